Source: an optimization exercise on an open RTL-to-GDS flow (aim: small area and a short achievable clock period). Production flows keep margins and buffers that such runs may drop.
Function was checked by simulation only, so behaviour that the tests miss may differ from the original.
The runs stand in the order in which they began. Some may have run side by side, so a run need not build on the results above it, and the first need not be the original design.
Not every run is shown, and edits may drop behaviour that the tests do not exercise.

$ cat design/flow/design.v
`timescale 1ns / 1ps
module Mux1Bit2To1(out, inA, inB, sel);
    input inA, inB, sel;
    output reg out;
    always@(inA, inB, sel) begin
        case(sel)
            1'b0: out <= inA;
            1'b1: out <= inB;
        endcase
    end
endmodule
`timescale 1ns / 1ps
module Mux5Bit2To1(out, inA, inB, sel);
    output reg [4:0] out;
    input [4:0] inA;
    input [4:0] inB;
    input sel;
    always @(inA, inB, sel) begin
        case(sel)
            1'b0: out = inA;
            1'b1: out = inB;
        endcase
    end
endmodule
`timescale 1ns / 1ps
module Mux32Bit2To1(out, inA, inB, sel);
    output reg [31:0] out;
    input [31:0] inA;
    input [31:0] inB;
    input sel;
    always @(inA, inB, sel) begin
        case(sel)
            1'b0: out = inA;
            1'b1: out = inB;
        endcase
    end
endmodule
`timescale 1ns / 1ps
module And2(A, B, out);
    input A, B;
    output reg out;     
    always @(A, B) begin
        out <= A & B;
    end
endmodule
`timescale 1ns / 1ps
module Or2(A, B, out);
    input A, B;
    output reg out;
    always@(A, B) begin
        out <= A | B;
    end
endmodule
`timescale 1ns / 1ps
module Xnor2(A, B, out);
    input A, B;
    output reg out;
    always@(A, B) begin
        out <= A ^ B;
    end
endmodule
`timescale 1ns / 1ps
module CompareZero(in, out);
    input [31:0] in;
    output reg out;
    always@(in) begin
        if (in == 32'h00000000)
            out <= 1'b1;
        else
            out <= 1'b0;
    end
endmodule
`timescale 1ns / 1ps
module SignExtension(in, out);
    input [15:0] in;
    output reg [31:0] out;     
    always @(in) begin
        out[31:0] <= { {16{in[15]}}, in[15:0] };
    end
endmodule
`timescale 1ns / 1ps
module ShiftLeft2(unshifted, shifted);
    input [31:0] unshifted;
    output reg [31:0] shifted ;
    always@(unshifted) begin
        shifted <= unshifted << 2;
    end
endmodule
`timescale 1ns / 1ps
module PCAdder(PCResult, PCAddResult);
    input [31:0] PCResult;
    output reg [31:0] PCAddResult;
    always @(PCResult) begin
        PCAddResult <= PCResult + 'd4;
    end
endmodule
`timescale 1ns / 1ps
module Adder32Bit(A, B, out);
    input [31:0] A, B;
    output reg [31:0] out;
    always@(A, B) begin
        out <= A + B;
    end
endmodule
`timescale 1ns / 1ps
module Adder64Bit(A, B, add64, out);
    input [63:0] A, B;
    input add64;
    output reg [63:0] out;
    always@(A, B, add64) begin
        if (add64 == 1'b1)
            out <= A + B;
        else 
            out <= A - B;
    end
endmodule
`timescale 1ns / 1ps
module BranchLogic(rs, zero, branch_cntrl, branch_out);
    input [31:0] rs;
    input [1:0] branch_cntrl;
    input zero;
    output reg branch_out;
    always@(rs, branch_cntrl, zero) begin
        case(branch_cntrl)
            2'b00: begin     
                branch_out <= ~rs[31];
            end
            2'b01: begin     
                branch_out <= rs[31];
            end
            2'b10: begin     
                branch_out <= ~rs[31] & ~zero; 
            end
            2'b11: begin     
                branch_out <= rs[31] | zero;
            end
            default: begin
                branch_out <= 0;
            end
        endcase
    end
endmodule
`timescale 1ns / 1ps
module ProgramCounter(Address, PCResult, Reset, Clk);
	input [31:0] Address;
	input Reset, Clk;
	output reg [31:0] PCResult;
    always @(posedge Clk) begin
        if (Reset == 0)
            PCResult <= Address;
        else 
            PCResult <= 0;
    end
endmodule
`timescale 1ns / 1ps
module HiLoRegisterFile(Clk, write_lo, write_hi, ld_lo, ld_hi, Hi, Lo);   
    input Clk;
    input [31:0] write_lo, write_hi;
    input ld_lo, ld_hi;
    output reg [31:0] Hi, Lo;
    always@(posedge Clk) begin
        if (ld_hi == 1)
            Hi <= write_hi;
        if (ld_lo == 1)
            Lo <= write_lo;
    end
endmodule
`timescale 1ns / 1ps
module RegisterFile(ReadRegister1, ReadRegister2, WriteRegister, WriteData, RegWrite, Clk, ReadData1, ReadData2);
	input Clk;
	input [4:0] ReadRegister1;
	input [4:0] ReadRegister2;
	input [4:0] WriteRegister;
	input [31:0] WriteData;
	input RegWrite;
	reg [31:0] RegArray [0:31];
	output reg [31:0] ReadData1;
	output reg [31:0] ReadData2;
    always @(*) begin
        ReadData1 = (ReadRegister1 == 5'd0) ? 32'h00000000 : RegArray[ReadRegister1];
        ReadData2 = (ReadRegister2 == 5'd0) ? 32'h00000000 : RegArray[ReadRegister2];
    end
    always @(posedge Clk) begin
        if (RegWrite == 1'b1)
            RegArray[WriteRegister] <= WriteData;
    end
endmodule
`timescale 1ns / 1ps
module ALU32Bit(ALUControl, A, B, ALUResult, HiResult, Zero);
	input [4:0] ALUControl;  
	input [31:0] A, B;	     
	output reg [31:0] ALUResult;	 
	output reg [31:0] HiResult;
	output reg Zero;	     
    always @(A, B, ALUControl, ALUResult) begin
        HiResult <= 32'h00000000;
        case (ALUControl)
            5'b00000: begin   
                ALUResult <= A & B;
            end
            5'b00001: begin   
                ALUResult <= A | B;
            end
            5'b00010: begin   
                ALUResult <= A + B;
            end
            5'b00011: begin   
                ALUResult <= A ^ B;
            end
            5'b00100: begin   
                ALUResult <= ~(A | B);
            end
            5'b00101: begin  
                if (B[31] == 1'b1) begin
                     ALUResult <= (32'hffffffff << ('d32-A)) | (B >> A);
                end
                else begin 
                     ALUResult <= B >> A;                
                end
            end
            5'b00110: begin   
                ALUResult <= A - B;
            end
            5'b00111: begin   
                if (A < B)
                    ALUResult <= 32'h00000001;
                else
                    ALUResult <= 32'h00000000;
            end
            5'b01000: begin   
                ALUResult <= B << A;
            end
            5'b01001: begin   
                ALUResult <= B >> A;
            end
            5'b01010: begin   
                {{HiResult}, {ALUResult}} <= $signed(A * B);
            end
            5'b01011: begin  
                {{HiResult}, {ALUResult}} <= A * B;
            end
            5'b01100: begin   
                ALUResult <= (B << ('d32-A)) | (B >> A);
            end  
            5'b01101: begin   
                ALUResult <= {{24{B[7]}},{B[7:0]}};
            end
            5'b01110: begin  
                ALUResult <= {{16{B[15]}},{B[15:0]}};
            end
            5'b01111: begin   
                ALUResult <= A;   
            end
            5'b10000: begin
                ALUResult <= B << 16;
            end
            default: begin             
                ALUResult <= 32'h00000000;
            end
        endcase
    end
    always @(ALUResult) begin
        if (ALUResult == 32'h00000000)
            Zero <= 1'b1;
        else
            Zero <= 1'b0;
    end
endmodule
`timescale 1ns / 1ps
module Controller(Instruction, ALUOp, ALUSrc, RegDst, Jump, Branch, MemRead, MemWrite, MemToReg, RegWrite, WriteHi, WriteLo, HiOrLo, HiLoReg, MovEn, Movz, SignExtension, Add64, HiLoSelect, RsRtMux, HiRsSel, SignExtendImmediate, MEMop, BRANCHop, regAddr_jal, regWrite_jal, JumpType, Branch_sel, zero_sel);
    input [31:0] Instruction;
    output reg [4:0] ALUOp;
    output reg [3:0] MEMop;
    output reg [1:0] BRANCHop;
    output reg ALUSrc, RegDst, Jump, Branch, MemRead, MemWrite, MemToReg, RegWrite, WriteHi, WriteLo, HiOrLo, HiLoReg, MovEn, Movz, SignExtension, Add64, HiLoSelect, RsRtMux, HiRsSel, SignExtendImmediate, regAddr_jal, regWrite_jal, JumpType, Branch_sel, zero_sel;
    always@(Instruction) begin
        ALUOp <= 5'b00000; MEMop <= 4'b0000; BRANCHop <= 2'b00;
        ALUSrc <= 0; RegDst <= 0; Jump <= 0; Branch <= 0; MemRead <= 0; MemWrite <= 0;
        MemToReg <= 0; RegWrite <= 0; WriteHi <= 0; WriteLo <= 0; HiOrLo <= 0; HiLoReg <= 0; SignExtendImmediate <= 0;
        MovEn <= 0; Movz <= 0; SignExtension <= 0; Add64 <= 0; HiLoSelect <= 0; RsRtMux <= 0; HiRsSel <= 0; zero_sel <= 0;
        regAddr_jal <= 0; regWrite_jal <= 0; JumpType <= 0; Branch_sel <= 0;
        case(Instruction[31:26])    
            6'b000000: begin     
			    case(Instruction[5:0])
					6'b100000: begin  
						ALUOp <= 5'b00010;
						ALUSrc <= 0; RegDst <= 1; Jump <= 0; Branch <= 0; MemRead <= 0; MemWrite <= 0; MemToReg <= 0; RegWrite <= 1; RsRtMux <= 0; SignExtendImmediate <= 0;
						WriteHi <= 0; WriteLo <= 0; HiOrLo <= 1'b0; HiLoReg <= 0; MovEn <= 0; Movz <= 1'b0; SignExtension <= 0; Add64 <= 0; HiLoSelect <= 1'b0;  HiRsSel <= 0;
						MEMop <= 4'b0000;  BRANCHop <= 2'b00; regAddr_jal <= 1'b0; regWrite_jal <= 1'b0; JumpType <= 1'b0; Branch_sel <= 1'b0; zero_sel <= 1'b0;
					end
					6'b100001: begin  
						ALUOp <= 5'b00010;
						ALUSrc <= 0; RegDst <= 1; Jump <= 0; Branch <= 0; MemRead <= 0; MemWrite <= 0; MemToReg <= 0; RegWrite <= 1; RsRtMux <= 0; SignExtendImmediate <= 0;
					    WriteHi <= 0; WriteLo <= 0; HiOrLo <= 1'b0; HiLoReg <= 0; MovEn <= 0; Movz <= 1'b0; SignExtension <= 0; Add64 <= 0; HiLoSelect <= 1'b0; HiRsSel <= 0;
					    MEMop <= 4'b0000;  BRANCHop <= 2'b00; regAddr_jal <= 1'b0; regWrite_jal <= 1'b0; JumpType <= 1'b0; Branch_sel <= 1'b0; zero_sel <= 1'b0;
					end
					6'b100100: begin  
                        ALUOp <= 5'b00000;
                        ALUSrc <= 0; RegDst <= 1; Jump <= 0; Branch <= 0; MemRead <= 0; MemWrite <= 0; MemToReg <= 0; RegWrite <= 1;  RsRtMux <= 0; SignExtendImmediate <= 0;
                        WriteHi <= 0; WriteLo <= 0; HiOrLo <= 1'b0; HiLoReg <= 0; MovEn <= 0; Movz <= 1'b0; SignExtension <= 0; Add64 <= 0; HiLoSelect <= 1'b0;  HiRsSel <= 0;
                        MEMop <= 4'b0000;  BRANCHop <= 2'b00; regAddr_jal <= 1'b0; regWrite_jal <= 1'b0; JumpType <= 1'b0; Branch_sel <= 1'b0; zero_sel <= 1'b0;
                    end
					6'b001000: begin  
                        ALUOp <= 5'b00000;
                        ALUSrc <= 1'b0; RegDst <= 1'b0; Jump <= 1; Branch <= 0; MemRead <= 0; MemWrite <= 0; MemToReg <= 0; RegWrite <= 0;  RsRtMux <= 0; SignExtendImmediate <= 0;
                        WriteHi <= 0; WriteLo <= 0; HiOrLo <= 1'b0; HiLoReg <= 0; MovEn <= 0; Movz <= 1'b0; SignExtension <= 0; Add64 <= 0; HiLoSelect <= 1'b0; HiRsSel <= 0;
                        MEMop <= 4'b0000;  BRANCHop <= 2'b00; regAddr_jal <= 1'b0; regWrite_jal <= 1'b0; JumpType <= 1'b1; Branch_sel <= 1'b0; zero_sel <= 1'b0;
                    end
					6'b010000: begin  
                        ALUOp <= 5'b00000;
                        ALUSrc <= 1'b0; RegDst <= 1; Jump <= 0; Branch <= 0; MemRead <= 0; MemWrite <= 0; MemToReg <= 1'b0; RegWrite <= 1;  RsRtMux <= 0; SignExtendImmediate <= 0;
                        WriteHi <= 0; WriteLo <= 0; HiOrLo <= 1; HiLoReg <= 1; MovEn <= 0; Movz <= 1'b0; SignExtension <= 0; Add64 <= 0; HiLoSelect <= 1'b0; HiRsSel <= 0;
                        MEMop <= 4'b0000;  BRANCHop <= 2'b00; regAddr_jal <= 1'b0; regWrite_jal <= 1'b0; JumpType <= 1'b0; Branch_sel <= 1'b0; zero_sel <= 1'b0;
                    end
					6'b010010: begin  
                        ALUOp <= 5'b00000;
                        ALUSrc <= 1'b0; RegDst <= 1; Jump <= 0; Branch <= 0; MemRead <= 0; MemWrite <= 0; MemToReg <= 1'b0; RegWrite <= 1; RsRtMux <= 0;SignExtendImmediate <= 0;
                        WriteHi <= 0; WriteLo <= 0; HiOrLo <= 0; HiLoReg <= 1; MovEn <= 0; Movz <= 1'b0; SignExtension <= 0; Add64 <= 0; HiLoSelect <= 1'b0; HiRsSel <= 0;
                        MEMop <= 4'b0000;  BRANCHop <= 2'b00; regAddr_jal <= 1'b0; regWrite_jal <= 1'b0; JumpType <= 1'b0; Branch_sel <= 1'b0; zero_sel <= 1'b0;
                    end
					6'b010001: begin  
                        ALUOp <= 5'b00010;
                        ALUSrc <= 0; RegDst <= 0; Jump <= 0; Branch <= 0; MemRead <= 0; MemWrite <= 0; MemToReg <= 0; RegWrite <= 0;  RsRtMux <= 0;SignExtendImmediate <= 0;
                        WriteHi <= 1; WriteLo <= 0; HiOrLo <= 1'b0; HiLoReg <= 0; MovEn <= 0; Movz <= 1'b0; SignExtension <= 0; Add64 <= 0; HiLoSelect <= 0; HiRsSel <= 1;
                        MEMop <= 4'b0000;  BRANCHop <= 2'b00; regAddr_jal <= 1'b0; regWrite_jal <= 1'b0; JumpType <= 1'b0; Branch_sel <= 1'b0; zero_sel <= 1'b0;
                    end
                    6'b010011: begin  
                        ALUOp <= 5'b00010;
                        ALUSrc <= 0; RegDst <= 0; Jump <= 0; Branch <= 0; MemRead <= 0; MemWrite <= 0; MemToReg <= 0; RegWrite <= 0;  RsRtMux <= 0;SignExtendImmediate <= 0;
                        WriteHi <= 0; WriteLo <= 1; HiOrLo <= 1'b0; HiLoReg <= 0; MovEn <= 0; Movz <= 1'b0; SignExtension <= 0; Add64 <= 0; HiLoSelect <= 0;  HiRsSel <= 0;
                        MEMop <= 4'b0000;  BRANCHop <= 2'b00; regAddr_jal <= 1'b0; regWrite_jal <= 1'b0; JumpType <= 1'b0; Branch_sel <= 1'b0; zero_sel <= 1'b0;
                    end
					6'b011000: begin  
                        ALUOp <= 5'b01010;     
                        ALUSrc <= 0; RegDst <= 1; Jump <= 0; Branch <= 0; MemRead <= 0; MemWrite <= 0; MemToReg <= 0; RegWrite <= 0;  RsRtMux <= 0;SignExtendImmediate <= 0;
                        WriteHi <= 1; WriteLo <= 1; HiOrLo <= 1'b0; HiLoReg <= 0; MovEn <= 0; Movz <= 1'b0; SignExtension <= 0; Add64 <= 0; HiLoSelect <= 1'b0;    HiRsSel <= 0; 
                        MEMop <= 4'b0000;  BRANCHop <= 2'b00; regAddr_jal <= 1'b0; regWrite_jal <= 1'b0; JumpType <= 1'b0; Branch_sel <= 1'b0; zero_sel <= 1'b0;
                    end
                    6'b011001: begin  
                        ALUOp <= 5'b01011;
                        ALUSrc <= 0; RegDst <= 1; Jump <= 0; Branch <= 0; MemRead <= 0; MemWrite <= 0; MemToReg <= 0; RegWrite <= 0;  RsRtMux <= 0;SignExtendImmediate <= 0;
                        WriteHi <= 1; WriteLo <= 1; HiOrLo <= 1'b0; HiLoReg <= 0; MovEn <= 0; Movz <= 1'b0; SignExtension <= 0; Add64 <= 0; HiLoSelect <= 1'b0; HiRsSel <= 0;
                        MEMop <= 4'b0000;  BRANCHop <= 2'b00; regAddr_jal <= 1'b0; regWrite_jal <= 1'b0; JumpType <= 1'b0; Branch_sel <= 1'b0; zero_sel <= 1'b0;
                    end
					6'b100111: begin  
                        ALUOp <= 5'b00100;
                        ALUSrc <= 0; RegDst <= 1; Jump <= 0; Branch <= 0; MemRead <= 0; MemWrite <= 0; MemToReg <= 0; RegWrite <= 1;  RsRtMux <= 0;SignExtendImmediate <= 0;
                        WriteHi <= 0; WriteLo <= 0; HiOrLo <= 1'b0; HiLoReg <= 0; MovEn <= 0; Movz <= 1'b0; SignExtension <= 0; Add64 <= 0; HiLoSelect <= 1'b0; HiRsSel <= 0;
                        MEMop <= 4'b0000;  BRANCHop <= 2'b00; regAddr_jal <= 1'b0; regWrite_jal <= 1'b0; JumpType <= 1'b0; Branch_sel <= 1'b0; zero_sel <= 1'b0;
                    end
                    6'b100101: begin  
                        ALUOp <= 5'b00001;
                        ALUSrc <= 0; RegDst <= 1; Jump <= 0; Branch <= 0; MemRead <= 0; MemWrite <= 0; MemToReg <= 0; RegWrite <= 1;  RsRtMux <= 0;SignExtendImmediate <= 0;
                        WriteHi <= 0; WriteLo <= 0; HiOrLo <= 1'b0; HiLoReg <= 0; MovEn <= 0; Movz <= 1'b0; SignExtension <= 0; Add64 <= 0; HiLoSelect <= 1'b0; HiRsSel <= 0;
                        MEMop <= 4'b0000;  BRANCHop <= 2'b00; regAddr_jal <= 1'b0; regWrite_jal <= 1'b0; JumpType <= 1'b0; Branch_sel <= 1'b0; zero_sel <= 1'b0;
                    end
					6'b100010: begin  
						ALUOp <= 5'b00110;
						ALUSrc <= 0; RegDst <= 1; Jump <= 0; Branch <= 0; MemRead <= 0; MemWrite <= 0; MemToReg <= 0; RegWrite <= 1;  RsRtMux <= 0;SignExtendImmediate <= 0;
					    WriteHi <= 0; WriteLo <= 0; HiOrLo <= 1'b0; HiLoReg <= 0; MovEn <= 0; Movz <= 1'b0; SignExtension <= 0; Add64 <= 0; HiLoSelect <= 1'b0; HiRsSel <= 0;
					    MEMop <= 4'b0000;  BRANCHop <= 2'b00; regAddr_jal <= 1'b0; regWrite_jal <= 1'b0; JumpType <= 1'b0; Branch_sel <= 1'b0; zero_sel <= 1'b0;
					end
					6'b100110: begin  
						ALUOp <= 5'b00011;
						ALUSrc <= 0; RegDst <= 1; Jump <= 0; Branch <= 0; MemRead <= 0; MemWrite <= 0; MemToReg <= 0; RegWrite <= 1;  RsRtMux <= 0;SignExtendImmediate <= 0;
					    WriteHi <= 0; WriteLo <= 0; HiOrLo <= 1'b0; HiLoReg <= 0; MovEn <= 0; Movz <= 1'b0; SignExtension <= 0; Add64 <= 0; HiLoSelect <= 1'b0; HiRsSel <= 0;
					    MEMop <= 4'b0000;  BRANCHop <= 2'b00; regAddr_jal <= 1'b0; regWrite_jal <= 1'b0; JumpType <= 1'b0; Branch_sel <= 1'b0; zero_sel <= 1'b0;
					end                
					6'b000000: begin  
						ALUOp <= 5'b01000;
						ALUSrc <= 0; RegDst <= 1; Jump <= 0; Branch <= 0; MemRead <= 0; MemWrite <= 0; MemToReg <= 0; RegWrite <= 1;  RsRtMux <= 1;SignExtendImmediate <= 0;
					    WriteHi <= 0; WriteLo <= 0; HiOrLo <= 1'b0; HiLoReg <= 0; MovEn <= 0; Movz <= 1'b0; SignExtension <= 0; Add64 <= 0; HiLoSelect <= 1'b0; HiRsSel <= 0;
					    MEMop <= 4'b0000;  BRANCHop <= 2'b00; regAddr_jal <= 1'b0; regWrite_jal <= 1'b0; JumpType <= 1'b0; Branch_sel <= 1'b0; zero_sel <= 1'b0;
					end 
					6'b000100: begin  
                        ALUOp <= 5'b01000;
                        ALUSrc <= 0; RegDst <= 1; Jump <= 0; Branch <= 0; MemRead <= 0; MemWrite <= 0; MemToReg <= 0; RegWrite <= 1;  RsRtMux <= 0;SignExtendImmediate <= 0;
                        WriteHi <= 0; WriteLo <= 0; HiOrLo <= 1'b0; HiLoReg <= 0; MovEn <= 0; Movz <= 1'b0; SignExtension <= 0; Add64 <= 0; HiLoSelect <= 1'b0; HiRsSel <= 0;
                        MEMop <= 4'b0000;  BRANCHop <= 2'b00; regAddr_jal <= 1'b0; regWrite_jal <= 1'b0; JumpType <= 1'b0; Branch_sel <= 1'b0; zero_sel <= 1'b0;
                    end
					6'b101010: begin  
                        ALUOp <= 5'b00111;
                        ALUSrc <= 0; RegDst <= 1; Jump <= 0; Branch <= 0; MemRead <= 0; MemWrite <= 0; MemToReg <= 0; RegWrite <= 1;  RsRtMux <= 0;SignExtendImmediate <= 0;
                        WriteHi <= 0; WriteLo <= 0; HiOrLo <= 1'b0; HiLoReg <= 0; MovEn <= 0; Movz <= 1'b0; SignExtension <= 0; Add64 <= 0; HiLoSelect <= 1'b0; HiRsSel <= 0;
                        MEMop <= 4'b0000;  BRANCHop <= 2'b00; regAddr_jal <= 1'b0; regWrite_jal <= 1'b0; JumpType <= 1'b0; Branch_sel <= 1'b0; zero_sel <= 1'b0;
                    end
					6'b101011: begin  
                        ALUOp <= 5'b00111;
                        ALUSrc <= 0; RegDst <= 1; Jump <= 0; Branch <= 0; MemRead <= 0; MemWrite <= 0; MemToReg <= 0; RegWrite <= 1;  RsRtMux <= 0;SignExtendImmediate <= 0;
                        WriteHi <= 0; WriteLo <= 0; HiOrLo <= 1'b0; HiLoReg <= 0; MovEn <= 0; Movz <= 1'b0; SignExtension <= 0; Add64 <= 0; HiLoSelect <= 1'b0; HiRsSel <= 0;
                        MEMop <= 4'b0000;  BRANCHop <= 2'b00; regAddr_jal <= 1'b0; regWrite_jal <= 1'b0; JumpType <= 1'b0; Branch_sel <= 1'b0; zero_sel <= 1'b0;
                    end 
					6'b000011: begin  
    					ALUOp <= 5'b00101;
                        ALUSrc <= 0; RegDst <= 1; Jump <= 0; Branch <= 0; MemRead <= 0; MemWrite <= 0; MemToReg <= 0; RegWrite <= 1;  RsRtMux <= 1;SignExtendImmediate <= 0;
                        WriteHi <= 0; WriteLo <= 0; HiOrLo <= 1'b0; HiLoReg <= 0; MovEn <= 0; Movz <= 1'b0; SignExtension <= 0; Add64 <= 0; HiLoSelect <= 1'b0; HiRsSel <= 0;
                        MEMop <= 4'b0000;  BRANCHop <= 2'b00; regAddr_jal <= 1'b0; regWrite_jal <= 1'b0; JumpType <= 1'b0; Branch_sel <= 1'b0; zero_sel <= 1'b0;
                    end
                    6'b000111: begin  
                        ALUOp <= 5'b00101;
                        ALUSrc <= 0; RegDst <= 1; Jump <= 0; Branch <= 0; MemRead <= 0; MemWrite <= 0; MemToReg <= 0; RegWrite <= 1; RsRtMux <= 0;SignExtendImmediate <= 0;
                        WriteHi <= 0; WriteLo <= 0; HiOrLo <= 1'b0; HiLoReg <= 0; MovEn <= 0; Movz <= 1'b0; SignExtension <= 0; Add64 <= 0; HiLoSelect <= 1'b0; HiRsSel <= 0;
                        MEMop <= 4'b0000;  BRANCHop <= 2'b00; regAddr_jal <= 1'b0; regWrite_jal <= 1'b0; JumpType <= 1'b0; Branch_sel <= 1'b0; zero_sel <= 1'b0;
                    end
					6'b001011: begin  
                        ALUOp <= 5'b01001;
                        ALUSrc <= 1; RegDst <= 1; Jump <= 0; Branch <= 0; MemRead <= 0; MemWrite <= 0; MemToReg <= 0; RegWrite <= 0;  RsRtMux <= 0;SignExtendImmediate <= 0;
                        WriteHi <= 0; WriteLo <= 0; HiOrLo <= 1'b0; HiLoReg <= 0; MovEn <= 1; Movz <= 0; SignExtension <= 0; Add64 <= 0; HiLoSelect <= 1'b0; HiRsSel <= 0;
                        MEMop <= 4'b0000;  BRANCHop <= 2'b00; regAddr_jal <= 1'b0; regWrite_jal <= 1'b0; JumpType <= 1'b0; Branch_sel <= 1'b0; zero_sel <= 1'b0;
                    end
                    6'b001010: begin  
                        ALUOp <= 5'b00111;
                        ALUSrc <= 0; RegDst <= 1; Jump <= 0; Branch <= 0; MemRead <= 0; MemWrite <= 0; MemToReg <= 0; RegWrite <= 0; RsRtMux <= 0;SignExtendImmediate <= 0;
                        WriteHi <= 0; WriteLo <= 0; HiOrLo <= 1'b0; HiLoReg <= 0; MovEn <= 1; Movz <= 1; SignExtension <= 0; Add64 <= 0; HiLoSelect <= 1'b0; HiRsSel <= 0;
                        MEMop <= 4'b0000;  BRANCHop <= 2'b00; regAddr_jal <= 1'b0; regWrite_jal <= 1'b0; JumpType <= 1'b0; Branch_sel <= 1'b0; zero_sel <= 1'b0;
                    end                    
					6'b000010: begin  
					    if (Instruction[21] == 1'b0) begin  
					        ALUOp <= 5'b01001;
                            ALUSrc <= 0; RegDst <= 1; Jump <= 0; Branch <= 0; MemRead <= 0; MemWrite <= 0; MemToReg <= 0; RegWrite <= 1;  RsRtMux <= 1;SignExtendImmediate <= 0;
                            WriteHi <= 0; WriteLo <= 0; HiOrLo <= 1'b0; HiLoReg <= 0; MovEn <= 0; Movz <= 1'b0; SignExtension <= 0; Add64 <= 0; HiLoSelect <= 1'b0; HiRsSel <= 0;
                            MEMop <= 4'b0000;  BRANCHop <= 2'b00; regAddr_jal <= 1'b0; regWrite_jal <= 1'b0; JumpType <= 1'b0; Branch_sel <= 1'b0; zero_sel <= 1'b0;
                        end
                        else begin
                            ALUOp <= 5'b01100;
                            ALUSrc <= 0; RegDst <= 1; Jump <= 0; Branch <= 0; MemRead <= 0; MemWrite <= 0; MemToReg <= 0; RegWrite <= 1; RsRtMux <= 1;SignExtendImmediate <= 0;
                            WriteHi <= 0; WriteLo <= 0; HiOrLo <= 1'b0; HiLoReg <= 0; MovEn <= 0; Movz <= 1'b0; SignExtension <= 0; Add64 <= 0; HiLoSelect <= 1'b0; HiRsSel <= 0;
                            MEMop <= 4'b0000;  BRANCHop <= 2'b00; regAddr_jal <= 1'b0; regWrite_jal <= 1'b0; JumpType <= 1'b0; Branch_sel <= 1'b0; zero_sel <= 1'b0;
                        end
                    end     
                    6'b000110: begin  
                        if (Instruction[6] == 1'b0) begin    
                            ALUOp <= 5'b01001;
                            ALUSrc <= 0; RegDst <= 1; Jump <= 0; Branch <= 0; MemRead <= 0; MemWrite <= 0; MemToReg <= 0; RegWrite <= 1;  RsRtMux <= 0;SignExtendImmediate <= 0;
                            WriteHi <= 0; WriteLo <= 0; HiOrLo <= 1'b0; HiLoReg <= 0; MovEn <= 0; Movz <= 1'b0; SignExtension <= 0; Add64 <= 0; HiLoSelect <= 1'b0; HiRsSel <= 0;
                            MEMop <= 4'b0000;  BRANCHop <= 2'b00; regAddr_jal <= 1'b0; regWrite_jal <= 1'b0; JumpType <= 1'b0; Branch_sel <= 1'b0; zero_sel <= 1'b0;
                        end
                        else begin
                            ALUOp <= 5'b01100;
                            ALUSrc <= 0; RegDst <= 1; Jump <= 0; Branch <= 0; MemRead <= 0; MemWrite <= 0; MemToReg <= 0; RegWrite <= 1; RsRtMux <= 0;SignExtendImmediate <= 0;
                            WriteHi <= 0; WriteLo <= 0; HiOrLo <= 1'b0; HiLoReg <= 0; MovEn <= 0; Movz <= 1'b0; SignExtension <= 0; Add64 <= 0; HiLoSelect <= 1'b0; HiRsSel <= 0;
                            MEMop <= 4'b0000;  BRANCHop <= 2'b00; regAddr_jal <= 1'b0; regWrite_jal <= 1'b0; JumpType <= 1'b0; Branch_sel <= 1'b0; zero_sel <= 1'b0;
                        end
                    end
				endcase
            end
            6'b011100: begin     
                if (Instruction[5:0] == 6'b000000) begin  
                    ALUOp <= 5'b01010;
                    ALUSrc <= 0; RegDst <= 1'b0; Jump <= 0; Branch <= 0; MemRead <= 0; MemWrite <= 0; MemToReg <= 0; RegWrite <= 0;  RsRtMux <= 0;SignExtendImmediate <= 0;
                    WriteHi <= 1; WriteLo <= 1; HiOrLo <= 1'b0; HiLoReg <= 0; MovEn <= 0; Movz <= 1'b0; SignExtension <= 0; Add64 <= 1; HiLoSelect <= 1; HiRsSel <= 0;
                    MEMop <= 4'b0000;  BRANCHop <= 2'b00; regAddr_jal <= 1'b0; regWrite_jal <= 1'b0; JumpType <= 1'b0; Branch_sel <= 1'b0; zero_sel <= 1'b0;
                end
                else if (Instruction[5:0] == 6'b000010) begin  
                    ALUOp <= 5'b01010;
                    ALUSrc <= 0; RegDst <= 1'b1; Jump <= 0; Branch <= 0; MemRead <= 0; MemWrite <= 0; MemToReg <= 1'b0; RegWrite <= 1;  RsRtMux <= 0;SignExtendImmediate <= 0;
                    WriteHi <= 0; WriteLo <= 0; HiOrLo <= 1'b0; HiLoReg <= 0;  MovEn <= 0; Movz <= 1'b0; SignExtension <= 0; Add64 <= 0; HiLoSelect <= 1'b0; HiRsSel <= 0;
                    MEMop <= 4'b0000;  BRANCHop <= 2'b00; regAddr_jal <= 1'b0; regWrite_jal <= 1'b0; JumpType <= 1'b0; Branch_sel <= 1'b0; zero_sel <= 1'b0;
                end
                else begin   
                    ALUOp <= 5'b01010;
                    ALUSrc <= 0; RegDst <= 1'b0; Jump <= 0; Branch <= 0; MemRead <= 0; MemWrite <= 0; MemToReg <= 0; RegWrite <= 0;  RsRtMux <= 0;SignExtendImmediate <= 0;
                    WriteHi <= 1; WriteLo <= 1; HiOrLo <= 1'b0; HiLoReg <= 0; MovEn <= 0; Movz <= 1'b0; SignExtension <= 0; Add64 <= 0; HiLoSelect <= 1; HiRsSel <= 0;
                    MEMop <= 4'b0000;  BRANCHop <= 2'b00; regAddr_jal <= 1'b0; regWrite_jal <= 1'b0; JumpType <= 1'b0; Branch_sel <= 1'b0; zero_sel <= 1'b0;
                end
            end
            6'b011111: begin     
                if (Instruction[10:6] == 5'b11000) begin    
                    ALUOp <= 5'b01110;
                    ALUSrc <= 0; RegDst <= 1'b1; Jump <= 0; Branch <= 0; MemRead <= 0; MemWrite <= 0; MemToReg <= 0; RegWrite <= 1;  RsRtMux <= 0;SignExtendImmediate <= 0;
                    WriteHi <= 0; WriteLo <= 0; HiOrLo <= 1'b0; HiLoReg <= 0; MovEn <= 0; Movz <= 1'b0; SignExtension <= 1; Add64 <= 0; HiLoSelect <= 1'b0; HiRsSel <= 0;
                    MEMop <= 4'b0000;  BRANCHop <= 2'b00; regAddr_jal <= 1'b0; regWrite_jal <= 1'b0; JumpType <= 1'b0; Branch_sel <= 1'b0; zero_sel <= 1'b0;
                end
                else begin    
                    ALUOp <= 5'b01101;
                    ALUSrc <= 0; RegDst <= 1'b1; Jump <= 0; Branch <= 0; MemRead <= 0; MemWrite <= 0; MemToReg <= 0; RegWrite <= 1;  RsRtMux <= 0;SignExtendImmediate <= 0;
                    WriteHi <= 0; WriteLo <= 0; HiOrLo <= 1'b0; HiLoReg <= 0; MovEn <= 0; Movz <= 1'b0; SignExtension <= 1; Add64 <= 0; HiLoSelect <= 1'b0; HiRsSel <= 0;
                    MEMop <= 4'b0000;  BRANCHop <= 2'b00; regAddr_jal <= 1'b0; regWrite_jal <= 1'b0; JumpType <= 1'b0; Branch_sel <= 1'b0; zero_sel <= 1'b0;
                end
            end
            6'b001000: begin     
                ALUOp <= 5'b00010;
                ALUSrc <= 1; RegDst <= 0; Jump <= 0; Branch <= 0; MemRead <= 0; MemWrite <= 0; MemToReg <= 0; RegWrite <= 1;  RsRtMux <= 0;SignExtendImmediate <= 0;
                WriteHi <= 0; WriteLo <= 0; HiOrLo <= 1'b0; HiLoReg <= 0; MovEn <= 0; Movz <= 1'b0; SignExtension <= 0; Add64 <= 0; HiLoSelect <= 1'b0; HiRsSel <= 0;
                MEMop <= 4'b0000;  BRANCHop <= 2'b00; regAddr_jal <= 1'b0; regWrite_jal <= 1'b0; JumpType <= 1'b0; Branch_sel <= 1'b0; zero_sel <= 1'b0;
            end
            6'b001001: begin     
                ALUOp <= 5'b00010;
                ALUSrc <= 1; RegDst <= 0; Jump <= 0; Branch <= 0; MemRead <= 0; MemWrite <= 0; MemToReg <= 0; RegWrite <= 1;  RsRtMux <= 0;SignExtendImmediate <= 0;
                WriteHi <= 0; WriteLo <= 0; HiOrLo <= 1'b0; HiLoReg <= 0; MovEn <= 0; Movz <= 1'b0; SignExtension <= 0; Add64 <= 0; HiLoSelect <= 1'b0; HiRsSel <= 0;
                MEMop <= 4'b0000;  BRANCHop <= 2'b00; regAddr_jal <= 1'b0; regWrite_jal <= 1'b0; JumpType <= 1'b0; Branch_sel <= 1'b0; zero_sel <= 1'b0;
            end
            6'b001100: begin     
                ALUOp <= 5'b00000;
                ALUSrc <= 1; RegDst <= 0; Jump <= 0; Branch <= 0; MemRead <= 0; MemWrite <= 0; MemToReg <= 0; RegWrite <= 1;  RsRtMux <= 0;SignExtendImmediate <= 1;
                WriteHi <= 0; WriteLo <= 0; HiOrLo <= 1'b0; HiLoReg <= 0; MovEn <= 0; Movz <= 1'b0; SignExtension <= 0; Add64 <= 0; HiLoSelect <= 1'b0;   HiRsSel <= 0; 
                MEMop <= 4'b0000;  BRANCHop <= 2'b00; regAddr_jal <= 1'b0; regWrite_jal <= 1'b0; JumpType <= 1'b0; Branch_sel <= 1'b0; zero_sel <= 1'b0;
            end
            6'b001101: begin     
                ALUOp <= 5'b00001;
                ALUSrc <= 1; RegDst <= 0; Jump <= 0; Branch <= 0; MemRead <= 0; MemWrite <= 0; MemToReg <= 0; RegWrite <= 1;  RsRtMux <= 0;SignExtendImmediate <= 1;
                WriteHi <= 0; WriteLo <= 0; HiOrLo <= 1'b0; HiLoReg <= 0; MovEn <= 0; Movz <= 1'b0; SignExtension <= 0; Add64 <= 0; HiLoSelect <= 1'b0;  HiRsSel <= 0;   
                MEMop <= 4'b0000;  BRANCHop <= 2'b00; regAddr_jal <= 1'b0; regWrite_jal <= 1'b0; JumpType <= 1'b0; Branch_sel <= 1'b0; zero_sel <= 1'b0;
            end
            6'b001110: begin     
                ALUOp <= 5'b00011;
                ALUSrc <= 1; RegDst <= 0; Jump <= 0; Branch <= 0; MemRead <= 0; MemWrite <= 0; MemToReg <= 0; RegWrite <= 1;  RsRtMux <= 0;SignExtendImmediate <= 1;
                WriteHi <= 0; WriteLo <= 0; HiOrLo <= 1'b0; HiLoReg <= 0;  MovEn <= 0; Movz <= 1'b0; SignExtension <= 0; Add64 <= 0; HiLoSelect <= 1'b0; HiRsSel <= 0;
                MEMop <= 4'b0000;  BRANCHop <= 2'b00; regAddr_jal <= 1'b0; regWrite_jal <= 1'b0; JumpType <= 1'b0; Branch_sel <= 1'b0; zero_sel <= 1'b0;
            end            
            6'b001010: begin     
                ALUOp <= 5'b00111;
                ALUSrc <= 1; RegDst <= 0; Jump <= 0; Branch <= 0; MemRead <= 0; MemWrite <= 0; MemToReg <= 0; RegWrite <= 1;  RsRtMux <= 0;SignExtendImmediate <= 0;
                WriteHi <= 0; WriteLo <= 0; HiOrLo <= 1'b0; HiLoReg <= 0;  MovEn <= 0; Movz <= 1'b0; SignExtension <= 0; Add64 <= 0; HiLoSelect <= 1'b0; HiRsSel <= 0;
                MEMop <= 4'b0000;  BRANCHop <= 2'b00; regAddr_jal <= 1'b0; regWrite_jal <= 1'b0; JumpType <= 1'b0; Branch_sel <= 1'b0; zero_sel <= 1'b0;
            end                     
            6'b001011: begin     
                ALUOp <= 5'b00111;
                ALUSrc <= 1; RegDst <= 0; Jump <= 0; Branch <= 0; MemRead <= 0; MemWrite <= 0; MemToReg <= 0; RegWrite <= 1;  RsRtMux <= 0;SignExtendImmediate <= 0;
                WriteHi <= 0; WriteLo <= 0; HiOrLo <= 1'b0; HiLoReg <= 0;MovEn <= 0; Movz <= 1'b0; SignExtension <= 0; Add64 <= 0;  HiLoSelect <= 1'b0;  HiRsSel <= 0; 
                MEMop <= 4'b0000;  BRANCHop <= 2'b00; regAddr_jal <= 1'b0; regWrite_jal <= 1'b0; JumpType <= 1'b0; Branch_sel <= 1'b0; zero_sel <= 1'b0;
            end 
            6'b100011: begin     
                ALUOp <= 5'b00010;
                ALUSrc <= 1; RegDst <= 0; Jump <= 0; Branch <= 0; MemRead <= 1; MemWrite <= 0; MemToReg <= 1; RegWrite <= 1;  RsRtMux <= 0; SignExtendImmediate <= 0;
                WriteHi <= 0; WriteLo <= 0; HiOrLo <= 1'b0; HiLoReg <= 0; MovEn <= 0; Movz <= 1'b0; SignExtension <= 1'b0; Add64 <= 1'b0;  HiLoSelect <= 1'b0;  HiRsSel <= 1'b0;  
                MEMop <= 4'b0011;  BRANCHop <= 2'b00; regAddr_jal <= 1'b0; regWrite_jal <= 1'b0; JumpType <= 1'b0; Branch_sel <= 1'b0; zero_sel <= 1'b0;
            end 
            6'b101011: begin     
                ALUOp <= 5'b00010;
                ALUSrc <= 1; RegDst <= 0; Jump <= 0; Branch <= 0; MemRead <= 0; MemWrite <= 1; MemToReg <= 1'b0; RegWrite <= 0;  RsRtMux <= 0; SignExtendImmediate <= 0;
                WriteHi <= 0; WriteLo <= 0; HiOrLo <= 1'b0; HiLoReg <= 0; MovEn <= 0; Movz <= 1'b0; SignExtension <= 1'b0; Add64 <= 1'b0;  HiLoSelect <= 1'b0;  HiRsSel <= 1'b0;
                MEMop <= 4'b1100;  BRANCHop <= 2'b00; regAddr_jal <= 1'b0; regWrite_jal <= 1'b0; JumpType <= 1'b0; Branch_sel <= 1'b0; zero_sel <= 1'b0;
            end 
            6'b101000: begin     
                ALUOp <= 5'b00010;
                ALUSrc <= 1; RegDst <= 0; Jump <= 0; Branch <= 0; MemRead <= 0; MemWrite <= 1; MemToReg <= 1'b0; RegWrite <= 0;  RsRtMux <= 0; SignExtendImmediate <= 0;
                WriteHi <= 0; WriteLo <= 0; HiOrLo <= 1'b0; HiLoReg <= 0; MovEn <= 0; Movz <= 1'b0; SignExtension <= 1'b0; Add64 <= 1'b0;  HiLoSelect <= 1'b0;  HiRsSel <= 1'b0;
                MEMop <= 4'b0100;  BRANCHop <= 2'b00; regAddr_jal <= 1'b0; regWrite_jal <= 1'b0; JumpType <= 1'b0; Branch_sel <= 1'b0; zero_sel <= 1'b0;
            end 
            6'b100001: begin     
                ALUOp <= 5'b00010;
                ALUSrc <= 1; RegDst <= 0; Jump <= 0; Branch <= 0; MemRead <= 1; MemWrite <= 0; MemToReg <= 1; RegWrite <= 1;  RsRtMux <= 0; SignExtendImmediate <= 0;
                WriteHi <= 0; WriteLo <= 0; HiOrLo <= 1'b0; HiLoReg <= 0; MovEn <= 0; Movz <= 1'b0; SignExtension <= 1'b0; Add64 <= 1'b0;  HiLoSelect <= 1'b0;  HiRsSel <= 1'b0;
                MEMop <= 4'b0010;  BRANCHop <= 2'b00; regAddr_jal <= 1'b0; regWrite_jal <= 1'b0; JumpType <= 1'b0; Branch_sel <= 1'b0; zero_sel <= 1'b0;
            end 
            6'b100000: begin     
                ALUOp <= 5'b00010;
                ALUSrc <= 1; RegDst <= 0; Jump <= 0; Branch <= 0; MemRead <= 1; MemWrite <= 0; MemToReg <= 1; RegWrite <= 1;  RsRtMux <= 0; SignExtendImmediate <= 0;
                WriteHi <= 0; WriteLo <= 0; HiOrLo <= 1'b0; HiLoReg <= 0; MovEn <= 0; Movz <= 1'b0; SignExtension <= 1'b0; Add64 <= 1'b0;  HiLoSelect <= 1'b0;  HiRsSel <= 1'b0;
                MEMop <= 4'b0001;  BRANCHop <= 2'b00; regAddr_jal <= 1'b0; regWrite_jal <= 1'b0; JumpType <= 1'b0; Branch_sel <= 1'b0; zero_sel <= 1'b0;
            end 
            6'b101001: begin     
                ALUOp <= 5'b00010;
                ALUSrc <= 1; RegDst <= 0; Jump <= 0; Branch <= 0; MemRead <= 0; MemWrite <= 1; MemToReg <= 1'b0; RegWrite <= 0;  RsRtMux <= 0; SignExtendImmediate <= 0;
                WriteHi <= 0; WriteLo <= 0; HiOrLo <= 1'b0; HiLoReg <= 0; MovEn <= 0; Movz <= 1'b0; SignExtension <= 1'b0; Add64 <= 1'b0;  HiLoSelect <= 1'b0;  HiRsSel <= 1'b0;  
                MEMop <= 4'b1000;  BRANCHop <= 2'b00; regAddr_jal <= 1'b0; regWrite_jal <= 1'b0; JumpType <= 1'b0; Branch_sel <= 1'b0; zero_sel <= 1'b0;
            end 
            6'b001111: begin     
                ALUOp <= 5'b10000;
                ALUSrc <= 1; RegDst <= 0; Jump <= 0; Branch <= 0; MemRead <= 0; MemWrite <= 0; MemToReg <= 0; RegWrite <= 1;  RsRtMux <= 0; SignExtendImmediate <= 0;
                WriteHi <= 0; WriteLo <= 0; HiOrLo <= 1'b0; HiLoReg <= 0; MovEn <= 0; Movz <= 1'b0; SignExtension <= 1'b0; Add64 <= 1'b0;  HiLoSelect <= 1'b0;  HiRsSel <= 1'b0;
                MEMop <= 4'b0000;  BRANCHop <= 2'b00; regAddr_jal <= 1'b0; regWrite_jal <= 1'b0; JumpType <= 1'b0; Branch_sel <= 1'b0; zero_sel <= 1'b0;
            end 
            6'b000100: begin     
                ALUOp <= 5'b00110;
                ALUSrc <= 0; RegDst <= 0; Jump <= 0; Branch <= 1; MemRead <= 0; MemWrite <= 0; MemToReg <= 1'b0; RegWrite <= 0;  RsRtMux <= 0; SignExtendImmediate <= 0;
                WriteHi <= 0; WriteLo <= 0; HiOrLo <= 1'b0; HiLoReg <= 0; MovEn <= 0; Movz <= 1'b0; SignExtension <= 1'b0; Add64 <= 1'b0;  HiLoSelect <= 1'b0;  HiRsSel <= 1'b0;
                MEMop <= 4'b0000;  BRANCHop <= 2'b00; regAddr_jal <= 1'b0; regWrite_jal <= 1'b0; JumpType <= 1'b0; Branch_sel <= 1'b0; zero_sel <= 0;
            end 
            6'b000101: begin     
                ALUOp <= 5'b00110;
                ALUSrc <= 0; RegDst <= 0; Jump <= 0; Branch <= 1; MemRead <= 0; MemWrite <= 0; MemToReg <= 1'b0; RegWrite <= 0;  RsRtMux <= 0; SignExtendImmediate <= 0;
                WriteHi <= 0; WriteLo <= 0; HiOrLo <= 1'b0; HiLoReg <= 0; MovEn <= 0; Movz <= 1'b0; SignExtension <= 1'b0; Add64 <= 1'b0;  HiLoSelect <= 1'b0;  HiRsSel <= 1'b0;
                MEMop <= 4'b0000;  BRANCHop <= 2'b00; regAddr_jal <= 1'b0; regWrite_jal <= 1'b0; JumpType <= 1'b0; Branch_sel <= 1'b0;  zero_sel <= 1;
            end
            6'b000001: begin
                case(Instruction[20:16])
                    5'b00001: begin     
                        ALUOp <= 5'b01111;
                        ALUSrc <= 0; RegDst <= 0; Jump <= 0; Branch <= 1; MemRead <= 0; MemWrite <= 0; MemToReg <= 1'b0; RegWrite <= 0;  RsRtMux <= 0; SignExtendImmediate <= 0;
                        WriteHi <= 0; WriteLo <= 0; HiOrLo <= 1'b0; HiLoReg <= 0; MovEn <= 0; Movz <= 1'b0; SignExtension <= 1'b0; Add64 <= 1'b0;  HiLoSelect <= 1'b0;  HiRsSel <= 1'b0; 
                        MEMop <= 4'b0000;  BRANCHop <= 2'b00; regAddr_jal <= 1'b0; regWrite_jal <= 1'b0; JumpType <= 1'b0; Branch_sel <= 1'b1; zero_sel <= 1'b0;
                    end 
                    5'b00000: begin     
                        ALUOp <= 5'b01111;
                        ALUSrc <= 0; RegDst <= 0; Jump <= 0; Branch <= 1; MemRead <= 0; MemWrite <= 0; MemToReg <= 1'b0; RegWrite <= 0;  RsRtMux <= 0; SignExtendImmediate <= 0;
                        WriteHi <= 0; WriteLo <= 0; HiOrLo <= 1'b0; HiLoReg <= 0; MovEn <= 0; Movz <= 1'b0; SignExtension <= 1'b0; Add64 <= 1'b0;  HiLoSelect <= 1'b0;  HiRsSel <= 1'b0;
                        MEMop <= 4'b0000;  BRANCHop <= 2'b01; regAddr_jal <= 1'b0; regWrite_jal <= 1'b0; JumpType <= 1'b0; Branch_sel <= 1'b1; zero_sel <= 1'b0;
                    end 
                endcase
            end
            6'b000111: begin     
                ALUOp <= 5'b01111;
                ALUSrc <= 0; RegDst <= 0; Jump <= 0; Branch <= 1; MemRead <= 0; MemWrite <= 0; MemToReg <= 1'b0; RegWrite <= 0;  RsRtMux <= 0; SignExtendImmediate <= 0;
                WriteHi <= 0; WriteLo <= 0; HiOrLo <= 1'b0; HiLoReg <= 0; MovEn <= 0; Movz <= 1'b0; SignExtension <= 1'b0; Add64 <= 1'b0;  HiLoSelect <= 1'b0;  HiRsSel <= 1'b0;
                MEMop <= 4'b0000;  BRANCHop <= 2'b10; regAddr_jal <= 1'b0; regWrite_jal <= 1'b0; JumpType <= 1'b0; Branch_sel <= 1'b1; zero_sel <= 1'b0;
            end 
            6'b000110: begin     
                ALUOp <= 5'b01111;
                ALUSrc <= 0; RegDst <= 0; Jump <= 0; Branch <= 1; MemRead <= 0; MemWrite <= 0; MemToReg <= 1'b0; RegWrite <= 0;  RsRtMux <= 0; SignExtendImmediate <= 0;
                WriteHi <= 0; WriteLo <= 0; HiOrLo <= 1'b0; HiLoReg <= 0; MovEn <= 0; Movz <= 1'b0; SignExtension <= 1'b0; Add64 <= 1'b0;  HiLoSelect <= 1'b0;  HiRsSel <= 1'b0;
                MEMop <= 4'b0000;  BRANCHop <= 2'b11; regAddr_jal <= 1'b0; regWrite_jal <= 1'b0; JumpType <= 1'b0; Branch_sel <= 1'b1; zero_sel <= 1'b0;
            end 
            6'b000010: begin     
                ALUOp <= 5'b00000;
                ALUSrc <= 1'b0; RegDst <= 1'b0; Jump <= 1; Branch <= 0; MemRead <= 0; MemWrite <= 0; MemToReg <= 0; RegWrite <= 0;  RsRtMux <= 0; SignExtendImmediate <= 0;
                WriteHi <= 0; WriteLo <= 0; HiOrLo <= 1'b0; HiLoReg <= 0; MovEn <= 0; Movz <= 1'b0; SignExtension <= 1'b0; Add64 <= 1'b0;  HiLoSelect <= 1'b0;  HiRsSel <= 1'b0;
                MEMop <= 4'b0000;  BRANCHop <= 2'b00; regAddr_jal <= 1'b0; regWrite_jal <= 1'b0; JumpType <= 1'b0; Branch_sel <= 1'b0; zero_sel <= 1'b0;
            end 
            6'b000011: begin     
                ALUOp <= 5'b00000;
                ALUSrc <= 1'b0; RegDst <= 1'b0; Jump <= 1; Branch <= 0; MemRead <= 0; MemWrite <= 0; MemToReg <= 0; RegWrite <= 1;  RsRtMux <= 0; SignExtendImmediate <= 0;
                WriteHi <= 0; WriteLo <= 0; HiOrLo <= 1'b0; HiLoReg <= 0; MovEn <= 0; Movz <= 1'b0; SignExtension <= 1'b0; Add64 <= 1'b0;  HiLoSelect <= 1'b0;  HiRsSel <= 1'b0;
                MEMop <= 4'b0000;  BRANCHop <= 2'b00; regAddr_jal <= 1'b1; regWrite_jal <= 1'b1; JumpType <= 1'b0; Branch_sel <= 1'b0; zero_sel <= 1'b0;
            end 
            default: begin
            ALUOp <= 5'b00000;
            ALUSrc <= 1'b0; RegDst <= 1'b0; Jump <= 1'b0; Branch <= 1'b0; MemRead <= 1'b0; MemWrite <= 1'b0; MemToReg <= 1'b0; RegWrite <= 1'b0;  RsRtMux <= 1'b0;SignExtendImmediate <= 1'b0;
            WriteHi <= 1'b0; WriteLo <= 1'b0; HiOrLo <= 1'b0; HiLoReg <= 1'b0; MovEn <= 1'b0; Movz <= 1'b0; SignExtension <= 1'b0; Add64 <= 1'b0; HiLoSelect <= 1'b0; HiRsSel <= 1'b0;
            MEMop <= 4'b0000;  BRANCHop <= 2'b00; regAddr_jal <= 1'b0; regWrite_jal <= 1'b0; JumpType <= 1'b0; Branch_sel <= 1'b0; zero_sel <= 1'b0;
            end
        endcase
    end
endmodule
`timescale 1ns / 1ps
module DataMemoryPort(Address, WriteData, MemWrite, MemRead, MemOp, WordIn,
                      WordAddress, WordData, WordMask, WordRead, ReadData);
    input [31:0] Address;
    input [31:0] WriteData;
    input MemWrite;
    input MemRead;
    input [3:0] MemOp;
    input [31:0] WordIn;           
    output [9:0] WordAddress;
    output reg [31:0] WordData;
    output reg [3:0] WordMask;
    output WordRead;
    output reg [31:0] ReadData;
    assign WordAddress = Address[11:2];
    assign WordRead = MemRead;
    always @(*) begin
        WordMask = 4'b0000;
        WordData = WriteData;
        if (MemWrite == 1'b1) begin
            if (MemOp[3:0] == 4'b1000) begin           
                WordMask = 4'b0011;
                WordData = {WriteData[15:0], WriteData[15:0]};
            end
            else if (MemOp[3:0] == 4'b0100) begin      
                WordData = {4{WriteData[7:0]}};
                case (Address[1:0])
                    2'b00: WordMask = 4'b0001;
                    2'b01: WordMask = 4'b0010;
                    2'b10: WordMask = 4'b0100;
                    default: WordMask = 4'b1000;
                endcase
            end
            else if (MemOp[3:0] == 4'b1100) begin      
                WordMask = 4'b1111;
            end
        end
    end
    always @(*) begin
        ReadData = 32'h00000000;
        if (MemRead == 1) begin
            if (MemOp[3:0] == 4'b0010) begin  
                if (Address[1:0] == 2'b01)
                    ReadData = {{16{WordIn[23]}}, WordIn[23:8]};
                else if (Address[1:0] == 2'b10)
                    ReadData = {{16{WordIn[31]}}, WordIn[31:16]};
                else
                    ReadData = {{16{WordIn[15]}}, WordIn[15:0]};
            end
            else if (MemOp[3:0] == 4'b0001) begin   
                case (Address[1:0])
                    2'b00: ReadData = {{24{WordIn[7]}}, WordIn[7:0]};
                    2'b01: ReadData = {{24{WordIn[15]}}, WordIn[15:8]};
                    2'b10: ReadData = {{24{WordIn[23]}}, WordIn[23:16]};
                    default: ReadData = {{24{WordIn[31]}}, WordIn[31:24]};
                endcase
            end
            else if (MemOp[3:0] == 4'b0011) begin  
                ReadData = WordIn;
            end
        end
    end
endmodule
`timescale 1ns / 1ps
module Datapath(Clk, Reset, PC_Counter, IM_out, DMem_Addr, DMem_WData, DMem_WMask, DMem_Read, DMem_RData,
                Reg_Write, RegWrite_or, Write_Reg);
    input Clk, Reset;
    output wire [31:0] PC_Counter;
    input wire [31:0] IM_out;           
    output wire [9:0] DMem_Addr;        
    output wire [31:0] DMem_WData;      
    output wire [3:0] DMem_WMask;       
    output wire DMem_Read;              
    input wire [31:0] DMem_RData;       
    output wire [31:0] Reg_Write;
    output wire [4:0] Write_Reg;
    wire [31:0] ReadReg1, ReadReg2; 
    wire [31:0] ALU_out;
    output wire RegWrite_or;
    wire  Branch_type, Branch_ineq;
    wire [31:0] Mux_Mem, Mux_regData_HiLo;
    wire [31:0] Mux_regData_Mov;
    wire [31:0] Mux_Branch_out, Mux_JumpType, Mux_Jump;
    wire [63:0] HiLoAddition;
    wire [31:0] SE_out , Mux_ALU_In;
    wire [31:0] ReadMem;
    wire [31:0] PC_PlusFour, Branch_Shift, regFile_writeData;   
    wire [31:0] ALU_hi, Hi, Lo, Lo_in, Hi_in, HiLo_out, Branch_add, Address_to_PC, RsRtReg, HiRsMux, SignExtendOrNot;
    wire [4:0] Mux_RegF_In, Mux_RegF_RdRt;
    wire zero_inv;
    wire [4:0] ALUOp;
    wire [3:0] MEMop;
    wire [1:0] BRANCHop;
    wire ALUSrc, MovEn, Movz, Add64, zero_sel, RegDst, Jump, Branch, MemRead, MemWrite, MemToReg, RegWrite, WriteHi, WriteLo, HiOrLo, HiLoReg, HiLo_sel;
    wire ALU_zero;
    wire Mux_Mov;
    wire compare_out, xnor_out, Mux_Branch, and_mov_out, RsRtMux, HiRsSel;  
    wire SignExtensionX, SignExtendImmediate;
    wire regAddr_jal, regWrite_jal, JumpType, Branch_sel;
    Controller Controller_1(IM_out, ALUOp, ALUSrc, RegDst, Jump, Branch, MemRead, MemWrite, MemToReg, 
        RegWrite, WriteHi, WriteLo, HiOrLo, HiLoReg, MovEn, Movz, SignExtensionX, Add64, HiLo_sel, RsRtMux, 
        HiRsSel, SignExtendImmediate, MEMop, BRANCHop, regAddr_jal, regWrite_jal, JumpType, Branch_sel, zero_sel);
    ProgramCounter ProgramCounter_1( Address_to_PC, PC_Counter, Reset, Clk);
    PCAdder PCAdder_1(PC_Counter, PC_PlusFour);
    Mux5Bit2To1 Mux5Bit2To1_rdReg(Mux_RegF_RdRt, IM_out[20:16], IM_out[15:11], RegDst);
    Mux5Bit2To1 Mux5Bit2To1_Jal(Mux_RegF_In, Mux_RegF_RdRt, 5'b11111, regAddr_jal);
    assign Write_Reg = Mux_RegF_In;
    RegisterFile RegisterFile_1(IM_out[25:21], IM_out[20:16], Mux_RegF_In, Reg_Write, RegWrite_or, Clk, ReadReg1, ReadReg2);
    SignExtension SignExtension_1(IM_out[15:0], SE_out[31:0]);
    Mux32Bit2To1 Mux32Bit2To1_SignExtendImmediate(SignExtendOrNot, SE_out[31:0] ,{{16{1'b0}},{IM_out[15:0]}} ,SignExtendImmediate );
    Mux32Bit2To1 Mux32Bit2To1_ALUsrc(Mux_ALU_In, ReadReg2, SignExtendOrNot, ALUSrc);
    Mux32Bit2To1 Mux32Bit2To1_RsShift(RsRtReg, ReadReg1, {{27{1'b0}},{IM_out[10:6]}},  RsRtMux);
    Mux32Bit2To1 Mux32Bit2To1_HiLo(Mux_regData_HiLo, Mux_Mem, HiLo_out, HiLoReg);
    Mux32Bit2To1 Mux32Bit2To1_Mov(Mux_regData_Mov, Mux_regData_HiLo, ReadReg1, MovEn);
    Mux32Bit2To1 Mux32Bit2To1_Jal(Reg_Write, Mux_regData_Mov, PC_PlusFour + 32'h00000000, regWrite_jal);
    CompareZero CompareZero_2(ReadReg2,compare_out);
    Xnor2 XNOR2_2(compare_out, Movz, xnor_out); 
    And2 And2_2(xnor_out, MovEn, and_mov_out);   
    Or2 Or2_1(and_mov_out, RegWrite, RegWrite_or);
    ALU32Bit ALU32Bit_1( ALUOp, RsRtReg, Mux_ALU_In, ALU_out, ALU_hi, ALU_zero);
    Mux1Bit2To1 Mux1Bit2To1_ZeroSel(zero_inv, ALU_zero, ~ALU_zero, zero_sel);
    HiLoRegisterFile HiLoRegisterFile_1(Clk, Lo_in, HiRsMux, WriteLo, WriteHi, Hi, Lo);
    Adder64Bit Adder64Bit_1({{Hi},{Lo}}, {{ALU_hi},{ALU_out}}, Add64, HiLoAddition);
    Mux32Bit2To1 Mux32Bit2To1_LoData(Lo_in, ALU_out, HiLoAddition[31:0], HiLo_sel); 
    Mux32Bit2To1 Mux32Bit2To1_HiData(Hi_in, ALU_hi, HiLoAddition[63:32], HiLo_sel);
    Mux32Bit2To1 Mux32Bit2To1_HiRs(HiRsMux, Hi_in, ReadReg1, HiRsSel);
    Mux32Bit2To1 Mux32Bit2To1_HiLoOut(HiLo_out, Lo, Hi, HiOrLo);
    DataMemoryPort DataMemoryPort_1(ALU_out, ReadReg2, MemWrite, MemRead, MEMop, DMem_RData,
        DMem_Addr, DMem_WData, DMem_WMask, DMem_Read, ReadMem);
    Mux32Bit2To1 Mux32Bit2To1_Mem(Mux_Mem, ALU_out, ReadMem, MemToReg);     
    Mux32Bit2To1 Mux32Bit2To1_JumpType(Mux_JumpType, {{PC_PlusFour[31:28]},{IM_out[25:0] << 2}}, ReadReg1, JumpType);
    ShiftLeft2 ShiftLeft2_Branch(SE_out, Branch_Shift);
    Adder32Bit Adder32Bit_Branch(PC_PlusFour, Branch_Shift, Branch_add);
    BranchLogic BranchLogic_1(ALU_out, ALU_zero, BRANCHop, Branch_ineq);
    Mux1Bit2To1 Mux1Bit2To1_Branch_eqIneq(Branch_type, zero_inv, Branch_ineq, Branch_sel);
    And2 And2_Branch(Branch_type, Branch, Mux_Branch);
    Mux32Bit2To1 Mux32Bit2To1_Branch(Mux_Branch_out,PC_PlusFour, Branch_add, Mux_Branch);
    Mux32Bit2To1 Mux32Bit2To1_BranchOrJump(Address_to_PC, Mux_Branch_out, Mux_JumpType, Jump); 
endmodule
$ cat design/flow/run.sh
#!/bin/bash
# synth_recipe.tcl (not shown) runs the flow's synth.tcl, then flattens the netlist and writes it again
# the make line also repeats each setting of config.mk as NAME=value (left out here)
make -C /OpenROAD-flow-scripts/flow DESIGN_CONFIG=/design/flow/config.mk WORK_HOME=/design/flow/orfs CLKGATE_MAP_FILE= SYNTH_SCRIPT=/design/flow/synth_recipe.tcl finish
$ cat design/flow/config.mk
export PLATFORM = sky130hd
export DESIGN_NAME = Datapath
export DESIGN_NICKNAME = Datapath
export VERILOG_FILES = /design/flow/design.v
export SDC_FILE = /design/flow/constraint.sdc
export NUM_CORES = 4
export LEC_CHECK = 0
export CAP_MARGIN = 30
export CORE_MARGIN = 2
export CORE_UTILIZATION = 40
export SLEW_MARGIN = 30
$ cat design/flow/constraint.sdc
create_clock -name core_clock -period 25.0 [get_ports {Clk}]
set_input_delay 5.0000 -clock core_clock [delete_from_list [all_inputs] [get_ports {Clk}]]
set_output_delay 5.0000 -clock core_clock [all_outputs]
set_load 0.01 [all_outputs]
==> results of run 1 <==
## cells in the final DEF, fill, tap and decap left out, types with 111 or more instances in the layout
cell / count
sky130_fd_sc_hd__nand2_1: 1152
sky130_fd_sc_hd__edfxtp_1: 1088
sky130_fd_sc_hd__inv_1: 938
sky130_fd_sc_hd__fa_1: 900
sky130_fd_sc_hd__nor2_1: 821
sky130_fd_sc_hd__mux2i_1: 746
sky130_fd_sc_hd__a21oi_1: 587
sky130_fd_sc_hd__ha_1: 457
sky130_fd_sc_hd__buf_4: 448
sky130_fd_sc_hd__o21ai_0: 334
sky130_fd_sc_hd__a22oi_1: 324
sky130_fd_sc_hd__mux4_2: 222
sky130_fd_sc_hd__clkdlybuf4s50_1: 173
sky130_fd_sc_hd__xnor2_1: 162
sky130_fd_sc_hd__nand3_1: 152
sky130_fd_sc_hd__o22ai_1: 129
sky130_fd_sc_hd__nor3_1: 127
sky130_fd_sc_hd__clkbuf_16: 111
## state kept, by name, indices dropped and copies added, names as in the netlist
register / flops
HiLoRegisterFile_1.Hi: 32
RegisterFile_1.RegArray: 1024
HiLoRegisterFile_1.Lo: 32
ProgramCounter_1.PCResult: 32
## per-stage QoR
step	cells	utilization [%]
3_5_place_dp	14000	43.0
6_report	14300	44.4
5_1_grt	14200	44.3
3_3_place_gp	14000	42.9
2_1_floorplan	10600	-
4_1_cts	14200	44.3
## logic make-up after synthesis
kind of cell / share of synthesized area (%)
and+or+nand+nor: 11.6
AOI/OAI and AO/OA: 14.0
buffers and inverters: 6.58
adders and majority gates: 22.1
DFF: 31.0
muxes: 12.8
xor gates and xnor gates: 1.98
## final timing paths
kind / startpoint / slack (ns) / to
setup / recovery: IM_out[27] / 1.19 / Reg_Write[30]
hold / removal: ProgramCounter_1.PCResult[0] / 0.58 / ProgramCounter_1.PCResult[0]
setup reg to reg: RegisterFile_1.RegArray[5][15] / 7.76 / HiLoRegisterFile_1.Hi[31]
hold reg to reg: ProgramCounter_1.PCResult[0] / 0.58 / ProgramCounter_1.PCResult[0]
## worst max-delay path, delay by kind of cell
family	cells	cell delay (ns)
AOI/OAI and AO/OA	14	4.52
xor gates and xnor gates	1	0.20
adders and majority gates	9	4.04
buffers and inverters	9	3.43
and+or+nand+nor	6	1.55
## layer usage
metal  global-route usage (%)  wire length [um]  part of all wire, %  up-vias
li1                         -                 -                    -    37900
met1                     46.4            190000                   36    47500
met2                     56.1            224000                   43     6651
met3                     10.5             61600                   12     1668
met4                     27.2             45900                  8.8       38
met5                        0               218                0.042        -
## cell type report
| type | instances | area [um2] | area share (%) |
|---|---|---|---|
| Multi-Input combinational cell | 7746 | 68100 | 57.4 |
| Sequential cell | 1120 | 33300 | 28.1 |
| Timing Repair Buffer | 649 | 5540 | 4.67 |
| Tap cell | 3552 | 4440 | 3.74 |
| Inverter | 968 | 3640 | 3.06 |
| Clock buffer | 126 | 2830 | 2.39 |
| Clock inverter | 71 | 682 | 0.575 |
| Antenna cell | 34 | 85.1 | 0.0717 |
==> run notes, run 1 <==
- Across all setup checks in the final design, the least slack found is 1.19 ns.
- The via count of the first global-routing pass came to 92300.
- The tightest hold path in the finished design has a slack of 0.578 ns.
- In this design, the critical path's most frequently occurring cell is sky130_fd_sc_hd__fa_1.
- Summing all placed instances gives a cell area of 115000 um2.
- The summed instance area of the synthesized netlist is 107000 um2.
- The area fraction of the dominant cell type after synthesis is 30.4%.
- The final hold violation count is 0.
- The endpoint type of the worst setup path is a primary output.
- On the critical path, the stage with the largest delay is an instance of sky130_fd_sc_hd__clkdlybuf4s50_1.
- The violation count after the first detailed-routing iteration is 13700.
- The mean area per synthesized cell is 10.2 um2.
- The final critical path time including I/O delays and setup is 23.81 ns.
- The number of clock buffers inserted by TritonCTS is 109.
- The root buffer cell is sky130_fd_sc_hd__clkbuf_16.
- The area added between synthesis and finish is 10.5%.
- The clock skew after layout is 0.0982 ns.
- The arrival time at the worst endpoint is 18.81 ns.
- The routability congestion estimate from global placement is 1.06.
- The full die area is 273000 um2.
- The leading area contributor after synthesis is sky130_fd_sc_hd__edfxtp_1.
- Ranked by total cell area, the synthesized netlist is headed by sky130_fd_sc_hd__edfxtp_1, sky130_fd_sc_hd__fa_1, sky130_fd_sc_hd__mux2i_1.
- The initial antenna violation count is 48.
- The sequential-to-total area share from yosys stat is 31.0%.
- For this run, the slowest stage of the critical path takes 0.84 ns.
- The number of buffers added to fix hold violations after cts is 0.
- The number of DRC violations after detailed routing is 0.
- The final critical-path share of the clock period is 95.2%.
- In this run, post-CTS repair resized a total of 0 instances.
- The flow ran to the end and the layout has no timing, DRC or antenna violations.
- Global routing consumed, over all layers together, 37.5% of the routing resources.
- Setup repair after global routing left no endpoint under its margin.
- The total number of clock tree sinks is 1120.
- The TritonCTS clock tree is built.
- The clock tree buffer depth is 3.
- Counting distinct cell types in the post-synthesis netlist gives 123.
- The pre-CTS setup slack is 1.39 ns.
- After floorplanning, the core was divided into 190 placement rows.
- By startpoint and endpoint, the worst setup path is classified as in -> out.
- The worst hold path class is reg -> reg.
- By count the netlist is led by sky130_fd_sc_hd__nand2_1, sky130_fd_sc_hd__edfxtp_1, sky130_fd_sc_hd__inv_1, sky130_fd_sc_hd__fa_1, sky130_fd_sc_hd__nor2_1.
- After legalization and detailed placement, the total HPWL measured 378000 um.
- After clock tree synthesis, the clock-pin slew on the worst setup and hold paths is 0.06 ns.
- The routed length per placed instance is 36.6 um.
- Once the floorplan was initialized, standard cells occupied 40.2% of the core.
- Setup violations remaining at the end of the flow were counted as 0.
- The count of max-cap constraint violations is 0.
- The height of the chip is 522 um.
- Counting cells, the worst reg-to-reg path comes to 47.
- The slew at the pin closest to its max-slew limit is 1.25 ns.
- The number of enable-type register cells in the synthesized netlist is 1088.
- The count of TritonRoute iterations in the first routing pass is 8.
- The setup fix buffers added after clock tree synthesis is 0.
- The largest net degree at the start of global routing is 107.
- The final layout contains routed wiring with a total length of 522000 um.
- The global route total overflow is 0.
- The number of port buffers is 182.
- The total I/O pin count is 183.
- Yosys instantiated no cell more often than sky130_fd_sc_hd__nand2_1.
- Among all flip-flop cells after synthesis, the most frequent one is sky130_fd_sc_hd__edfxtp_1.
- The largest fanout of any net on the critical path is 20.
- The remaining number of nets flagged by the antenna check after routing is 0.
- Counting every net in the synthesized netlist gives 12000.
- For this run, the post-layout net count is 12000.
- The post-route cell area is 119000 um2.
- The number of max-slew violations in the final report is 0.
- The remaining max-slew budget at the tightest pin is 16.6%.
- The final-layout setup total negative slack is 0 ns.
- The width of the die is 522 um.
- The fraction of registers with async set or reset after synthesis is 0%.
- The required time of the critical path is 20.00 ns.
- The number of vias in the routed layout is 93700.
- The post-route netlist has 11.5% of its cells at a drive strength greater than 1.
- The top achievable clock speed is 42.0 MHz.
- After floorplanning, the core was sized to cover 267000 um2.
- The number of storage elements in the synthesis netlist is 1120.
- The clock latency on the worst-skew pair is 0.81 ns.
- The CTS H-tree depth is 3.
- Counting instances, the worst hold path has a depth of 2.
- The first global-routing pass estimated 722000 um of wire.
- The number of cells produced by synthesis is 10600.
- Fill cells in the final layout number 25100.
- The worst setup path is launched from a primary input.
- Dividing the detail-routed via count by the number of cells gives 6.57.
- The number of warnings reported in the yosys synthesis log is 20.
Power of run 1 is left out: the tool's default activity adds up to more than one toggle a clock period on the data nets, which glitch-free logic cannot reach.
==> inputs of run 2 (changes only) <==
==> design/flow/design.v (replaced) <==
`timescale 1ns / 1ps
module Datapath(Clk, Reset, PC_Counter, IM_out, DMem_Addr, DMem_WData, DMem_WMask, DMem_Read, DMem_RData,
                Reg_Write, RegWrite_or, Write_Reg);
    input Clk, Reset;
    output wire [31:0] PC_Counter;
    input wire [31:0] IM_out;
    output wire [9:0] DMem_Addr;
    output wire [31:0] DMem_WData;
    output wire [3:0] DMem_WMask;
    output wire DMem_Read;
    input wire [31:0] DMem_RData;
    output wire [31:0] Reg_Write;
    output wire RegWrite_or;
    output wire [4:0] Write_Reg;
    reg [31:0] PC;
    reg [31:0] Hi, Lo;
    reg [31:0] RF [1:31];
    assign PC_Counter = PC;
    wire [5:0] op = IM_out[31:26];
    wire [5:0] fn = IM_out[5:0];
    wire [4:0] rs = IM_out[25:21];
    wire [4:0] rt = IM_out[20:16];
    wire [4:0] rd = IM_out[15:11];
    wire [4:0] sa = IM_out[10:6];
    wire [15:0] imm = IM_out[15:0];
    wire rtype = (op == 6'h00);
    wire f_sll  = rtype & (fn == 6'h00);
    wire f_srl  = rtype & (fn == 6'h02);    
    wire f_sra  = rtype & (fn == 6'h03);
    wire f_sllv = rtype & (fn == 6'h04);
    wire f_srlv = rtype & (fn == 6'h06);    
    wire f_srav = rtype & (fn == 6'h07);
    wire f_jr   = rtype & (fn == 6'h08);
    wire f_movz = rtype & (fn == 6'h0A);
    wire f_movn = rtype & (fn == 6'h0B);
    wire f_mfhi = rtype & (fn == 6'h10);
    wire f_mthi = rtype & (fn == 6'h11);
    wire f_mflo = rtype & (fn == 6'h12);
    wire f_mtlo = rtype & (fn == 6'h13);
    wire f_mult = rtype & (fn == 6'h18);
    wire f_multu= rtype & (fn == 6'h19);
    wire f_add  = rtype & ((fn == 6'h20) | (fn == 6'h21));
    wire f_sub  = rtype & (fn == 6'h22);
    wire f_and  = rtype & (fn == 6'h24);
    wire f_or   = rtype & (fn == 6'h25);
    wire f_xor  = rtype & (fn == 6'h26);
    wire f_nor  = rtype & (fn == 6'h27);
    wire f_slt  = rtype & ((fn == 6'h2A) | (fn == 6'h2B));
    wire o_regimm = (op == 6'h01);
    wire o_bltz = o_regimm & (rt == 5'd0);
    wire o_bgez = o_regimm & (rt == 5'd1);
    wire o_j    = (op == 6'h02);
    wire o_jal  = (op == 6'h03);
    wire o_beq  = (op == 6'h04);
    wire o_bne  = (op == 6'h05);
    wire o_blez = (op == 6'h06);
    wire o_bgtz = (op == 6'h07);
    wire o_addi = (op == 6'h08) | (op == 6'h09);
    wire o_slti = (op == 6'h0A) | (op == 6'h0B);
    wire o_andi = (op == 6'h0C);
    wire o_ori  = (op == 6'h0D);
    wire o_xori = (op == 6'h0E);
    wire o_lui  = (op == 6'h0F);
    wire o_sp2  = (op == 6'h1C);
    wire o_madd = o_sp2 & (fn == 6'h00);
    wire o_mul  = o_sp2 & (fn == 6'h02);
    wire o_msub = o_sp2 & ~(fn == 6'h00) & ~(fn == 6'h02);
    wire o_sp3  = (op == 6'h1F);            
    wire o_seh  = o_sp3 & (sa == 5'b11000);
    wire o_lb   = (op == 6'h20);
    wire o_lh   = (op == 6'h21);
    wire o_lw   = (op == 6'h23);
    wire o_sb   = (op == 6'h28);
    wire o_sh   = (op == 6'h29);
    wire o_sw   = (op == 6'h2B);
    wire is_load  = o_lb | o_lh | o_lw;
    wire is_store = o_sb | o_sh | o_sw;
    wire is_shift = f_sll | f_srl | f_sra | f_sllv | f_srlv | f_srav;
    wire is_mov   = f_movz | f_movn;
    wire [31:0] R1 = (rs == 5'd0) ? 32'd0 : RF[rs];
    wire [31:0] R2 = (rt == 5'd0) ? 32'd0 : RF[rt];
    wire use_imm = (op[5:3] == 3'b001) | is_load | is_store;
    wire zext    = o_andi | o_ori | o_xori;
    wire [31:0] IMMX = {{16{imm[15] & ~zext}}, imm};
    wire [31:0] B = use_imm ? IMMX : R2;
    wire do_sub = f_sub | f_slt | o_slti;
    wire [32:0] sum = {1'b0, R1} + {1'b0, do_sub ? ~B : B} + {32'd0, do_sub};
    wire ltu = ~sum[32];                     
    wire [31:0] x_and = R1 & B;
    wire [31:0] x_or  = R1 | B;
    wire [31:0] x_xor = R1 ^ B;
    wire var_sh = f_sllv | f_srlv | f_srav;
    wire [31:0] A = var_sh ? R1 : {27'd0, sa};
    wire [4:0] s = A[4:0];
    wire big  = |A[31:5];
    wire eq32 = (A[31:5] == 27'd1) & (s == 5'd0);
    wire sh_left = f_sll | f_sllv;
    wire sh_sra  = f_sra | f_srav;
    wire sh_rot  = (f_srl & IM_out[21]) | (f_srlv & IM_out[6]);
    wire [4:0] rot = sh_left ? (5'd0 - s) : s;
    wire [63:0] rr = {R2, R2} >> rot;
    wire [31:0] r = rr[31:0];
    reg  [31:0] therm;                       
    integer k;
    always @(*) for (k = 0; k < 32; k = k + 1) therm[k] = (k >= s);
    wire [31:0] keep;
    genvar gi;
    generate for (gi = 0; gi < 32; gi = gi + 1) begin : g_keep
        assign keep[gi] = sh_rot | (sh_left ? therm[gi] : therm[31 - gi]);
    end endgenerate
    wire fill = sh_sra & R2[31];
    wire zero_all = big & ~(eq32 & (sh_rot | sh_sra));
    wire sra32 = big & eq32 & sh_sra;
    wire [31:0] x_sh = zero_all ? 32'd0 : ((keep & ~{32{sra32}} & r) | (~(keep & ~{32{sra32}}) & {32{fill}}));
    wire [63:0] P = R1 * R2;
    wire [31:0] EA = sum[31:0];
    reg [31:0] LD;
    always @(*) begin
        if (o_lw) LD = DMem_RData;
        else if (o_lh) begin
            case (EA[1:0])
                2'b01: LD = {{16{DMem_RData[23]}}, DMem_RData[23:8]};
                2'b10: LD = {{16{DMem_RData[31]}}, DMem_RData[31:16]};
                default: LD = {{16{DMem_RData[15]}}, DMem_RData[15:0]};
            endcase
        end else begin
            case (EA[1:0])
                2'b00: LD = {{24{DMem_RData[7]}}, DMem_RData[7:0]};
                2'b01: LD = {{24{DMem_RData[15]}}, DMem_RData[15:8]};
                2'b10: LD = {{24{DMem_RData[23]}}, DMem_RData[23:16]};
                default: LD = {{24{DMem_RData[31]}}, DMem_RData[31:24]};
            endcase
        end
    end
    wire [31:0] PC4 = PC + 32'd4;
    reg [31:0] WB;
    always @(*) begin
        WB = x_and;
        if (f_add | o_addi | f_sub) WB = sum[31:0];
        if (f_or | o_ori) WB = x_or;
        if (f_xor | o_xori) WB = x_xor;
        if (f_nor) WB = ~x_or;
        if (f_slt | o_slti) WB = {31'd0, ltu};
        if (is_shift) WB = x_sh;
        if (o_lui) WB = {imm, 16'd0};
        if (o_sp3) WB = o_seh ? {{16{R2[15]}}, R2[15:0]} : {{24{R2[7]}}, R2[7:0]};
        if (f_mfhi) WB = Hi;
        if (f_mflo) WB = Lo;
        if (is_mov) WB = R1;
        if (o_jal) WB = PC4;
        if (is_load) WB = LD;
        if (o_mul) WB = P[31:0];
    end
    assign Reg_Write = WB;
    wire reg_write = f_add | f_sub | f_and | f_or | f_xor | f_nor | f_slt | is_shift |
                     f_mfhi | f_mflo | o_addi | o_slti | o_andi | o_ori | o_xori | o_lui |
                     is_load | o_mul | o_sp3 | o_jal;
    wire r2zero = (R2 == 32'd0);
    assign RegWrite_or = reg_write | (f_movn & r2zero) | (f_movz & ~r2zero);
    assign Write_Reg = o_jal ? 5'd31 : ((rtype | o_sp2 | o_sp3) ? rd : rt);
    always @(posedge Clk)
        if (RegWrite_or & (Write_Reg != 5'd0)) RF[Write_Reg] <= Reg_Write;
    wire [63:0] HL = {Hi, Lo};
    wire [63:0] MX = {{32{P[31]}}, P[31:0]};
    wire [63:0] HLsum = HL + (o_msub ? ~MX : MX) + {63'd0, o_msub};
    always @(posedge Clk) begin
        if (f_mthi) Hi <= R1;
        else if (f_mult) Hi <= {32{P[31]}};
        else if (f_multu) Hi <= P[63:32];
        else if (o_madd | o_msub) Hi <= HLsum[63:32];
        if (f_mtlo) Lo <= sum[31:0];
        else if (f_mult | f_multu) Lo <= P[31:0];
        else if (o_madd | o_msub) Lo <= HLsum[31:0];
    end
    wire eq = (x_xor == 32'd0);              
    wire r1zero = (R1 == 32'd0);
    wire taken = (o_beq & eq) | (o_bne & ~eq) | (o_bltz & R1[31]) | (o_bgez & ~R1[31]) |
                 (o_bgtz & ~R1[31] & ~r1zero) | (o_blez & (R1[31] | r1zero));
    wire [31:0] BT = PC4 + {{14{imm[15]}}, imm, 2'b00};
    wire [31:0] JT = {2'b00, PC4[31:28], IM_out[23:0], 2'b00};
    wire [31:0] NPC = f_jr ? R1 : ((o_j | o_jal) ? JT : (taken ? BT : PC4));
    always @(posedge Clk)
        PC <= Reset ? 32'd0 : NPC;
    assign DMem_Addr = EA[11:2];
    assign DMem_Read = is_load;
    assign DMem_WMask = o_sw ? 4'b1111 : o_sh ? 4'b0011 :
                        o_sb ? (4'b0001 << EA[1:0]) : 4'b0000;
    assign DMem_WData = {o_sb ? R2[7:0] : R2[31:24],
                         o_sb ? R2[7:0] : R2[23:16],
                         o_sb ? R2[7:0] : R2[15:8],
                         R2[7:0]};
endmodule
==> run notes, run 2 <==
- The post-synthesis cell type count was 116 (was 123).
- Unrepaired setup endpoints after global routing: no (unchanged).
- The CTS H-tree depth came to 3 (unchanged).
- The source of the critical timing path was IM_out[24] (was IM_out[27]).
- The root buffer cell is sky130_fd_sc_hd__clkbuf_16 (unchanged).
- The remaining number of nets flagged by the antenna check after routing is 0 (unchanged).
- The total I/O pin count came to 183 (unchanged).
- The top achievable clock speed was 44.8 MHz (was 42.0 MHz).
- The multiplexer share of the synthesized area came to 13.3% (was 12.8%).
- The beginning of the worst hold path is PC[1] (was ProgramCounter_1.PCResult[0]).
- The full die area came to 257000 um2 (was 273000 um2).
- The largest register by flop count is RF (was RegisterFile_1.RegArray).
- The fraction of the mapped netlist area in compound gates is 11.7% (was 14.0%).
- The total nets after synthesis was 10800 (was 12000).
- The final critical-path share of the clock period came to 89.3% (was 95.2%).
- Dominant cells by area after synthesis: sky130_fd_sc_hd__edfxtp_1, sky130_fd_sc_hd__fa_1, sky130_fd_sc_hd__mux4_2 (was sky130_fd_sc_hd__edfxtp_1, sky130_fd_sc_hd__fa_1, sky130_fd_sc_hd__mux2i_1).
- The area added between synthesis and finish was 10.7% (was 10.5%).
- The number of flip-flops under the largest register name was 992 (was 1024).
- The slew at the pin closest to its max-slew limit is 1.22 ns (was 1.25 ns).
- List of most frequent post-synthesis cells: sky130_fd_sc_hd__edfxtp_1, sky130_fd_sc_hd__nand2_1, sky130_fd_sc_hd__inv_1, sky130_fd_sc_hd__fa_1, sky130_fd_sc_hd__nor2_1 (was sky130_fd_sc_hd__nand2_1, sky130_fd_sc_hd__edfxtp_1, sky130_fd_sc_hd__inv_1, sky130_fd_sc_hd__fa_1, sky130_fd_sc_hd__nor2_1).
- The prevailing post-synth register cell is sky130_fd_sc_hd__edfxtp_1 (unchanged).
- The count of max-cap constraint violations came to 0 (unchanged).
- The number of clock buffers inserted by TritonCTS came to 115 (was 109).
- The routed length per placed instance is 35.0 um (was 36.6 um).
- The worst hold margin is 0.611 ns (was 0.578 ns).
- The global route total overflow is 0 (unchanged).
- The leading cell type in the layout, fill and taps excluded is sky130_fd_sc_hd__edfxtp_1 (was sky130_fd_sc_hd__nand2_1).
- The number of buffers added to fix hold violations after cts is 0 (unchanged).
- The critical register-to-register path startpoint is RF[31][19] (was RegisterFile_1.RegArray[5][15]).
- The post-synthesis share of cell area spent on and, or, nand and nor gates is 10.3% (was 11.6%).
- The count of endpoints failing setup in the final report is 0 (unchanged).
- The clock tree buffer depth came to 3 (unchanged).
- The final-layout setup total negative slack is 0 ns (unchanged).
- Top library cells by usage in the layout, fill and taps aside: sky130_fd_sc_hd__edfxtp_1, sky130_fd_sc_hd__nand2_1, sky130_fd_sc_hd__inv_1 (was sky130_fd_sc_hd__nand2_1, sky130_fd_sc_hd__edfxtp_1, sky130_fd_sc_hd__inv_1).
- The clock edge transition at the registers on the reported setup and hold paths is 0.06 ns (about the same).
- The violation count after the first detailed-routing iteration is 12100 (was 13700).
- The library cell with the highest instance count after synthesis is sky130_fd_sc_hd__edfxtp_1 (was sky130_fd_sc_hd__nand2_1).
- The global router's overall resource usage is 34.6% (was 37.5%).
- The total number of placement rows is 184 (was 190).
- The endpoint type of the worst setup path was a primary output (unchanged).
- The leading area contributor after synthesis is sky130_fd_sc_hd__edfxtp_1 (unchanged).
- The worst hold path class is reg -> reg (unchanged).
- The total number of clock tree sinks came to 1088 (was 1120).
- The sequential-to-total area share from yosys stat was 32.0% (was 31.0%).
- The kind of start point of the critical path is a primary input (unchanged).
- The required time of the critical path is 20.00 ns (about the same).
- The area fraction of the dominant cell type after synthesis is 31.4% (was 30.4%).
- The number of enable-type register cells in the synthesized netlist is 1056 (was 1088).
- The wire length of the first global-routing pass is 630000 um (was 722000 um).
- The via count normalized by instance count is 6.43 (was 6.57).
- The count of TritonRoute iterations in the first routing pass is 8 (unchanged).
- The number of storage elements in the synthesis netlist is 1088 (was 1120).
- The initial antenna violation count was 29 (was 48).
- The number of warnings reported in the yosys synthesis log was 1 (was 20).
- The total core area is 251000 um2 (was 267000 um2).
- The overall routed net length was 452000 um (was 522000 um).
- The fraction of registers with async set or reset after synthesis is 0% (unchanged).
- The number of gates given a new drive strength after cts came to 0 (unchanged).
- The cell depth of the worst min-delay path is 2 (unchanged).
- The number of max-slew violations in the final report is 0 (unchanged).
- The type of the worst setup path is in -> out (unchanged).
- The mean area per synthesized cell is 10.7 um2 (was 10.2 um2).
- The final critical path time including I/O delays and setup is 22.33 ns (was 23.81 ns).
- The remaining max-slew budget at the tightest pin is 17.8% (was 16.6%).
- The initial cell density of the core came to 40.2% (about the same).
- The delay of the slowest cell on the worst path is 0.84 ns (about the same).
- The setup fix buffers added after clock tree synthesis came to 0 (unchanged).
- The path depth of the worst reg2reg path is 47 (unchanged).
- The number of port buffers is 182 (unchanged).
- The HPWL reported at the end of detailed placement is 326000 um (was 378000 um).
- The arrival time at the worst endpoint is 17.33 ns (was 18.81 ns).
- The via count of the first global-routing pass was 82300 (was 92300).
- The summed instance area of the synthesized netlist is 101000 um2 (was 107000 um2).
- The largest family of logic cells by synthesized area is adder cells (unchanged).
- The net total in the final layout is 10900 (was 12000).
- The number of DRC violations after detailed routing is 0 (unchanged).
- Result of the run: finished clean (unchanged).
- The xor and xnor area share after synthesis was 2.29% (was 1.98%).
- The routability congestion estimate from global placement is 1.13 (was 1.06).
- The height of the chip is 507 um (was 522 um).
- The TritonCTS clock tree is built (unchanged).
- The clock skew after layout is 0.0843 ns (was 0.0982 ns).
- The clock latency on the worst-skew pair is 0.82 ns (was 0.81 ns).
- The largest net degree at the start of global routing came to 99 (was 107).
- The final hold violation count is 0 (unchanged).
- The adder and majority gate portion of the synthesized area came to 23.5% (was 22.1%).
- The largest fanout of any net on the critical path is 32 (was 20).
- The share of post-route cells with drive strength above 1 came to 12.9% (was 11.5%).
- The slowest cell on the critical path is sky130_fd_sc_hd__a22oi_1 (was sky130_fd_sc_hd__clkdlybuf4s50_1).
- The number of cells produced by synthesis is 9405 (was 10600).
- The number of vias in the routed layout is 83000 (was 93700).
- The width of the die is 507 um (was 522 um).
==> run 2: changes by cell type after synthesis, sizes merged, moves of 50 or more <==
| cell | previous run | this run |
|---|---|---|
| a21oi | 612 | 513 |
| a22oi | 324 | 48 |
| buf | 309 | 222 |
| inv | 951 | 1049 |
| mux2i | 747 | 353 |
| mux4 | 223 | 402 |
| nand2 | 1153 | 1055 |
| nand3 | 154 | 104 |
| nor2 | 871 | 771 |
| nor3 | 145 | 94 |
| o22ai | 130 | 68 |
==> run 2: cells by family (layout without fill, tap and decap cells) <==
kind of cell | Yosys count | count (layout)
compound gates | 1783 | 1783
xor+xnor | 262 | 262
fa+ha+maj | 1359 | 1359
buf+inv | 1669 | 1813
flops | 1088 | 1088
mux | 830 | 830
other cells | 0 | 18
simple gates | 2414 | 2414
==> run 2: path summary, 6_finish.rpt <==
check / end / slack, ns
max reg2reg: Hi[24] / 10.26
max: Reg_Write[20] / 2.67
min: PC[1] / 0.61
min reg2reg: PC[1] / 0.61
==> run 2: metrics by stage <==
step	setup WS (ns)	instances	utilization (%)	cell area, um2
after floorplan	5.49	9405	-	101000
after global placement	2.89	12700	42.9	108000
after detailed placement	2.77	12700	43.0	108000
after CTS	2.72	12900	44.5	112000
after global routing	2.49	12900	44.5	112000
final	2.67	12900	44.5	112000
==> run 2: area by class of cell <==
type | count | area, um2
fillers | 23300 | 139000
multi-input cells | 6648 | 62800
flip-flops and latches | 1088 | 32400
repair buffers | 542 | 4690
well taps | 3348 | 4190
inverters | 1061 | 3980
clock buffers | 141 | 3010
clock inverters | 69 | 749
diodes | 18 | 45.0
==> run 2: routing by layer <==
metal | vias up | GRT usage (%) | share of wire (%)
met3 | 1401 | 8.33 | 11
met1 | 42600 | 43.5 | 36
li1 | 33400 | - | -
met2 | 5654 | 53.3 | 45
met4 | 18 | 22.9 | 8.0
met5 | - | 0 | 0.032
==> run 2: critical path: cells and delay by family <==
kind,cells,cell delay (ns)
and+or+nand+nor,5,1.57
xor gates and xnor gates,1,0.36
adders and majority gates,9,3.90
buffers and inverters,13,3.46
AOI/OAI and AO/OA,9,2.83
Power of run 2 is left out for the same reason.
## Run 3: large edit since run 2, in outline
design/flow/design.v: 192 -> 2476 lines; modules unchanged: 0
  AddBK32: new, 124 lines
  AddBK30: new, 112 lines
  AddBK64: new, 250 lines
  IncBK30: new, 85 lines
  BoothMul32: new, 1692 lines, shown in part
  FA: new, 6 lines
  HA: new, 6 lines
  Datapath: edited, 191 -> 200 lines
==> module AddBK32 as of run 3 <==
module AddBK32(a, b, ci, s, co);
    input [31:0] a, b;
    input ci;
    output [31:0] s;
    output co;
    wire [31:0] p = a ^ b;
    wire g1 = (a[0] & b[0]) | (p[0] & ci);
    wire g2 = (a[2] & b[2]) | (p[2] & (a[1] & b[1]));
    wire q2 = p[2] & p[1];
    wire g3 = (a[4] & b[4]) | (p[4] & (a[3] & b[3]));
    wire q3 = p[4] & p[3];
    wire g4 = (a[6] & b[6]) | (p[6] & (a[5] & b[5]));
    wire q4 = p[6] & p[5];
    wire g5 = (a[8] & b[8]) | (p[8] & (a[7] & b[7]));
    wire q5 = p[8] & p[7];
    wire g6 = (a[10] & b[10]) | (p[10] & (a[9] & b[9]));
    wire q6 = p[10] & p[9];
    wire g7 = (a[12] & b[12]) | (p[12] & (a[11] & b[11]));
    wire q7 = p[12] & p[11];
    wire g8 = (a[14] & b[14]) | (p[14] & (a[13] & b[13]));
    wire q8 = p[14] & p[13];
    wire g9 = (a[16] & b[16]) | (p[16] & (a[15] & b[15]));
    wire q9 = p[16] & p[15];
    wire g10 = (a[18] & b[18]) | (p[18] & (a[17] & b[17]));
    wire q10 = p[18] & p[17];
    wire g11 = (a[20] & b[20]) | (p[20] & (a[19] & b[19]));
    wire q11 = p[20] & p[19];
    wire g12 = (a[22] & b[22]) | (p[22] & (a[21] & b[21]));
    wire q12 = p[22] & p[21];
    wire g13 = (a[24] & b[24]) | (p[24] & (a[23] & b[23]));
    wire q13 = p[24] & p[23];
    wire g14 = (a[26] & b[26]) | (p[26] & (a[25] & b[25]));
    wire q14 = p[26] & p[25];
    wire g15 = (a[28] & b[28]) | (p[28] & (a[27] & b[27]));
    wire q15 = p[28] & p[27];
    wire g16 = (a[30] & b[30]) | (p[30] & (a[29] & b[29]));
    wire q16 = p[30] & p[29];
    wire g17 = g2 | (q2 & g1);
    wire g18 = g4 | (q4 & g3);
    wire q18 = q4 & q3;
    wire g19 = g6 | (q6 & g5);
    wire q19 = q6 & q5;
    wire g20 = g8 | (q8 & g7);
    wire q20 = q8 & q7;
    wire g21 = g10 | (q10 & g9);
    wire q21 = q10 & q9;
    wire g22 = g12 | (q12 & g11);
    wire q22 = q12 & q11;
    wire g23 = g14 | (q14 & g13);
    wire q23 = q14 & q13;
    wire g24 = g16 | (q16 & g15);
    wire q24 = q16 & q15;
    wire g25 = g18 | (q18 & g17);
    wire g26 = g20 | (q20 & g19);
    wire q26 = q20 & q19;
    wire g27 = g22 | (q22 & g21);
    wire q27 = q22 & q21;
    wire g28 = g24 | (q24 & g23);
    wire q28 = q24 & q23;
    wire g29 = g26 | (q26 & g25);
    wire g30 = g28 | (q28 & g27);
    wire q30 = q28 & q27;
    wire g31 = g30 | (q30 & g29);
    wire g32 = g27 | (q27 & g29);
    wire g33 = g19 | (q19 & g25);
    wire g34 = g21 | (q21 & g29);
    wire g35 = g23 | (q23 & g32);
    wire g36 = g3 | (q3 & g17);
    wire g37 = g5 | (q5 & g25);
    wire g38 = g7 | (q7 & g33);
    wire g39 = g9 | (q9 & g29);
    wire g40 = g11 | (q11 & g34);
    wire g41 = g13 | (q13 & g32);
    wire g42 = g15 | (q15 & g35);
    wire g43 = (a[1] & b[1]) | (p[1] & g1);
    wire g44 = (a[3] & b[3]) | (p[3] & g17);
    wire g45 = (a[5] & b[5]) | (p[5] & g36);
    wire g46 = (a[7] & b[7]) | (p[7] & g25);
    wire g47 = (a[9] & b[9]) | (p[9] & g37);
    wire g48 = (a[11] & b[11]) | (p[11] & g33);
    wire g49 = (a[13] & b[13]) | (p[13] & g38);
    wire g50 = (a[15] & b[15]) | (p[15] & g29);
    wire g51 = (a[17] & b[17]) | (p[17] & g39);
    wire g52 = (a[19] & b[19]) | (p[19] & g34);
    wire g53 = (a[21] & b[21]) | (p[21] & g40);
    wire g54 = (a[23] & b[23]) | (p[23] & g32);
    wire g55 = (a[25] & b[25]) | (p[25] & g41);
    wire g56 = (a[27] & b[27]) | (p[27] & g35);
    wire g57 = (a[29] & b[29]) | (p[29] & g42);
    wire g58 = (a[31] & b[31]) | (p[31] & g31);
    assign s[0] = p[0] ^ ci;
    assign s[1] = p[1] ^ g1;
    assign s[2] = p[2] ^ g43;
    assign s[3] = p[3] ^ g17;
    assign s[4] = p[4] ^ g44;
    assign s[5] = p[5] ^ g36;
    assign s[6] = p[6] ^ g45;
    assign s[7] = p[7] ^ g25;
    assign s[8] = p[8] ^ g46;
    assign s[9] = p[9] ^ g37;
    assign s[10] = p[10] ^ g47;
    assign s[11] = p[11] ^ g33;
    assign s[12] = p[12] ^ g48;
    assign s[13] = p[13] ^ g38;
    assign s[14] = p[14] ^ g49;
    assign s[15] = p[15] ^ g29;
    assign s[16] = p[16] ^ g50;
    assign s[17] = p[17] ^ g39;
    assign s[18] = p[18] ^ g51;
    assign s[19] = p[19] ^ g34;
    assign s[20] = p[20] ^ g52;
    assign s[21] = p[21] ^ g40;
    assign s[22] = p[22] ^ g53;
    assign s[23] = p[23] ^ g32;
    assign s[24] = p[24] ^ g54;
    assign s[25] = p[25] ^ g41;
    assign s[26] = p[26] ^ g55;
    assign s[27] = p[27] ^ g35;
    assign s[28] = p[28] ^ g56;
    assign s[29] = p[29] ^ g42;
    assign s[30] = p[30] ^ g57;
    assign s[31] = p[31] ^ g31;
    assign co = g58;
endmodule
==> module AddBK30 as of run 3 <==
module AddBK30(a, b, ci, s, co);
    input [29:0] a, b;
    input ci;
    output [29:0] s;
    output co;
    wire [29:0] p = a ^ b;
    wire g1 = (a[0] & b[0]) | (p[0] & ci);
    wire g2 = (a[2] & b[2]) | (p[2] & (a[1] & b[1]));
    wire q2 = p[2] & p[1];
    wire g3 = (a[4] & b[4]) | (p[4] & (a[3] & b[3]));
    wire q3 = p[4] & p[3];
    wire g4 = (a[6] & b[6]) | (p[6] & (a[5] & b[5]));
    wire q4 = p[6] & p[5];
    wire g5 = (a[8] & b[8]) | (p[8] & (a[7] & b[7]));
    wire q5 = p[8] & p[7];
    wire g6 = (a[10] & b[10]) | (p[10] & (a[9] & b[9]));
    wire q6 = p[10] & p[9];
    wire g7 = (a[12] & b[12]) | (p[12] & (a[11] & b[11]));
    wire q7 = p[12] & p[11];
    wire g8 = (a[14] & b[14]) | (p[14] & (a[13] & b[13]));
    wire q8 = p[14] & p[13];
    wire g9 = (a[16] & b[16]) | (p[16] & (a[15] & b[15]));
    wire q9 = p[16] & p[15];
    wire g10 = (a[18] & b[18]) | (p[18] & (a[17] & b[17]));
    wire q10 = p[18] & p[17];
    wire g11 = (a[20] & b[20]) | (p[20] & (a[19] & b[19]));
    wire q11 = p[20] & p[19];
    wire g12 = (a[22] & b[22]) | (p[22] & (a[21] & b[21]));
    wire q12 = p[22] & p[21];
    wire g13 = (a[24] & b[24]) | (p[24] & (a[23] & b[23]));
    wire q13 = p[24] & p[23];
    wire g14 = (a[26] & b[26]) | (p[26] & (a[25] & b[25]));
    wire q14 = p[26] & p[25];
    wire g15 = (a[28] & b[28]) | (p[28] & (a[27] & b[27]));
    wire q15 = p[28] & p[27];
    wire g16 = g2 | (q2 & g1);
    wire g17 = g4 | (q4 & g3);
    wire q17 = q4 & q3;
    wire g18 = g6 | (q6 & g5);
    wire q18 = q6 & q5;
    wire g19 = g8 | (q8 & g7);
    wire q19 = q8 & q7;
    wire g20 = g10 | (q10 & g9);
    wire q20 = q10 & q9;
    wire g21 = g12 | (q12 & g11);
    wire q21 = q12 & q11;
    wire g22 = g14 | (q14 & g13);
    wire q22 = q14 & q13;
    wire g23 = g17 | (q17 & g16);
    wire g24 = g19 | (q19 & g18);
    wire q24 = q19 & q18;
    wire g25 = g21 | (q21 & g20);
    wire q25 = q21 & q20;
    wire g26 = g24 | (q24 & g23);
    wire g27 = g25 | (q25 & g26);
    wire g28 = g18 | (q18 & g23);
    wire g29 = g20 | (q20 & g26);
    wire g30 = g22 | (q22 & g27);
    wire g31 = g3 | (q3 & g16);
    wire g32 = g5 | (q5 & g23);
    wire g33 = g7 | (q7 & g28);
    wire g34 = g9 | (q9 & g26);
    wire g35 = g11 | (q11 & g29);
    wire g36 = g13 | (q13 & g27);
    wire g37 = g15 | (q15 & g30);
    wire g38 = (a[1] & b[1]) | (p[1] & g1);
    wire g39 = (a[3] & b[3]) | (p[3] & g16);
    wire g40 = (a[5] & b[5]) | (p[5] & g31);
    wire g41 = (a[7] & b[7]) | (p[7] & g23);
    wire g42 = (a[9] & b[9]) | (p[9] & g32);
    wire g43 = (a[11] & b[11]) | (p[11] & g28);
    wire g44 = (a[13] & b[13]) | (p[13] & g33);
    wire g45 = (a[15] & b[15]) | (p[15] & g26);
    wire g46 = (a[17] & b[17]) | (p[17] & g34);
    wire g47 = (a[19] & b[19]) | (p[19] & g29);
    wire g48 = (a[21] & b[21]) | (p[21] & g35);
    wire g49 = (a[23] & b[23]) | (p[23] & g27);
    wire g50 = (a[25] & b[25]) | (p[25] & g36);
    wire g51 = (a[27] & b[27]) | (p[27] & g30);
    wire g52 = (a[29] & b[29]) | (p[29] & g37);
    assign s[0] = p[0] ^ ci;
    assign s[1] = p[1] ^ g1;
    assign s[2] = p[2] ^ g38;
    assign s[3] = p[3] ^ g16;
    assign s[4] = p[4] ^ g39;
    assign s[5] = p[5] ^ g31;
    assign s[6] = p[6] ^ g40;
    assign s[7] = p[7] ^ g23;
    assign s[8] = p[8] ^ g41;
    assign s[9] = p[9] ^ g32;
    assign s[10] = p[10] ^ g42;
    assign s[11] = p[11] ^ g28;
    assign s[12] = p[12] ^ g43;
    assign s[13] = p[13] ^ g33;
    assign s[14] = p[14] ^ g44;
    assign s[15] = p[15] ^ g26;
    assign s[16] = p[16] ^ g45;
    assign s[17] = p[17] ^ g34;
    assign s[18] = p[18] ^ g46;
    assign s[19] = p[19] ^ g29;
    assign s[20] = p[20] ^ g47;
    assign s[21] = p[21] ^ g35;
    assign s[22] = p[22] ^ g48;
    assign s[23] = p[23] ^ g27;
    assign s[24] = p[24] ^ g49;
    assign s[25] = p[25] ^ g36;
    assign s[26] = p[26] ^ g50;
    assign s[27] = p[27] ^ g30;
    assign s[28] = p[28] ^ g51;
    assign s[29] = p[29] ^ g37;
    assign co = g52;
endmodule
==> module AddBK64 as of run 3 <==
module AddBK64(a, b, ci, s, co);
    input [63:0] a, b;
    input ci;
    output [63:0] s;
    output co;
    wire [63:0] p = a ^ b;
    wire g1 = (a[0] & b[0]) | (p[0] & ci);
    wire g2 = (a[2] & b[2]) | (p[2] & (a[1] & b[1]));
    wire q2 = p[2] & p[1];
    wire g3 = (a[4] & b[4]) | (p[4] & (a[3] & b[3]));
    wire q3 = p[4] & p[3];
    wire g4 = (a[6] & b[6]) | (p[6] & (a[5] & b[5]));
    wire q4 = p[6] & p[5];
    wire g5 = (a[8] & b[8]) | (p[8] & (a[7] & b[7]));
    wire q5 = p[8] & p[7];
    wire g6 = (a[10] & b[10]) | (p[10] & (a[9] & b[9]));
    wire q6 = p[10] & p[9];
    wire g7 = (a[12] & b[12]) | (p[12] & (a[11] & b[11]));
    wire q7 = p[12] & p[11];
    wire g8 = (a[14] & b[14]) | (p[14] & (a[13] & b[13]));
    wire q8 = p[14] & p[13];
    wire g9 = (a[16] & b[16]) | (p[16] & (a[15] & b[15]));
    wire q9 = p[16] & p[15];
    wire g10 = (a[18] & b[18]) | (p[18] & (a[17] & b[17]));
    wire q10 = p[18] & p[17];
    wire g11 = (a[20] & b[20]) | (p[20] & (a[19] & b[19]));
    wire q11 = p[20] & p[19];
    wire g12 = (a[22] & b[22]) | (p[22] & (a[21] & b[21]));
    wire q12 = p[22] & p[21];
    wire g13 = (a[24] & b[24]) | (p[24] & (a[23] & b[23]));
    wire q13 = p[24] & p[23];
    wire g14 = (a[26] & b[26]) | (p[26] & (a[25] & b[25]));
    wire q14 = p[26] & p[25];
    wire g15 = (a[28] & b[28]) | (p[28] & (a[27] & b[27]));
    wire q15 = p[28] & p[27];
    wire g16 = (a[30] & b[30]) | (p[30] & (a[29] & b[29]));
    wire q16 = p[30] & p[29];
    wire g17 = (a[32] & b[32]) | (p[32] & (a[31] & b[31]));
    wire q17 = p[32] & p[31];
    wire g18 = (a[34] & b[34]) | (p[34] & (a[33] & b[33]));
    wire q18 = p[34] & p[33];
    wire g19 = (a[36] & b[36]) | (p[36] & (a[35] & b[35]));
    wire q19 = p[36] & p[35];
    wire g20 = (a[38] & b[38]) | (p[38] & (a[37] & b[37]));
    wire q20 = p[38] & p[37];
    wire g21 = (a[40] & b[40]) | (p[40] & (a[39] & b[39]));
    wire q21 = p[40] & p[39];
    wire g22 = (a[42] & b[42]) | (p[42] & (a[41] & b[41]));
    wire q22 = p[42] & p[41];
    wire g23 = (a[44] & b[44]) | (p[44] & (a[43] & b[43]));
    wire q23 = p[44] & p[43];
    wire g24 = (a[46] & b[46]) | (p[46] & (a[45] & b[45]));
    wire q24 = p[46] & p[45];
    wire g25 = (a[48] & b[48]) | (p[48] & (a[47] & b[47]));
    wire q25 = p[48] & p[47];
    wire g26 = (a[50] & b[50]) | (p[50] & (a[49] & b[49]));
    wire q26 = p[50] & p[49];
    wire g27 = (a[52] & b[52]) | (p[52] & (a[51] & b[51]));
    wire q27 = p[52] & p[51];
    wire g28 = (a[54] & b[54]) | (p[54] & (a[53] & b[53]));
    wire q28 = p[54] & p[53];
    wire g29 = (a[56] & b[56]) | (p[56] & (a[55] & b[55]));
    wire q29 = p[56] & p[55];
    wire g30 = (a[58] & b[58]) | (p[58] & (a[57] & b[57]));
    wire q30 = p[58] & p[57];
    wire g31 = (a[60] & b[60]) | (p[60] & (a[59] & b[59]));
    wire q31 = p[60] & p[59];
    wire g32 = (a[62] & b[62]) | (p[62] & (a[61] & b[61]));
    wire q32 = p[62] & p[61];
    wire g33 = g2 | (q2 & g1);
    wire g34 = g4 | (q4 & g3);
    wire q34 = q4 & q3;
    wire g35 = g6 | (q6 & g5);
    wire q35 = q6 & q5;
    wire g36 = g8 | (q8 & g7);
    wire q36 = q8 & q7;
    wire g37 = g10 | (q10 & g9);
    wire q37 = q10 & q9;
    wire g38 = g12 | (q12 & g11);
    wire q38 = q12 & q11;
    wire g39 = g14 | (q14 & g13);
    wire q39 = q14 & q13;
    wire g40 = g16 | (q16 & g15);
    wire q40 = q16 & q15;
    wire g41 = g18 | (q18 & g17);
    wire q41 = q18 & q17;
    wire g42 = g20 | (q20 & g19);
    wire q42 = q20 & q19;
    wire g43 = g22 | (q22 & g21);
    wire q43 = q22 & q21;
    wire g44 = g24 | (q24 & g23);
    wire q44 = q24 & q23;
    wire g45 = g26 | (q26 & g25);
    wire q45 = q26 & q25;
    wire g46 = g28 | (q28 & g27);
    wire q46 = q28 & q27;
    wire g47 = g30 | (q30 & g29);
    wire q47 = q30 & q29;
    wire g48 = g32 | (q32 & g31);
    wire q48 = q32 & q31;
    wire g49 = g34 | (q34 & g33);
    wire g50 = g36 | (q36 & g35);
    wire q50 = q36 & q35;
    wire g51 = g38 | (q38 & g37);
    wire q51 = q38 & q37;
    wire g52 = g40 | (q40 & g39);
    wire q52 = q40 & q39;
    wire g53 = g42 | (q42 & g41);
    wire q53 = q42 & q41;
    wire g54 = g44 | (q44 & g43);
    wire q54 = q44 & q43;
    wire g55 = g46 | (q46 & g45);
    wire q55 = q46 & q45;
    wire g56 = g48 | (q48 & g47);
    wire q56 = q48 & q47;
    wire g57 = g50 | (q50 & g49);
    wire g58 = g52 | (q52 & g51);
    wire q58 = q52 & q51;
    wire g59 = g54 | (q54 & g53);
    wire q59 = q54 & q53;
    wire g60 = g56 | (q56 & g55);
    wire q60 = q56 & q55;
    wire g61 = g58 | (q58 & g57);
    wire g62 = g60 | (q60 & g59);
    wire q62 = q60 & q59;
    wire g63 = g62 | (q62 & g61);
    wire g64 = g59 | (q59 & g61);
    wire g65 = g51 | (q51 & g57);
    wire g66 = g53 | (q53 & g61);
    wire g67 = g55 | (q55 & g64);
    wire g68 = g35 | (q35 & g49);
    wire g69 = g37 | (q37 & g57);
    wire g70 = g39 | (q39 & g65);
    wire g71 = g41 | (q41 & g61);
    wire g72 = g43 | (q43 & g66);
    wire g73 = g45 | (q45 & g64);
    wire g74 = g47 | (q47 & g67);
    wire g75 = g3 | (q3 & g33);
    wire g76 = g5 | (q5 & g49);
    wire g77 = g7 | (q7 & g68);
    wire g78 = g9 | (q9 & g57);
    wire g79 = g11 | (q11 & g69);
    wire g80 = g13 | (q13 & g65);
    wire g81 = g15 | (q15 & g70);
    wire g82 = g17 | (q17 & g61);
    wire g83 = g19 | (q19 & g71);
    wire g84 = g21 | (q21 & g66);
    wire g85 = g23 | (q23 & g72);
    wire g86 = g25 | (q25 & g64);
    wire g87 = g27 | (q27 & g73);
    wire g88 = g29 | (q29 & g67);
    wire g89 = g31 | (q31 & g74);
    wire g90 = (a[1] & b[1]) | (p[1] & g1);
    wire g91 = (a[3] & b[3]) | (p[3] & g33);
    wire g92 = (a[5] & b[5]) | (p[5] & g75);
    wire g93 = (a[7] & b[7]) | (p[7] & g49);
    wire g94 = (a[9] & b[9]) | (p[9] & g76);
    wire g95 = (a[11] & b[11]) | (p[11] & g68);
    wire g96 = (a[13] & b[13]) | (p[13] & g77);
    wire g97 = (a[15] & b[15]) | (p[15] & g57);
    wire g98 = (a[17] & b[17]) | (p[17] & g78);
    wire g99 = (a[19] & b[19]) | (p[19] & g69);
    wire g100 = (a[21] & b[21]) | (p[21] & g79);
    wire g101 = (a[23] & b[23]) | (p[23] & g65);
    wire g102 = (a[25] & b[25]) | (p[25] & g80);
    wire g103 = (a[27] & b[27]) | (p[27] & g70);
    wire g104 = (a[29] & b[29]) | (p[29] & g81);
    wire g105 = (a[31] & b[31]) | (p[31] & g61);
    wire g106 = (a[33] & b[33]) | (p[33] & g82);
    wire g107 = (a[35] & b[35]) | (p[35] & g71);
    wire g108 = (a[37] & b[37]) | (p[37] & g83);
    wire g109 = (a[39] & b[39]) | (p[39] & g66);
    wire g110 = (a[41] & b[41]) | (p[41] & g84);
    wire g111 = (a[43] & b[43]) | (p[43] & g72);
    wire g112 = (a[45] & b[45]) | (p[45] & g85);
    wire g113 = (a[47] & b[47]) | (p[47] & g64);
    wire g114 = (a[49] & b[49]) | (p[49] & g86);
    wire g115 = (a[51] & b[51]) | (p[51] & g73);
    wire g116 = (a[53] & b[53]) | (p[53] & g87);
    wire g117 = (a[55] & b[55]) | (p[55] & g67);
    wire g118 = (a[57] & b[57]) | (p[57] & g88);
    wire g119 = (a[59] & b[59]) | (p[59] & g74);
    wire g120 = (a[61] & b[61]) | (p[61] & g89);
    wire g121 = (a[63] & b[63]) | (p[63] & g63);
    assign s[0] = p[0] ^ ci;
    assign s[1] = p[1] ^ g1;
    assign s[2] = p[2] ^ g90;
    assign s[3] = p[3] ^ g33;
    assign s[4] = p[4] ^ g91;
    assign s[5] = p[5] ^ g75;
    assign s[6] = p[6] ^ g92;
    assign s[7] = p[7] ^ g49;
    assign s[8] = p[8] ^ g93;
    assign s[9] = p[9] ^ g76;
    assign s[10] = p[10] ^ g94;
    assign s[11] = p[11] ^ g68;
    assign s[12] = p[12] ^ g95;
    assign s[13] = p[13] ^ g77;
    assign s[14] = p[14] ^ g96;
    assign s[15] = p[15] ^ g57;
    assign s[16] = p[16] ^ g97;
    assign s[17] = p[17] ^ g78;
    assign s[18] = p[18] ^ g98;
    assign s[19] = p[19] ^ g69;
    assign s[20] = p[20] ^ g99;
    assign s[21] = p[21] ^ g79;
    assign s[22] = p[22] ^ g100;
    assign s[23] = p[23] ^ g65;
    assign s[24] = p[24] ^ g101;
    assign s[25] = p[25] ^ g80;
    assign s[26] = p[26] ^ g102;
    assign s[27] = p[27] ^ g70;
    assign s[28] = p[28] ^ g103;
    assign s[29] = p[29] ^ g81;
    assign s[30] = p[30] ^ g104;
    assign s[31] = p[31] ^ g61;
    assign s[32] = p[32] ^ g105;
    assign s[33] = p[33] ^ g82;
    assign s[34] = p[34] ^ g106;
    assign s[35] = p[35] ^ g71;
    assign s[36] = p[36] ^ g107;
    assign s[37] = p[37] ^ g83;
    assign s[38] = p[38] ^ g108;
    assign s[39] = p[39] ^ g66;
    assign s[40] = p[40] ^ g109;
    assign s[41] = p[41] ^ g84;
    assign s[42] = p[42] ^ g110;
    assign s[43] = p[43] ^ g72;
    assign s[44] = p[44] ^ g111;
    assign s[45] = p[45] ^ g85;
    assign s[46] = p[46] ^ g112;
    assign s[47] = p[47] ^ g64;
    assign s[48] = p[48] ^ g113;
    assign s[49] = p[49] ^ g86;
    assign s[50] = p[50] ^ g114;
    assign s[51] = p[51] ^ g73;
    assign s[52] = p[52] ^ g115;
    assign s[53] = p[53] ^ g87;
    assign s[54] = p[54] ^ g116;
    assign s[55] = p[55] ^ g67;
    assign s[56] = p[56] ^ g117;
    assign s[57] = p[57] ^ g88;
    assign s[58] = p[58] ^ g118;
    assign s[59] = p[59] ^ g74;
    assign s[60] = p[60] ^ g119;
    assign s[61] = p[61] ^ g89;
    assign s[62] = p[62] ^ g120;
    assign s[63] = p[63] ^ g63;
    assign co = g121;
endmodule
==> module IncBK30 as of run 3 <==
module IncBK30(a, s);
    input [29:0] a;
    output [29:0] s;
    wire t1 = a[1] & a[0];
    wire t2 = a[3] & a[2];
    wire t3 = a[5] & a[4];
    wire t4 = a[7] & a[6];
    wire t5 = a[9] & a[8];
    wire t6 = a[11] & a[10];
    wire t7 = a[13] & a[12];
    wire t8 = a[15] & a[14];
    wire t9 = a[17] & a[16];
    wire t10 = a[19] & a[18];
    wire t11 = a[21] & a[20];
    wire t12 = a[23] & a[22];
    wire t13 = a[25] & a[24];
    wire t14 = a[27] & a[26];
    wire t15 = a[29] & a[28];
    wire t16 = t2 & t1;
    wire t17 = t4 & t3;
    wire t18 = t6 & t5;
    wire t19 = t8 & t7;
    wire t20 = t10 & t9;
    wire t21 = t12 & t11;
    wire t22 = t14 & t13;
    wire t23 = t17 & t16;
    wire t24 = t19 & t18;
    wire t25 = t21 & t20;
    wire t26 = t24 & t23;
    wire t27 = t25 & t26;
    wire t28 = t18 & t23;
    wire t29 = t20 & t26;
    wire t30 = t22 & t27;
    wire t31 = t3 & t16;
    wire t32 = t5 & t23;
    wire t33 = t7 & t28;
    wire t34 = t9 & t26;
    wire t35 = t11 & t29;
    wire t36 = t13 & t27;
    wire t37 = t15 & t30;
    wire t38 = a[2] & t1;
    wire t39 = a[4] & t16;
    wire t40 = a[6] & t31;
    wire t41 = a[8] & t23;
    wire t42 = a[10] & t32;
    wire t43 = a[12] & t28;
    wire t44 = a[14] & t33;
    wire t45 = a[16] & t26;
    wire t46 = a[18] & t34;
    wire t47 = a[20] & t29;
    wire t48 = a[22] & t35;
    wire t49 = a[24] & t27;
    wire t50 = a[26] & t36;
    wire t51 = a[28] & t30;
    assign s[0] = ~a[0];
    assign s[1] = a[1] ^ a[0];
    assign s[2] = a[2] ^ t1;
    assign s[3] = a[3] ^ t38;
    assign s[4] = a[4] ^ t16;
    assign s[5] = a[5] ^ t39;
    assign s[6] = a[6] ^ t31;
    assign s[7] = a[7] ^ t40;
    assign s[8] = a[8] ^ t23;
    assign s[9] = a[9] ^ t41;
    assign s[10] = a[10] ^ t32;
    assign s[11] = a[11] ^ t42;
    assign s[12] = a[12] ^ t28;
    assign s[13] = a[13] ^ t43;
    assign s[14] = a[14] ^ t33;
    assign s[15] = a[15] ^ t44;
    assign s[16] = a[16] ^ t26;
    assign s[17] = a[17] ^ t45;
    assign s[18] = a[18] ^ t34;
    assign s[19] = a[19] ^ t46;
    assign s[20] = a[20] ^ t29;
    assign s[21] = a[21] ^ t47;
    assign s[22] = a[22] ^ t35;
    assign s[23] = a[23] ^ t48;
    assign s[24] = a[24] ^ t27;
    assign s[25] = a[25] ^ t49;
    assign s[26] = a[26] ^ t36;
    assign s[27] = a[27] ^ t50;
    assign s[28] = a[28] ^ t30;
    assign s[29] = a[29] ^ t51;
endmodule
==> module BoothMul32 as of run 3, first 33 of 1692 lines <==
module BoothMul32(X, Y, P);
    input [31:0] X, Y;
    output [63:0] P;
    wire [33:0] yy = {2'b00, Y};
    wire [32:0] xx = {1'b0, X};
    wire b0_n = yy[1] & ~(yy[0] & 1'b0);
    wire b0_1 = yy[0] ^ 1'b0;
    wire b0_2 = (yy[1] & ~yy[0] & ~1'b0) | (~yy[1] & yy[0] & 1'b0);
    wire pp0_0 = ((xx[0] & b0_1) | (1'b0 & b0_2)) ^ b0_n;
    wire pp0_1 = ((xx[1] & b0_1) | (xx[0] & b0_2)) ^ b0_n;
    wire pp0_2 = ((xx[2] & b0_1) | (xx[1] & b0_2)) ^ b0_n;
    wire pp0_3 = ((xx[3] & b0_1) | (xx[2] & b0_2)) ^ b0_n;
    wire pp0_4 = ((xx[4] & b0_1) | (xx[3] & b0_2)) ^ b0_n;
    wire pp0_5 = ((xx[5] & b0_1) | (xx[4] & b0_2)) ^ b0_n;
    wire pp0_6 = ((xx[6] & b0_1) | (xx[5] & b0_2)) ^ b0_n;
    wire pp0_7 = ((xx[7] & b0_1) | (xx[6] & b0_2)) ^ b0_n;
    wire pp0_8 = ((xx[8] & b0_1) | (xx[7] & b0_2)) ^ b0_n;
    wire pp0_9 = ((xx[9] & b0_1) | (xx[8] & b0_2)) ^ b0_n;
    wire pp0_10 = ((xx[10] & b0_1) | (xx[9] & b0_2)) ^ b0_n;
    wire pp0_11 = ((xx[11] & b0_1) | (xx[10] & b0_2)) ^ b0_n;
    wire pp0_12 = ((xx[12] & b0_1) | (xx[11] & b0_2)) ^ b0_n;
    wire pp0_13 = ((xx[13] & b0_1) | (xx[12] & b0_2)) ^ b0_n;
    wire pp0_14 = ((xx[14] & b0_1) | (xx[13] & b0_2)) ^ b0_n;
    wire pp0_15 = ((xx[15] & b0_1) | (xx[14] & b0_2)) ^ b0_n;
    wire pp0_16 = ((xx[16] & b0_1) | (xx[15] & b0_2)) ^ b0_n;
    wire pp0_17 = ((xx[17] & b0_1) | (xx[16] & b0_2)) ^ b0_n;
    wire pp0_18 = ((xx[18] & b0_1) | (xx[17] & b0_2)) ^ b0_n;
    wire pp0_19 = ((xx[19] & b0_1) | (xx[18] & b0_2)) ^ b0_n;
    wire pp0_20 = ((xx[20] & b0_1) | (xx[19] & b0_2)) ^ b0_n;
    wire pp0_21 = ((xx[21] & b0_1) | (xx[20] & b0_2)) ^ b0_n;
    wire pp0_22 = ((xx[22] & b0_1) | (xx[21] & b0_2)) ^ b0_n;
    wire pp0_23 = ((xx[23] & b0_1) | (xx[22] & b0_2)) ^ b0_n;
    wire pp0_24 = ((xx[24] & b0_1) | (xx[23] & b0_2)) ^ b0_n;
==> module FA as of run 3 <==
module FA(a, b, c, s, co);
    input a, b, c;
    output s, co;
    assign s = a ^ b ^ c;
    assign co = (a & b) | (a & c) | (b & c);
endmodule
==> module HA as of run 3 <==
module HA(a, b, s, co);
    input a, b;
    output s, co;
    assign s = a ^ b;
    assign co = a & b;
endmodule
==> module Datapath, changes in run 3 <==
@@ -84,9 +84,20 @@
     wire [31:0] B = use_imm ? IMMX : R2;
     wire do_sub = f_sub | f_slt | o_slti;
-    wire [32:0] sum = {1'b0, R1} + {1'b0, do_sub ? ~B : B} + {32'd0, do_sub};
-    wire ltu = ~sum[32];                     
-    wire [31:0] x_and = R1 & B;
-    wire [31:0] x_or  = R1 | B;
-    wire [31:0] x_xor = R1 ^ B;
+    wire [31:0] sum;
+    wire sum_co;
+    AddBK32 u_add(R1, do_sub ? ~B : B, do_sub, sum, sum_co);
+    wire ltu = ~sum_co;                      
+    wire lu_and = f_and | o_andi;
+    wire lu_or  = f_or | o_ori;
+    wire lu_xor = f_xor | o_xori;
+    wire lu_eq  = o_beq | o_bne;             
+    wire lu_nor = f_nor;
+    wire lu_a   = is_mov;                    
+    wire [3:0] tt = {lu_and | lu_or | lu_a, lu_or | lu_xor | lu_eq | lu_a, lu_or | lu_xor | lu_eq, lu_nor};
+    wire [31:0] LU;
+    genvar gl;
+    generate for (gl = 0; gl < 32; gl = gl + 1) begin : g_lu
+        assign LU[gl] = tt[{R1[gl], B[gl]}];
+    end endgenerate
     wire var_sh = f_sllv | f_srlv | f_srav;
     wire [31:0] A = var_sh ? R1 : {27'd0, sa};
@@ -111,7 +122,9 @@
     wire zero_all = big & ~(eq32 & (sh_rot | sh_sra));
     wire sra32 = big & eq32 & sh_sra;
-    wire [31:0] x_sh = zero_all ? 32'd0 : ((keep & ~{32{sra32}} & r) | (~(keep & ~{32{sra32}}) & {32{fill}}));
-    wire [63:0] P = R1 * R2;
-    wire [31:0] EA = sum[31:0];
+    wire [31:0] keep2 = keep & ~{32{sra32}};
+    wire [31:0] x_sh = zero_all ? 32'd0 : ((keep2 & r) | (~keep2 & {32{fill}}));
+    wire [63:0] P;
+    BoothMul32 u_mul(R1, R2, P);
+    wire [31:0] EA = sum;
     reg [31:0] LD;
     always @(*) begin
@@ -132,23 +145,19 @@
         end
     end
-    wire [31:0] PC4 = PC + 32'd4;
-    reg [31:0] WB;
-    always @(*) begin
-        WB = x_and;
-        if (f_add | o_addi | f_sub) WB = sum[31:0];
-        if (f_or | o_ori) WB = x_or;
-        if (f_xor | o_xori) WB = x_xor;
-        if (f_nor) WB = ~x_or;
-        if (f_slt | o_slti) WB = {31'd0, ltu};
-        if (is_shift) WB = x_sh;
-        if (o_lui) WB = {imm, 16'd0};
-        if (o_sp3) WB = o_seh ? {{16{R2[15]}}, R2[15:0]} : {{24{R2[7]}}, R2[7:0]};
-        if (f_mfhi) WB = Hi;
-        if (f_mflo) WB = Lo;
-        if (is_mov) WB = R1;
-        if (o_jal) WB = PC4;
-        if (is_load) WB = LD;
-        if (o_mul) WB = P[31:0];
-    end
+    wire [29:0] pc_inc, pc_bt;
+    wire bt_co;
+    IncBK30 u_inc(PC[31:2], pc_inc);
+    AddBK30 u_bt(PC[31:2], {{14{imm[15]}}, imm}, 1'b1, pc_bt, bt_co);
+    wire [31:0] PC4 = {pc_inc, PC[1:0]};
+    wire [31:0] BT = {pc_bt, PC[1:0]};      
+    wire sel_lu  = lu_and | lu_or | lu_xor | lu_nor | lu_a;
+    wire sel_sum = f_add | o_addi | f_sub;
+    wire sel_slt = f_slt | o_slti;
+    wire [31:0] WB0 = ({32{sel_lu}} & LU) | ({32{sel_sum}} & sum) | {31'd0, sel_slt & ltu} |
+                      ({32{is_shift}} & x_sh) | ({32{o_lui}} & {imm, 16'd0}) |
+                      ({32{o_sp3}} & (o_seh ? {{16{R2[15]}}, R2[15:0]} : {{24{R2[7]}}, R2[7:0]})) |
+                      ({32{f_mfhi}} & Hi) | ({32{f_mflo}} & Lo) | ({32{o_jal}} & PC4) |
+                      ({32{is_load}} & LD);
+    wire [31:0] WB = o_mul ? P[31:0] : WB0;
     assign Reg_Write = WB;
     wire reg_write = f_add | f_sub | f_and | f_or | f_xor | f_nor | f_slt | is_shift |
@@ -159,8 +168,9 @@
     assign Write_Reg = o_jal ? 5'd31 : ((rtype | o_sp2 | o_sp3) ? rd : rt);
     always @(posedge Clk)
-        if (RegWrite_or & (Write_Reg != 5'd0)) RF[Write_Reg] <= Reg_Write;
-    wire [63:0] HL = {Hi, Lo};
+        if (RegWrite_or & (Write_Reg != 5'd0)) RF[Write_Reg] <= WB;
     wire [63:0] MX = {{32{P[31]}}, P[31:0]};
-    wire [63:0] HLsum = HL + (o_msub ? ~MX : MX) + {63'd0, o_msub};
+    wire [63:0] HLsum;
+    wire hl_co;
+    AddBK64 u_hl({Hi, Lo}, o_msub ? ~MX : MX, o_msub, HLsum, hl_co);
     always @(posedge Clk) begin
         if (f_mthi) Hi <= R1;
@@ -168,13 +178,12 @@
         else if (f_multu) Hi <= P[63:32];
         else if (o_madd | o_msub) Hi <= HLsum[63:32];
-        if (f_mtlo) Lo <= sum[31:0];
+        if (f_mtlo) Lo <= sum;
         else if (f_mult | f_multu) Lo <= P[31:0];
         else if (o_madd | o_msub) Lo <= HLsum[31:0];
     end
-    wire eq = (x_xor == 32'd0);              
+    wire eq = (LU == 32'd0);                 
     wire r1zero = (R1 == 32'd0);
     wire taken = (o_beq & eq) | (o_bne & ~eq) | (o_bltz & R1[31]) | (o_bgez & ~R1[31]) |
                  (o_bgtz & ~R1[31] & ~r1zero) | (o_blez & (R1[31] | r1zero));
-    wire [31:0] BT = PC4 + {{14{imm[15]}}, imm, 2'b00};
     wire [31:0] JT = {2'b00, PC4[31:28], IM_out[23:0], 2'b00};
     wire [31:0] NPC = f_jr ? R1 : ((o_j | o_jal) ? JT : (taken ? BT : PC4));
--- a/design/flow/config.mk
+++ b/design/flow/config.mk
@@ -8,4 +8,7 @@
 export CAP_MARGIN = 30
 export CORE_MARGIN = 2
-export CORE_UTILIZATION = 40
+export CORE_UTILIZATION = 50
+export SETUP_SLACK_MARGIN = 5
 export SLEW_MARGIN = 30
+export SYNTH_HIERARCHICAL = 1
+export SYNTH_MINIMUM_KEEP_SIZE = 0
==> run notes, run 3 <==
- The total buffers and inverters traversed by the critical path was 9 (was 13).
- The share of post-route cells with drive strength above 1 is 15.5% (was 12.9%).
- The TritonCTS clock tree was built (unchanged).
- The delay of the slowest cell on the worst path is 0.66 ns (was 0.84 ns).
- The routability congestion estimate from global placement is 1.03 (was 1.13).
- The count of TritonRoute iterations in the first routing pass is 7 (was 8).
- The worst-case register-to-register setup slack is 13.13 ns (was 10.26 ns).
- The number of flip-flops under the largest register name is 992 (unchanged).
- The count of max-cap constraint violations is 0 (unchanged).
- The summed instance area of the synthesized netlist is 91200 um2 (was 101000 um2).
- Result of the run: finished clean (unchanged).
- The arrival time at the worst endpoint was 14.94 ns (was 17.33 ns).
- The area added between synthesis and finish is 10.4% (was 10.7%).
- The critical path's most frequent cell is sky130_fd_sc_hd__fa_1.
- The height of the chip is 431 um (was 507 um).
- The initial cell density of the core is 50.4% (was 40.2%).
- The total nets after synthesis is 8750 (was 10800).
- The leading cell type in the layout, fill and taps excluded is sky130_fd_sc_hd__edfxtp_1 (unchanged).
- The critical path depth is 31 (was 37).
- The worst hold margin came to 0.607 ns (was 0.611 ns).
- The number of DRC violations after detailed routing was 0 (unchanged).
- The via count normalized by instance count is 7.26 (was 6.43).
- The remaining number of nets flagged by the antenna check after routing is 0 (unchanged).
- The overall routed net length is 419000 um (was 452000 um).
- The path depth of the worst reg2reg path is 38 (was 47).
- The number of clock buffers inserted by TritonCTS is 116 (was 115).
- The top achievable clock speed is 50.2 MHz (was 44.8 MHz).
- The count of endpoints failing setup in the final report came to 0 (unchanged).
- The capture instance of the worst register-to-register path was Hi[21] (was Hi[24]).
- The CTS H-tree depth is 3 (unchanged).
- The full die area is 186000 um2 (was 257000 um2).
- Unrepaired setup endpoints after global routing: yes (was no).
- The largest register by flop count is RF (unchanged).
- The total number of clock tree sinks is 1088 (unchanged).
- The clock edge transition at the registers on the reported setup and hold paths is 0.05 ns (was 0.06 ns).
- The end point of the critical path was Reg_Write[31] (was Reg_Write[20]).
- The global router's overall resource usage is 44.2% (was 34.6%).
- The slew at the pin closest to its max-slew limit is 1.15 ns (was 1.22 ns).
- The total core area was 181000 um2 (was 251000 um2).
- The number of warnings reported in the yosys synthesis log is 7 (was 1).
- The via count of the first global-routing pass came to 72100 (was 82300).
- The final-layout setup total negative slack is 0 ns (unchanged).
- The largest net degree at the start of global routing came to 82 (was 99).
- The number of vias in the routed layout is 74800 (was 83000).
- The global route total overflow is 0 (unchanged).
- The total I/O pin count is 183 (unchanged).
- The kind of start point of the critical path is a primary input (unchanged).
- The initial antenna violation count is 19 (was 29).
- The endpoint type of the worst setup path is a primary output (unchanged).
- The final critical path time including I/O delays and setup is 19.94 ns (was 22.33 ns).
- The root buffer cell is sky130_fd_sc_hd__clkbuf_16 (unchanged).
- The net total in the final layout is 8706 (was 10900).
- The number of max-slew violations in the final report is 0 (unchanged).
- The worst hold path class is reg -> reg (unchanged).
- The number of cells produced by synthesis is 7860 (was 9405).
- The clock skew after layout is 0.0826 ns (was 0.0843 ns).
- The mean area per synthesized cell is 11.6 um2 (was 10.7 um2).
- The routed length per placed instance is 40.7 um (was 35.0 um).
- The largest fanout of any net on the critical path is 59 (was 32).
- The multi-input combinational cell area was 55600 um2 (was 62800 um2).
- The final critical-path share of the clock period is 79.8% (was 89.3%).
- The remaining max-slew budget at the tightest pin came to 23.0% (was 17.8%).
- The combined flip-flop and latch cell area is 32400 um2 (unchanged).
- The critical path's top delay family is adder cells (unchanged).
- The source of the critical timing path is IM_out[18] (was IM_out[24]).
- The HPWL reported at the end of detailed placement is 285000 um (was 326000 um).
- The critical register-to-register path startpoint is RF[7][9] (was RF[31][19]).
- The number of inserted filler cells in the final layout was 15300 (was 23300).
- The non-filler instance count after layout is 10300 (was 12900).
- The required time of the critical path is 20.00 ns (about the same).
- The number of port buffers came to 182 (unchanged).
- The total instance count after detailed placement is 10000 (was 12700).
- The clock tree buffer depth is 3 (unchanged).
- Top library cells by usage in the layout, fill and taps aside: sky130_fd_sc_hd__edfxtp_1, sky130_fd_sc_hd__a22oi_1, sky130_fd_sc_hd__xnor2_1 (was sky130_fd_sc_hd__edfxtp_1, sky130_fd_sc_hd__nand2_1, sky130_fd_sc_hd__inv_1).
- The type of the worst setup path is in -> out (unchanged).
- The total number of placement rows was 156 (was 184).
- The slowest cell on the critical path is sky130_fd_sc_hd__a221oi_2 (was sky130_fd_sc_hd__a22oi_1).
- The wire length of the first global-routing pass came to 575000 um (was 630000 um).
- The violation count after the first detailed-routing iteration came to 10500 (was 12100).
- The clock latency on the worst-skew pair was 0.81 ns (was 0.82 ns).
- The final hold violation count is 0 (unchanged).
- The width of the die is 431 um (was 507 um).
-- run 3: cell count changes in the layout (fill, tap and decap cells not counted), moves of 194 or more --
cell	change
sky130_fd_sc_hd__ha_1	-194
sky130_fd_sc_hd__nand2_1	-590
sky130_fd_sc_hd__inv_1	-784
sky130_fd_sc_hd__fa_1	-347
sky130_fd_sc_hd__nor2_1	-400
sky130_fd_sc_hd__a21oi_1	-195
sky130_fd_sc_hd__xnor2_1	+406
sky130_fd_sc_hd__a22oi_1	+567
-- run 3: stage by stage --
step / utilization [%] / area [um2] / setup slack, ns
global route: 55.6 / 101000 / 4.97
global placement: 53.1 / 96000 / 3.60
CTS: 55.4 / 100000 / 4.97
finish: 55.6 / 101000 / 5.06
floorplan: - / 91200 / 6.12
detailed placement: 53.2 / 96200 / 3.44
-- run 3: worst min-delay path by stage --
stage                     slack [ns]  depth (start not counted)     to   from
after floorplan                 0.50                          2  PC[0]  PC[0]
after global placement          0.58                          2  PC[0]  PC[0]
after detailed placement        0.58                          2  PC[0]  PC[0]
after CTS                       0.60                          2  PC[0]  PC[0]
after global routing            0.65                          2  PC[0]  PC[0]
final                           0.61                          2  PC[0]  PC[0]
-- run 3: worst register-to-register path: cells and delay by family (launching register included) --
family / cells / cell delay, ns
simple gates: 3 / 0.80
xor+xnor: 3 / 0.73
compound gates: 17 / 3.99
flops: 1 / 0.39
fa+ha+maj: 9 / 3.95
buf+inv: 5 / 1.36
mux: 1 / 0.49
-- run 3: layout make-up --
cell class / instances / share of cell area, %
antenna: 9 / 0.0224
clock buffer: 149 / 3.03
clock inverter: 67 / 0.600
inverter: 274 / 1.06
multi-input combinational: 5790 / 55.3
sequential: 1088 / 32.1
tap: 2370 / 2.95
timing repair buffer: 546 / 4.94
-- run 3: repair_timing --
item / in CTS / in global routing
gates cloned: 3 / 3
pin swaps: 0 / 3
gates resized for setup: 46 / 48
buffers inserted: 6 / 10
endpoints found under the setup margin: 18 / 9
hold buffers: 0 / 0
-- run 3: layer usage --
layer | up-vias | global-route usage [%] | wire, um
met5 | - | 0 | 92
met4 | 14 | 31.4 | 36200
met3 | 1313 | 11.1 | 49400
met2 | 5802 | 65.7 | 182000
met1 | 38000 | 56.6 | 152000
li1 | 29600 | - | -
Power of run 3 is left out for the same reason.
==> inputs of run 4 (changes only) <==
--- a/design/flow/design.v
+++ b/design/flow/design.v
@@ -1,2 +1,10 @@
+`timescale 1ns / 1ps
+module Mux32Bit2To1(out, inA, inB, sel);
+    output [31:0] out;
+    input [31:0] inA;
+    input [31:0] inB;
+    input sel;
+    assign out = sel ? inB : inA;
+endmodule
 module AddBK32(a, b, ci, s, co);
     input [31:0] a, b;
@@ -235,254 +243,4 @@
     assign co = g52;
 endmodule
-module AddBK64(a, b, ci, s, co);
-    input [63:0] a, b;
-    input ci;
-    output [63:0] s;
-    output co;
-    wire [63:0] p = a ^ b;
-    wire g1 = (a[0] & b[0]) | (p[0] & ci);
-    wire g2 = (a[2] & b[2]) | (p[2] & (a[1] & b[1]));
-    wire q2 = p[2] & p[1];
-    wire g3 = (a[4] & b[4]) | (p[4] & (a[3] & b[3]));
-    wire q3 = p[4] & p[3];
-    wire g4 = (a[6] & b[6]) | (p[6] & (a[5] & b[5]));
-    wire q4 = p[6] & p[5];
-    wire g5 = (a[8] & b[8]) | (p[8] & (a[7] & b[7]));
-    wire q5 = p[8] & p[7];
-    wire g6 = (a[10] & b[10]) | (p[10] & (a[9] & b[9]));
-    wire q6 = p[10] & p[9];
-    wire g7 = (a[12] & b[12]) | (p[12] & (a[11] & b[11]));
-    wire q7 = p[12] & p[11];
-    wire g8 = (a[14] & b[14]) | (p[14] & (a[13] & b[13]));
-    wire q8 = p[14] & p[13];
-    wire g9 = (a[16] & b[16]) | (p[16] & (a[15] & b[15]));
-    wire q9 = p[16] & p[15];
-    wire g10 = (a[18] & b[18]) | (p[18] & (a[17] & b[17]));
-    wire q10 = p[18] & p[17];
-    wire g11 = (a[20] & b[20]) | (p[20] & (a[19] & b[19]));
-    wire q11 = p[20] & p[19];
-    wire g12 = (a[22] & b[22]) | (p[22] & (a[21] & b[21]));
-    wire q12 = p[22] & p[21];
-    wire g13 = (a[24] & b[24]) | (p[24] & (a[23] & b[23]));
-    wire q13 = p[24] & p[23];
-    wire g14 = (a[26] & b[26]) | (p[26] & (a[25] & b[25]));
-    wire q14 = p[26] & p[25];
-    wire g15 = (a[28] & b[28]) | (p[28] & (a[27] & b[27]));
-    wire q15 = p[28] & p[27];
-    wire g16 = (a[30] & b[30]) | (p[30] & (a[29] & b[29]));
-    wire q16 = p[30] & p[29];
-    wire g17 = (a[32] & b[32]) | (p[32] & (a[31] & b[31]));
-    wire q17 = p[32] & p[31];
-    wire g18 = (a[34] & b[34]) | (p[34] & (a[33] & b[33]));
-    wire q18 = p[34] & p[33];
-    wire g19 = (a[36] & b[36]) | (p[36] & (a[35] & b[35]));
-    wire q19 = p[36] & p[35];
-    wire g20 = (a[38] & b[38]) | (p[38] & (a[37] & b[37]));
-    wire q20 = p[38] & p[37];
-    wire g21 = (a[40] & b[40]) | (p[40] & (a[39] & b[39]));
-    wire q21 = p[40] & p[39];
-    wire g22 = (a[42] & b[42]) | (p[42] & (a[41] & b[41]));
-    wire q22 = p[42] & p[41];
-    wire g23 = (a[44] & b[44]) | (p[44] & (a[43] & b[43]));
-    wire q23 = p[44] & p[43];
-    wire g24 = (a[46] & b[46]) | (p[46] & (a[45] & b[45]));
-    wire q24 = p[46] & p[45];
-    wire g25 = (a[48] & b[48]) | (p[48] & (a[47] & b[47]));
-    wire q25 = p[48] & p[47];
-    wire g26 = (a[50] & b[50]) | (p[50] & (a[49] & b[49]));
-    wire q26 = p[50] & p[49];
-    wire g27 = (a[52] & b[52]) | (p[52] & (a[51] & b[51]));
-    wire q27 = p[52] & p[51];
-    wire g28 = (a[54] & b[54]) | (p[54] & (a[53] & b[53]));
-    wire q28 = p[54] & p[53];
-    wire g29 = (a[56] & b[56]) | (p[56] & (a[55] & b[55]));
-    wire q29 = p[56] & p[55];
-    wire g30 = (a[58] & b[58]) | (p[58] & (a[57] & b[57]));
-    wire q30 = p[58] & p[57];
-    wire g31 = (a[60] & b[60]) | (p[60] & (a[59] & b[59]));
-    wire q31 = p[60] & p[59];
-    wire g32 = (a[62] & b[62]) | (p[62] & (a[61] & b[61]));
-    wire q32 = p[62] & p[61];
-    wire g33 = g2 | (q2 & g1);
-    wire g34 = g4 | (q4 & g3);
-    wire q34 = q4 & q3;
-    wire g35 = g6 | (q6 & g5);
-    wire q35 = q6 & q5;
-    wire g36 = g8 | (q8 & g7);
-    wire q36 = q8 & q7;
-    wire g37 = g10 | (q10 & g9);
-    wire q37 = q10 & q9;
-    wire g38 = g12 | (q12 & g11);
-    wire q38 = q12 & q11;
-    wire g39 = g14 | (q14 & g13);
-    wire q39 = q14 & q13;
-    wire g40 = g16 | (q16 & g15);
-    wire q40 = q16 & q15;
-    wire g41 = g18 | (q18 & g17);
-    wire q41 = q18 & q17;
-    wire g42 = g20 | (q20 & g19);
-    wire q42 = q20 & q19;
-    wire g43 = g22 | (q22 & g21);
-    wire q43 = q22 & q21;
-    wire g44 = g24 | (q24 & g23);
-    wire q44 = q24 & q23;
-    wire g45 = g26 | (q26 & g25);
-    wire q45 = q26 & q25;
-    wire g46 = g28 | (q28 & g27);
-    wire q46 = q28 & q27;
-    wire g47 = g30 | (q30 & g29);
-    wire q47 = q30 & q29;
-    wire g48 = g32 | (q32 & g31);
-    wire q48 = q32 & q31;
-    wire g49 = g34 | (q34 & g33);
-    wire g50 = g36 | (q36 & g35);
-    wire q50 = q36 & q35;
-    wire g51 = g38 | (q38 & g37);
-    wire q51 = q38 & q37;
-    wire g52 = g40 | (q40 & g39);
-    wire q52 = q40 & q39;
-    wire g53 = g42 | (q42 & g41);
-    wire q53 = q42 & q41;
-    wire g54 = g44 | (q44 & g43);
-    wire q54 = q44 & q43;
-    wire g55 = g46 | (q46 & g45);
-    wire q55 = q46 & q45;
-    wire g56 = g48 | (q48 & g47);
-    wire q56 = q48 & q47;
-    wire g57 = g50 | (q50 & g49);
-    wire g58 = g52 | (q52 & g51);
-    wire q58 = q52 & q51;
-    wire g59 = g54 | (q54 & g53);
-    wire q59 = q54 & q53;
-    wire g60 = g56 | (q56 & g55);
-    wire q60 = q56 & q55;
-    wire g61 = g58 | (q58 & g57);
-    wire g62 = g60 | (q60 & g59);
-    wire q62 = q60 & q59;
-    wire g63 = g62 | (q62 & g61);
-    wire g64 = g59 | (q59 & g61);
-    wire g65 = g51 | (q51 & g57);
-    wire g66 = g53 | (q53 & g61);
-    wire g67 = g55 | (q55 & g64);
-    wire g68 = g35 | (q35 & g49);
-    wire g69 = g37 | (q37 & g57);
-    wire g70 = g39 | (q39 & g65);
-    wire g71 = g41 | (q41 & g61);
-    wire g72 = g43 | (q43 & g66);
-    wire g73 = g45 | (q45 & g64);
-    wire g74 = g47 | (q47 & g67);
-    wire g75 = g3 | (q3 & g33);
-    wire g76 = g5 | (q5 & g49);
-    wire g77 = g7 | (q7 & g68);
-    wire g78 = g9 | (q9 & g57);
-    wire g79 = g11 | (q11 & g69);
-    wire g80 = g13 | (q13 & g65);
-    wire g81 = g15 | (q15 & g70);
-    wire g82 = g17 | (q17 & g61);
-    wire g83 = g19 | (q19 & g71);
-    wire g84 = g21 | (q21 & g66);
-    wire g85 = g23 | (q23 & g72);
-    wire g86 = g25 | (q25 & g64);
-    wire g87 = g27 | (q27 & g73);
-    wire g88 = g29 | (q29 & g67);
-    wire g89 = g31 | (q31 & g74);
-    wire g90 = (a[1] & b[1]) | (p[1] & g1);
-    wire g91 = (a[3] & b[3]) | (p[3] & g33);
-    wire g92 = (a[5] & b[5]) | (p[5] & g75);
-    wire g93 = (a[7] & b[7]) | (p[7] & g49);
-    wire g94 = (a[9] & b[9]) | (p[9] & g76);
-    wire g95 = (a[11] & b[11]) | (p[11] & g68);
-    wire g96 = (a[13] & b[13]) | (p[13] & g77);
-    wire g97 = (a[15] & b[15]) | (p[15] & g57);
-    wire g98 = (a[17] & b[17]) | (p[17] & g78);
-    wire g99 = (a[19] & b[19]) | (p[19] & g69);
-    wire g100 = (a[21] & b[21]) | (p[21] & g79);
-    wire g101 = (a[23] & b[23]) | (p[23] & g65);
-    wire g102 = (a[25] & b[25]) | (p[25] & g80);
-    wire g103 = (a[27] & b[27]) | (p[27] & g70);
-    wire g104 = (a[29] & b[29]) | (p[29] & g81);
-    wire g105 = (a[31] & b[31]) | (p[31] & g61);
-    wire g106 = (a[33] & b[33]) | (p[33] & g82);
-    wire g107 = (a[35] & b[35]) | (p[35] & g71);
-    wire g108 = (a[37] & b[37]) | (p[37] & g83);
-    wire g109 = (a[39] & b[39]) | (p[39] & g66);
-    wire g110 = (a[41] & b[41]) | (p[41] & g84);
-    wire g111 = (a[43] & b[43]) | (p[43] & g72);
-    wire g112 = (a[45] & b[45]) | (p[45] & g85);
-    wire g113 = (a[47] & b[47]) | (p[47] & g64);
-    wire g114 = (a[49] & b[49]) | (p[49] & g86);
-    wire g115 = (a[51] & b[51]) | (p[51] & g73);
-    wire g116 = (a[53] & b[53]) | (p[53] & g87);
-    wire g117 = (a[55] & b[55]) | (p[55] & g67);
-    wire g118 = (a[57] & b[57]) | (p[57] & g88);
-    wire g119 = (a[59] & b[59]) | (p[59] & g74);
-    wire g120 = (a[61] & b[61]) | (p[61] & g89);
-    wire g121 = (a[63] & b[63]) | (p[63] & g63);
-    assign s[0] = p[0] ^ ci;
-    assign s[1] = p[1] ^ g1;
-    assign s[2] = p[2] ^ g90;
-    assign s[3] = p[3] ^ g33;
-    assign s[4] = p[4] ^ g91;
-    assign s[5] = p[5] ^ g75;
-    assign s[6] = p[6] ^ g92;
-    assign s[7] = p[7] ^ g49;
-    assign s[8] = p[8] ^ g93;
-    assign s[9] = p[9] ^ g76;
-    assign s[10] = p[10] ^ g94;
-    assign s[11] = p[11] ^ g68;
-    assign s[12] = p[12] ^ g95;
-    assign s[13] = p[13] ^ g77;
-    assign s[14] = p[14] ^ g96;
-    assign s[15] = p[15] ^ g57;
-    assign s[16] = p[16] ^ g97;
-    assign s[17] = p[17] ^ g78;
-    assign s[18] = p[18] ^ g98;
-    assign s[19] = p[19] ^ g69;
-    assign s[20] = p[20] ^ g99;
-    assign s[21] = p[21] ^ g79;
-    assign s[22] = p[22] ^ g100;
-    assign s[23] = p[23] ^ g65;
-    assign s[24] = p[24] ^ g101;
-    assign s[25] = p[25] ^ g80;
-    assign s[26] = p[26] ^ g102;
-    assign s[27] = p[27] ^ g70;
-    assign s[28] = p[28] ^ g103;
-    assign s[29] = p[29] ^ g81;
-    assign s[30] = p[30] ^ g104;
-    assign s[31] = p[31] ^ g61;
-    assign s[32] = p[32] ^ g105;
-    assign s[33] = p[33] ^ g82;
-    assign s[34] = p[34] ^ g106;
-    assign s[35] = p[35] ^ g71;
-    assign s[36] = p[36] ^ g107;
-    assign s[37] = p[37] ^ g83;
-    assign s[38] = p[38] ^ g108;
-    assign s[39] = p[39] ^ g66;
-    assign s[40] = p[40] ^ g109;
-    assign s[41] = p[41] ^ g84;
-    assign s[42] = p[42] ^ g110;
-    assign s[43] = p[43] ^ g72;
-    assign s[44] = p[44] ^ g111;
-    assign s[45] = p[45] ^ g85;
-    assign s[46] = p[46] ^ g112;
-    assign s[47] = p[47] ^ g64;
-    assign s[48] = p[48] ^ g113;
-    assign s[49] = p[49] ^ g86;
-    assign s[50] = p[50] ^ g114;
-    assign s[51] = p[51] ^ g73;
-    assign s[52] = p[52] ^ g115;
-    assign s[53] = p[53] ^ g87;
-    assign s[54] = p[54] ^ g116;
-    assign s[55] = p[55] ^ g67;
-    assign s[56] = p[56] ^ g117;
-    assign s[57] = p[57] ^ g88;
-    assign s[58] = p[58] ^ g118;
-    assign s[59] = p[59] ^ g74;
-    assign s[60] = p[60] ^ g119;
-    assign s[61] = p[61] ^ g89;
-    assign s[62] = p[62] ^ g120;
-    assign s[63] = p[63] ^ g63;
-    assign co = g121;
-endmodule
 module IncBK30(a, s);
     input [29:0] a;
@@ -570,4 +328,97 @@
     assign s[29] = a[29] ^ t51;
 endmodule
+module IncBK32(a, s);
+    input [31:0] a;
+    output [31:0] s;
+    wire t1 = a[1] & a[0];
+    wire t2 = a[3] & a[2];
+    wire t3 = a[5] & a[4];
+    wire t4 = a[7] & a[6];
+    wire t5 = a[9] & a[8];
+    wire t6 = a[11] & a[10];
+    wire t7 = a[13] & a[12];
+    wire t8 = a[15] & a[14];
+    wire t9 = a[17] & a[16];
+    wire t10 = a[19] & a[18];
+    wire t11 = a[21] & a[20];
+    wire t12 = a[23] & a[22];
+    wire t13 = a[25] & a[24];
+    wire t14 = a[27] & a[26];
+    wire t15 = a[29] & a[28];
+    wire t16 = a[31] & a[30];
+    wire t17 = t2 & t1;
+    wire t18 = t4 & t3;
+    wire t19 = t6 & t5;
+    wire t20 = t8 & t7;
+    wire t21 = t10 & t9;
+    wire t22 = t12 & t11;
+    wire t23 = t14 & t13;
+    wire t24 = t16 & t15;
+    wire t25 = t18 & t17;
+    wire t26 = t20 & t19;
+    wire t27 = t22 & t21;
+    wire t28 = t24 & t23;
+    wire t29 = t26 & t25;
+    wire t30 = t28 & t27;
+    wire t31 = t30 & t29;
+    wire t32 = t27 & t29;
+    wire t33 = t19 & t25;
+    wire t34 = t21 & t29;
+    wire t35 = t23 & t32;
+    wire t36 = t3 & t17;
+    wire t37 = t5 & t25;
+    wire t38 = t7 & t33;
+    wire t39 = t9 & t29;
+    wire t40 = t11 & t34;
+    wire t41 = t13 & t32;
+    wire t42 = t15 & t35;
+    wire t43 = a[2] & t1;
+    wire t44 = a[4] & t17;
+    wire t45 = a[6] & t36;
+    wire t46 = a[8] & t25;
+    wire t47 = a[10] & t37;
+    wire t48 = a[12] & t33;
+    wire t49 = a[14] & t38;
+    wire t50 = a[16] & t29;
+    wire t51 = a[18] & t39;
+    wire t52 = a[20] & t34;
+    wire t53 = a[22] & t40;
+    wire t54 = a[24] & t32;
+    wire t55 = a[26] & t41;
+    wire t56 = a[28] & t35;
+    wire t57 = a[30] & t42;
+    assign s[0] = ~a[0];
+    assign s[1] = a[1] ^ a[0];
+    assign s[2] = a[2] ^ t1;
+    assign s[3] = a[3] ^ t43;
+    assign s[4] = a[4] ^ t17;
+    assign s[5] = a[5] ^ t44;
+    assign s[6] = a[6] ^ t36;
+    assign s[7] = a[7] ^ t45;
+    assign s[8] = a[8] ^ t25;
+    assign s[9] = a[9] ^ t46;
+    assign s[10] = a[10] ^ t37;
+    assign s[11] = a[11] ^ t47;
+    assign s[12] = a[12] ^ t33;
+    assign s[13] = a[13] ^ t48;
+    assign s[14] = a[14] ^ t38;
+    assign s[15] = a[15] ^ t49;
+    assign s[16] = a[16] ^ t29;
+    assign s[17] = a[17] ^ t50;
+    assign s[18] = a[18] ^ t39;
+    assign s[19] = a[19] ^ t51;
+    assign s[20] = a[20] ^ t34;
+    assign s[21] = a[21] ^ t52;
+    assign s[22] = a[22] ^ t40;
+    assign s[23] = a[23] ^ t53;
+    assign s[24] = a[24] ^ t32;
+    assign s[25] = a[25] ^ t54;
+    assign s[26] = a[26] ^ t41;
+    assign s[27] = a[27] ^ t55;
+    assign s[28] = a[28] ^ t35;
+    assign s[29] = a[29] ^ t56;
+    assign s[30] = a[30] ^ t42;
+    assign s[31] = a[31] ^ t57;
+endmodule
 module BoothMul32(X, Y, P);
     input [31:0] X, Y;
@@ -2435,6 +2286,7 @@
                       ({32{f_mfhi}} & Hi) | ({32{f_mflo}} & Lo) | ({32{o_jal}} & PC4) |
                       ({32{is_load}} & LD);
-    wire [31:0] WB = o_mul ? P[31:0] : WB0;
-    assign Reg_Write = WB;
+    wire [31:0] WB;
+    Mux32Bit2To1 u_wb_out(Reg_Write, WB0, P[31:0], o_mul);
+    Mux32Bit2To1 u_wb_rf(WB, WB0, P[31:0], o_mul);
     wire reg_write = f_add | f_sub | f_and | f_or | f_xor | f_nor | f_slt | is_shift |
                      f_mfhi | f_mflo | o_addi | o_slti | o_andi | o_ori | o_xori | o_lui |
@@ -2445,16 +2297,22 @@
     always @(posedge Clk)
         if (RegWrite_or & (Write_Reg != 5'd0)) RF[Write_Reg] <= WB;
-    wire [63:0] MX = {{32{P[31]}}, P[31:0]};
-    wire [63:0] HLsum;
-    wire hl_co;
-    AddBK64 u_hl({Hi, Lo}, o_msub ? ~MX : MX, o_msub, HLsum, hl_co);
+    wire [31:0] lo_sum;
+    wire lo_c;
+    AddBK32 u_lo(Lo, o_msub ? ~P[31:0] : P[31:0], o_msub, lo_sum, lo_c);
+    wire [31:0] hi_inc, hi_decn;
+    IncBK32 u_hinc(Hi, hi_inc);
+    IncBK32 u_hdec(~Hi, hi_decn);           
+    wire hm = P[31] ^ o_msub;
+    wire hi_up = lo_c & ~hm;
+    wire hi_dn = ~lo_c & hm;
+    wire [31:0] hi_acc = hi_up ? hi_inc : (hi_dn ? ~hi_decn : Hi);
     always @(posedge Clk) begin
         if (f_mthi) Hi <= R1;
         else if (f_mult) Hi <= {32{P[31]}};
         else if (f_multu) Hi <= P[63:32];
-        else if (o_madd | o_msub) Hi <= HLsum[63:32];
+        else if (o_madd | o_msub) Hi <= hi_acc;
         if (f_mtlo) Lo <= sum;
         else if (f_mult | f_multu) Lo <= P[31:0];
-        else if (o_madd | o_msub) Lo <= HLsum[31:0];
+        else if (o_madd | o_msub) Lo <= lo_sum;
     end
     wire eq = (LU == 32'd0);                 
--- a/design/flow/config.mk
+++ b/design/flow/config.mk
@@ -8,5 +8,5 @@
 export CAP_MARGIN = 30
 export CORE_MARGIN = 2
-export CORE_UTILIZATION = 50
+export CORE_UTILIZATION = 60
 export SETUP_SLACK_MARGIN = 5
 export SLEW_MARGIN = 30
==> run notes, run 4 <==
- The worst hold path class is reg -> reg (unchanged).
- The number of cells produced by synthesis is 7711 (was 7860).
- The kind of start point of the critical path was a primary input (unchanged).
- The number of warnings reported in the yosys synthesis log is 7 (unchanged).
- The routed length per placed instance was 39.5 um (was 40.7 um).
- The number of max-slew violations in the final report is 0 (unchanged).
- The count of endpoints failing setup in the final report was 0 (unchanged).
- The area added between synthesis and finish is 8.10% (was 10.4%).
- The largest net degree at the start of global routing is 92 (was 82).
- The width of the die is 395 um (was 431 um).
- The total core area is 152000 um2 (was 181000 um2).
- The remaining max-slew budget at the tightest pin is 18.9% (was 23.0%).
- The wire length of the first global-routing pass came to 535000 um (was 575000 um).
- The largest fanout of any net on the critical path is 19 (was 59).
- The global route total overflow is 0 (unchanged).
- The clock latency on the worst-skew pair came to 0.79 ns (was 0.81 ns).
- The initial antenna violation count came to 18 (was 19).
- The clock edge transition at the registers on the reported setup and hold paths is 0.06 ns (was 0.05 ns).
- The endpoint type of the worst setup path is a primary output (unchanged).
- The remaining number of nets flagged by the antenna check after routing is 0 (unchanged).
- The multi-input combinational cell area is 55200 um2 (was 55600 um2).
- The net total in the final layout came to 8451 (was 8706).
- The violation count after the first detailed-routing iteration is 12600 (was 10500).
- The number of inserted filler cells in the final layout is 11500 (was 15300).
- The clock tree buffer depth is 3 (unchanged).
- The number of flip-flops under the largest register name came to 992 (unchanged).
- The top achievable clock speed was 50.1 MHz (was 50.2 MHz).
- The CTS H-tree depth came to 3 (unchanged).
- The root buffer cell is sky130_fd_sc_hd__clkbuf_16 (unchanged).
- The number of DRC violations after detailed routing came to 0 (unchanged).
- The number of vias in the routed layout was 74100 (was 74800).
- The share of post-route cells with drive strength above 1 is 15.6% (was 15.5%).
- The mean area per synthesized cell came to 11.9 um2 (was 11.6 um2).
- The worst-case register-to-register setup slack is 13.09 ns (was 13.13 ns).
- The routability congestion estimate from global placement was 1.08 (was 1.03).
- The global router's overall resource usage is 48.4% (was 44.2%).
- The total number of clock tree sinks was 1088 (unchanged).
- The initial cell density of the core is 60.4% (was 50.4%).
- The final critical-path share of the clock period was 79.9% (was 79.8%).
- The required time of the critical path is 20.00 ns (about the same).
- The total nets after synthesis is 8585 (was 8750).
- The arrival time at the worst endpoint is 14.96 ns (was 14.94 ns).
- The total I/O pin count is 183 (unchanged).
- The type of the worst setup path is in -> out (unchanged).
- The count of max-cap constraint violations is 0 (unchanged).
- The largest register by flop count was RF (unchanged).
- The final core utilization is 65.3% (was 55.6%).
- The final-layout setup total negative slack is 0 ns (unchanged).
- The height of the chip is 395 um (was 431 um).
- The count of TritonRoute iterations in the first routing pass is 12 (was 7).
- Result of the run: finished clean (unchanged).
- The HPWL reported at the end of detailed placement is 258000 um (was 285000 um).
- The number of port buffers is 182 (unchanged).
- The via count normalized by instance count is 7.63 (was 7.26).
- The final critical path time including I/O delays and setup is 19.96 ns (was 19.94 ns).
- The slew at the pin closest to its max-slew limit is 1.20 ns (was 1.15 ns).
- The total number of placement rows is 143 (was 156).
- Unrepaired setup endpoints after global routing: no (was yes).
- The summed instance area of the synthesized netlist is 91600 um2 (was 91200 um2).
- The TritonCTS clock tree is built (unchanged).
- The leading cell type in the layout, fill and taps excluded is sky130_fd_sc_hd__edfxtp_1 (unchanged).
- The final hold violation count is 0 (unchanged).
- Top library cells by usage in the layout, fill and taps aside: sky130_fd_sc_hd__edfxtp_1, sky130_fd_sc_hd__xnor2_1, sky130_fd_sc_hd__a22oi_1 (was sky130_fd_sc_hd__edfxtp_1, sky130_fd_sc_hd__a22oi_1, sky130_fd_sc_hd__xnor2_1).
- The full die area is 156000 um2 (was 186000 um2).
- The overall routed net length is 384000 um (was 419000 um).
- The number of clock buffers inserted by TritonCTS is 111 (was 116).
- The combined flip-flop and latch cell area is 32400 um2 (unchanged).
- The clock skew after layout is 0.0767 ns (was 0.0826 ns).
- The via count of the first global-routing pass is 72200 (was 72100).
run 4: repair_timing:
| action | 4_1_cts | 5_1_grt |
|---|---|---|
| gates resized for setup | 9 | 29 |
| hold buffers | 0 | 0 |
| pin swaps | 0 | 0 |
| endpoints found under the setup margin | 9 | 11 |
| buffers inserted | 0 | 3 |
run 4: final timing paths:
kind	startpoint	endpoint	depth (start not counted)
max	IM_out[19]	Reg_Write[30]	27
min	PC[0]	PC[0]	2
max reg2reg	RF[11][23]	Hi[25]	33
min reg2reg	PC[0]	PC[0]	2
run 4: through the flow:
stage	instances	cell area (um2)	worst slack [ns]	hold slack (ns)
final	9707	99100	5.04	0.552
after floorplan	7711	91600	7.63	0.500
after detailed placement	9490	95200	4.55	0.537
after global routing	9697	99000	4.99	0.592
after CTS	9691	98900	5.00	0.546
after global placement	9488	95100	4.68	0.546
run 4: cell type report:
| class | count | share of cell area (%) |
|---|---|---|
| tap | 2030 | 2.56 |
| antenna | 12 | 0.0303 |
| timing repair buffer | 465 | 4.13 |
| multi-input combinational | 5608 | 55.8 |
| sequential | 1088 | 32.7 |
| inverter | 303 | 1.15 |
| clock inverter | 72 | 0.817 |
| clock buffer | 129 | 2.89 |
run 4: metal layers:
metal	global-route usage, %	wire length, um
met4	33.9	33000
met2	70.8	165000
met3	13.9	54900
met1	62.3	131000
met5	0.123	57
run 4: worst max-delay path: stages:
cell and delay [ns]:
sky130_fd_sc_hd__buf_2 0.46, sky130_fd_sc_hd__inv_1 0.46, sky130_fd_sc_hd__buf_4 0.41, sky130_fd_sc_hd__a21oi_2 0.30
sky130_fd_sc_hd__buf_4 0.38, sky130_fd_sc_hd__a31oi_1 0.09, sky130_fd_sc_hd__o21ai_0 0.17, sky130_fd_sc_hd__and3_1 0.21
sky130_fd_sc_hd__buf_4 0.34, sky130_fd_sc_hd__ha_1 0.21, sky130_fd_sc_hd__nand2b_1 0.30, sky130_fd_sc_hd__clkinv_1 0.69
sky130_fd_sc_hd__buf_4 0.54, sky130_fd_sc_hd__xnor2_1 0.22, sky130_fd_sc_hd__fa_1 0.51, sky130_fd_sc_hd__fa_1 0.55
sky130_fd_sc_hd__fa_1 0.44, sky130_fd_sc_hd__fa_1 0.55, sky130_fd_sc_hd__fa_1 0.45, sky130_fd_sc_hd__ha_1 0.50
sky130_fd_sc_hd__nand4_1 0.19, sky130_fd_sc_hd__nor2_1 0.28, sky130_fd_sc_hd__o21ai_1 0.14, sky130_fd_sc_hd__a21oi_1 0.17
sky130_fd_sc_hd__xor2_1 0.49, sky130_fd_sc_hd__mux2_4 0.25, sky130_fd_sc_hd__clkdlybuf4s50_1 0.54
Power of run 4 is left out for the same reason.
==> inputs of run 5 (changes only) <==
==> design/flow/flow/run.sh (new file) <==
#!/bin/bash
# The standard layout (standard.sh: the standard flow's synthesis and ORFS flow, unchanged
# scripts), with two layout settings given through the environment:
#  - the port buffers that buffer_ports inserts on every input and output are
#    buf_2 cells instead of the default delay-buffer cells.
# The make/ORFS output goes to standard.log here; ORFS's per-step logs are in
# orfs/logs/.
set -euo pipefail
export SETUP_SLACK_MARGIN=8
export BUFFER_PORTS_ARGS="-buffer_cell sky130_fd_sc_hd__buf_2"
bash standard.sh > standard.log 2>&1
==> design/flow/standard.sh (new file) <==
#!/bin/bash
# synth_recipe.tcl (not shown) runs the flow's synth.tcl, then flattens the netlist and writes it again
# the make line also repeats each setting of config.mk as NAME=value (left out here)
make -C /OpenROAD-flow-scripts/flow DESIGN_CONFIG=/design/flow/config.mk WORK_HOME=/design/flow/orfs CLKGATE_MAP_FILE= SYNTH_SCRIPT=/design/flow/synth_recipe.tcl "${@:-finish}"
--- a/design/flow/config.mk
+++ b/design/flow/config.mk
@@ -9,5 +9,5 @@
 export CORE_MARGIN = 2
 export CORE_UTILIZATION = 60
-export SETUP_SLACK_MARGIN = 5
+export CTS_BUF_LIST = sky130_fd_sc_hd__clkbuf_8
 export SLEW_MARGIN = 30
 export SYNTH_HIERARCHICAL = 1
removed: design/flow/run.sh
==> run notes, run 5 <==
- The number of max-slew violations in the final report is 0 (unchanged).
- The largest fanout of any net on the critical path is 13 (was 19).
- The full die area is 156000 um2 (unchanged).
- The clock skew after layout is 0.0677 ns (was 0.0767 ns).
- Result of the run: finished clean (unchanged).
- The summed instance area of the synthesized netlist is 91600 um2 (unchanged).
- The kind of start point of the critical path is a primary input (unchanged).
- The overall routed net length is 414000 um (was 384000 um).
- The initial antenna violation count came to 25 (was 18).
- The share of post-route cells with drive strength above 1 was 25.4% (was 15.6%).
- The count of max-cap constraint violations was 0 (unchanged).
- The critical register-to-register path startpoint is RF[15][3] (was RF[11][23]).
- The endpoint type of the worst setup path is a primary output (unchanged).
- The final-layout setup total negative slack came to 0 ns (unchanged).
- The number of vias in the routed layout is 77900 (was 74100).
- The count of TritonRoute iterations in the first routing pass is 9 (was 12).
- The required time of the critical path is 20.00 ns (about the same).
- The net total in the final layout is 8846 (was 8451).
- The total core area is 152000 um2 (unchanged).
- The pre-CTS setup slack is 4.86 ns (was 4.55 ns).
- The total number of placement rows is 143 (unchanged).
- The arrival time at the worst endpoint is 12.43 ns (was 14.96 ns).
- Walking the worst path, the cells encountered are buf_4 > buf_4 > nand2_4 > o22ai_1 > a21oi_1 > buf_4 > inv_1 > buf_4 > nand2_1 > o21ai_0 > fa_1 > fa_1 > fa_1 > fa_2 > fa_1 > fa_2 > ha_4 > nand3_2 > o41ai_2 > xor2_1 > buf_6 > mux2_4 > buf_2.
- The clock tree buffer depth is 3 (unchanged).
- The final critical path time including I/O delays and setup was 17.43 ns (was 19.96 ns).
- The width of the die is 395 um (unchanged).
- The via count normalized by instance count is 7.67 (was 7.63).
- The routability congestion estimate from global placement was 1.05 (was 1.08).
- The top achievable clock speed came to 57.4 MHz (was 50.1 MHz).
- Unrepaired setup endpoints after global routing: yes (was no).
- The number of warnings reported in the yosys synthesis log is 7 (unchanged).
- The global router's overall resource usage is 52.0% (was 48.4%).
- The largest register by flop count was RF (unchanged).
- The number of DRC violations after detailed routing is 0 (unchanged).
- The post-layout worst setup margin is 7.57 ns (was 5.04 ns).
- The routed length per placed instance came to 40.8 um (was 39.5 um).
- The count of endpoints failing setup in the final report was 0 (unchanged).
- The leading cell type in the layout, fill and taps excluded is sky130_fd_sc_hd__edfxtp_1 (unchanged).
- The clock latency on the worst-skew pair was 0.97 ns (was 0.79 ns).
- The CTS H-tree depth is 4 (was 3).
- The HPWL reported at the end of detailed placement came to 258000 um (about the same).
- The height of the chip is 395 um (unchanged).
- The final critical-path share of the clock period is 69.7% (was 79.9%).
- The via count of the first global-routing pass is 75600 (was 72200).
- The total nets after synthesis was 8585 (unchanged).
- The beginning of the worst hold path is PC[1] (was PC[0]).
- The non-filler instance count after layout is 10200 (was 9707).
- The initial cell density of the core is 60.4% (unchanged).
- The number of port buffers is 182 (unchanged).
- The TritonCTS clock tree is built (unchanged).
- The global route total overflow was 0 (unchanged).
- The root buffer cell is sky130_fd_sc_hd__clkbuf_8 (was sky130_fd_sc_hd__clkbuf_16).
- The total number of clock tree sinks is 1088 (unchanged).
- The final core utilization is 69.7% (was 65.3%).
- The number of clock buffers inserted by TritonCTS is 179 (was 111).
- The final hold violation count is 0 (unchanged).
- The remaining max-slew budget at the tightest pin came to 23.5% (was 18.9%).
- The source of the critical timing path is IM_out[25] (was IM_out[19]).
- The total I/O pin count is 183 (unchanged).
- The clock edge transition at the registers on the reported setup and hold paths is 0.06 ns (about the same).
- The number of flip-flops under the largest register name is 992 (unchanged).
- The largest net degree at the start of global routing is 66 (was 92).
- The mean area per synthesized cell is 11.9 um2 (unchanged).
- The violation count after the first detailed-routing iteration came to 14600 (was 12600).
- The delay of the slowest cell on the worst path is 0.53 ns (was 0.69 ns).
- Top library cells by usage in the layout, fill and taps aside: sky130_fd_sc_hd__edfxtp_1, sky130_fd_sc_hd__xnor2_1, sky130_fd_sc_hd__a22oi_1 (unchanged).
- The slew at the pin closest to its max-slew limit is 1.13 ns (was 1.20 ns).
- The total instance count after detailed placement is 9481 (was 9490).
- The slowest cell on the critical path was sky130_fd_sc_hd__fa_1 (was sky130_fd_sc_hd__clkinv_1).
- The wire length of the first global-routing pass is 571000 um (was 535000 um).
- The number of cells produced by synthesis is 7711 (unchanged).
- The remaining number of nets flagged by the antenna check after routing is 0 (unchanged).
- The worst hold path class is reg -> reg (unchanged).
- The area added between synthesis and finish was 15.4% (was 8.10%).
- The type of the worst setup path is in -> out (unchanged).
-- run 5: cell count changes in the layout (fill, tap and decap cells not counted), sizes merged --
cell	change
clkbuf	+61
clkinv	+27
bufinv	-7
bufbuf	+51
clkdlybuf4s50	-172
inv	+39
clkinvlp	+6
diode	+6
buf	+439
-- run 5: final timing paths --
| path | end | slack [ns] | cells past startpoint |
|---|---|---|---|
| setup reg to reg | Hi[13] | 14.34 | 36 |
| setup / recovery | Reg_Write[31] | 7.57 | 23 |
| hold reg to reg | PC[1] | 0.58 | 2 |
| hold / removal | PC[1] | 0.58 | 2 |
-- run 5: cell type report --
| class | instances | area, um2 |
|---|---|---|
| Multi-Input combinational cell | 5608 | 57200 |
| Fill cell | 10600 | 45900 |
| Sequential cell | 1088 | 32400 |
| Timing Repair Buffer | 792 | 9060 |
| Tap cell | 2030 | 2540 |
| Clock buffer | 181 | 2490 |
| Inverter | 303 | 1250 |
| Clock inverter | 137 | 833 |
| Antenna cell | 18 | 45.0 |
-- run 5: stage by stage --
step                hold WS (ns)  cell area, um2
floorplan                  0.500           91700
global placement           0.550           94200
detailed placement         0.552           94300
CTS                        0.567          104000
global route               0.583          106000
finish                     0.580          106000
-- run 5: repair_timing --
action                                  CTS  global route
endpoints found under the setup margin   59            20
gates cloned                             71             9
pin swaps                                71            81
gates resized for setup                 561           205
hold buffers                              0             0
setup buffers                           162            98
-- run 5: worst max-delay path, delay by kind of cell --
family	cells	cell delay, ns
xor+xnor	1	0.14
fa+ha+maj	7	3.21
compound gates	4	1.25
simple gates	3	0.56
mux	1	0.28
buf+inv	7	1.92
-- run 5: routing by layer --
layer	wire, um	share of wire (%)	GRT usage (%)	up-vias
li1	-	-	-	29700
met1	136000	33	64.4	38200
met2	172000	41	73.7	7799
met3	65100	16	19.5	2222
met4	41600	10	40.3	16
met5	212	0.051	0	-
Power of run 5 is left out for the same reason.
==> inputs of run 6 (changes only) <==
--- a/design/flow/flow/run.sh
+++ b/design/flow/flow/run.sh
@@ -7,5 +7,5 @@
 # orfs/logs/.
 set -euo pipefail
-export SETUP_SLACK_MARGIN=8
+export SETUP_SLACK_MARGIN=7.5
 export BUFFER_PORTS_ARGS="-buffer_cell sky130_fd_sc_hd__buf_2"
 bash standard.sh > standard.log 2>&1
==> run notes, run 6 <==
- The number of buffers added to fix hold violations after cts is 0 (unchanged).
- The initial antenna violation count was 30 (was 25).
- The number of cells produced by synthesis is 7711 (unchanged).
- The clock edge transition at the registers on the reported setup and hold paths is 0.06 ns (about the same).
- The share of post-route cells with drive strength above 1 is 23.2% (was 25.4%).
- The via count normalized by instance count is 7.63 (was 7.67).
- The number of clock buffers inserted by TritonCTS was 176 (was 179).
- The largest fanout of any net on the critical path was 16 (was 13).
- The total buffers and inverters traversed by the critical path is 9 (was 7).
- The total core area is 152000 um2 (unchanged).
- The count of max-cap constraint violations was 0 (unchanged).
- The overall routed net length came to 406000 um (was 414000 um).
- The mean area per synthesized cell is 11.9 um2 (unchanged).
- The required time of the critical path is 20.00 ns (about the same).
- The final critical-path share of the clock period is 70.6% (was 69.7%).
- The leading cell type in the layout, fill and taps excluded is sky130_fd_sc_hd__edfxtp_1 (unchanged).
- The total number of placement rows was 143 (unchanged).
- The slowest cell on the critical path was sky130_fd_sc_hd__xnor2_1 (was sky130_fd_sc_hd__fa_1).
- The remaining max-slew budget at the tightest pin is 22.8% (was 23.5%).
- The largest net degree at the start of global routing came to 73 (was 66).
- The clock skew after layout came to 0.0944 ns (was 0.0677 ns).
- The number of vias in the routed layout was 76700 (was 77900).
- The full die area came to 156000 um2 (unchanged).
- The routability congestion estimate from global placement came to 1.06 (was 1.05).
- The delay of the slowest cell on the worst path was 0.57 ns (was 0.53 ns).
- The worst hold path class is reg -> reg (unchanged).
- The root buffer cell is sky130_fd_sc_hd__clkbuf_8 (unchanged).
- The critical path's top delay family is adder cells (unchanged).
- The via count of the first global-routing pass came to 73800 (was 75600).
- The summed instance area of the synthesized netlist is 91600 um2 (unchanged).
- The number of port buffers came to 182 (unchanged).
- The final hold violation count is 0 (unchanged).
- The count of TritonRoute iterations in the first routing pass is 12 (was 9).
- The CTS H-tree depth is 4 (unchanged).
- The number of max-slew violations in the final report came to 0 (unchanged).
- The violation count after the first detailed-routing iteration is 13300 (was 14600).
- The total nets after synthesis is 8585 (unchanged).
- Result of the run: finished clean (unchanged).
- The routed length per placed instance is 40.4 um (was 40.8 um).
- The number of flip-flops under the largest register name is 992 (unchanged).
- The clock tree buffer depth is 3 (unchanged).
- The endpoint type of the worst setup path was a primary output (unchanged).
- The remaining number of nets flagged by the antenna check after routing came to 0 (unchanged).
- The worst-case register-to-register setup slack is 13.89 ns (was 14.34 ns).
- The global route total overflow is 0 (unchanged).
- The global router's overall resource usage is 50.6% (was 52.0%).
- The final-layout setup total negative slack was 0 ns (unchanged).
- The height of the chip is 395 um (unchanged).
- Top library cells by usage in the layout, fill and taps aside: sky130_fd_sc_hd__edfxtp_1, sky130_fd_sc_hd__xnor2_1, sky130_fd_sc_hd__a22oi_1 (unchanged).
- The number of inserted filler cells in the final layout was 11000 (was 10600).
- The largest register by flop count is RF (unchanged).
- The count of endpoints failing setup in the final report is 0 (unchanged).
- The type of the worst setup path is in -> out (unchanged).
- The width of the die is 395 um (unchanged).
- The TritonCTS clock tree is built (unchanged).
- The net total in the final layout is 8739 (was 8846).
- The area added between synthesis and finish came to 12.6% (was 15.4%).
- The arrival time at the worst endpoint is 12.66 ns (was 12.43 ns).
- The total I/O pin count came to 183 (unchanged).
- The wire length of the first global-routing pass is 555000 um (was 571000 um).
- The initial cell density of the core came to 60.4% (unchanged).
- The final critical path time including I/O delays and setup was 17.66 ns (was 17.43 ns).
- The kind of start point of the critical path is a primary input (unchanged).
- The slew at the pin closest to its max-slew limit was 1.15 ns (was 1.13 ns).
- The clock latency on the worst-skew pair came to 0.99 ns (was 0.97 ns).
- The HPWL reported at the end of detailed placement is 261000 um (was 258000 um).
- The total number of clock tree sinks is 1088 (unchanged).
- Unrepaired setup endpoints after global routing: yes (unchanged).
- The number of DRC violations after detailed routing is 0 (unchanged).
- The top achievable clock speed is 56.6 MHz (was 57.4 MHz).
- The number of warnings reported in the yosys synthesis log came to 7 (unchanged).
[run 6: worst min-delay path: stages, from the launching register on]
cell	delay, ns
sky130_fd_sc_hd__dfxtp_1	0.39
sky130_fd_sc_hd__nand3_1	0.10
sky130_fd_sc_hd__a21oi_1	0.06
[run 6: repair_timing]
item / in CTS / in global routing
resized for setup: 354 / 205
pin swaps: 21 / 76
buffers inserted: 78 / 103
gates cloned: 36 / 16
setup endpoints to repair: 32 / 19
[run 6: cell type report]
cell class,count,area (um2),area share [%]
multi-input cells,5608,56600,54.8
flip-flops and latches,1088,32400,31.4
repair buffers,688,7180,6.96
well taps,2030,2540,2.46
clock buffers,177,2440,2.36
inverters,303,1250,1.21
clock inverters,133,786,0.762
diodes,20,50.0,0.0485
[run 6: worst paths after layout]
check / from / end / cells past startpoint
setup / recovery: IM_out[16] / Reg_Write[18] / 28
hold / removal: PC[0] / PC[0] / 2
setup reg to reg: RF[11][3] / Hi[5] / 38
hold reg to reg: PC[0] / PC[0] / 2
[run 6: stage by stage]
step / setup slack [ns] / cells / cell area, um2 / utilization [%] / hold WS [ns]
after global routing: 7.28 / 10000 / 103000 / 68.0 / 0.613
after floorplan: 7.63 / 7711 / 91600 / - / 0.500
after CTS: 7.44 / 9907 / 101000 / 66.5 / 0.590
final: 7.34 / 10000 / 103000 / 68.0 / 0.600
after detailed placement: 4.53 / 9483 / 94300 / 62.2 / 0.582
after global placement: 4.40 / 9478 / 94200 / 62.1 / 0.576
[run 6: metal layers]
metal / vias to the layer above / GRT usage (%) / routed length (um)
li1: 29400 / - / -
met4: 16 / 38.2 / 38800
met1: 37700 / 63.1 / 132000
met3: 2063 / 16.8 / 62700
met5: - / 0 / 103
met2: 7492 / 73.1 / 172000
Power of run 6 is left out for the same reason.
==> inputs of run 7 (changes only) <==
--- a/design/flow/flow/run.sh
+++ b/design/flow/flow/run.sh
@@ -7,5 +7,5 @@
 # orfs/logs/.
 set -euo pipefail
-export SETUP_SLACK_MARGIN=7.5
+export SETUP_SLACK_MARGIN=7
 export BUFFER_PORTS_ARGS="-buffer_cell sky130_fd_sc_hd__buf_2"
 bash standard.sh > standard.log 2>&1
==> run notes, run 7 <==
- The clock latency on the worst-skew pair is 0.98 ns (was 0.99 ns).
- The via count of the first global-routing pass was 73200 (was 73800).
- The total nets after synthesis is 8585 (unchanged).
- The final hold violation count is 0 (unchanged).
- The endpoint type of the worst setup path is a primary output (unchanged).
- The number of vias in the routed layout came to 75000 (was 76700).
- The worst hold margin was 0.605 ns (was 0.600 ns).
- The overall routed net length was 395000 um (was 406000 um).
- The number of inserted filler cells in the final layout is 11400 (was 11000).
- The leading cell type in the layout, fill and taps excluded was sky130_fd_sc_hd__edfxtp_1 (unchanged).
- The arrival time at the worst endpoint is 13.08 ns (was 12.66 ns).
- The remaining number of nets flagged by the antenna check after routing is 0 (unchanged).
- The final-layout setup total negative slack was 0 ns (unchanged).
- The largest net degree at the start of global routing is 73 (unchanged).
- The final critical path time including I/O delays and setup was 18.08 ns (was 17.66 ns).
- The count of TritonRoute iterations in the first routing pass was 11 (was 12).
- The final critical-path share of the clock period is 72.3% (was 70.6%).
- Unrepaired setup endpoints after global routing: yes (unchanged).
- The count of max-cap constraint violations came to 0 (unchanged).
- The height of the chip was 395 um (unchanged).
- The number of warnings reported in the yosys synthesis log is 7 (unchanged).
- The largest register by flop count is RF (unchanged).
- The via count normalized by instance count was 7.57 (was 7.63).
- The global router's overall resource usage is 49.6% (was 50.6%).
- The top achievable clock speed is 55.3 MHz (was 56.6 MHz).
- The clock edge transition at the registers on the reported setup and hold paths is 0.06 ns (about the same).
- The cell depth of the worst min-delay path is 2 (unchanged).
- The kind of start point of the critical path was a primary input (unchanged).
- Top library cells by usage in the layout, fill and taps aside: sky130_fd_sc_hd__edfxtp_1, sky130_fd_sc_hd__xnor2_1, sky130_fd_sc_hd__a22oi_1 (unchanged).
- The number of clock buffers inserted by TritonCTS is 176 (unchanged).
- The type of the worst setup path is in -> out (unchanged).
- The delay of the slowest cell on the worst path is 0.54 ns (was 0.57 ns).
- The required time of the critical path came to 20.00 ns (about the same).
- The CTS H-tree depth was 4 (unchanged).
- The wire length of the first global-routing pass is 546000 um (was 555000 um).
- The total core area is 152000 um2 (unchanged).
- The share of post-route cells with drive strength above 1 is 20.3% (was 23.2%).
- The number of cells produced by synthesis is 7711 (unchanged).
- The worst hold path class is reg -> reg (unchanged).
- The count of endpoints failing setup in the final report was 0 (unchanged).
- The area added between synthesis and finish is 9.52% (was 12.6%).
- The TritonCTS clock tree is built (unchanged).
- The total I/O pin count came to 183 (unchanged).
- The number of port buffers is 182 (unchanged).
- The root buffer cell is sky130_fd_sc_hd__clkbuf_8 (unchanged).
- The path depth of the worst reg2reg path is 32 (was 38).
- The total number of clock tree sinks is 1088 (unchanged).
- The global route total overflow was 0 (unchanged).
- The clock skew after layout is 0.0879 ns (was 0.0944 ns).
- The combined flip-flop and latch cell area is 32400 um2 (unchanged).
- The width of the die is 395 um (unchanged).
- The HPWL reported at the end of detailed placement came to 261000 um (unchanged).
- The violation count after the first detailed-routing iteration is 12400 (was 13300).
- The slew at the pin closest to its max-slew limit was 1.23 ns (was 1.15 ns).
- The clock tree buffer depth came to 3 (unchanged).
- The summed instance area of the synthesized netlist came to 91600 um2 (unchanged).
- Traced cell by cell, the critical path runs through buf_4 > buf_4 > nand2b_2 > buf_4 > o22ai_1 > a21oi_1 > inv_1 > buf_4 > buf_4 > a22oi_1 > xnor2_1 > ha_1 > fa_1 > fa_1 > fa_1 > fa_1 > fa_1 > ha_1 > nand3_1 > o41ai_2 > xor2_1 > buf_6 > mux2_2 > buf_2.
- The number of buffers added to fix hold violations after cts was 0 (unchanged).
- The largest fanout of any net on the critical path is 27 (was 16).
- The total number of placement rows is 143 (unchanged).
- The initial cell density of the core came to 60.4% (unchanged).
- The mean area per synthesized cell came to 11.9 um2 (unchanged).
- The remaining max-slew budget at the tightest pin is 17.2% (was 22.8%).
- The final core utilization is 66.1% (was 68.0%).
- The number of DRC violations after detailed routing is 0 (unchanged).
- The full die area is 156000 um2 (unchanged).
- The multi-input combinational cell area was 55700 um2 (was 56600 um2).
- The routed length per placed instance is 39.9 um (was 40.4 um).
- The routability congestion estimate from global placement was 1.06 (unchanged).
- The number of max-slew violations in the final report is 0 (unchanged).
- The initial antenna violation count is 27 (was 30).
- The number of flip-flops under the largest register name came to 992 (unchanged).
- The net total in the final layout is 8600 (was 8739).
- The slowest cell on the critical path was sky130_fd_sc_hd__nand2b_2 (was sky130_fd_sc_hd__xnor2_1).
- Result of the run: finished clean (unchanged).
[run 7: changes by cell type in the layout (fill, tap and decap cells not counted), sizes merged]
cell and delta:
diode -7, clkinv +3, bufbuf -14, inv +1, buf -121, clkbuf -4, clkinvlp -4
[run 7: what timing repair did]
item                                   CTS  global route
pin swaps                                9            15
endpoints found under the hold margin    0             0
gates cloned                            20            11
gates resized for setup                230            76
setup endpoints to repair               26             9
setup buffers                           32            31
[run 7: worst paths after layout]
path | from | to | slack (ns)
setup / recovery | IM_out[24] | Reg_Write[31] | 6.92
hold / removal | PC[0] | PC[0] | 0.61
setup reg to reg | RF[15][13] | Hi[21] | 13.64
hold reg to reg | PC[0] | PC[0] | 0.61
[run 7: final cells by class]
type	count	share of cell area, %
inverter	303	1.21
antenna	13	0.0324
sequential	1088	32.2
clock inverter	133	0.783
tap	2030	2.53
clock buffer	177	2.43
timing repair buffer	549	5.26
multi-input combinational	5608	55.5
[run 7: worst max-delay path, delay by kind of cell]
family / cells / cell delay, ns
muxes: 1 / 0.19
AOI/OAI and AO/OA: 4 / 1.29
adders and majority gates: 7 / 3.08
and+or+nand+nor: 2 / 0.76
buffers and inverters: 8 / 2.19
xor gates and xnor gates: 2 / 0.52
[run 7: routing by layer]
layer	up-vias	part of all wire (%)	GRT usage, %
met5	-	0.032	0
met4	16	9.1	36.1
met3	1823	15	16.2
met2	6888	43	72.4
met1	37100	33	62.1
li1	29100	-	-
[run 7: stage by stage]
| stage | area (um2) | setup WS, ns | instances |
|---|---|---|---|
| 2_1_floorplan | 91600 | 7.63 | 7711 |
| 3_3_place_gp | 94200 | 4.40 | 9478 |
| 3_5_place_dp | 94300 | 4.53 | 9483 |
| 4_1_cts | 99400 | 7.00 | 9845 |
| 5_1_grt | 100000 | 6.94 | 9891 |
| 6_report | 100000 | 6.92 | 9901 |
Power of run 7 is left out for the same reason.

[separate check: timing with driven ports]
In the flow no input, the clock included, has a driving cell. The finished layouts below were timed again as built, in two steps. Step 1 sets driving cells, clkbuf_16 on the clock port and buf_2 on the other inputs (assumed; they add their load-dependent delay and slew). Step 2 also shifts input and output timing later by t, the mid clock arrival at the registers, as if the neighbouring blocks saw the same clock. Slacks: ideal ports / drivers / drivers and shift; pairs: ideal ports / drivers.
| run | t (ns) | setup WS [ns] | cell pins on the clock port's net |
|---|---|---|---|
| run 1 | 0.852 | 1.195 / 1.074 / 1.074 | 1 |
| run 2 | 0.878 | 2.666 / 2.639 / 2.639 | 1 |
| run 3 | 0.861 | 5.060 / 4.885 / 4.885 | 1 |
| run 4 | 0.839 | 5.036 / 5.010 / 5.010 | 1 |
| run 5 | 1.020 | 7.571 / 7.288 / 7.288 | 1 |
| run 6 | 1.020 | 7.339 / 7.050 / 7.050 | 1 |
| run 7 | 1.015 | 6.918 / 6.707 / 6.707 | 1 |
After both steps setup and hold are still met in every run listed. For run 6, which loses most, drivers alone change the setup slack by -0.289 ns; drivers and shift together by -0.289 ns.
